From an optimization exercise on the open Yosys and OpenROAD flow, aimed at small area, a short achievable clock period and few clock cycles per item; shortcuts taken in it are not production practice.
RTL that was checked went through simulation tests only; none was proved equivalent to the original.
The runs stand in the order in which they began. Some may have run side by side, so a run need not build on the results above it, and the first need not be the original design.
Some runs may be left out. An edit can pass the tests and still lose a function that they never use.
Function not checked in runs 2 to 4, 8, 9 and 12: the RTL went through the layout flow alone.

==> design.v <==
`timescale 1ns / 1ps
module RTL_crypto_hashblocks_sha256(
												input wire 			CLK,
                                    input	wire			RST,
                                    input	wire			start_in,
                                    input	wire	[511:0]	message_in,
                                    input	wire	[255:0]	digest_in,
                                    output	reg		[255:0]	digest_out,
                                    output	reg            	valid_out
);
    reg  [6:0] 		round_reg;
    reg				round_add;
    reg [511:0] 	message_reg;	
    wire [31:0] 	W0_wr, W1_wr, W2_wr, W3_wr, W4_wr, W5_wr, W6_wr, W7_wr, W8_wr, W9_wr, W10_wr, W11_wr, W12_wr, W13_wr, W14_wr, W15_wr, W16_wr;
    wire [31:0] 	a_wr, b_wr, c_wr, d_wr, e_wr, f_wr, g_wr, h_wr, a_new_wr, e_new_wr;
    reg [255:0] 	digest_reg;	
    reg [255:0] 	digest_init_reg;
    wire [31:0] 	sigma0_wr;
	wire [31:0] 	sigma1_wr;
	wire [31:0] 	SIGMA0_wr;
	wire [31:0] 	SIGMA1_wr;
	wire [31:0]  	Ch_wr;
	wire [31:0]  	Maj_wr;
    reg	 [31:0]		K_reg;
    always @ (posedge CLK)
    begin 
        if(RST == 1'b0) begin
            round_reg 			<= 7'b0;
            round_add			<= 1'b0;
        end
        else begin
            if(start_in) begin
                round_add			<= 1'b1;
                round_reg 			<= round_reg + 1'b1;
            end
            else if (round_reg == 7'd65) begin
                round_reg  		<= 7'b0;
                round_add		<= 1'b0;
            end
            else begin
                round_add			<= round_add;
                round_reg 			<= round_reg + round_add;
            end
        end
	end
	assign W0_wr  = (start_in) ? message_in[511:480] : message_reg[511:480];
	assign W1_wr  = (start_in) ? message_in[479:448] : message_reg[479:448];
	assign W2_wr  = (start_in) ? message_in[447:416] : message_reg[447:416];
	assign W3_wr  = (start_in) ? message_in[415:384] : message_reg[415:384];
	assign W4_wr  = (start_in) ? message_in[383:352] : message_reg[383:352];
	assign W5_wr  = (start_in) ? message_in[351:320] : message_reg[351:320];
	assign W6_wr  = (start_in) ? message_in[319:288] : message_reg[319:288];
	assign W7_wr  = (start_in) ? message_in[287:256] : message_reg[287:256];
	assign W8_wr  = (start_in) ? message_in[255:224] : message_reg[255:224];
	assign W9_wr  = (start_in) ? message_in[223:192] : message_reg[223:192];
	assign W10_wr = (start_in) ? message_in[191:160] : message_reg[191:160];
	assign W11_wr = (start_in) ? message_in[159:128] : message_reg[159:128];
	assign W12_wr = (start_in) ? message_in[127:96 ] : message_reg[127:96 ];
	assign W13_wr = (start_in) ? message_in[95:64  ] : message_reg[95:64  ];
	assign W14_wr = (start_in) ? message_in[63:32  ] : message_reg[63:32  ];
	assign W15_wr = (start_in) ? message_in[31:0   ] : message_reg[31:0   ];
    assign sigma0_wr = {W1_wr[6:0],W1_wr[31:7],W1_wr[6:0],W1_wr[31:7]}^{W1_wr[17:0],W1_wr[31:18],W1_wr[17:0],W1_wr[31:18]}^{3'b000,W1_wr[31:3],3'b000,W1_wr[31:3]};
	assign sigma1_wr = {W14_wr[16:0],W14_wr[31:17],W14_wr[16:0],W14_wr[31:17]}^{W14_wr[18:0],W14_wr[31:19],W14_wr[18:0],W14_wr[31:19]}^{10'b0000000000,W14_wr[31:10],10'b0000000000,W14_wr[31:10]};
	assign W16_wr = sigma0_wr + sigma1_wr + W0_wr + W9_wr; 
   always @(posedge CLK or negedge RST) 
	begin
		if(RST == 1'b0) begin
			message_reg 	<= 512'b0;
		end
		else begin
			message_reg <= {W1_wr, W2_wr, W3_wr, W4_wr, W5_wr, W6_wr, W7_wr, W8_wr, W9_wr, W10_wr, W11_wr, W12_wr, W13_wr, W14_wr, W15_wr, W16_wr};
		end
	end
    assign a_wr = (start_in) ? digest_in[255:224] : digest_reg[255:224];
	assign b_wr = (start_in) ? digest_in[223:192] : digest_reg[223:192];
	assign c_wr = (start_in) ? digest_in[191:160] : digest_reg[191:160];
	assign d_wr = (start_in) ? digest_in[159:128] : digest_reg[159:128];
	assign e_wr = (start_in) ? digest_in[127:96 ] : digest_reg[127:96 ];
	assign f_wr = (start_in) ? digest_in[95:64  ] : digest_reg[95:64  ];
	assign g_wr = (start_in) ? digest_in[63:32  ] : digest_reg[63:32  ];
	assign h_wr = (start_in) ? digest_in[31:0   ] : digest_reg[31:0   ];
    assign SIGMA1_wr 	= {e_wr[5:0],e_wr[31:6]} ^ {e_wr[10:0], e_wr[31:11]} ^ {e_wr[24:0], e_wr[31:25]};
	assign SIGMA0_wr 	= {a_wr[1:0], a_wr[31:2]} ^ {a_wr[12:0], a_wr[31:13]} ^ {a_wr[21:0], a_wr[31:22]};
	assign Ch_wr   	 	= (e_wr & f_wr) ^ ((~e_wr) & g_wr);
	assign Maj_wr	 	= (a_wr & b_wr) ^ (a_wr & c_wr) ^ (b_wr & c_wr);
	assign a_new_wr 		= SIGMA0_wr + Maj_wr + K_reg + W0_wr + h_wr + SIGMA1_wr + Ch_wr;
	assign e_new_wr 		= K_reg + W0_wr + h_wr + SIGMA1_wr + Ch_wr + d_wr;
    always @(posedge CLK or negedge RST)	
	begin
		if(RST == 1'b0) begin
			digest_reg			<= 256'h0;
			digest_init_reg	    <= 256'h0;
			digest_out			<= 256'h0;
			valid_out			<= 1'b0;
		end
		else begin
			digest_reg		<= {a_new_wr,a_wr,b_wr,c_wr,e_new_wr,e_wr,f_wr,g_wr};
			if(start_in) begin								
				digest_init_reg	    <= digest_in;
				digest_out			<= 256'h0;
				valid_out			<= 1'b0;
			end
			else if(round_reg == 7'd64) begin
				digest_out[255:224] <= digest_init_reg[255:224] + digest_reg[255:224];
				digest_out[223:192] <= digest_init_reg[223:192] + digest_reg[223:192];
				digest_out[191:160] <= digest_init_reg[191:160] + digest_reg[191:160];
				digest_out[159:128] <= digest_init_reg[159:128] + digest_reg[159:128];
				digest_out[127:96] 	<= digest_init_reg[127:96]  + digest_reg[127:96];
				digest_out[95:64] 	<= digest_init_reg[95:64]   + digest_reg[95:64];  
				digest_out[63:32]	<= digest_init_reg[63:32]   + digest_reg[63:32];  
				digest_out[31:0] 	<= digest_init_reg[31:0]    + digest_reg[31:0];   
				valid_out			<= 1'b1;
			end
			else begin				
				digest_init_reg	    <= digest_init_reg;				
				digest_out			<= digest_out;
				valid_out			<= 1'b0;
			end
		end
	end
    always @*
    begin
        case(round_reg)
            7'd00: K_reg <= 32'h428a2f98;
            7'd01: K_reg <= 32'h71374491;
            7'd02: K_reg <= 32'hb5c0fbcf;
            7'd03: K_reg <= 32'he9b5dba5;
            7'd04: K_reg <= 32'h3956c25b;
            7'd05: K_reg <= 32'h59f111f1;
            7'd06: K_reg <= 32'h923f82a4;
            7'd07: K_reg <= 32'hab1c5ed5;
            7'd08: K_reg <= 32'hd807aa98;
            7'd09: K_reg <= 32'h12835b01;
            7'd10: K_reg <= 32'h243185be;
            7'd11: K_reg <= 32'h550c7dc3;
            7'd12: K_reg <= 32'h72be5d74;
            7'd13: K_reg <= 32'h80deb1fe;
            7'd14: K_reg <= 32'h9bdc06a7;
            7'd15: K_reg <= 32'hc19bf174;
            7'd16: K_reg <= 32'he49b69c1;
            7'd17: K_reg <= 32'hefbe4786;
            7'd18: K_reg <= 32'h0fc19dc6;
            7'd19: K_reg <= 32'h240ca1cc;
            7'd20: K_reg <= 32'h2de92c6f;
            7'd21: K_reg <= 32'h4a7484aa;
            7'd22: K_reg <= 32'h5cb0a9dc;
            7'd23: K_reg <= 32'h76f988da;
            7'd24: K_reg <= 32'h983e5152;
            7'd25: K_reg <= 32'ha831c66d;
            7'd26: K_reg <= 32'hb00327c8;
            7'd27: K_reg <= 32'hbf597fc7;
            7'd28: K_reg <= 32'hc6e00bf3;
            7'd29: K_reg <= 32'hd5a79147;
            7'd30: K_reg <= 32'h06ca6351;
            7'd31: K_reg <= 32'h14292967;
            7'd32: K_reg <= 32'h27b70a85;
            7'd33: K_reg <= 32'h2e1b2138;
            7'd34: K_reg <= 32'h4d2c6dfc;
            7'd35: K_reg <= 32'h53380d13;
            7'd36: K_reg <= 32'h650a7354;
            7'd37: K_reg <= 32'h766a0abb;
            7'd38: K_reg <= 32'h81c2c92e;
            7'd39: K_reg <= 32'h92722c85;
            7'd40: K_reg <= 32'ha2bfe8a1;
            7'd41: K_reg <= 32'ha81a664b;
            7'd42: K_reg <= 32'hc24b8b70;
            7'd43: K_reg <= 32'hc76c51a3;
            7'd44: K_reg <= 32'hd192e819;
            7'd45: K_reg <= 32'hd6990624;
            7'd46: K_reg <= 32'hf40e3585;
            7'd47: K_reg <= 32'h106aa070;
            7'd48: K_reg <= 32'h19a4c116;
            7'd49: K_reg <= 32'h1e376c08;
            7'd50: K_reg <= 32'h2748774c;
            7'd51: K_reg <= 32'h34b0bcb5;
            7'd52: K_reg <= 32'h391c0cb3;
            7'd53: K_reg <= 32'h4ed8aa4a;
            7'd54: K_reg <= 32'h5b9cca4f;
            7'd55: K_reg <= 32'h682e6ff3;
            7'd56: K_reg <= 32'h748f82ee;
            7'd57: K_reg <= 32'h78a5636f;
            7'd58: K_reg <= 32'h84c87814;
            7'd59: K_reg <= 32'h8cc70208;
            7'd60: K_reg <= 32'h90befffa;
            7'd61: K_reg <= 32'ha4506ceb;
            7'd62: K_reg <= 32'hbef9a3f7;
            7'd63: K_reg <= 32'hc67178f2;
            default: K_reg <= 32'b0;
        endcase
    end
endmodule
`timescale 1ns/1ps
module sphincs_compute_H_msg (
  input  wire         CLK,
  input  wire         RST,         
  input  wire         start,       
  input  wire [127:0] R_in,
  input  wire [127:0] PKseed,
  input  wire [127:0] PKroot,
  input  wire [263:0] msg,         
  output reg  [271:0] H_msg,       
  output reg          valid
);
  localparam [255:0] SHA256_IV = {
    32'h6a09e667, 32'hbb67ae85, 32'h3c6ef372, 32'ha54ff53a,
    32'h510e527f, 32'h9b05688c, 32'h1f83d9ab, 32'h5be0cd19
  };
  wire [127:0] msg_hi16 = msg[263:136];
  wire [135:0] msg_lo17 = msg[135:0];
  wire [511:0] H_blk0 = {R_in, PKseed, PKroot, msg_hi16};
  wire [511:0] H_blk1 = { msg_lo17, 8'h80, 304'h0, 64'h0000_0000_0000_0288 };
  wire [511:0] MGF1_blk0 = { 256'b0, 256'h0 };  
  wire [511:0] MGF1_blk1 = { 256'b0, 256'h0 };
  reg          core_start;
  reg  [511:0] core_msg;
  reg  [255:0] core_digest_in;
  wire [255:0] core_digest_out;
  wire         core_valid_out;
  RTL_crypto_hashblocks_sha256 core (
    .CLK(CLK), .RST(RST), .start_in(core_start),
    .message_in(core_msg), .digest_in(core_digest_in),
    .digest_out(core_digest_out), .valid_out(core_valid_out)
  );
  localparam S_IDLE  = 4'd0;
  localparam S_H0_P  = 4'd1;
  localparam S_H0_W  = 4'd2;
  localparam S_H1_P  = 4'd3;
  localparam S_H1_W  = 4'd4;
  localparam S_M0_P  = 4'd5;
  localparam S_M0_W  = 4'd6;
  localparam S_M1_P  = 4'd7;
  localparam S_M1_W  = 4'd8;
  localparam S_DONE  = 4'd9;
  reg [3:0]  state, state_n;
  reg [255:0] h_digest;
  reg [255:0] T0, T1;
  wire [511:0] mgf_blk0 = { h_digest, 32'h00000000, 8'h80, 152'h0, 64'h0000_0000_0000_0120 };
  wire [511:0] mgf_blk1 = { h_digest, 32'h00000001, 8'h80, 152'h0, 64'h0000_0000_0000_0120 };
  always @(posedge CLK or negedge RST) begin
    if (RST == 1'b0) begin
      state     <= S_IDLE;
      h_digest  <= 256'b0;
      T0        <= 256'b0;
      T1        <= 256'b0;
      H_msg     <= 272'b0;
      valid     <= 1'b0;
    end else begin
      state <= state_n;
      if (state == S_H1_W && core_valid_out) begin
        h_digest <= core_digest_out;
      end
      if (state == S_M0_W && core_valid_out) begin
        T0 <= core_digest_out;
      end
      if (state == S_M1_W && core_valid_out) begin
        T1    <= core_digest_out;
        H_msg <= { T0, core_digest_out[255:240] };
        valid <= 1'b1;
      end else begin
        valid <= 1'b0;
      end
    end
  end
  always @* begin
    state_n        = state;
    core_start     = 1'b0;
    core_msg       = 512'b0;
    core_digest_in = 256'b0;
    case (state)
      S_IDLE: begin
        if (start) begin
          core_start     = 1'b1;
          core_msg       = H_blk0;
          core_digest_in = SHA256_IV;
          state_n        = S_H0_W;
        end
      end
      S_H0_W: begin
        if (core_valid_out) begin
          state_n = S_H1_P;
        end
      end
      S_H1_P: begin
        core_start     = 1'b1;
        core_msg       = H_blk1;
        core_digest_in = core_digest_out;  
        state_n        = S_H1_W;
      end
      S_H1_W: begin
        if (core_valid_out) begin
          state_n = S_M0_P;
        end
      end
      S_M0_P: begin
        core_start     = 1'b1;
        core_msg       = mgf_blk0;
        core_digest_in = SHA256_IV;
        state_n        = S_M0_W;
      end
      S_M0_W: begin
        if (core_valid_out) begin
          state_n = S_M1_P;
        end
      end
      S_M1_P: begin
        core_start     = 1'b1;
        core_msg       = mgf_blk1;
        core_digest_in = SHA256_IV;
        state_n        = S_M1_W;
      end
      S_M1_W: begin
        if (core_valid_out) begin
          state_n = S_DONE;
        end
      end
      S_DONE: begin
        if (start) begin
          core_start     = 1'b1;
          core_msg       = H_blk0;
          core_digest_in = SHA256_IV;
          state_n        = S_H0_W;
        end
      end
      default: state_n = S_IDLE;
    endcase
  end
endmodule
==> run.sh <==
#!/bin/bash
# synth_recipe.tcl (not shown) runs the flow's synth.tcl, then flattens the netlist and writes it again
# the make line also repeats each setting of config.mk as NAME=value (left out here)
make -C /OpenROAD-flow-scripts/flow DESIGN_CONFIG=/design/flow/config.mk WORK_HOME=/design/flow/orfs CLKGATE_MAP_FILE= SYNTH_SCRIPT=/design/flow/synth_recipe.tcl finish
==> config.mk <==
export PLATFORM = sky130hd
export DESIGN_NAME = sphincs_compute_H_msg
export DESIGN_NICKNAME = sphincs_compute_H_msg
export VERILOG_FILES = /design/flow/design.v
export SDC_FILE = /design/flow/constraint.sdc
export NUM_CORES = 4
export LEC_CHECK = 0
export CAP_MARGIN = 20
export CORE_MARGIN = 2
export CORE_UTILIZATION = 40
export SLEW_MARGIN = 20
==> constraint.sdc <==
create_clock -name core_clock -period 10.0 [get_ports {CLK}]
set_input_delay 2.0000 -clock core_clock [delete_from_list [all_inputs] [get_ports {CLK}]]
set_output_delay 2.0000 -clock core_clock [all_outputs]
set_load 0.01 [all_outputs]
==> summary.txt, run 1 <==
Status -> complete, no violations
Die extent in y -> 525 um
Global-route wire length before repair -> 669 mm
CTS buffer count -> 232
FMAX -> 112 MHz
Setup_tns -> 0 ps
Cts repair resizes -> 0
Post-DP HPWL -> 372 mm
Syn_area_per_cell -> 11.1 sq um
Share of flip-flops with an asynchronous set or reset -> 98.1%
Worst path arrival time -> 9780 ps
Most frequent cells in the layout -> dfrtp_1, nand2_1, clkdlybuf4s50_1
Antenna viol nets, final -> 0
CTS tree -> built
Slowest cell on the critical path -> a22oi_2
FF-to-FF Start -> state[0]
Die W -> 525 um
Row count -> 191
Reg clk slew, reported paths -> 70 ps
Max clock buf depth -> 4
Post-synth cell types -> 101
GRT Resource Usage Total -> 34.0%
Crit path from -> start
DP Worst Slack -> 200 ps
Top FF cell, synth -> dfrtp_1
Worst skew pair latency -> 960 ps
DIE AREA -> 0.276 sq mm
Post-Synthesis Cell Area -> 0.109 sq mm
Post-synth net total -> 11100
EDFF count, synth -> 0
Crit Path Category -> input pin to flip-flop
CP startpoint kind -> input pin
Core Region -> 0.270 sq mm
Delay of the slowest critical-path stage -> 800 ps
Max reg flops -> 512
Max-Cap Viols -> 0
Net count reported at finish -> 12000
Post-DR vias/cell -> 5.94
Detailed-route DRC error count -> 0
Worst Skew -> 109 ps
RSZ-0062 raised after global routing -> no
Worst-Margin Slew -> 1300 ps
Crit end category -> flip-flop
Final Cycle Share -> 89.5%
Min Tclk post-route -> 8950 ps
Number of top-level pins -> 924
CTS H-tree lvls -> 4
Commonest non-fill, non-tap cell in the layout -> dfrtp_1
WL per Instance -> 33.1 um
Mapped Cells -> 9750
Routed vias -> 85800
Routed WL -> 477 mm
Crit path depth -> 23
Clk sinks -> 2110
Most used cell, CP -> fa_1
Hold Buf Count CTS -> 0
Slew headroom -> 13.4%
Crit path to -> core.digest_reg[255]
Crit-path cells -> clkdlybuf4s50_1 > nor3b_2 > a22oi_2 > a22oi_1 > xnor2_1 > xor2_1 > fa_1 > fa_1 > fa_1 > inv_1 > ha_1 > ha_1 > fa_1 > a211oi_2 > o21ai_1 > a41oi_2 > nor4b_1 > o21a_1 > a221o_1 > a41o_1 > or4_4 > a31oi_4 > xor2_1
Final setup fails -> 0
Synthesis-to-layout area growth -> 20.5%
Hold crit path type -> flip-flop to flip-flop
Postcts setup bufs -> 0
PortBufs -> 923
Drt initial violations -> 11300
Seq/Total Area, Yosys -> 48.5%
Seq cells post-synth -> 2110
Reg-to-reg endpoint -> core.digest_reg[255]
Flop2flop setup slack -> 1170 ps
Initial DRT Pass Iterations -> 10
Buf/Inv on CP -> 2
Initial antenna violation count -> 73
Starting Density -> 40.2%
Required time worst endpoint -> 10830 ps
Final Hold Vio Count -> 0
Final WS setup -> 1050 ps
CP Max Fanout -> 8
Reg2reg path depth -> 24
Final GP Congestion -> 1.02
Overflow after GRT -> 0
YS warnings -> 2
Vias in the first global route -> 84300
Critical path's top delay family -> compound AO/OA/AOI/OAI gates
Share of cells above drive strength 1 -> 14.1%
Pin count of the biggest net entering global routing -> 167
Max Slew Vio Count -> 0
Root Buffer -> clkbuf_16
## synthesized netlist by cell type, types with 13 or more instances
library cell | count | share of area [%]
o21a_1 | 54 | 0.37
dfrtp_1 | 2070 | 48
o21ai_1 | 50 | 0.23
inv_1 | 611 | 2.1
a222oi_1 | 255 | 2.4
a22oi_1 | 52 | 0.36
o211ai_1 | 36 | 0.25
o22ai_1 | 17 | 0.098
o21ai_0 | 276 | 1.3
a211oi_1 | 76 | 0.53
o31ai_1 | 17 | 0.12
a221oi_1 | 13 | 0.10
nand4_1 | 20 | 0.12
nor4_1 | 16 | 0.092
a31oi_1 | 53 | 0.31
ha_1 | 364 | 4.2
fa_1 | 345 | 6.4
clkbuf_1 | 348 | 1.2
nand2_1 | 1015 | 3.5
o21bai_1 | 40 | 0.28
xor2_1 | 119 | 0.96
a21boi_0 | 13 | 0.090
mux2_2 | 801 | 8.3
and2_1 | 20 | 0.12
and3_1 | 39 | 0.22
buf_1 | 50 | 0.17
xnor2_1 | 422 | 3.4
maj3_1 | 23 | 0.21
buf_2 | 141 | 0.65
a21oi_1 | 722 | 3.3
nand2b_1 | 72 | 0.41
mux2i_1 | 20 | 0.18
a22o_1 | 447 | 3.6
nor3_1 | 76 | 0.35
nor2b_1 | 40 | 0.23
a21o_1 | 216 | 1.5
or3_1 | 27 | 0.16
dfxtp_1 | 40 | 0.74
a211o_1 | 17 | 0.14
nand3_1 | 104 | 0.48
nor2_1 | 403 | 1.4
## metal layers
layer | vias to the layer above | GRT usage, % | share of wire, %
met2 | 4334 | 49.5 | 43
met1 | 44300 | 48.2 | 43
met5 | - | 0 | 0.027
li1 | 36300 | - | -
met4 | 20 | 13.5 | 4.5
met3 | 728 | 8.78 | 9.7
## how the worst min path moves through the flow
stage,from,endpoint,slack [ps],depth (start not counted)
after global routing,core.message_reg[11],core.message_reg[43],420,1
after detailed placement,core.message_reg[137],core.message_reg[169],450,1
after global placement,core.message_reg[114],core.message_reg[146],450,1
after floorplan,core.message_reg[68],core.message_reg[100],440,1
after CTS,core.message_reg[11],core.message_reg[43],390,1
final,core.message_reg[11],core.message_reg[43],420,1
## metrics by stage
| step | hold WS (ps) | instances | utilization, % | cell area, sq um |
|---|---|---|---|---|
| after detailed placement | 447 | 14000 | 45.3 | 123000 |
| after global placement | 447 | 14000 | 45.3 | 122000 |
| after global routing | 422 | 14400 | 48.4 | 131000 |
| after CTS | 394 | 14400 | 48.4 | 131000 |
| after floorplan | 443 | 9750 | - | 109000 |
| final | 416 | 14400 | 48.4 | 131000 |
## area by class of cell
type	count	area (sq um)
Clock buffer	332	6730
Timing Repair Buffer	1200	11700
Fill cell	24400	139000
Antenna cell	36	90.1
Clock inverter	100	1460
Tap cell	3570	4470
Sequential cell	2110	52600
Inverter	618	2320
Multi-Input combinational cell	6476	51500
## logic make-up (layout without fill, tap and decap cells)
kind of cell	after synthesis	count (layout)	synth area share (%)
other cells	0	36	0
simple gates	1893	1893	7.53
xor+xnor	542	542	4.39
mux	821	821	8.49
fa+ha+maj	732	732	10.8
buf+inv	1164	2250	4.22
compound gates	2488	2488	16.1
flops	2110	2110	48.5
Testbench counts, summed over its fixed seeds: cycles 33,792, hashes 128.
Power of run 1 is not shown: default switching activity piles up to over one toggle a cycle in this logic, so the estimate is an artifact.
==> inputs of run 2 (changes only) <==
==> design.v (replaced) <==
`timescale 1ns/1ps
module sphincs_compute_H_msg (
  input  wire         CLK,
  input  wire         RST,         
  input  wire         start,       
  input  wire [127:0] R_in,
  input  wire [127:0] PKseed,
  input  wire [127:0] PKroot,
  input  wire [263:0] msg,         
  output wire [271:0] H_msg,       
  output reg          valid
);
  localparam [255:0] IV = {
    32'h6a09e667, 32'hbb67ae85, 32'h3c6ef372, 32'ha54ff53a,
    32'h510e527f, 32'h9b05688c, 32'h1f83d9ab, 32'h5be0cd19
  };
  localparam [31:0] K0_PLUS_IVH = 32'h428a2f98 + 32'h5be0cd19;
  function [31:0] rotr;
    input [31:0] x;
    input integer n;
    rotr = (x >> n) | (x << (32 - n));
  endfunction
  function [63:0] csa;
    input [31:0] x, y, z;
    reg [31:0] s, c;
    begin
      s = x ^ y ^ z;
      c = (x & y) | (x & z) | (y & z);
      csa = {s, c[30:0], 1'b0};
    end
  endfunction
  function [31:0] kconst;
    input [5:0] i;
    case (i)
      6'd00: kconst = 32'h428a2f98; 6'd01: kconst = 32'h71374491;
      6'd02: kconst = 32'hb5c0fbcf; 6'd03: kconst = 32'he9b5dba5;
      6'd04: kconst = 32'h3956c25b; 6'd05: kconst = 32'h59f111f1;
      6'd06: kconst = 32'h923f82a4; 6'd07: kconst = 32'hab1c5ed5;
      6'd08: kconst = 32'hd807aa98; 6'd09: kconst = 32'h12835b01;
      6'd10: kconst = 32'h243185be; 6'd11: kconst = 32'h550c7dc3;
      6'd12: kconst = 32'h72be5d74; 6'd13: kconst = 32'h80deb1fe;
      6'd14: kconst = 32'h9bdc06a7; 6'd15: kconst = 32'hc19bf174;
      6'd16: kconst = 32'he49b69c1; 6'd17: kconst = 32'hefbe4786;
      6'd18: kconst = 32'h0fc19dc6; 6'd19: kconst = 32'h240ca1cc;
      6'd20: kconst = 32'h2de92c6f; 6'd21: kconst = 32'h4a7484aa;
      6'd22: kconst = 32'h5cb0a9dc; 6'd23: kconst = 32'h76f988da;
      6'd24: kconst = 32'h983e5152; 6'd25: kconst = 32'ha831c66d;
      6'd26: kconst = 32'hb00327c8; 6'd27: kconst = 32'hbf597fc7;
      6'd28: kconst = 32'hc6e00bf3; 6'd29: kconst = 32'hd5a79147;
      6'd30: kconst = 32'h06ca6351; 6'd31: kconst = 32'h14292967;
      6'd32: kconst = 32'h27b70a85; 6'd33: kconst = 32'h2e1b2138;
      6'd34: kconst = 32'h4d2c6dfc; 6'd35: kconst = 32'h53380d13;
      6'd36: kconst = 32'h650a7354; 6'd37: kconst = 32'h766a0abb;
      6'd38: kconst = 32'h81c2c92e; 6'd39: kconst = 32'h92722c85;
      6'd40: kconst = 32'ha2bfe8a1; 6'd41: kconst = 32'ha81a664b;
      6'd42: kconst = 32'hc24b8b70; 6'd43: kconst = 32'hc76c51a3;
      6'd44: kconst = 32'hd192e819; 6'd45: kconst = 32'hd6990624;
      6'd46: kconst = 32'hf40e3585; 6'd47: kconst = 32'h106aa070;
      6'd48: kconst = 32'h19a4c116; 6'd49: kconst = 32'h1e376c08;
      6'd50: kconst = 32'h2748774c; 6'd51: kconst = 32'h34b0bcb5;
      6'd52: kconst = 32'h391c0cb3; 6'd53: kconst = 32'h4ed8aa4a;
      6'd54: kconst = 32'h5b9cca4f; 6'd55: kconst = 32'h682e6ff3;
      6'd56: kconst = 32'h748f82ee; 6'd57: kconst = 32'h78a5636f;
      6'd58: kconst = 32'h84c87814; 6'd59: kconst = 32'h8cc70208;
      6'd60: kconst = 32'h90befffa; 6'd61: kconst = 32'ha4506ceb;
      6'd62: kconst = 32'hbef9a3f7; default: kconst = 32'hc67178f2;
    endcase
  endfunction
  reg        busy;      
  reg        su;        
  reg [1:0]  blk;       
  reg [5:0]  rnd;       
  wire       rounding = busy & ~su;
  wire       setup    = ~busy | su;           
  wire [1:0] sblk     = busy ? blk : 2'd0;    
  wire       last     = (rnd == 6'd63);
  always @(posedge CLK or negedge RST) begin
    if (RST == 1'b0) begin
      busy  <= 1'b0;
      su    <= 1'b0;
      blk   <= 2'd0;
      rnd   <= 6'd0;
      valid <= 1'b0;
    end else begin
      valid <= rounding & last & (blk == 2'd3);
      if (!busy) begin
        if (start) begin
          busy <= 1'b1;
          su   <= 1'b0;
          blk  <= 2'd0;
          rnd  <= 6'd0;
        end
      end else if (su) begin
        su <= 1'b0;
      end else begin
        rnd <= rnd + 6'd1;
        if (last) begin
          if (blk == 2'd3) busy <= 1'b0;
          else begin
            su  <= 1'b1;
            blk <= blk + 2'd1;
          end
        end
      end
    end
  end
  reg [31:0] a, b, c, d, e, f, g, h;
  reg [31:0] P;
  reg [31:0] w0, w1, w2, w3, w4, w5, w6, w7, w8, w9, w10, w11, w12, w13, w14, w15;
  reg [255:0] hr;        
  reg [15:0]  t1top;     
  wire [255:0] state = {a, b, c, d, e, f, g, h};
  wire         ff_hr = busy & su & (blk == 2'd2);
  wire [255:0] ffx   = ff_hr ? hr : IV;
  wire [255:0] ff;
  genvar gi;
  generate
    for (gi = 0; gi < 8; gi = gi + 1) begin : g_ff
      assign ff[32*gi +: 32] = ffx[32*gi +: 32] + state[32*gi +: 32];
    end
  endgenerate
  assign H_msg = {ff, t1top};
  wire [31:0] S1 = rotr(e, 6) ^ rotr(e, 11) ^ rotr(e, 25);
  wire [31:0] S0 = rotr(a, 2) ^ rotr(a, 13) ^ rotr(a, 22);
  wire [31:0] ch = (e & f) ^ (~e & g);
  wire [31:0] mj = (a & b) | (c & (a | b));
  wire [63:0] l1 = csa(P, S1, ch);
  wire [63:0] le = csa(d, l1[63:32], l1[31:0]);
  wire [63:0] la2 = csa(l1[63:32], l1[31:0], S0);
  wire [63:0] la3 = csa(la2[63:32], la2[31:0], mj);
  wire [31:0] e_new = le[63:32] + le[31:0];
  wire [31:0] a_new = la3[63:32] + la3[31:0];
  wire [511:0] blk0 = {R_in, PKseed, PKroot, msg[263:136]};
  reg [31:0] srcw;
  always @* begin
    srcw = 32'h0;
    case (blk)
      2'd0: srcw = blk0[511 - 32*(rnd[3:0] + 4'd2) -: 32];
      2'd1: case (rnd[3:0] + 4'd2)
              4'd2:  srcw = msg[71:40];
              4'd3:  srcw = msg[39:8];
              4'd4:  srcw = {msg[7:0], 8'h80, 16'h0};
              4'd15: srcw = 32'h00000288;
              default: srcw = 32'h0;
            endcase
      default: case (rnd[3:0] + 4'd2)
              4'd2:  srcw = hr[191:160];
              4'd3:  srcw = hr[159:128];
              4'd4:  srcw = hr[127:96];
              4'd5:  srcw = hr[95:64];
              4'd6:  srcw = hr[63:32];
              4'd7:  srcw = hr[31:0];
              4'd8:  srcw = {31'h0, ~blk[0]};
              4'd9:  srcw = 32'h80000000;
              4'd15: srcw = 32'h00000120;
              default: srcw = 32'h0;
            endcase
    endcase
  end
  reg [31:0] src0, src1;
  always @* begin
    case (sblk)
      2'd0: begin src0 = R_in[127:96];  src1 = R_in[95:64];  end
      2'd1: begin src0 = msg[135:104];  src1 = msg[103:72];  end
      2'd2: begin src0 = ff[255:224];   src1 = ff[223:192];  end
      default: begin src0 = hr[255:224]; src1 = hr[223:192]; end
    endcase
  end
  wire [31:0] s0w = rotr(w1, 7) ^ rotr(w1, 18) ^ (w1 >> 3);
  wire [31:0] s1w = rotr(w14, 17) ^ rotr(w14, 19) ^ (w14 >> 10);
  wire [63:0] lw1 = csa(w0, w9, s0w);
  wire [63:0] lw2 = csa(lw1[63:32], lw1[31:0], s1w);
  wire [31:0] wcomp = lw2[63:32] + lw2[31:0];
  reg  [31:0] px, pw, pk;
  always @* begin
    if (setup) begin
      pk = K0_PLUS_IVH;
      case (sblk)
        2'd0: begin px = 32'h0; pw = R_in[127:96]; end
        2'd1: begin px = h;     pw = msg[135:104]; end
        2'd2: begin px = a;     pw = hr[255:224];  end
        default: begin px = 32'h0; pw = hr[255:224]; end
      endcase
    end else begin
      pk = kconst(rnd + 6'd1);
      px = g;
      pw = w15;
    end
  end
  wire [63:0] lp = csa(px, pw, pk);
  wire [31:0] p_new = lp[63:32] + lp[31:0];
  always @(posedge CLK) begin
    P <= p_new;
    if (setup) begin
      if (sblk == 2'd1) {a, b, c, d, e, f, g, h} <= ff;
      else              {a, b, c, d, e, f, g, h} <= IV;
    end else begin
      {a, b, c, d, e, f, g, h} <= {a_new, a, b, c, e_new, e, f, g};
    end
    {w0, w1, w2, w3, w4, w5, w6, w7, w8, w9, w10, w11, w12, w13} <=
      {w1, w2, w3, w4, w5, w6, w7, w8, w9, w10, w11, w12, w13, w14};
    if (setup) begin
      w14 <= src0;
      w15 <= src1;
    end else begin
      w14 <= w15;
      w15 <= (rnd < 6'd14) ? srcw : wcomp;
    end
    if (busy & su & (blk == 2'd1 | blk == 2'd2)) hr <= ff;
    if (busy & su & (blk == 2'd3)) t1top <= ff[255:240];
  end
endmodule
==> summary.txt, run 2 <==
Status -> complete, no violations
Final Cycle Share -> 89.0%
Final WS setup -> 1100 ps
Top FF cell, synth -> dfxtp_1
YS warnings -> 1
Worst skew pair latency -> 830 ps
Post-Synthesis Cell Area -> 0.0679 sq mm
GRT Resource Usage Total -> 45.8%
Initial DRT Pass Iterations -> 7
Syn_area_per_cell -> 9.54 sq um
Hold crit path type -> flip-flop to flip-flop
Max clock buf depth -> 3
Starting Density -> 40.2%
Reg2reg path depth -> 18
Routed WL -> 411 mm
FF-to-FF Start -> rnd[0]
EDFF count, synth -> 272
Seq/Total Area, Yosys -> 36.0%
Die extent in y -> 416 um
Commonest non-fill, non-tap cell in the layout -> clkdlybuf4s50_1
Count leader, synth -> dfxtp_1
Synth top area share -> 23.6%
Initial antenna violation count -> 62
Flop2flop setup slack -> 2670 ps
RSZ-0062 raised after global routing -> no
Reg clk slew, reported paths -> 70 ps
CTS tree -> built
Share of flip-flops with an asynchronous set or reset -> 1.02%
Hold_ws -> 303 ps
Critical path's top delay family -> compound AO/OA/AOI/OAI gates
Reg area -> 0.0245 sq mm
Worst hold start -> w12[14]
Crit Path Category -> flip-flop to primary output
Clk sinks -> 1083
Synth area leaders -> dfxtp_1, edfxtp_1, ha_1, xnor2_1, fa_1
Hold Path Sink -> w11[14]
Setup_tns -> 0 ps
WL per Instance -> 40.1 um
Slowest cell on the critical path -> and3_4
Most common library cells after synthesis -> dfxtp_1, nand2_1, a21oi_1
Pin count of the biggest net entering global routing -> 135
Reg-to-reg endpoint -> P[26]
Number of top-level pins -> 924
Max reg flops -> 256
Max Slew Vio Count -> 0
Final setup fails -> 0
FMAX -> 112 MHz
Worst-Margin Slew -> 1320 ps
Antenna viol nets, final -> 0
CTS buffer count -> 118
Post-layout util -> 49.6%
Min Tclk post-route -> 8900 ps
Hold Crit Depth -> 0
Mapped Cells -> 7120
Detailed-route DRC error count -> 0
Seq cells post-synth -> 1083
Routed vias -> 65600
Post-DP HPWL -> 333 mm
Worst Skew -> 100 ps
Most frequent cells in the layout -> clkdlybuf4s50_1, dfxtp_1, nand2_1
CTS H-tree lvls -> 3
Global-route wire length before repair -> 538 mm
DP Worst Slack -> 2080 ps
DIE AREA -> 0.173 sq mm
Postcts setup bufs -> 0
Footprint of the multi-input gates -> 0.0411 sq mm
Net count reported at finish -> 9135
Buf/Inv on CP -> 3
Crit-path cells -> and3_4 > buf_4 > buf_4 > nand2b_1 > ha_1 > a21o_1 > a21o_1 > a21oi_1 > a21boi_0 > a2111oi_0 > o21ai_1 > a311o_1 > xnor2_1 > clkdlybuf4s50_1
CP startpoint kind -> flip-flop
Post-synth net total -> 8379
# fillers -> 15900
Slew headroom -> 11.5%
PortBufs -> 923
Leading area contributor after synthesis -> dfxtp_1
Vias in the first global route -> 60300
Row count -> 151
Worst path arrival time -> 6900 ps
Delay of the slowest critical-path stage -> 880 ps
Drt initial violations -> 9361
Die W -> 416 um
Final GP Congestion -> 1.08
Overflow after GRT -> 0
Post-DR vias/cell -> 6.40
Cts repair resizes -> 0
Synthesis-to-layout area growth -> 23.4%
Core Region -> 0.169 sq mm
Post-synth cell types -> 107
CP Max Fanout -> 61
Root Buffer -> clkbuf_16
Final Hold Vio Count -> 0
Max-Cap Viols -> 0
Required time worst endpoint -> 8000 ps
Crit end category -> primary output
Hold Buf Count CTS -> 0
Share of cells above drive strength 1 -> 6.93%
==> run 2: cell types whose count changed after synthesis, moves of 109 or more <==
cell / delta
edfxtp_1: +272
inv_1: -371
fa_1: -146
a222oi_1: -236
a22o_1: -356
nand2_1: -422
o21ai_0: +172
a21oi_1: -218
dfxtp_1: +760
mux2_2: -783
dfrtp_1: -2059
buf_2: -109
==> run 2: how the worst max path moves through the flow <==
stage          from          to  slack, ps  cells past startpoint
2_1_floorplan  busy       hr[0]       2640                      3
3_3_place_gp   busy  H_msg[172]       2190                     14
3_5_place_dp   busy  H_msg[206]       2080                     15
4_1_cts        busy  H_msg[174]       1230                     14
5_1_grt        busy  H_msg[204]        730                     15
6_report       busy  H_msg[269]       1100                     14
==> run 2: layout make-up <==
class                           count  area share (%)
Clock buffer                      152            3.93
Tap cell                         2218            3.31
Antenna cell                       46           0.137
Multi-Input combinational cell   5360            49.0
Inverter                          245            1.10
Clock inverter                     72           0.897
Timing Repair Buffer             1068            12.4
Sequential cell                  1083            29.2
==> run 2: kinds of logic (layout without fill, tap and decap cells) <==
group	Yosys count	count (layout)	synth area share [%]
AOI/OAI and AO/OA	2188	2188	21.8
and+or+nand+nor	1722	1722	11.9
DFF	1083	1083	36.0
buffers and inverters	677	1537	3.80
adders and majority gates	639	639	13.9
xor gates and xnor gates	638	638	8.25
muxes	173	173	4.37
other	0	46	0
==> run 2: per-stage QoR <==
step	instance area (sq um)	instances
2_1_floorplan	67900	7120
5_1_grt	83800	10200
6_report	83800	10200
3_3_place_gp	79600	9972
4_1_cts	83700	10200
3_5_place_dp	79700	9973
==> run 2: per-layer routing <==
metal	wire [um]	part of all wire, %	track usage [%]
met5	99	0.024	0
met4	46400	11	42.2
met2	172000	42	67.1
met1	153000	37	56.1
met3	39500	9.6	10.0
Power of run 2 is left out for the same reason.
==> inputs of run 3 (changes only) <==
--- a/design.v
+++ b/design.v
@@ -30,39 +30,71 @@
     end
   endfunction
-  function [31:0] kconst;
+  function [31:0] knext;
     input [5:0] i;
     case (i)
-      6'd00: kconst = 32'h428a2f98; 6'd01: kconst = 32'h71374491;
-      6'd02: kconst = 32'hb5c0fbcf; 6'd03: kconst = 32'he9b5dba5;
-      6'd04: kconst = 32'h3956c25b; 6'd05: kconst = 32'h59f111f1;
-      6'd06: kconst = 32'h923f82a4; 6'd07: kconst = 32'hab1c5ed5;
-      6'd08: kconst = 32'hd807aa98; 6'd09: kconst = 32'h12835b01;
-      6'd10: kconst = 32'h243185be; 6'd11: kconst = 32'h550c7dc3;
-      6'd12: kconst = 32'h72be5d74; 6'd13: kconst = 32'h80deb1fe;
-      6'd14: kconst = 32'h9bdc06a7; 6'd15: kconst = 32'hc19bf174;
-      6'd16: kconst = 32'he49b69c1; 6'd17: kconst = 32'hefbe4786;
-      6'd18: kconst = 32'h0fc19dc6; 6'd19: kconst = 32'h240ca1cc;
-      6'd20: kconst = 32'h2de92c6f; 6'd21: kconst = 32'h4a7484aa;
-      6'd22: kconst = 32'h5cb0a9dc; 6'd23: kconst = 32'h76f988da;
-      6'd24: kconst = 32'h983e5152; 6'd25: kconst = 32'ha831c66d;
-      6'd26: kconst = 32'hb00327c8; 6'd27: kconst = 32'hbf597fc7;
-      6'd28: kconst = 32'hc6e00bf3; 6'd29: kconst = 32'hd5a79147;
-      6'd30: kconst = 32'h06ca6351; 6'd31: kconst = 32'h14292967;
-      6'd32: kconst = 32'h27b70a85; 6'd33: kconst = 32'h2e1b2138;
-      6'd34: kconst = 32'h4d2c6dfc; 6'd35: kconst = 32'h53380d13;
-      6'd36: kconst = 32'h650a7354; 6'd37: kconst = 32'h766a0abb;
-      6'd38: kconst = 32'h81c2c92e; 6'd39: kconst = 32'h92722c85;
-      6'd40: kconst = 32'ha2bfe8a1; 6'd41: kconst = 32'ha81a664b;
-      6'd42: kconst = 32'hc24b8b70; 6'd43: kconst = 32'hc76c51a3;
-      6'd44: kconst = 32'hd192e819; 6'd45: kconst = 32'hd6990624;
-      6'd46: kconst = 32'hf40e3585; 6'd47: kconst = 32'h106aa070;
-      6'd48: kconst = 32'h19a4c116; 6'd49: kconst = 32'h1e376c08;
-      6'd50: kconst = 32'h2748774c; 6'd51: kconst = 32'h34b0bcb5;
-      6'd52: kconst = 32'h391c0cb3; 6'd53: kconst = 32'h4ed8aa4a;
-      6'd54: kconst = 32'h5b9cca4f; 6'd55: kconst = 32'h682e6ff3;
-      6'd56: kconst = 32'h748f82ee; 6'd57: kconst = 32'h78a5636f;
-      6'd58: kconst = 32'h84c87814; 6'd59: kconst = 32'h8cc70208;
-      6'd60: kconst = 32'h90befffa; 6'd61: kconst = 32'ha4506ceb;
-      6'd62: kconst = 32'hbef9a3f7; default: kconst = 32'hc67178f2;
+      6'd00: knext = 32'h71374491;
+      6'd01: knext = 32'hb5c0fbcf;
+      6'd02: knext = 32'he9b5dba5;
+      6'd03: knext = 32'h3956c25b;
+      6'd04: knext = 32'h59f111f1;
+      6'd05: knext = 32'h923f82a4;
+      6'd06: knext = 32'hab1c5ed5;
+      6'd07: knext = 32'hd807aa98;
+      6'd08: knext = 32'h12835b01;
+      6'd09: knext = 32'h243185be;
+      6'd10: knext = 32'h550c7dc3;
+      6'd11: knext = 32'h72be5d74;
+      6'd12: knext = 32'h80deb1fe;
+      6'd13: knext = 32'h9bdc06a7;
+      6'd14: knext = 32'hc19bf174;
+      6'd15: knext = 32'he49b69c1;
+      6'd16: knext = 32'hefbe4786;
+      6'd17: knext = 32'h0fc19dc6;
+      6'd18: knext = 32'h240ca1cc;
+      6'd19: knext = 32'h2de92c6f;
+      6'd20: knext = 32'h4a7484aa;
+      6'd21: knext = 32'h5cb0a9dc;
+      6'd22: knext = 32'h76f988da;
+      6'd23: knext = 32'h983e5152;
+      6'd24: knext = 32'ha831c66d;
+      6'd25: knext = 32'hb00327c8;
+      6'd26: knext = 32'hbf597fc7;
+      6'd27: knext = 32'hc6e00bf3;
+      6'd28: knext = 32'hd5a79147;
+      6'd29: knext = 32'h06ca6351;
+      6'd30: knext = 32'h14292967;
+      6'd31: knext = 32'h27b70a85;
+      6'd32: knext = 32'h2e1b2138;
+      6'd33: knext = 32'h4d2c6dfc;
+      6'd34: knext = 32'h53380d13;
+      6'd35: knext = 32'h650a7354;
+      6'd36: knext = 32'h766a0abb;
+      6'd37: knext = 32'h81c2c92e;
+      6'd38: knext = 32'h92722c85;
+      6'd39: knext = 32'ha2bfe8a1;
+      6'd40: knext = 32'ha81a664b;
+      6'd41: knext = 32'hc24b8b70;
+      6'd42: knext = 32'hc76c51a3;
+      6'd43: knext = 32'hd192e819;
+      6'd44: knext = 32'hd6990624;
+      6'd45: knext = 32'hf40e3585;
+      6'd46: knext = 32'h106aa070;
+      6'd47: knext = 32'h19a4c116;
+      6'd48: knext = 32'h1e376c08;
+      6'd49: knext = 32'h2748774c;
+      6'd50: knext = 32'h34b0bcb5;
+      6'd51: knext = 32'h391c0cb3;
+      6'd52: knext = 32'h4ed8aa4a;
+      6'd53: knext = 32'h5b9cca4f;
+      6'd54: knext = 32'h682e6ff3;
+      6'd55: knext = 32'h748f82ee;
+      6'd56: knext = 32'h78a5636f;
+      6'd57: knext = 32'h84c87814;
+      6'd58: knext = 32'h8cc70208;
+      6'd59: knext = 32'h90befffa;
+      6'd60: knext = 32'ha4506ceb;
+      6'd61: knext = 32'hbef9a3f7;
+      6'd62: knext = 32'hc67178f2;
+      default: knext = 32'h428a2f98;
     endcase
   endfunction
@@ -75,4 +107,5 @@
   wire [1:0] sblk     = busy ? blk : 2'd0;    
   wire       last     = (rnd == 6'd63);
+  wire       fin      = busy & su & (blk == 2'd0);   
   always @(posedge CLK or negedge RST) begin
     if (RST == 1'b0) begin
@@ -83,5 +116,5 @@
       valid <= 1'b0;
     end else begin
-      valid <= rounding & last & (blk == 2'd3);
+      valid <= fin;
       if (!busy) begin
         if (start) begin
@@ -93,12 +126,10 @@
       end else if (su) begin
         su <= 1'b0;
+        if (blk == 2'd0) busy <= 1'b0;    
       end else begin
         rnd <= rnd + 6'd1;
         if (last) begin
-          if (blk == 2'd3) busy <= 1'b0;
-          else begin
-            su  <= 1'b1;
-            blk <= blk + 2'd1;
-          end
+          su  <= 1'b1;
+          blk <= blk + 2'd1;
         end
       end
@@ -120,5 +151,5 @@
     end
   endgenerate
-  assign H_msg = {ff, t1top};
+  assign H_msg = {a, b, c, d, e, f, g, h, t1top};
   wire [31:0] S1 = rotr(e, 6) ^ rotr(e, 11) ^ rotr(e, 25);
   wire [31:0] S0 = rotr(a, 2) ^ rotr(a, 13) ^ rotr(a, 22);
@@ -183,5 +214,5 @@
       endcase
     end else begin
-      pk = kconst(rnd + 6'd1);
+      pk = knext(rnd);
       px = g;
       pw = w15;
@@ -193,5 +224,5 @@
     P <= p_new;
     if (setup) begin
-      if (sblk == 2'd1) {a, b, c, d, e, f, g, h} <= ff;
+      if (sblk == 2'd1 || fin) {a, b, c, d, e, f, g, h} <= ff;
       else              {a, b, c, d, e, f, g, h} <= IV;
     end else begin
==> summary.txt, run 3 <==
Status -> complete, no violations
Worst path arrival time -> 8020 ps
Seq/Total Area, Yosys -> 36.7%
FMAX -> 136 MHz
Mapped Cells -> 6817
Count leader, synth -> dfxtp_1
DP Worst Slack -> 2750 ps
Post-synth cell types -> 105
Slowest cell on the critical path -> ha_4
Postcts setup bufs -> 0
Most used cell, CP -> a21oi_1
Crit Path Category -> flip-flop to flip-flop
Final Cycle Share -> 73.6%
Initial antenna violation count -> 70
Crit end category -> flip-flop
Commonest non-fill, non-tap cell in the layout -> clkdlybuf4s50_1
Final setup fails -> 0
Routed vias -> 63600
Core Region -> 0.165 sq mm
Crit path from -> busy
Reg clk slew, reported paths -> 60 ps
Max clock buf depth -> 3
Vias in the first global route -> 60500
DIE AREA -> 0.170 sq mm
Synth top area share -> 24.0%
Post-DR vias/cell -> 6.38
Final WS setup -> 2640 ps
WL per Instance -> 40.7 um
Routed WL -> 405 mm
Net count reported at finish -> 8870
EDFF count, synth -> 272
Syn_area_per_cell -> 9.78 sq um
Top FF cell, synth -> dfxtp_1
Post-synth net total -> 8087
Max-Cap Viols -> 0
Footprint of the multi-input gates -> 0.0401 sq mm
Final Cell Area -> 0.0827 sq mm
Worst Skew -> 82.2 ps
Clk sinks -> 1083
GRT Resource Usage Total -> 46.5%
Hold crit path type -> flip-flop to flip-flop
Share of cells above drive strength 1 -> 7.07%
Min Tclk post-route -> 7360 ps
Drt initial violations -> 8344
Number of top-level pins -> 924
Final Hold Vio Count -> 0
Starting Density -> 40.4%
Reg area -> 0.0245 sq mm
# fillers -> 15600
FF-to-FF Start -> busy
CTS H-tree lvls -> 3
Max Slew Vio Count -> 0
Pin count of the biggest net entering global routing -> 131
Leading area contributor after synthesis -> dfxtp_1
Global-route wire length before repair -> 533 mm
Initial DRT Pass Iterations -> 10
Hold Buf Count CTS -> 0
Post-DP HPWL -> 322 mm
Synth area leaders -> dfxtp_1, edfxtp_1, ha_1, xnor2_1, fa_1
Reg2reg path depth -> 19
YS warnings -> 1
CTS buffer count -> 119
Antenna viol nets, final -> 0
Final GP Congestion -> 1.09
CP Max Fanout -> 69
Root Buffer -> clkbuf_16
Worst hold start -> w8[17]
Delay of the slowest critical-path stage -> 930 ps
Overflow after GRT -> 0
Dpl cell area -> 0.0784 sq mm
Row count -> 149
Crit-path cells -> nand2_2 > ha_4 > a22oi_1 > nand2_1 > o21ai_0 > o21ai_0 > fa_1 > ha_1 > a2111oi_0 > o211ai_1 > nand2_1 > a221oi_1 > o21a_1 > a21oi_1 > o21bai_1 > o21a_1 > a21oi_1 > a21oi_1 > xor2_1
Worst-Margin Slew -> 1240 ps
Required time worst endpoint -> 10660 ps
RSZ-0062 raised after global routing -> no
Detailed-route DRC error count -> 0
Worst skew pair latency -> 850 ps
CTS tree -> built
Hold Crit Depth -> 0
Synthesis-to-layout area growth -> 24.0%
Most common library cells after synthesis -> dfxtp_1, a21oi_1, nand2_1
Share of flip-flops with an asynchronous set or reset -> 1.02%
Die W -> 412 um
Die extent in y -> 412 um
Max reg flops -> 256
Setup_tns -> 0 ps
CP startpoint kind -> flip-flop
Most frequent cells in the layout -> clkdlybuf4s50_1, dfxtp_1, a21oi_1
Slew headroom -> 17.1%
Seq cells post-synth -> 1083
Cts repair resizes -> 0
PortBufs -> 923
Post-Synthesis Cell Area -> 0.0667 sq mm
==> run 3: cell types whose count changed after synthesis, sizes merged, moves of 18 or more <==
cell and change:
inv -23, o21ai -23, o22ai -21, nand3 -46
buf -24, nand2 -93, a221oi -35, nor2 -35
a311oi +18, a211oi -43
==> run 3: layout make-up <==
class | instances | area share, %
inverter | 222 | 1.01
sequential | 1083 | 29.6
clock buffer | 170 | 4.02
timing repair buffer | 1062 | 12.6
multi-input combinational | 5112 | 48.5
tap | 2189 | 3.31
antenna | 66 | 0.200
clock inverter | 57 | 0.832
==> run 3: critical path, delay by kind of cell (launching register included) <==
kind | cells | cell delay, ps
AO/OA/AOI/OAI | 12 | 3530
XOR/XNOR | 1 | 160
flip-flops | 1 | 630
AND/OR/NAND/NOR | 3 | 910
adder cells (fa/ha/maj) | 3 | 1900
==> run 3: final timing paths <==
| path | to | slack [ps] |
|---|---|---|
| setup / recovery | P[29] | 2640 |
| hold / removal | w7[17] | 300 |
| setup reg to reg | P[29] | 2640 |
| hold reg to reg | w7[17] | 300 |
| max in group asynchronous | rnd[3] | 7820 |
| min in group asynchronous | blk[0] | 1630 |
==> run 3: routing by layer <==
metal / share of wire (%) / GRT usage (%)
met1: 35 / 52.3
met2: 43 / 70.7
met3: 9.2 / 11.5
met4: 12 / 47.3
met5: 0.046 / 0
==> run 3: logic make-up after synthesis <==
group                    after synthesis  share of synthesized area, %
XOR/XNOR                             641                          8.45
flip-flops                          1083                          36.7
AO/OA/AOI/OAI                       2121                          21.4
adder cells (fa/ha/maj)              650                          14.3
multiplexers                         176                          4.71
AND/OR/NAND/NOR                     1524                          10.9
buffers and inverters                622                          3.57
==> run 3: through the flow <==
| stage | std cells | hold WS, ps | util (%) |
|---|---|---|---|
| 2_1_floorplan | 6817 | 310 | - |
| 3_3_place_gp | 9660 | 310 | 47.5 |
| 3_5_place_dp | 9660 | 312 | 47.5 |
| 4_1_cts | 9887 | 295 | 49.9 |
| 5_1_grt | 9923 | 295 | 50.0 |
| 6_report | 9961 | 301 | 50.0 |
Power of run 3 is left out for the same reason.
==> inputs of run 4 (changes only) <==
--- a/config.mk
+++ b/config.mk
@@ -6,6 +6,8 @@
 export NUM_CORES = 4
 export LEC_CHECK = 0
+export ABC_CLOCK_PERIOD_IN_PS = 5000
 export CAP_MARGIN = 20
 export CORE_MARGIN = 2
 export CORE_UTILIZATION = 40
+export SETUP_SLACK_MARGIN = 4
 export SLEW_MARGIN = 20
==> summary.txt, run 4 <==
Status -> complete, no violations
Core Region -> 0.165 sq mm
Row count -> 149
Final Hold Vio Count -> 0
Reg-to-reg endpoint -> w15[9]
Synth area leaders -> dfxtp_1, edfxtp_1, ha_1, xnor2_1, fa_1
Crit Path Category -> flip-flop to flip-flop
Hold Path Sink -> w9[27]
Flop2flop setup slack -> 4010 ps
Crit-path cells -> buf_8 > ha_1 > xor2_4 > nor2_2 > and2_2 > buf_6 > a221o_1 > a221oi_1 > o22ai_1 > o21ai_1 > o21ai_0 > a21o_1
Post-synth net total -> 8087
Post-DR vias/cell -> 6.40
Final setup fails -> 0
Global-route wire length before repair -> 536 mm
Share of cells above drive strength 1 -> 7.84%
Leading area contributor after synthesis -> dfxtp_1
Seq/Total Area, Yosys -> 36.7%
RSZ-0062 raised after global routing -> no
Hold crit path type -> flip-flop to flip-flop
GRT Resource Usage Total -> 46.8%
Max clock buf depth -> 3
Most common library cells after synthesis -> dfxtp_1, a21oi_1, nand2_1
EDFF count, synth -> 272
Buf/Inv on CP -> 2
Hold Crit Depth -> 0
Pin count of the biggest net entering global routing -> 129
Worst Skew -> 119 ps
Worst-Margin Slew -> 1240 ps
Max-Cap Viols -> 0
Max Slew Vio Count -> 0
Fin cells -> 9941
Count leader, synth -> dfxtp_1
Top FF cell, synth -> dfxtp_1
Worst hold start -> w10[27]
Routed WL -> 411 mm
CTS tree -> built
Detailed-route DRC error count -> 0
Worst skew pair latency -> 830 ps
Hold_ws -> 317 ps
Share of flip-flops with an asynchronous set or reset -> 1.02%
Max reg flops -> 256
Post-synth cell types -> 105
PortBufs -> 923
Die W -> 412 um
Drt initial violations -> 8603
Reg2reg path depth -> 12
Antenna viol nets, final -> 0
Starting Density -> 40.4%
Synthesis-to-layout area growth -> 24.7%
Root Buffer -> clkbuf_16
Initial antenna violation count -> 61
Min Tclk post-route -> 5990 ps
FMAX -> 167 MHz
Syn_area_per_cell -> 9.78 sq um
Setup_tns -> 0 ps
Most frequent cells in the layout -> clkdlybuf4s50_1, dfxtp_1, a21oi_1
Synth top area share -> 24.0%
Crit end category -> flip-flop
CTS H-tree lvls -> 3
Post-Synthesis Cell Area -> 0.0667 sq mm
CTS buffer count -> 118
Slowest cell on the critical path -> o21ai_1
FF-to-FF Start -> rnd[2]
Slew headroom -> 17.0%
Final GP Congestion -> 1.12
Commonest non-fill, non-tap cell in the layout -> clkdlybuf4s50_1
# fillers -> 15600
Overflow after GRT -> 0
Post-layout util -> 50.3%
Vias in the first global route -> 60400
Clk sinks -> 1083
Critical path's top delay family -> compound AO/OA/AOI/OAI gates
CP Max Fanout -> 65
Routed vias -> 63600
Delay of the slowest critical-path stage -> 680 ps
Initial DRT Pass Iterations -> 8
Final Cycle Share -> 59.9%
CP startpoint kind -> flip-flop
YS warnings -> 1
Seq cells post-synth -> 1083
Hold Buf Count CTS -> 0
WL per Instance -> 41.3 um
Number of top-level pins -> 924
Required time worst endpoint -> 10660 ps
Post-DP HPWL -> 323 mm
Worst path arrival time -> 6650 ps
Reg clk slew, reported paths -> 70 ps
DIE AREA -> 0.170 sq mm
Mapped Cells -> 6817
Net count reported at finish -> 8870
Die extent in y -> 412 um
Placed cell count -> 9648
==> run 4: what timing repair did <==
action,4_1_cts,5_1_grt
gates resized for setup,42,53
setup buffers,3,9
cloned,1,4
endpoints found under the setup margin,32,29
pin swaps,2,4
==> run 4: stage by stage <==
step                      setup slack, ps  instance area [sq um]
after floorplan                      4030                  66700
after global placement               2800                  78300
after detailed placement             2860                  78300
after CTS                            3970                  82600
after global routing                 4010                  83100
final                                4010                  83200
==> run 4: how the worst max path moves through the flow <==
stage                     startpoint  endpoint  slack (ps)  depth (start not counted)
after floorplan               rnd[0]     P[29]        4030                         29
after global placement     R_in[102]     P[29]        2800                         18
after detailed placement   R_in[102]     P[29]        2860                         18
after CTS                  R_in[102]     P[29]        3970                         18
after global routing          rnd[1]     P[29]        4010                         24
final                         rnd[2]    w15[9]        4010                         12
==> run 4: per-layer routing <==
layer | up-vias | wire length [um] | GRT usage [%]
met1 | 31400 | 144000 | 53.3
met5 | - | 102 | 0.0565
met2 | 4539 | 177000 | 70.5
met3 | 1276 | 39200 | 10.8
li1 | 26400 | - | -
met4 | 16 | 50900 | 47.9
==> run 4: layout make-up <==
cell class                      count  area, sq um  share of cell area, %
Clock buffer                      161         3350                   4.03
Clock inverter                     63          752                  0.904
Sequential cell                  1083        24500                   29.4
Inverter                          222          852                   1.02
Tap cell                         2189         2740                   3.29
Antenna cell                       48          120                  0.144
Multi-Input combinational cell   5115        40400                   48.5
Timing Repair Buffer             1060        10500                   12.6
==> run 4: kinds of logic after synthesis <==
| logic type | synth area share (%) |
|---|---|
| buffers and inverters | 3.57 |
| XOR/XNOR | 8.45 |
| flip-flops | 36.7 |
| AND/OR/NAND/NOR | 10.9 |
| AO/OA/AOI/OAI | 21.4 |
| multiplexers | 4.71 |
| adder cells (fa/ha/maj) | 14.3 |
Power of run 4 is left out for the same reason.
==> inputs of run 5 (changes only) <==
--- a/design.v
+++ b/design.v
@@ -15,4 +15,5 @@
     32'h510e527f, 32'h9b05688c, 32'h1f83d9ab, 32'h5be0cd19
   };
+  localparam [31:0] K0          = 32'h428a2f98;
   localparam [31:0] K0_PLUS_IVH = 32'h428a2f98 + 32'h5be0cd19;
   function [31:0] rotr;
@@ -100,25 +101,37 @@
   endfunction
   reg        busy;      
+  reg        dr;        
   reg        su;        
+  reg [1:0]  dk;
   reg [1:0]  blk;       
   reg [5:0]  rnd;       
-  wire       rounding = busy & ~su;
-  wire       setup    = ~busy | su;           
-  wire [1:0] sblk     = busy ? blk : 2'd0;    
-  wire       last     = (rnd == 6'd63);
-  wire       fin      = busy & su & (blk == 2'd0);   
+  wire rounding = busy & ~dr & ~su;
+  wire last     = (rnd == 6'd63);
+  wire dlast    = (dk == 2'd3);
+  wire d1       = busy & dr & (blk == 2'd0);    
+  wire d2       = busy & dr & (blk == 2'd1);    
+  wire d3       = busy & dr & (blk == 2'd3);    
+  wire su_b0    = ~busy;                        
+  wire su_b1    = d1 & dlast;
+  wire su_t1    = d2 & dlast;
+  wire su_t0    = busy & su;
+  wire load_iv  = su_b0 | su_t1 | su_t0;
   always @(posedge CLK or negedge RST) begin
     if (RST == 1'b0) begin
       busy  <= 1'b0;
+      dr    <= 1'b0;
       su    <= 1'b0;
+      dk    <= 2'd0;
       blk   <= 2'd0;
       rnd   <= 6'd0;
       valid <= 1'b0;
     end else begin
-      valid <= fin;
+      valid <= d3 & dlast;
       if (!busy) begin
         if (start) begin
           busy <= 1'b1;
+          dr   <= 1'b0;
           su   <= 1'b0;
+          dk   <= 2'd0;
           blk  <= 2'd0;
           rnd  <= 6'd0;
@@ -126,10 +139,20 @@
       end else if (su) begin
         su <= 1'b0;
-        if (blk == 2'd0) busy <= 1'b0;    
+      end else if (dr) begin
+        dk <= dk + 2'd1;
+        if (dlast) begin
+          dr  <= 1'b0;
+          blk <= blk + 2'd1;
+          if (blk == 2'd3) busy <= 1'b0;
+        end
       end else begin
         rnd <= rnd + 6'd1;
         if (last) begin
-          su  <= 1'b1;
-          blk <= blk + 2'd1;
+          if (blk == 2'd2) begin
+            su  <= 1'b1;
+            blk <= 2'd3;
+          end else begin
+            dr <= 1'b1;
+          end
         end
       end
@@ -139,23 +162,28 @@
   reg [31:0] P;
   reg [31:0] w0, w1, w2, w3, w4, w5, w6, w7, w8, w9, w10, w11, w12, w13, w14, w15;
-  reg [255:0] hr;        
-  reg [15:0]  t1top;     
-  wire [255:0] state = {a, b, c, d, e, f, g, h};
-  wire         ff_hr = busy & su & (blk == 2'd2);
-  wire [255:0] ffx   = ff_hr ? hr : IV;
-  wire [255:0] ff;
-  genvar gi;
-  generate
-    for (gi = 0; gi < 8; gi = gi + 1) begin : g_ff
-      assign ff[32*gi +: 32] = ffx[32*gi +: 32] + state[32*gi +: 32];
-    end
-  endgenerate
+  reg [31:0] ha, hb, hc, hd, he, hf, hg, hh;    
+  reg [15:0] t1top;                             
   assign H_msg = {a, b, c, d, e, f, g, h, t1top};
+  reg [31:0] xa_iv, xe_iv;
+  always @* begin
+    case (dk)
+      2'd0: begin xa_iv = IV[159:128]; xe_iv = IV[31:0];   end
+      2'd1: begin xa_iv = IV[191:160]; xe_iv = IV[63:32];  end
+      2'd2: begin xa_iv = IV[223:192]; xe_iv = IV[95:64];  end
+      default: begin xa_iv = IV[255:224]; xe_iv = IV[127:96]; end
+    endcase
+    if (su_t0) xa_iv = IV[255:224];
+  end
+  wire [31:0] opa  = su_t0 ? a : d;
+  wire [31:0] xa   = d2 ? hd : xa_iv;
+  wire [31:0] xe   = d2 ? hh : xe_iv;
+  wire [31:0] suma = opa + xa;
+  wire [31:0] sume = h + xe;
   wire [31:0] S1 = rotr(e, 6) ^ rotr(e, 11) ^ rotr(e, 25);
   wire [31:0] S0 = rotr(a, 2) ^ rotr(a, 13) ^ rotr(a, 22);
   wire [31:0] ch = (e & f) ^ (~e & g);
   wire [31:0] mj = (a & b) | (c & (a | b));
-  wire [63:0] l1 = csa(P, S1, ch);
-  wire [63:0] le = csa(d, l1[63:32], l1[31:0]);
+  wire [63:0] l1  = csa(P, S1, ch);
+  wire [63:0] le  = csa(d, l1[63:32], l1[31:0]);
   wire [63:0] la2 = csa(l1[63:32], l1[31:0], S0);
   wire [63:0] la3 = csa(la2[63:32], la2[31:0], mj);
@@ -176,10 +204,10 @@
             endcase
       default: case (rnd[3:0] + 4'd2)
-              4'd2:  srcw = hr[191:160];
-              4'd3:  srcw = hr[159:128];
-              4'd4:  srcw = hr[127:96];
-              4'd5:  srcw = hr[95:64];
-              4'd6:  srcw = hr[63:32];
-              4'd7:  srcw = hr[31:0];
+              4'd2:  srcw = hc;
+              4'd3:  srcw = hd;
+              4'd4:  srcw = he;
+              4'd5:  srcw = hf;
+              4'd6:  srcw = hg;
+              4'd7:  srcw = hh;
               4'd8:  srcw = {31'h0, ~blk[0]};
               4'd9:  srcw = 32'h80000000;
@@ -189,13 +217,4 @@
     endcase
   end
-  reg [31:0] src0, src1;
-  always @* begin
-    case (sblk)
-      2'd0: begin src0 = R_in[127:96];  src1 = R_in[95:64];  end
-      2'd1: begin src0 = msg[135:104];  src1 = msg[103:72];  end
-      2'd2: begin src0 = ff[255:224];   src1 = ff[223:192];  end
-      default: begin src0 = hr[255:224]; src1 = hr[223:192]; end
-    endcase
-  end
   wire [31:0] s0w = rotr(w1, 7) ^ rotr(w1, 18) ^ (w1 >> 3);
   wire [31:0] s1w = rotr(w14, 17) ^ rotr(w14, 19) ^ (w14 >> 10);
@@ -203,41 +222,39 @@
   wire [63:0] lw2 = csa(lw1[63:32], lw1[31:0], s1w);
   wire [31:0] wcomp = lw2[63:32] + lw2[31:0];
-  reg  [31:0] px, pw, pk;
+  reg [31:0] px, pw, pk, src0, src1;
   always @* begin
-    if (setup) begin
-      pk = K0_PLUS_IVH;
-      case (sblk)
-        2'd0: begin px = 32'h0; pw = R_in[127:96]; end
-        2'd1: begin px = h;     pw = msg[135:104]; end
-        2'd2: begin px = a;     pw = hr[255:224];  end
-        default: begin px = 32'h0; pw = hr[255:224]; end
-      endcase
-    end else begin
-      pk = knext(rnd);
-      px = g;
-      pw = w15;
+    px = g; pw = w15; pk = knext(rnd);
+    src0 = w15; src1 = srcw;
+    if (su_b0) begin
+      px = 32'h0; pw = R_in[127:96]; pk = K0_PLUS_IVH;
+      src0 = R_in[127:96]; src1 = R_in[95:64];
+    end else if (su_b1) begin
+      px = g; pw = msg[135:104]; pk = K0;              
+      src0 = msg[135:104]; src1 = msg[103:72];
+    end else if (su_t1) begin
+      px = d; pw = hd; pk = K0_PLUS_IVH;               
+      src0 = suma; src1 = ha;                          
+    end else if (su_t0) begin
+      px = 32'h0; pw = ha; pk = K0_PLUS_IVH;
+      src0 = ha; src1 = hb;
     end
   end
   wire [63:0] lp = csa(px, pw, pk);
   wire [31:0] p_new = lp[63:32] + lp[31:0];
+  wire setup = su_b0 | su_b1 | su_t1 | su_t0;
   always @(posedge CLK) begin
     P <= p_new;
-    if (setup) begin
-      if (sblk == 2'd1 || fin) {a, b, c, d, e, f, g, h} <= ff;
-      else              {a, b, c, d, e, f, g, h} <= IV;
-    end else begin
-      {a, b, c, d, e, f, g, h} <= {a_new, a, b, c, e_new, e, f, g};
-    end
+    if (load_iv) {a, b, c, d, e, f, g, h} <= IV;
+    else {a, b, c, d, e, f, g, h} <= {rounding ? a_new : suma, a, b, c,
+                                      rounding ? e_new : sume, e, f, g};
     {w0, w1, w2, w3, w4, w5, w6, w7, w8, w9, w10, w11, w12, w13} <=
       {w1, w2, w3, w4, w5, w6, w7, w8, w9, w10, w11, w12, w13, w14};
-    if (setup) begin
-      w14 <= src0;
-      w15 <= src1;
-    end else begin
-      w14 <= w15;
-      w15 <= (rnd < 6'd14) ? srcw : wcomp;
-    end
-    if (busy & su & (blk == 2'd1 | blk == 2'd2)) hr <= ff;
-    if (busy & su & (blk == 2'd3)) t1top <= ff[255:240];
+    w14 <= src0;
+    w15 <= (setup | rnd < 6'd14) ? src1 : wcomp;
+    if (d1 | d2) begin
+      {ha, hb, hc, hd} <= {suma, ha, hb, hc};
+      {he, hf, hg, hh} <= {sume, he, hf, hg};
+    end
+    if (su_t0) t1top <= suma[31:16];
   end
 endmodule
--- a/config.mk
+++ b/config.mk
@@ -6,8 +6,8 @@
 export NUM_CORES = 4
 export LEC_CHECK = 0
-export ABC_CLOCK_PERIOD_IN_PS = 5000
+export ABC_CLOCK_PERIOD_IN_PS = 4000
 export CAP_MARGIN = 20
 export CORE_MARGIN = 2
 export CORE_UTILIZATION = 40
-export SETUP_SLACK_MARGIN = 4
+export SETUP_SLACK_MARGIN = 5
 export SLEW_MARGIN = 20
==> summary.txt, run 5 <==
Routed vias -> 52600
Detailed-route DRC error count -> 0
Overflow after GRT -> 0
Commonest non-fill, non-tap cell in the layout -> clkdlybuf4s50_1
CTS buffer count -> 115
FMAX -> 188 MHz
CTS H-tree lvls -> 3
Max-Cap Viols -> 0
Root Buffer -> clkbuf_16
GRT Resource Usage Total -> 43.8%
Max Slew Vio Count -> 0
Synth area leaders -> dfxtp_1, edfxtp_1, fa_1, ha_1, mux4_2
Mapped Cells -> 5623
PortBufs -> 923
Seq cells post-synth -> 1086
Share of flip-flops with an asynchronous set or reset -> 1.29%
DP Worst Slack -> 3320 ps
Starting Density -> 40.2%
Global-route wire length before repair -> 438 mm
Post-synth cell types -> 87
Final Cycle Share -> 53.1%
Worst path arrival time -> 5920 ps
Fin cells -> 8475
CTS tree -> built
RSZ-0062 raised after global routing -> yes
Initial DRT Pass Iterations -> 8
Synth top area share -> 27.8%
Post-Synthesis Cell Area -> 0.0576 sq mm
Leading area contributor after synthesis -> dfxtp_1
Share of cells above drive strength 1 -> 12.5%
Worst skew pair latency -> 800 ps
Syn_area_per_cell -> 10.2 sq um
Reg2reg path depth -> 19
Setup_tns -> 0 ps
Initial antenna violation count -> 38
Required time worst endpoint -> 10600 ps
WL per Instance -> 39.0 um
Clk sinks -> 1086
Top FF cell, synth -> dfxtp_1
Die W -> 383 um
Slew headroom -> 11.7%
Most common library cells after synthesis -> dfxtp_1, nand2_1, a21oi_1
CP Max Fanout -> 5
Row count -> 139
Worst-Margin Slew -> 1310 ps
Final setup fails -> 0
Net count reported at finish -> 7541
Hold crit path type -> flip-flop to flip-flop
Post-DR vias/cell -> 6.20
Count leader, synth -> dfxtp_1
Vias in the first global route -> 50800
Placed cell count -> 8159
YS warnings -> 1
Core Region -> 0.143 sq mm
Max clock buf depth -> 3
Pin count of the biggest net entering global routing -> 170
CP startpoint kind -> input pin
Status -> complete, no violations
EDFF count, synth -> 272
Drt initial violations -> 7360
Most frequent cells in the layout -> clkdlybuf4s50_1, dfxtp_1, nand2_1
Hold Path Sink -> w6[27]
FF-to-FF Start -> rnd[1]
Worst Skew -> 72.4 ps
Reg clk slew, reported paths -> 60 ps
Routed WL -> 331 mm
Number of top-level pins -> 924
Die extent in y -> 383 um
Final Hold Vio Count -> 0
Reg-to-reg endpoint -> P[30]
Hold_ws -> 293 ps
Final WS setup -> 4690 ps
Worst hold start -> w7[27]
Flop2flop setup slack -> 4690 ps
Synthesis-to-layout area growth -> 30.5%
DIE AREA -> 0.147 sq mm
Min Tclk post-route -> 5310 ps
Crit end category -> flip-flop
Post-synth net total -> 6712
Hold Crit Depth -> 0
Crit Path Category -> input pin to flip-flop
# fillers -> 13000
Antenna viol nets, final -> 0
Post-DP HPWL -> 259 mm
Seq/Total Area, Yosys -> 42.6%
Final GP Congestion -> 1.09
-- run 5: cell count changes in the layout (fill, tap and decap cells not counted), moves of 80 or more --
| cell | previous run | this run |
|---|---|---|
| ha_1 | 409 | 196 |
| xnor2_1 | 477 | 273 |
| a21oi_1 | 510 | 377 |
| o21ai_0 | 389 | 258 |
| o22a_1 | 111 | 9 |
| a22o_1 | 100 | 20 |
-- run 5: stage by stage --
stage | util, % | cell area [sq um]
after floorplan | - | 57900
after global placement | 47.9 | 68700
after detailed placement | 47.9 | 68700
after CTS | 52.1 | 74600
after global routing | 52.4 | 75100
final | 52.4 | 75100
-- run 5: kinds of logic (layout without fill, tap and decap cells) --
group | Yosys count | in the layout | synth area share [%]
AOI/OAI and AO/OA | 1477 | 1477 | 16.6
and+or+nand+nor | 1409 | 1413 | 11.5
DFF | 1086 | 1086 | 42.6
buffers and inverters | 556 | 1481 | 3.84
adders and majority gates | 469 | 469 | 12.9
xor gates and xnor gates | 414 | 414 | 6.35
muxes | 212 | 212 | 6.25
other | 0 | 20 | 0
-- run 5: routing by layer --
| metal | global-route usage, % | part of all wire (%) | vias up |
|---|---|---|---|
| met4 | 36.7 | 10 | 18 |
| met1 | 52.2 | 36 | 26200 |
| met3 | 11.7 | 10 | 901 |
| met5 | 0 | 0.031 | - |
| li1 | - | - | 21800 |
| met2 | 66.0 | 43 | 3647 |
-- run 5: critical path, stage by stage --
cell and delay [ps]:
clkdlybuf4s50_1 410, a21oi_1 880, a21oi_1 400, fa_1 590, ha_1 400, and2_1 210
a31o_2 270, a311o_1 360, a31oi_1 150, o21bai_1 100, xnor2_1 130
-- run 5: area by class of cell --
class | instances | area, sq um | share of cell area [%]
antenna | 20 | 50.0 | 0.0666
clock buffer | 167 | 3460 | 4.61
clock inverter | 50 | 598 | 0.796
inverter | 188 | 748 | 0.996
multi-input combinational | 3985 | 32400 | 43.2
sequential | 1086 | 24600 | 32.8
tap | 1903 | 2380 | 3.17
timing repair buffer | 1075 | 10800 | 14.4
timing repair inverter | 1 | 8.76 | 0.0117
-- run 5: timing repair --
item / in CTS / in global routing
pin swaps: 49 / 23
buffers inserted: 55 / 9
gates cloned: 13 / 0
endpoints found under the setup margin: 178 / 93
resized for setup: 286 / 88
hold buffers: 0 / 0
-- run 5: how the worst max path moves through the flow --
stage                     startpoint  endpoint  cells after the start
final                       msg[129]     P[31]                     11
after floorplan               rnd[0]     P[30]                     29
after global placement        rnd[1]     P[30]                     19
after global routing          rnd[1]     P[30]                     20
after detailed placement        busy     P[30]                     18
after CTS                     rnd[1]     P[30]                     19
Testbench counts for the RTL of run 5, summed over its fixed seeds: cycles 34,560, hashes 128.
Power of run 5 is left out for the same reason.
==> inputs of run 6 (changes only) <==
==> flow/run.sh (new file) <==
#!/bin/bash
# The standard layout (standard.sh, standard synthesis unchanged), with
# every input and output port buffered by a buf_1 instead of the default
# clkdlybuf4s50_1 that buffer_ports picks.
set -euo pipefail
export BUFFER_PORTS_ARGS="-buffer_cell sky130_fd_sc_hd__buf_1"
bash standard.sh > standard_make.log 2>&1
==> standard.sh (new file) <==
#!/bin/bash
# synth_recipe.tcl (not shown) runs the flow's synth.tcl, then flattens the netlist and writes it again
# the make line also repeats each setting of config.mk as NAME=value (left out here)
make -C /OpenROAD-flow-scripts/flow DESIGN_CONFIG=/design/flow/config.mk WORK_HOME=/design/flow/orfs CLKGATE_MAP_FILE= SYNTH_SCRIPT=/design/flow/synth_recipe.tcl "${@:-finish}"
removed: run.sh
==> summary.txt, run 6 <==
Reg area -> 0.0246 sq mm
Row count -> 139
Final WS setup -> 4840 ps
Worst Skew -> 54.2 ps
CTS buffer count -> 113
PortBufs -> 923
Overflow after GRT -> 0
Pin count of the biggest net entering global routing -> 177
Status -> complete, no violations
Share of flip-flops with an asynchronous set or reset -> 1.29%
Crit Path Category -> flip-flop to flip-flop
Worst-Margin Slew -> 1270 ps
Vias in the first global route -> 49700
Synthesis-to-layout area growth -> 20.6%
CTS H-tree lvls -> 3
Seq cells post-synth -> 1086
Footprint of the multi-input gates -> 0.0323 sq mm
Slew headroom -> 15.3%
GRT Resource Usage Total -> 42.6%
Final setup fails -> 0
Reg clk slew, reported paths -> 60 ps
Crit end category -> flip-flop
Final Hold Vio Count -> 0
Worst skew pair latency -> 790 ps
Starting Density -> 40.2%
WL per Instance -> 38.0 um
Syn_area_per_cell -> 10.2 sq um
Drt initial violations -> 7267
Antenna viol nets, final -> 0
DIE AREA -> 0.147 sq mm
Post-DR vias/cell -> 6.18
Max Slew Vio Count -> 0
Post-synth net total -> 6712
Final Cycle Share -> 51.6%
Post-Synthesis Cell Area -> 0.0576 sq mm
Number of top-level pins -> 924
Count leader, synth -> dfxtp_1
Share of cells above drive strength 1 -> 12.8%
Detailed-route DRC error count -> 0
Final Cell Area -> 0.0695 sq mm
Initial DRT Pass Iterations -> 10
CP startpoint kind -> flip-flop
Mapped Cells -> 5623
Required time worst endpoint -> 10650 ps
Net count reported at finish -> 7573
Die extent in y -> 383 um
Final GP Congestion -> 1.07
Routed vias -> 52600
Leading area contributor after synthesis -> dfxtp_1
Worst path arrival time -> 5800 ps
Hold crit path type -> flip-flop to flip-flop
DP Worst Slack -> 3230 ps
Global-route wire length before repair -> 426 mm
Commonest non-fill, non-tap cell in the layout -> buf_1
Hold Buf Count CTS -> 0
Synth area leaders -> dfxtp_1, edfxtp_1, fa_1, ha_1, mux4_2
Routed WL -> 323 mm
Clk sinks -> 1086
RSZ-0062 raised after global routing -> yes
Post-synth cell types -> 87
Core Region -> 0.143 sq mm
# fillers -> 13600
Max clock buf depth -> 3
Min Tclk post-route -> 5160 ps
Most common library cells after synthesis -> dfxtp_1, nand2_1, a21oi_1
Max-Cap Viols -> 0
EDFF count, synth -> 272
Initial antenna violation count -> 68
Synth top area share -> 27.8%
CTS tree -> built
Most frequent cells in the layout -> buf_1, dfxtp_1, nand2_1
Post-DP HPWL -> 254 mm
Die W -> 383 um
YS warnings -> 1
Dpl cell area -> 0.0630 sq mm
Post-layout util -> 48.5%
Root Buffer -> clkbuf_16
Setup_tns -> 0 ps
Top FF cell, synth -> dfxtp_1
CP Max Fanout -> 36
Seq/Total Area, Yosys -> 42.6%
FMAX -> 194 MHz
==> run 6: cell counts after synthesis <==
No cell type changed its count.
==> run 6: worst paths after layout <==
kind | from | to | slack (ps) | depth (start not counted)
worst max-delay path | rnd[5] | P[30] | 4840 | 15
worst min-delay path | w2[31] | w1[31] | 300 | 0
worst max register to register | rnd[5] | P[30] | 4840 | 15
worst min register to register | w2[31] | w1[31] | 300 | 0
max in group asynchronous | RST | rnd[3] | 7970 | 1
min in group asynchronous | RST | rnd[1] | 1350 | 1
==> run 6: final cells by class <==
class	instances	share of cell area, %
Tap cell	1903	3.43
Antenna cell	30	0.108
Timing Repair Buffer	1109	7.80
Sequential cell	1086	35.4
Clock inverter	56	0.933
Clock buffer	155	4.65
Inverter	188	1.07
Timing Repair inverter	1	0.0126
Multi-Input combinational cell	3985	46.6
==> run 6: logic make-up after synthesis <==
group	Yosys count	share of synthesized area, %
compound gates	1477	16.6
xor+xnor	414	6.35
fa+ha+maj	469	12.9
buf+inv	556	3.84
flops	1086	42.6
mux	212	6.25
simple gates	1409	11.5
==> run 6: timing repair <==
item                       CTS  global route
cloned                       9             1
gates resized for setup    246           140
pin swaps                   33            36
setup buffers               63            26
setup endpoints to repair  192            84
==> run 6: stage by stage <==
| step | hold WS [ps] | cells |
|---|---|---|
| floorplan | 310 | 5623 |
| global placement | 310 | 8170 |
| detailed placement | 312 | 8170 |
| CTS | 296 | 8453 |
| global route | 303 | 8499 |
| finish | 304 | 8513 |
==> run 6: metal layers <==
metal	vias up	track usage [%]	wire, um
met1	25900	52.2	118000
met3	937	9.82	33400
met2	3875	64.5	140000
met5	-	0	178
li1	21900	-	-
met4	26	34.4	31800
==> run 6: worst max-delay path, cell delays in order (launching register included) <==
cell and delay, ps:
dfrtp_2 390, buf_4 290, nor2_1 930, o211ai_1 380, nand4_1 390, fa_1 460, ha_1 390, nor2_1 80
a21oi_2 200, a311o_1 280, nand4b_1 260, o31ai_4 300, a41o_1 260, o31a_1 170, mux2i_1 190, nand2_1 80
Power of run 6 is left out for the same reason.
==> inputs of run 7 (changes only) <==
--- a/design.v
+++ b/design.v
@@ -29,4 +29,22 @@
       c = (x & y) | (x & z) | (y & z);
       csa = {s, c[30:0], 1'b0};
+    end
+  endfunction
+  function [31:0] add32;
+    input [31:0] x, y;
+    reg [31:0] gg, pp, p0;
+    integer l, i, j;
+    begin
+      gg = x & y;
+      p0 = x ^ y;
+      pp = p0;
+      for (l = 0; l < 5; l = l + 1)
+        for (i = 0; i < 32; i = i + 1)
+          if ((i >> l) & 1) begin
+            j = ((i >> l) << l) - 1;
+            gg[i] = gg[i] | (pp[i] & gg[j]);
+            pp[i] = pp[i] & pp[j];
+          end
+      add32 = p0 ^ {gg[30:0], 1'b0};
     end
   endfunction
@@ -161,4 +179,5 @@
   reg [31:0] a, b, c, d, e, f, g, h;
   reg [31:0] P;
+  reg [31:0] Kr;        
   reg [31:0] w0, w1, w2, w3, w4, w5, w6, w7, w8, w9, w10, w11, w12, w13, w14, w15;
   reg [31:0] ha, hb, hc, hd, he, hf, hg, hh;    
@@ -188,6 +207,6 @@
   wire [63:0] la2 = csa(l1[63:32], l1[31:0], S0);
   wire [63:0] la3 = csa(la2[63:32], la2[31:0], mj);
-  wire [31:0] e_new = le[63:32] + le[31:0];
-  wire [31:0] a_new = la3[63:32] + la3[31:0];
+  wire [31:0] e_new = add32(le[63:32], le[31:0]);
+  wire [31:0] a_new = add32(la3[63:32], la3[31:0]);
   wire [511:0] blk0 = {R_in, PKseed, PKroot, msg[263:136]};
   reg [31:0] srcw;
@@ -224,5 +243,5 @@
   reg [31:0] px, pw, pk, src0, src1;
   always @* begin
-    px = g; pw = w15; pk = knext(rnd);
+    px = g; pw = w15; pk = Kr;
     src0 = w15; src1 = srcw;
     if (su_b0) begin
@@ -241,8 +260,9 @@
   end
   wire [63:0] lp = csa(px, pw, pk);
-  wire [31:0] p_new = lp[63:32] + lp[31:0];
+  wire [31:0] p_new = add32(lp[63:32], lp[31:0]);
   wire setup = su_b0 | su_b1 | su_t1 | su_t0;
   always @(posedge CLK) begin
     P <= p_new;
+    Kr <= rounding ? knext(rnd + 6'd1) : 32'h71374491;
     if (load_iv) {a, b, c, d, e, f, g, h} <= IV;
     else {a, b, c, d, e, f, g, h} <= {rounding ? a_new : suma, a, b, c,
==> flow/run.sh (replaced) <==
#!/bin/bash
# The standard layout (standard.sh, standard synthesis unchanged), with
# every input and output port buffered by a buf_1 instead of the default
# clkdlybuf4s50_1 that buffer_ports picks, and timing repair aiming at a
# setup slack of 6 ns (the clock period stays the design's).
set -euo pipefail
export BUFFER_PORTS_ARGS="-buffer_cell sky130_fd_sc_hd__buf_1"
export SETUP_SLACK_MARGIN=6
bash standard.sh > standard_make.log 2>&1
--- a/config.mk
+++ b/config.mk
@@ -10,4 +10,3 @@
 export CORE_MARGIN = 2
 export CORE_UTILIZATION = 40
-export SETUP_SLACK_MARGIN = 5
 export SLEW_MARGIN = 20
==> summary.txt, run 7 <==
Status -> complete, no violations
Worst skew pair latency -> 770 ps
Fin cells -> 8737
Placed cell count -> 8124
Post-DR vias/cell -> 6.31
FMAX -> 200 MHz
CTS H-tree lvls -> 3
Routed WL -> 340 mm
Global-route met2 utilization -> 62.9%
Post-synth net total -> 6685
Core Region -> 0.144 sq mm
Top FF cell, synth -> dfxtp_1
Met3 Use GR -> 12.8%
Share of flip-flops with an asynchronous set or reset -> 1.25%
Seq/Total Area, Yosys -> 43.4%
Synth area leaders -> dfxtp_1, edfxtp_1, fa_1, xnor2_1, ha_1
Max Slew Vio Count -> 0
Detailed-route DRC error count -> 0
Required time worst endpoint -> 10650 ps
Critical path's top delay family -> adder cells
FF-to-FF Start -> e[0]
Routed vias -> 55100
Seq cells post-synth -> 1118
Hold Crit Depth -> 0
Synthesis-to-layout area growth -> 31.7%
Slew headroom -> 13.4%
Crit end category -> flip-flop
Syn_area_per_cell -> 10.4 sq um
Final GP Congestion -> 1.05
Root Buffer -> clkbuf_16
Post-layout util -> 53.2%
Final Cycle Share -> 49.9%
Worst Skew -> 50.4 ps
Clk sinks -> 1118
Mapped Cells -> 5589
Post-synth cell types -> 95
Setup_tns -> 0 ps
CTS tree -> built
RSZ-0062 raised after global routing -> yes
Met1 Track Usage GR -> 60.2%
DIE AREA -> 0.148 sq mm
Number of top-level pins -> 924
EDFF count, synth -> 272
WL per Instance -> 39.0 um
Synth top area share -> 28.7%
Post-Synthesis Cell Area -> 0.0581 sq mm
Net count reported at finish -> 7803
Post-DP HPWL -> 259 mm
Reg2reg path depth -> 16
Final setup fails -> 0
Vias in the first global route -> 50900
Worst hold start -> w4[17]
Hold crit path type -> flip-flop to flip-flop
CP startpoint kind -> flip-flop
Slowest cell on the critical path -> dfxtp_2
Reg-to-reg endpoint -> a[31]
Most common library cells after synthesis -> dfxtp_1, nand2_1, a21oi_1
DP Worst Slack -> 3870 ps
Most frequent cells in the layout -> buf_1, dfxtp_1, nand2_1
Die W -> 385 um
Starting Density -> 40.4%
Hold Buf Count CTS -> 0
Final WS setup -> 5010 ps
Crit Path Category -> flip-flop to flip-flop
Worst-Margin Slew -> 1290 ps
Die extent in y -> 385 um
CTS buffer count -> 110
Row count -> 139
Pin count of the biggest net entering global routing -> 151
PortBufs -> 923
Reg clk slew, reported paths -> 70 ps
Share of cells above drive strength 1 -> 22.3%
CP Max Fanout -> 6
Buf/Inv on CP -> 1
Busiest grt layer -> met2
Leading area contributor after synthesis -> dfxtp_1
Antenna viol nets, final -> 0
GRT Resource Usage Total -> 44.2%
Commonest non-fill, non-tap cell in the layout -> buf_1
Overflow after GRT -> 0
Max-Cap Viols -> 0
Drt initial violations -> 8057
Hold Path Sink -> w3[17]
Count leader, synth -> dfxtp_1
Worst path arrival time -> 5640 ps
YS warnings -> 1
Delay of the slowest critical-path stage -> 530 ps
Crit-path cells -> xor2_1 > xnor2_1 > fa_1 > inv_1 > fa_1 > fa_1 > ha_1 > a21o_1 > a21oi_1 > o2111ai_2 > o21ai_4 > o21ai_4 > o41ai_4 > xnor2_1 > nand2_1 > o211a_1
Flop2flop setup slack -> 5010 ps
Global-route wire length before repair -> 444 mm
Initial DRT Pass Iterations -> 7
Final Hold Vio Count -> 0
Most used cell, CP -> fa_1
Max clock buf depth -> 3
Min Tclk post-route -> 4990 ps
Initial antenna violation count -> 84
-- run 7: through the flow --
step                hold WS, ps  area (sq um)
floorplan                   310         58700
global placement            310         63700
detailed placement          312         63700
CTS                         308         73500
global route                317         76400
finish                      304         76400
-- run 7: timing repair --
action | 4_1_cts | 5_1_grt
cloned | 25 | 4
buffers inserted | 213 | 132
pin swaps | 252 | 261
endpoints found under the setup margin | 249 | 179
gates resized for setup | 705 | 347
-- run 7: cells by family after synthesis --
| group | Yosys count | share of synthesized area [%] |
|---|---|---|
| DFF | 1118 | 43.4 |
| buffers and inverters | 611 | 4.12 |
| muxes | 206 | 6.20 |
| AOI/OAI and AO/OA | 1434 | 16.2 |
| adders and majority gates | 473 | 12.9 |
| and+or+nand+nor | 1309 | 10.6 |
| xor gates and xnor gates | 438 | 6.66 |
-- run 7: metal layers --
| layer | wire length, um | part of all wire (%) |
|---|---|---|
| met4 | 23900 | 7.0 |
| met2 | 140000 | 41 |
| met3 | 42100 | 12 |
| met1 | 134000 | 39 |
| met5 | 201 | 0.059 |
-- run 7: worst max path at each step --
stage	from	to	slack, ps	cells past startpoint
detailed placement	blk[1]	P[17]	3870	18
CTS	e[27]	e[31]	5130	16
global placement	blk[1]	P[17]	3910	18
finish	e[0]	a[31]	5010	16
floorplan	blk[1]	ha[0]	5000	5
global route	e[0]	a[31]	4940	16
-- run 7: layout make-up --
class | instances | area [sq um]
clock inverters | 69 | 925
inverters | 230 | 916
multi-input cells | 3869 | 35400
diodes | 34 | 85.1
repair buffers | 1378 | 8420
well taps | 1903 | 2380
fillers | 13000 | 67400
clock buffers | 136 | 2990
flip-flops and latches | 1118 | 25400
Testbench counts for the RTL of run 7, summed over its fixed seeds: cycles 34,560, hashes 128.
Power of run 7 is left out for the same reason.
==> inputs of run 8 (changes only) <==
--- a/design.v
+++ b/design.v
@@ -49,71 +49,71 @@
     end
   endfunction
-  function [31:0] knext;
+  function [31:0] knext2;
     input [5:0] i;
     case (i)
-      6'd00: knext = 32'h71374491;
-      6'd01: knext = 32'hb5c0fbcf;
-      6'd02: knext = 32'he9b5dba5;
-      6'd03: knext = 32'h3956c25b;
-      6'd04: knext = 32'h59f111f1;
-      6'd05: knext = 32'h923f82a4;
-      6'd06: knext = 32'hab1c5ed5;
-      6'd07: knext = 32'hd807aa98;
-      6'd08: knext = 32'h12835b01;
-      6'd09: knext = 32'h243185be;
-      6'd10: knext = 32'h550c7dc3;
-      6'd11: knext = 32'h72be5d74;
-      6'd12: knext = 32'h80deb1fe;
-      6'd13: knext = 32'h9bdc06a7;
-      6'd14: knext = 32'hc19bf174;
-      6'd15: knext = 32'he49b69c1;
-      6'd16: knext = 32'hefbe4786;
-      6'd17: knext = 32'h0fc19dc6;
-      6'd18: knext = 32'h240ca1cc;
-      6'd19: knext = 32'h2de92c6f;
-      6'd20: knext = 32'h4a7484aa;
-      6'd21: knext = 32'h5cb0a9dc;
-      6'd22: knext = 32'h76f988da;
-      6'd23: knext = 32'h983e5152;
-      6'd24: knext = 32'ha831c66d;
-      6'd25: knext = 32'hb00327c8;
-      6'd26: knext = 32'hbf597fc7;
-      6'd27: knext = 32'hc6e00bf3;
-      6'd28: knext = 32'hd5a79147;
-      6'd29: knext = 32'h06ca6351;
-      6'd30: knext = 32'h14292967;
-      6'd31: knext = 32'h27b70a85;
-      6'd32: knext = 32'h2e1b2138;
-      6'd33: knext = 32'h4d2c6dfc;
-      6'd34: knext = 32'h53380d13;
-      6'd35: knext = 32'h650a7354;
-      6'd36: knext = 32'h766a0abb;
-      6'd37: knext = 32'h81c2c92e;
-      6'd38: knext = 32'h92722c85;
-      6'd39: knext = 32'ha2bfe8a1;
-      6'd40: knext = 32'ha81a664b;
-      6'd41: knext = 32'hc24b8b70;
-      6'd42: knext = 32'hc76c51a3;
-      6'd43: knext = 32'hd192e819;
-      6'd44: knext = 32'hd6990624;
-      6'd45: knext = 32'hf40e3585;
-      6'd46: knext = 32'h106aa070;
-      6'd47: knext = 32'h19a4c116;
-      6'd48: knext = 32'h1e376c08;
-      6'd49: knext = 32'h2748774c;
-      6'd50: knext = 32'h34b0bcb5;
-      6'd51: knext = 32'h391c0cb3;
-      6'd52: knext = 32'h4ed8aa4a;
-      6'd53: knext = 32'h5b9cca4f;
-      6'd54: knext = 32'h682e6ff3;
-      6'd55: knext = 32'h748f82ee;
-      6'd56: knext = 32'h78a5636f;
-      6'd57: knext = 32'h84c87814;
-      6'd58: knext = 32'h8cc70208;
-      6'd59: knext = 32'h90befffa;
-      6'd60: knext = 32'ha4506ceb;
-      6'd61: knext = 32'hbef9a3f7;
-      6'd62: knext = 32'hc67178f2;
-      default: knext = 32'h428a2f98;
+      6'd00: knext2 = 32'hb5c0fbcf;
+      6'd01: knext2 = 32'he9b5dba5;
+      6'd02: knext2 = 32'h3956c25b;
+      6'd03: knext2 = 32'h59f111f1;
+      6'd04: knext2 = 32'h923f82a4;
+      6'd05: knext2 = 32'hab1c5ed5;
+      6'd06: knext2 = 32'hd807aa98;
+      6'd07: knext2 = 32'h12835b01;
+      6'd08: knext2 = 32'h243185be;
+      6'd09: knext2 = 32'h550c7dc3;
+      6'd10: knext2 = 32'h72be5d74;
+      6'd11: knext2 = 32'h80deb1fe;
+      6'd12: knext2 = 32'h9bdc06a7;
+      6'd13: knext2 = 32'hc19bf174;
+      6'd14: knext2 = 32'he49b69c1;
+      6'd15: knext2 = 32'hefbe4786;
+      6'd16: knext2 = 32'h0fc19dc6;
+      6'd17: knext2 = 32'h240ca1cc;
+      6'd18: knext2 = 32'h2de92c6f;
+      6'd19: knext2 = 32'h4a7484aa;
+      6'd20: knext2 = 32'h5cb0a9dc;
+      6'd21: knext2 = 32'h76f988da;
+      6'd22: knext2 = 32'h983e5152;
+      6'd23: knext2 = 32'ha831c66d;
+      6'd24: knext2 = 32'hb00327c8;
+      6'd25: knext2 = 32'hbf597fc7;
+      6'd26: knext2 = 32'hc6e00bf3;
+      6'd27: knext2 = 32'hd5a79147;
+      6'd28: knext2 = 32'h06ca6351;
+      6'd29: knext2 = 32'h14292967;
+      6'd30: knext2 = 32'h27b70a85;
+      6'd31: knext2 = 32'h2e1b2138;
+      6'd32: knext2 = 32'h4d2c6dfc;
+      6'd33: knext2 = 32'h53380d13;
+      6'd34: knext2 = 32'h650a7354;
+      6'd35: knext2 = 32'h766a0abb;
+      6'd36: knext2 = 32'h81c2c92e;
+      6'd37: knext2 = 32'h92722c85;
+      6'd38: knext2 = 32'ha2bfe8a1;
+      6'd39: knext2 = 32'ha81a664b;
+      6'd40: knext2 = 32'hc24b8b70;
+      6'd41: knext2 = 32'hc76c51a3;
+      6'd42: knext2 = 32'hd192e819;
+      6'd43: knext2 = 32'hd6990624;
+      6'd44: knext2 = 32'hf40e3585;
+      6'd45: knext2 = 32'h106aa070;
+      6'd46: knext2 = 32'h19a4c116;
+      6'd47: knext2 = 32'h1e376c08;
+      6'd48: knext2 = 32'h2748774c;
+      6'd49: knext2 = 32'h34b0bcb5;
+      6'd50: knext2 = 32'h391c0cb3;
+      6'd51: knext2 = 32'h4ed8aa4a;
+      6'd52: knext2 = 32'h5b9cca4f;
+      6'd53: knext2 = 32'h682e6ff3;
+      6'd54: knext2 = 32'h748f82ee;
+      6'd55: knext2 = 32'h78a5636f;
+      6'd56: knext2 = 32'h84c87814;
+      6'd57: knext2 = 32'h8cc70208;
+      6'd58: knext2 = 32'h90befffa;
+      6'd59: knext2 = 32'ha4506ceb;
+      6'd60: knext2 = 32'hbef9a3f7;
+      6'd61: knext2 = 32'hc67178f2;
+      6'd62: knext2 = 32'h428a2f98;
+      default: knext2 = 32'h71374491;
     endcase
   endfunction
@@ -127,12 +127,12 @@
   wire last     = (rnd == 6'd63);
   wire dlast    = (dk == 2'd3);
-  wire d1       = busy & dr & (blk == 2'd0);    
-  wire d2       = busy & dr & (blk == 2'd1);    
-  wire d3       = busy & dr & (blk == 2'd3);    
   wire su_b0    = ~busy;                        
-  wire su_b1    = d1 & dlast;
-  wire su_t1    = d2 & dlast;
-  wire su_t0    = busy & su;
-  wire load_iv  = su_b0 | su_t1 | su_t0;
+  wire su_b1    = busy & dr & dlast;
+  wire su_t1    = busy & su & (blk == 2'd1);
+  wire su_t0    = busy & su & (blk == 2'd2);
+  wire fin      = busy & su & (blk == 2'd3);
+  wire load_iv  = ~busy | su;
+  wire ovl      = busy & blk[0] & ((rounding & (rnd[5:2] == 4'hf) & (rnd[1:0] != 2'd0)) | su);
+  wire [1:0] lk = dr ? dk : (su ? 2'd3 : rnd[1:0] - 2'd1);
   always @(posedge CLK or negedge RST) begin
     if (RST == 1'b0) begin
@@ -145,5 +145,5 @@
       valid <= 1'b0;
     end else begin
-      valid <= d3 & dlast;
+      valid <= fin;
       if (!busy) begin
         if (start) begin
@@ -156,21 +156,18 @@
         end
       end else if (su) begin
-        su <= 1'b0;
+        su  <= 1'b0;
+        blk <= blk + 2'd1;
+        if (blk == 2'd3) busy <= 1'b0;
       end else if (dr) begin
         dk <= dk + 2'd1;
         if (dlast) begin
           dr  <= 1'b0;
-          blk <= blk + 2'd1;
-          if (blk == 2'd3) busy <= 1'b0;
+          blk <= 2'd1;
         end
       end else begin
         rnd <= rnd + 6'd1;
         if (last) begin
-          if (blk == 2'd2) begin
-            su  <= 1'b1;
-            blk <= 2'd3;
-          end else begin
-            dr <= 1'b1;
-          end
+          if (blk == 2'd0) dr <= 1'b1;
+          else             su <= 1'b1;
         end
       end
@@ -183,8 +180,8 @@
   reg [31:0] ha, hb, hc, hd, he, hf, hg, hh;    
   reg [15:0] t1top;                             
-  assign H_msg = {a, b, c, d, e, f, g, h, t1top};
+  assign H_msg = {ha, hb, hc, hd, he, hf, hg, hh, t1top};
   reg [31:0] xa_iv, xe_iv;
   always @* begin
-    case (dk)
+    case (lk)
       2'd0: begin xa_iv = IV[159:128]; xe_iv = IV[31:0];   end
       2'd1: begin xa_iv = IV[191:160]; xe_iv = IV[63:32];  end
@@ -192,11 +189,12 @@
       default: begin xa_iv = IV[255:224]; xe_iv = IV[127:96]; end
     endcase
-    if (su_t0) xa_iv = IV[255:224];
-  end
-  wire [31:0] opa  = su_t0 ? a : d;
-  wire [31:0] xa   = d2 ? hd : xa_iv;
-  wire [31:0] xe   = d2 ? hh : xe_iv;
+  end
+  wire        addh = busy & (blk == 2'd1) & ~dr;    
+  wire [31:0] opa  = dr ? d : a;
+  wire [31:0] ope  = dr ? h : e;
+  wire [31:0] xa   = addh ? hd : xa_iv;
+  wire [31:0] xe   = addh ? hh : xe_iv;
   wire [31:0] suma = opa + xa;
-  wire [31:0] sume = h + xe;
+  wire [31:0] sume = ope + xe;
   wire [31:0] S1 = rotr(e, 6) ^ rotr(e, 11) ^ rotr(e, 25);
   wire [31:0] S0 = rotr(a, 2) ^ rotr(a, 13) ^ rotr(a, 22);
@@ -252,5 +250,5 @@
       src0 = msg[135:104]; src1 = msg[103:72];
     end else if (su_t1) begin
-      px = d; pw = hd; pk = K0_PLUS_IVH;               
+      px = a; pw = hd; pk = K0_PLUS_IVH;               
       src0 = suma; src1 = ha;                          
     end else if (su_t0) begin
@@ -261,16 +259,19 @@
   wire [63:0] lp = csa(px, pw, pk);
   wire [31:0] p_new = add32(lp[63:32], lp[31:0]);
-  wire setup = su_b0 | su_b1 | su_t1 | su_t0;
+  wire setup = su_b0 | su_b1 | su_t1 | su_t0 | fin;
+  wire [31:0] a_alt = load_iv ? IV[255:224] : suma;
+  wire [31:0] e_alt = load_iv ? IV[127:96]  : sume;
   always @(posedge CLK) begin
     P <= p_new;
-    Kr <= rounding ? knext(rnd + 6'd1) : 32'h71374491;
-    if (load_iv) {a, b, c, d, e, f, g, h} <= IV;
-    else {a, b, c, d, e, f, g, h} <= {rounding ? a_new : suma, a, b, c,
-                                      rounding ? e_new : sume, e, f, g};
+    Kr <= rounding ? knext2(rnd) : 32'h71374491;
+    a <= rounding ? a_new : a_alt;
+    e <= rounding ? e_new : e_alt;
+    if (load_iv) {b, c, d, f, g, h} <= {IV[223:128], IV[95:0]};
+    else         {b, c, d, f, g, h} <= {a, b, c, e, f, g};
     {w0, w1, w2, w3, w4, w5, w6, w7, w8, w9, w10, w11, w12, w13} <=
       {w1, w2, w3, w4, w5, w6, w7, w8, w9, w10, w11, w12, w13, w14};
     w14 <= src0;
     w15 <= (setup | rnd < 6'd14) ? src1 : wcomp;
-    if (d1 | d2) begin
+    if (dr | ovl) begin
       {ha, hb, hc, hd} <= {suma, ha, hb, hc};
       {he, hf, hg, hh} <= {sume, he, hf, hg};
==> flow/run.sh (replaced) <==
#!/bin/bash
# The standard layout (standard.sh, standard synthesis unchanged), with
# every input and output port buffered by a buf_1 instead of the default
# clkdlybuf4s50_1 that buffer_ports picks.
set -euo pipefail
export BUFFER_PORTS_ARGS="-buffer_cell sky130_fd_sc_hd__buf_1"
bash standard.sh > standard_make.log 2>&1
--- a/config.mk
+++ b/config.mk
@@ -6,7 +6,8 @@
 export NUM_CORES = 4
 export LEC_CHECK = 0
-export ABC_CLOCK_PERIOD_IN_PS = 4000
+export ABC_CLOCK_PERIOD_IN_PS = 2500
 export CAP_MARGIN = 20
 export CORE_MARGIN = 2
 export CORE_UTILIZATION = 40
+export SETUP_SLACK_MARGIN = 5
 export SLEW_MARGIN = 20
==> summary.txt, run 8 <==
Antenna viol nets, final -> 0
Synthesis-to-layout area growth -> 21.7%
Core Region -> 0.143 sq mm
Worst path arrival time -> 5830 ps
Hold Crit Depth -> 0
Post-Synthesis Cell Area -> 0.0576 sq mm
Seq/Total Area, Yosys -> 43.7%
Crit Path Category -> input pin to flip-flop
Share of cells above drive strength 1 -> 16.1%
Routed WL -> 352 mm
Min Tclk post-route -> 5130 ps
Starting Density -> 40.2%
Mapped Cells -> 5525
PortBufs -> 923
CTS buffer count -> 109
Detailed-route DRC error count -> 0
EDFF count, synth -> 272
Post-synth net total -> 6626
Reg area -> 0.0253 sq mm
Setup_tns -> 0 ps
Max-Cap Viols -> 0
Pin count of the biggest net entering global routing -> 82
Max Slew Vio Count -> 0
Final GP Congestion -> 1.10
Synth area leaders -> dfxtp_1, edfxtp_1, fa_1, ha_1, xnor2_1
Share of flip-flops with an asynchronous set or reset -> 1.25%
Hold Path Sink -> w12[4]
Final setup fails -> 0
Initial antenna violation count -> 98
YS warnings -> 1
Row count -> 139
Footprint of the multi-input gates -> 0.0317 sq mm
Post-DR vias/cell -> 6.29
Worst skew pair latency -> 790 ps
Seq cells post-synth -> 1118
Slew headroom -> 9.98%
Required time worst endpoint -> 10690 ps
FMAX -> 195 MHz
Final Cycle Share -> 51.3%
Count leader, synth -> dfxtp_1
Final Hold Vio Count -> 0
Crit end category -> flip-flop
Synth top area share -> 28.9%
Commonest non-fill, non-tap cell in the layout -> buf_1
Reg clk slew, reported paths -> 60 ps
RSZ-0062 raised after global routing -> yes
CTS tree -> built
Clk sinks -> 1118
Most common library cells after synthesis -> dfxtp_1, nand2_1, nor2_1
GRT Resource Usage Total -> 46.5%
CP Max Fanout -> 4
Reg-to-reg endpoint -> w15[16]
Die W -> 383 um
CP startpoint kind -> input pin
Top FF cell, synth -> dfxtp_1
Global-route wire length before repair -> 455 mm
Root Buffer -> clkbuf_16
Crit path from -> msg[127]
FF-to-FF Start -> rnd[2]
# fillers -> 13600
Post-DP HPWL -> 283 mm
Most frequent cells in the layout -> buf_1, dfxtp_1, nand2_1
Initial DRT Pass Iterations -> 10
Syn_area_per_cell -> 10.4 sq um
Die extent in y -> 383 um
Hold Buf Count CTS -> 0
Drt initial violations -> 8664
CTS H-tree lvls -> 3
Net count reported at finish -> 7527
Flop2flop setup slack -> 4900 ps
Max clock buf depth -> 3
WL per Instance -> 41.6 um
Worst-Margin Slew -> 1350 ps
Status -> complete, no violations
Routed vias -> 53200
Worst Skew -> 70.8 ps
Vias in the first global route -> 49400
Number of top-level pins -> 924
Overflow after GRT -> 0
Hold crit path type -> flip-flop to flip-flop
DIE AREA -> 0.147 sq mm
Worst hold start -> w13[4]
Leading area contributor after synthesis -> dfxtp_1
Post-synth cell types -> 83
Reg2reg path depth -> 15
[run 8: layout make-up]
cell class,instances,area share [%]
Multi-Input combinational cell,3753,45.3
Tap cell,1903,3.40
Sequential cell,1118,36.1
Antenna cell,40,0.143
Clock inverter,55,0.882
Inverter,306,1.68
Timing Repair Buffer,1138,8.01
Clock buffer,152,4.56
[run 8: repair_timing]
| item | CTS | global route |
|---|---|---|
| pin swaps | 50 | 57 |
| buffers inserted | 59 | 35 |
| resized for setup | 265 | 143 |
| endpoints found under the setup margin | 196 | 89 |
| gates cloned | 10 | 3 |
[run 8: metrics by stage]
stage	std cells	area, sq um	setup slack [ps]	util (%)	hold WS, ps
after global routing	8432	70000	4890	48.9	323
after detailed placement	8110	63300	3250	44.2	312
final	8465	70100	4870	48.9	316
after global placement	8110	63300	3260	44.2	310
after floorplan	5525	57900	1680	-	310
after CTS	8386	69000	4970	48.2	311
[run 8: logic make-up after synthesis]
group           after synthesis  share of synthesized area (%)
xor+xnor                    415                           6.31
buf+inv                     660                           4.38
flops                      1118                           43.7
simple gates               1271                           10.4
mux                         246                           6.68
compound gates             1341                           15.3
fa+ha+maj                   474                           13.2
[run 8: worst max-delay path: stages]
cell	delay, ps
buf_1	290
or3_1	200
o21ai_0	80
buf_4	180
a21oi_1	610
fa_1	610
ha_1	380
inv_1	90
a2111oi_4	340
nor3_4	90
buf_12	150
o21ai_4	210
o41ai_4	110
o21bai_2	190
buf_4	140
xor2_1	130
[run 8: layer usage]
layer	GRT usage [%]	wire length (um)	vias up
met5	0	268	-
met4	22.6	21100	40
met3	16.9	48200	762
met2	64.8	142000	4179
met1	63.2	141000	26800
li1	-	-	21400
[run 8: how the worst max path moves through the flow]
stage / end / depth (start not counted) / slack, ps
after detailed placement: P[31] / 16 / 3250
after CTS: w15[30] / 14 / 4970
final: P[30] / 16 / 4870
after global placement: P[31] / 16 / 3260
after floorplan: ha[0] / 9 / 1680
after global routing: P[30] / 25 / 4890
Power of run 8 is left out for the same reason.
==> inputs of run 9 (changes only) <==
--- a/config.mk
+++ b/config.mk
@@ -10,4 +10,6 @@
 export CORE_MARGIN = 2
 export CORE_UTILIZATION = 40
+export CTS_BUF_LIST = sky130_fd_sc_hd__clkbuf_8
+export CTS_CLUSTER_SIZE = 24
 export SETUP_SLACK_MARGIN = 5
 export SLEW_MARGIN = 20
==> summary.txt, run 9 <==
Mapped Cells -> 5525
# fillers -> 13600
GRT Resource Usage Total -> 46.5%
Max Slew Vio Count -> 0
Antenna viol nets, final -> 0
Drt initial violations -> 8409
Vias in the first global route -> 50000
Crit Path Category -> flip-flop to flip-flop
YS warnings -> 1
Overflow after GRT -> 0
Crit end category -> flip-flop
Top FF cell, synth -> dfxtp_1
Final Cycle Share -> 51.4%
Number of top-level pins -> 924
Setup_tns -> 0 ps
Worst-Margin Slew -> 1340 ps
Min Tclk post-route -> 5140 ps
EDFF count, synth -> 272
Final setup fails -> 0
Seq/Total Area, Yosys -> 43.7%
Root Buffer -> clkbuf_8
Clk sinks -> 1118
Detailed-route DRC error count -> 0
Initial antenna violation count -> 89
Synth top area share -> 28.9%
Routed WL -> 353 mm
Footprint of the multi-input gates -> 0.0318 sq mm
Syn_area_per_cell -> 10.4 sq um
Hold crit path type -> flip-flop to flip-flop
CTS H-tree lvls -> 4
Final Cell Area -> 0.0705 sq mm
Count leader, synth -> dfxtp_1
Hold Buf Count CTS -> 0
Required time worst endpoint -> 10810 ps
Leading area contributor after synthesis -> dfxtp_1
Pin count of the biggest net entering global routing -> 82
Worst skew pair latency -> 960 ps
Final Hold Vio Count -> 0
Reg clk slew, reported paths -> 70 ps
Row count -> 139
Routed vias -> 53500
Synth area leaders -> dfxtp_1, edfxtp_1, fa_1, ha_1, xnor2_1
Reg area -> 0.0253 sq mm
Commonest non-fill, non-tap cell in the layout -> buf_1
CP startpoint kind -> flip-flop
FMAX -> 195 MHz
Worst path arrival time -> 5950 ps
CTS buffer count -> 175
Most frequent cells in the layout -> buf_1, dfxtp_1, nand2_1
Starting Density -> 40.2%
PortBufs -> 923
Worst Skew -> 89.7 ps
WL per Instance -> 41.1 um
Most common library cells after synthesis -> dfxtp_1, nand2_1, nor2_1
Die extent in y -> 383 um
Status -> complete, no violations
Synthesis-to-layout area growth -> 22.4%
DIE AREA -> 0.147 sq mm
Core Region -> 0.143 sq mm
Seq cells post-synth -> 1118
Slew headroom -> 10.7%
RSZ-0062 raised after global routing -> yes
Final GP Congestion -> 1.10
CP Max Fanout -> 29
Max clock buf depth -> 3
Dpl cell area -> 0.0633 sq mm
Die W -> 383 um
Initial DRT Pass Iterations -> 9
Post-Synthesis Cell Area -> 0.0576 sq mm
Max-Cap Viols -> 0
CTS tree -> built
Share of flip-flops with an asynchronous set or reset -> 1.25%
Net count reported at finish -> 7604
Post-synth net total -> 6626
Post-DP HPWL -> 283 mm
Global-route wire length before repair -> 456 mm
Post-DR vias/cell -> 6.23
Share of cells above drive strength 1 -> 17.2%
Post-synth cell types -> 83
run 9: cell counts after synthesis:
No cell type changed its count.
run 9: critical path: stages, from the launching register on:
cell and delay, ps:
dfrtp_4 520, buf_16 200, inv_6 230, and3_4 480
buf_6 320, nor3_4 110, nor2_1 170, ha_2 240
inv_1 70, fa_1 470, nor2b_1 190, o31a_1 270
o21ai_0 110, nand2b_1 130, a21oi_1 90, nor2_1 100
nor2_1 70, xnor2_2 530, o21ai_1 240, nand2_1 380
run 9: per-stage QoR:
step,util [%],hold WS (ps),setup slack (ps),std cells
floorplan,-,310,1680,5525
global placement,44.2,310,3260,8110
detailed placement,44.2,312,3250,8110
CTS,48.3,287,4950,8514
global route,49.1,298,4930,8567
finish,49.2,308,4860,8595
run 9: logic make-up (layout without fill, tap and decap cells):
logic type / after synthesis / in the layout / synth area share [%]
adders and majority gates: 474 / 474 / 13.2
xor gates and xnor gates: 415 / 415 / 6.31
and+or+nand+nor: 1271 / 1276 / 10.4
AOI/OAI and AO/OA: 1341 / 1341 / 15.3
muxes: 246 / 246 / 6.68
DFF: 1118 / 1118 / 43.7
other: 0 / 37 / 0
buffers and inverters: 660 / 1785 / 4.38
run 9: area by class of cell:
cell class                      instances  area share [%]
Sequential cell                      1118            35.9
Clock buffer                          218            4.26
Multi-Input combinational cell       3752            45.1
Timing Repair Buffer                 1150            8.11
Antenna cell                           37           0.131
Inverter                              306            1.68
Clock inverter                        111            1.46
Tap cell                             1903            3.38
run 9: worst paths after layout:
path,startpoint,endpoint,slack (ps),cells past startpoint
max,dr,w14[8],4860,19
min,w12[27],w11[27],310,0
max reg2reg,dr,w14[8],4860,19
min reg2reg,w12[27],w11[27],310,0
max in group asynchronous,RST,dr,7990,1
min in group asynchronous,RST,rnd[3],1240,1
run 9: what timing repair did:
action	CTS	global route
resized for setup	253	154
endpoints found under the setup margin	197	94
buffers inserted	65	38
gates cloned	10	5
pin swaps	47	69
run 9: metal layers:
layer | global-route usage (%) | wire length, um | part of all wire (%) | vias up
met5 | 0 | 286 | 0.081 | -
met4 | 23.7 | 20800 | 5.9 | 38
met3 | 17.2 | 47200 | 13 | 776
met2 | 64.9 | 142000 | 40 | 4155
met1 | 62.8 | 143000 | 40 | 27000
li1 | - | - | - | 21600
Power of run 9 is left out for the same reason.
==> inputs of run 10 (changes only) <==
--- a/design.v
+++ b/design.v
@@ -124,52 +124,86 @@
   reg [1:0]  blk;       
   reg [5:0]  rnd;       
-  wire rounding = busy & ~dr & ~su;
-  wire last     = (rnd == 6'd63);
-  wire dlast    = (dk == 2'd3);
-  wire su_b0    = ~busy;                        
-  wire su_b1    = busy & dr & dlast;
-  wire su_t1    = busy & su & (blk == 2'd1);
-  wire su_t0    = busy & su & (blk == 2'd2);
-  wire fin      = busy & su & (blk == 2'd3);
-  wire load_iv  = ~busy | su;
-  wire ovl      = busy & blk[0] & ((rounding & (rnd[5:2] == 4'hf) & (rnd[1:0] != 2'd0)) | su);
-  wire [1:0] lk = dr ? dk : (su ? 2'd3 : rnd[1:0] - 2'd1);
+  reg        busy_n, dr_n, su_n;
+  reg [1:0]  dk_n, blk_n;
+  reg [5:0]  rnd_n;
+  always @* begin
+    busy_n = busy; dr_n = dr; su_n = su; dk_n = dk; blk_n = blk; rnd_n = rnd;
+    if (!busy) begin
+      if (start) begin
+        busy_n = 1'b1; dr_n = 1'b0; su_n = 1'b0;
+        dk_n = 2'd0; blk_n = 2'd0; rnd_n = 6'd0;
+      end
+    end else if (su) begin
+      su_n  = 1'b0;
+      blk_n = blk + 2'd1;
+      if (blk == 2'd3) busy_n = 1'b0;
+    end else if (dr) begin
+      dk_n = dk + 2'd1;
+      if (dk == 2'd3) begin
+        dr_n  = 1'b0;
+        blk_n = 2'd1;
+      end
+    end else begin
+      rnd_n = rnd + 6'd1;
+      if (rnd == 6'd63) begin
+        if (blk == 2'd0) dr_n = 1'b1;
+        else             su_n = 1'b1;
+      end
+    end
+  end
+  wire       n_round = busy_n & ~dr_n & ~su_n;
+  reg        rounding;    
+  reg        su_b0;       
+  reg        su_b1;       
+  reg        su_t1;       
+  reg        su_t0;       
+  reg        fin;         
+  reg        load_iv;     
+  reg        setup;       
+  reg        ldw0;        
+  reg        ovl;         
+  reg        addh;        
+  reg [1:0]  lk;          
+  reg        wcen;        
+  reg [15:2] sel0;        
+  reg [4:2]  sel1;        
+  reg [7:2]  selh;        
+  reg        selk;        
+  reg [31:0] kword;
   always @(posedge CLK or negedge RST) begin
     if (RST == 1'b0) begin
-      busy  <= 1'b0;
-      dr    <= 1'b0;
-      su    <= 1'b0;
-      dk    <= 2'd0;
-      blk   <= 2'd0;
-      rnd   <= 6'd0;
+      busy <= 1'b0; dr <= 1'b0; su <= 1'b0;
+      dk <= 2'd0; blk <= 2'd0; rnd <= 6'd0;
       valid <= 1'b0;
+      rounding <= 1'b0; su_b0 <= 1'b1; su_b1 <= 1'b0; su_t1 <= 1'b0;
+      su_t0 <= 1'b0; fin <= 1'b0; load_iv <= 1'b1; setup <= 1'b1;
+      ldw0 <= 1'b0; ovl <= 1'b0; addh <= 1'b0; lk <= 2'd0; wcen <= 1'b0;
+      sel0 <= 14'd0; sel1 <= 3'd0; selh <= 6'd0; selk <= 1'b0;
+      kword <= 32'h0;
     end else begin
+      busy <= busy_n; dr <= dr_n; su <= su_n;
+      dk <= dk_n; blk <= blk_n; rnd <= rnd_n;
       valid <= fin;
-      if (!busy) begin
-        if (start) begin
-          busy <= 1'b1;
-          dr   <= 1'b0;
-          su   <= 1'b0;
-          dk   <= 2'd0;
-          blk  <= 2'd0;
-          rnd  <= 6'd0;
-        end
-      end else if (su) begin
-        su  <= 1'b0;
-        blk <= blk + 2'd1;
-        if (blk == 2'd3) busy <= 1'b0;
-      end else if (dr) begin
-        dk <= dk + 2'd1;
-        if (dlast) begin
-          dr  <= 1'b0;
-          blk <= 2'd1;
-        end
-      end else begin
-        rnd <= rnd + 6'd1;
-        if (last) begin
-          if (blk == 2'd0) dr <= 1'b1;
-          else             su <= 1'b1;
-        end
-      end
+      rounding <= n_round;
+      su_b0    <= ~busy_n;
+      su_b1    <= busy_n & dr_n & (dk_n == 2'd3);
+      su_t1    <= busy_n & su_n & (blk_n == 2'd1);
+      su_t0    <= busy_n & su_n & (blk_n == 2'd2);
+      fin      <= busy_n & su_n & (blk_n == 2'd3);
+      load_iv  <= ~busy_n | su_n;
+      setup    <= ~busy_n | su_n | (dr_n & (dk_n == 2'd3));
+      ldw0     <= busy_n & dr_n & (dk_n == 2'd2);
+      ovl      <= busy_n & blk_n[0] &
+                  ((n_round & (rnd_n[5:2] == 4'hf) & (rnd_n[1:0] != 2'd0)) | su_n);
+      addh     <= busy_n & (blk_n == 2'd1) & ~dr_n;
+      lk       <= dr_n ? dk_n : (su_n ? 2'd3 : rnd_n[1:0] - 2'd1);
+      wcen     <= n_round & (rnd_n >= 6'd14);
+      sel0     <= (n_round & (blk_n == 2'd0) & (rnd_n < 6'd14)) ? (14'd1 << rnd_n[3:0]) : 14'd0;
+      sel1     <= (n_round & (blk_n == 2'd1) & (rnd_n < 6'd3))  ? (3'd1 << rnd_n[1:0]) : 3'd0;
+      selh     <= (n_round & blk_n[1] & (rnd_n < 6'd6))         ? (6'd1 << rnd_n[2:0]) : 6'd0;
+      selk     <= n_round & (blk_n != 2'd0) & ((rnd_n == 6'd13) | (blk_n[1] & ((rnd_n == 6'd6) | (rnd_n == 6'd7))));
+      kword    <= (blk_n == 2'd1) ? 32'h00000288 :
+                  (rnd_n == 6'd6) ? {31'h0, ~blk_n[0]} :
+                  (rnd_n == 6'd7) ? 32'h80000000 : 32'h00000120;
     end
   end
@@ -190,5 +224,4 @@
     endcase
   end
-  wire        addh = busy & (blk == 2'd1) & ~dr;    
   wire [31:0] opa  = dr ? d : a;
   wire [31:0] ope  = dr ? h : e;
@@ -208,29 +241,17 @@
   wire [31:0] a_new = add32(la3[63:32], la3[31:0]);
   wire [511:0] blk0 = {R_in, PKseed, PKroot, msg[263:136]};
+  wire [255:0] hw   = {ha, hb, hc, hd, he, hf, hg, hh};
   reg [31:0] srcw;
+  integer k;
   always @* begin
     srcw = 32'h0;
-    case (blk)
-      2'd0: srcw = blk0[511 - 32*(rnd[3:0] + 4'd2) -: 32];
-      2'd1: case (rnd[3:0] + 4'd2)
-              4'd2:  srcw = msg[71:40];
-              4'd3:  srcw = msg[39:8];
-              4'd4:  srcw = {msg[7:0], 8'h80, 16'h0};
-              4'd15: srcw = 32'h00000288;
-              default: srcw = 32'h0;
-            endcase
-      default: case (rnd[3:0] + 4'd2)
-              4'd2:  srcw = hc;
-              4'd3:  srcw = hd;
-              4'd4:  srcw = he;
-              4'd5:  srcw = hf;
-              4'd6:  srcw = hg;
-              4'd7:  srcw = hh;
-              4'd8:  srcw = {31'h0, ~blk[0]};
-              4'd9:  srcw = 32'h80000000;
-              4'd15: srcw = 32'h00000120;
-              default: srcw = 32'h0;
-            endcase
-    endcase
+    for (k = 2; k < 16; k = k + 1)
+      srcw = srcw | ({32{sel0[k]}} & blk0[511 - 32*k -: 32]);
+    srcw = srcw | ({32{sel1[2]}} & msg[71:40])
+                | ({32{sel1[3]}} & msg[39:8])
+                | ({32{sel1[4]}} & {msg[7:0], 8'h80, 16'h0});
+    for (k = 2; k < 8; k = k + 1)
+      srcw = srcw | ({32{selh[k]}} & hw[255 - 32*k -: 32]);
+    srcw = srcw | ({32{selk}} & kword);
   end
   wire [31:0] s0w = rotr(w1, 7) ^ rotr(w1, 18) ^ (w1 >> 3);
@@ -238,15 +259,15 @@
   wire [63:0] lw1 = csa(w0, w9, s0w);
   wire [63:0] lw2 = csa(lw1[63:32], lw1[31:0], s1w);
-  wire [31:0] wcomp = lw2[63:32] + lw2[31:0];
+  wire [31:0] wcomp = add32(lw2[63:32], lw2[31:0]);
   reg [31:0] px, pw, pk, src0, src1;
   always @* begin
     px = g; pw = w15; pk = Kr;
-    src0 = w15; src1 = srcw;
+    src0 = w15; src1 = 32'h0;
     if (su_b0) begin
       px = 32'h0; pw = R_in[127:96]; pk = K0_PLUS_IVH;
       src0 = R_in[127:96]; src1 = R_in[95:64];
     end else if (su_b1) begin
-      px = g; pw = msg[135:104]; pk = K0;              
-      src0 = msg[135:104]; src1 = msg[103:72];
+      pk = K0;                                         
+      src1 = msg[103:72];
     end else if (su_t1) begin
       px = a; pw = hd; pk = K0_PLUS_IVH;               
@@ -255,9 +276,10 @@
       px = 32'h0; pw = ha; pk = K0_PLUS_IVH;
       src0 = ha; src1 = hb;
+    end else if (ldw0) begin
+      src1 = msg[135:104];
     end
   end
   wire [63:0] lp = csa(px, pw, pk);
   wire [31:0] p_new = add32(lp[63:32], lp[31:0]);
-  wire setup = su_b0 | su_b1 | su_t1 | su_t0 | fin;
   wire [31:0] a_alt = load_iv ? IV[255:224] : suma;
   wire [31:0] e_alt = load_iv ? IV[127:96]  : sume;
@@ -272,5 +294,5 @@
       {w1, w2, w3, w4, w5, w6, w7, w8, w9, w10, w11, w12, w13, w14};
     w14 <= src0;
-    w15 <= (setup | rnd < 6'd14) ? src1 : wcomp;
+    w15 <= wcen ? wcomp : (src1 | srcw);
     if (dr | ovl) begin
       {ha, hb, hc, hd} <= {suma, ha, hb, hc};
--- a/config.mk
+++ b/config.mk
@@ -10,6 +10,4 @@
 export CORE_MARGIN = 2
 export CORE_UTILIZATION = 40
-export CTS_BUF_LIST = sky130_fd_sc_hd__clkbuf_8
-export CTS_CLUSTER_SIZE = 24
 export SETUP_SLACK_MARGIN = 5
 export SLEW_MARGIN = 20
==> summary.txt, run 10 <==
Met3 Use GR -> 25.9%
Post-Synthesis Cell Area -> 0.0570 sq mm
Max clock buf depth -> 3
Worst Skew -> 54.1 ps
Worst path arrival time -> 5890 ps
Post-synth cell types -> 88
Overflow after GRT -> 0
Failed Checks -> slew limit
Vias in the first global route -> 49400
Crit Path Category -> flip-flop to flip-flop
Synthesis-to-layout area growth -> 19.2%
Clk sinks -> 1159
Crit end category -> flip-flop
Met1 Track Usage GR -> 62.8%
Routed vias -> 54800
Core Region -> 0.141 sq mm
Busiest grt layer -> met2
Antenna viol nets, final -> 0
GRT Resource Usage Total -> 52.4%
Crit path from -> lk[0]
Initial antenna violation count -> 92
Most frequent cells in the layout -> buf_1, dfxtp_1, inv_1
Seq/Total Area, Yosys -> 46.0%
YS warnings -> 1
Seq cells post-synth -> 1159
DIE AREA -> 0.145 sq mm
CP startpoint kind -> flip-flop
Pin count of the biggest net entering global routing -> 100
EDFF count, synth -> 272
Post-layout util -> 48.0%
Syn_area_per_cell -> 10.4 sq um
FF-to-FF Start -> lk[0]
Row count -> 138
Mapped Cells -> 5453
Root Buffer -> clkbuf_16
CTS tree -> built
Die W -> 381 um
Share of flip-flops with an asynchronous set or reset -> 4.75%
Net count reported at finish -> 7435
Number of top-level pins -> 924
Worst-Margin Slew -> 1510 ps
Reg clk slew, reported paths -> 60 ps
Min Tclk post-route -> 5190 ps
Final GP Congestion -> 1.14
Final Cycle Share -> 51.9%
Required time worst endpoint -> 10690 ps
Final setup fails -> 0
CP Max Fanout -> 6
Hold crit path type -> flip-flop to flip-flop
Post-DR vias/cell -> 6.52
Max-Cap Viols -> 0
Commonest non-fill, non-tap cell in the layout -> buf_1
Die extent in y -> 381 um
Post-synth net total -> 6556
Routed WL -> 394 mm
Slew headroom -> -0.429%
Leading area contributor after synthesis -> dfxtp_1
Worst hold start -> w5[5]
WL per Instance -> 46.8 um
Worst skew pair latency -> 790 ps
Drt initial violations -> 9427
Hold Buf Count CTS -> 0
Synth top area share -> 29.2%
Post-DP HPWL -> 326 mm
CTS buffer count -> 120
Detailed-route DRC error count -> 0
Count leader, synth -> dfxtp_1
Global-route met2 utilization -> 69.0%
Share of cells above drive strength 1 -> 10.9%
Max Slew Vio Count -> 1
Setup_tns -> 0 ps
Top FF cell, synth -> dfxtp_1
RSZ-0062 raised after global routing -> yes
Synth area leaders -> dfxtp_1, edfxtp_1, fa_1, ha_1, xnor2_1
CTS H-tree lvls -> 3
Status -> finished with violations
Starting Density -> 40.3%
Hold_ws -> 322 ps
Most common library cells after synthesis -> dfxtp_1, inv_1, a21oi_1
PortBufs -> 923
Global-route wire length before repair -> 495 mm
FMAX -> 193 MHz
Final Hold Vio Count -> 0
Initial DRT Pass Iterations -> 13
-- run 10: area by class of cell --
type	instances	area (sq um)
antenna	90	225
clock buffer	160	3540
clock inverter	67	883
fill	13400	73500
inverter	486	1830
multi-input combinational	3484	28000
sequential	1159	26300
tap	1890	2360
timing repair buffer	1081	4750
-- run 10: through the flow --
stage               instance area, sq um  worst slack [ps]  std cells
CTS                                67400              4940       8317
global route                       67700              4920       8355
global placement                   62700              4070       8081
floorplan                          57000              5120       5453
detailed placement                 62800              4040       8082
finish                             67900              4810       8417
-- run 10: critical path: stages, from the launching register on --
cell and delay [ps]:
dfrtp_1 400, inv_1 110, ha_1 410, nand2b_1 750, nand2_1 300, ha_1 510, nand3_1 110, nor2_1 140
o211ai_1 160, o211ai_1 380, a41oi_2 350, a21boi_0 400, a31oi_1 160, xnor2_1 640, a22o_1 270
-- run 10: what timing repair did --
item,CTS,global route
gates resized for setup,35,66
pin swaps,5,7
endpoints found under the setup margin,46,43
setup buffers,8,7
-- run 10: final timing paths --
check | endpoint | slack (ps) | depth (start not counted)
min in group asynchronous | kword[31] | 1390 | 2
hold / removal | w4[5] | 320 | 0
max in group asynchronous | su_b1 | 8010 | 2
setup reg to reg | e[25] | 4810 | 14
setup / recovery | e[25] | 4810 | 14
hold reg to reg | w4[5] | 320 | 0
-- run 10: metal layers --
metal / wire [um] / share of wire (%) / up-vias
met2: 150000 / 38 / 5014
met5: 810 / 0.21 / -
li1: - / - / 21100
met3: 57600 / 15 / 1131
met1: 144000 / 37 / 27500
met4: 42100 / 11 / 38
-- run 10: kinds of logic after synthesis --
family	count (synthesis)	synth area share [%]
AO/OA/AOI/OAI	1449	17.8
XOR/XNOR	408	6.27
adder cells (fa/ha/maj)	462	13.1
buffers and inverters	810	5.35
flip-flops	1159	46.0
multiplexers	120	2.33
AND/OR/NAND/NOR	1045	9.12
Testbench counts for the RTL of run 10, summed over its fixed seeds: cycles 33,792, hashes 128.
Power of run 10 is left out for the same reason.
==> inputs of run 11 (changes only) <==
==> design.v: back to that of run 7 <==
--- a/config.mk
+++ b/config.mk
@@ -6,5 +6,5 @@
 export NUM_CORES = 4
 export LEC_CHECK = 0
-export ABC_CLOCK_PERIOD_IN_PS = 2500
+export ABC_CLOCK_PERIOD_IN_PS = 4000
 export CAP_MARGIN = 20
 export CORE_MARGIN = 2
==> summary.txt, run 11 <==
Status -> complete, no violations
Clk sinks -> 1118
Synth Area in Simple Gates -> 10.6%
Post-Synth XOR/XNOR Area -> 6.66%
Row count -> 139
Delay of the slowest critical-path stage -> 570 ps
Crit-path cells -> xor2_1 > xnor2_1 > fa_2 > nor2_1 > o21ai_0 > fa_1 > inv_1 > ha_1 > a21o_1 > a221o_1 > o31ai_4 > o2111ai_2 > o21ai_2 > o21ai_2 > o41ai_2 > xnor2_1 > nand2_1 > o211a_1
Worst path arrival time -> 5660 ps
Synth top area share -> 28.7%
Reg area -> 0.0253 sq mm
Starting Density -> 40.4%
Hold Path Sink -> w12[10]
Detailed-route DRC error count -> 0
Overflow after GRT -> 0
Synth Area in Adders -> 12.9%
Seq cells post-synth -> 1118
Share of cells above drive strength 1 -> 11.3%
Mux cell area share after synthesis -> 6.20%
# fillers -> 13400
Commonest non-fill, non-tap cell in the layout -> buf_1
Final Cell Area -> 0.0694 sq mm
Share of flip-flops with an asynchronous set or reset -> 1.25%
Initial antenna violation count -> 98
Min Tclk post-route -> 5020 ps
Final Cycle Share -> 50.2%
Final setup fails -> 0
Post-synth cell types -> 95
Count leader, synth -> dfxtp_1
Syn_area_per_cell -> 10.4 sq um
Post-DR vias/cell -> 6.27
Drt initial violations -> 7987
Number of top-level pins -> 924
Max clock buf depth -> 3
Worst skew pair latency -> 790 ps
Reg clk slew, reported paths -> 70 ps
CTS buffer count -> 110
Slew headroom -> 15.5%
Hold crit path type -> flip-flop to flip-flop
Die W -> 385 um
Leading area contributor after synthesis -> dfxtp_1
Fin cells -> 8456
CP startpoint kind -> flip-flop
Vias in the first global route -> 49100
CTS tree -> built
Core Region -> 0.144 sq mm
WL per Instance -> 39.3 um
Crit Path Category -> flip-flop to flip-flop
Worst hold start -> w13[10]
Required time worst endpoint -> 10640 ps
Dpl cell area -> 0.0636 sq mm
Final GP Congestion -> 1.09
Slowest cell on the critical path -> fa_2
Global-route wire length before repair -> 432 mm
EDFF count, synth -> 272
Pin count of the biggest net entering global routing -> 150
Net count reported at finish -> 7520
Synthesis-to-layout area growth -> 19.5%
Hold Buf Count CTS -> 0
Final WS setup -> 4980 ps
Routed vias -> 53000
Post-Synthesis Cell Area -> 0.0581 sq mm
Reg2reg path depth -> 18
RSZ-0062 raised after global routing -> yes
Synth Area in Compound Gates -> 16.2%
Hold Crit Depth -> 0
Post-DP HPWL -> 263 mm
Antenna viol nets, final -> 0
Post-synth net total -> 6685
Routed WL -> 332 mm
Worst Skew -> 60.7 ps
Placed cell count -> 8149
FF-to-FF Start -> e[20]
Root Buffer -> clkbuf_16
FMAX -> 199 MHz
Footprint of the multi-input gates -> 0.0317 sq mm
DIE AREA -> 0.148 sq mm
Seq/Total Area, Yosys -> 43.4%
Most frequent cells in the layout -> buf_1, dfxtp_1, nand2_1
Crit end category -> flip-flop
Top FF cell, synth -> dfxtp_1
Final Hold Vio Count -> 0
DP Worst Slack -> 3750 ps
Max Slew Vio Count -> 0
PortBufs -> 923
GRT Resource Usage Total -> 43.1%
Synth area leaders -> dfxtp_1, edfxtp_1, fa_1, xnor2_1, ha_1
Worst-Margin Slew -> 1260 ps
Flop2flop setup slack -> 4980 ps
Largest family of logic cells by synthesized area -> compound AO/OA/AOI/OAI gates
YS warnings -> 1
Most common library cells after synthesis -> dfxtp_1, nand2_1, a21oi_1
Reg-to-reg endpoint -> a[31]
Mapped Cells -> 5589
Die extent in y -> 385 um
Max-Cap Viols -> 0
Setup_tns -> 0 ps
CP Max Fanout -> 6
Initial DRT Pass Iterations -> 7
CTS H-tree lvls -> 3
-- run 11: changes by cell type after synthesis, sizes merged, moves of 77 or more --
cell,previous run,this run
a221oi,144,27
mux4,3,122
and3,22,119
inv,483,228
a22o,143,34
o21ai,243,320
or2,117,5
nor2b,105,20
nand2b,37,140
nand2,293,491
-- run 11: what timing repair did --
| action | CTS | global route |
|---|---|---|
| setup buffers | 20 | 30 |
| gates resized for setup | 124 | 127 |
| pin swaps | 13 | 33 |
| endpoints found under the setup margin | 151 | 65 |
| cloned | 7 | 7 |
| endpoints found under the hold margin | 0 | 0 |
-- run 11: routing by layer --
layer  track usage [%]  routed length [um]  part of all wire (%)  up-vias
met2              62.8              139000                    42     4047
met4              21.2               19900                   6.0       50
met1              58.1              132000                    40    26300
met5                 0                 312                 0.094        -
met3              13.0               40700                    12      896
li1                  -                   -                     -    21700
-- run 11: worst max-delay path, delay by kind of cell, from the launching register on --
family / cells / cell delay, ps
simple gates: 2 / 170
fa+ha+maj: 3 / 1490
xor+xnor: 3 / 660
flops: 1 / 420
buf+inv: 1 / 50
compound gates: 9 / 2110
-- run 11: area by class of cell --
type / count / area share (%)
repair buffers: 1095 / 7.33
flip-flops and latches: 1118 / 36.4
inverters: 230 / 1.25
clock buffers: 142 / 4.54
diodes: 35 / 0.126
clock inverters: 64 / 1.23
multi-input cells: 3869 / 45.7
well taps: 1903 / 3.43
-- run 11: kinds of logic after synthesis --
group / count (synthesis)
buffers and inverters: 611
and+or+nand+nor: 1309
DFF: 1118
xor gates and xnor gates: 438
muxes: 206
adders and majority gates: 473
AOI/OAI and AO/OA: 1434
-- run 11: metrics by stage --
step / hold WS [ps] / utilization [%]
2_1_floorplan: 310 / -
3_3_place_gp: 310 / 44.2
5_1_grt: 307 / 48.2
4_1_cts: 291 / 47.5
6_report: 302 / 48.3
3_5_place_dp: 312 / 44.2
-- run 11: worst max-delay path by stage --
stage	slack [ps]	startpoint	to	cells after the start
after global routing	4870	e[22]	a[31]	19
after floorplan	5000	blk[0]	ha[0]	4
after detailed placement	3750	blk[0]	P[30]	18
after CTS	4940	busy	P[30]	20
after global placement	3680	blk[1]	t1top[12]	18
final	4980	e[20]	a[31]	18
Testbench counts for the RTL of run 11, summed over its fixed seeds: cycles 34,560, hashes 128.
Power of run 11 is left out for the same reason.
==> inputs of run 12 (changes only) <==
==> design.v: back to that of run 8 <==
==> flow/run.sh (replaced) <==
#!/bin/bash
# The standard layout (standard.sh, standard synthesis unchanged), with
# every input and output port buffered by a buf_1 instead of the default
# clkdlybuf4s50_1 that buffer_ports picks, and timing repair aiming at a
# setup slack of 5.5 ns (the clock period stays the design's).
set -euo pipefail
export BUFFER_PORTS_ARGS="-buffer_cell sky130_fd_sc_hd__buf_1"
export SETUP_SLACK_MARGIN=5.5
bash standard.sh > standard_make.log 2>&1
--- a/config.mk
+++ b/config.mk
@@ -6,8 +6,7 @@
 export NUM_CORES = 4
 export LEC_CHECK = 0
-export ABC_CLOCK_PERIOD_IN_PS = 4000
+export ABC_CLOCK_PERIOD_IN_PS = 2500
 export CAP_MARGIN = 20
 export CORE_MARGIN = 2
 export CORE_UTILIZATION = 40
-export SETUP_SLACK_MARGIN = 5
 export SLEW_MARGIN = 20
==> summary.txt, run 12 <==
Footprint of the multi-input gates -> 0.0338 sq mm
Synth area leaders -> dfxtp_1, edfxtp_1, fa_1, ha_1, xnor2_1
Flop2flop setup slack -> 5120 ps
Top FF cell, synth -> dfxtp_1
Routed WL -> 359 mm
Post-layout util -> 51.6%
GRT Resource Usage Total -> 46.7%
Crit path to -> P[30]
CP startpoint kind -> input pin
Synth top area share -> 28.9%
Hold Buf Count CTS -> 0
Routed vias -> 54500
Worst skew pair latency -> 790 ps
CTS H-tree lvls -> 3
RSZ-0062 raised after global routing -> yes
Required time worst endpoint -> 10640 ps
Reg area -> 0.0253 sq mm
Initial antenna violation count -> 107
Overflow after GRT -> 0
Post-DR vias/cell -> 6.35
Reg-to-reg endpoint -> he[30]
Max Slew Vio Count -> 0
Pin count of the biggest net entering global routing -> 165
FMAX -> 198 MHz
Vias in the first global route -> 49500
Max clock buf depth -> 3
CP Max Fanout -> 4
Root Buffer -> clkbuf_16
Final Cycle Share -> 50.5%
Antenna viol nets, final -> 0
Post-Synthesis Cell Area -> 0.0576 sq mm
Die W -> 383 um
Most common library cells after synthesis -> dfxtp_1, nand2_1, nor2_1
Core Region -> 0.143 sq mm
Syn_area_per_cell -> 10.4 sq um
# fillers -> 13100
Commonest non-fill, non-tap cell in the layout -> buf_1
Seq/Total Area, Yosys -> 43.7%
Crit path from -> R_in[122]
Leading area contributor after synthesis -> dfxtp_1
Hold crit path type -> flip-flop to flip-flop
Global-route wire length before repair -> 457 mm
Final GP Congestion -> 1.07
Post-synth net total -> 6626
Post-synth cell types -> 83
Initial DRT Pass Iterations -> 12
Worst-Margin Slew -> 1220 ps
Count leader, synth -> dfxtp_1
Detailed-route DRC error count -> 0
Share of cells above drive strength 1 -> 21.9%
Final Hold Vio Count -> 0
Die extent in y -> 383 um
Number of top-level pins -> 924
Post-DP HPWL -> 280 mm
EDFF count, synth -> 272
Clk sinks -> 1118
Min Tclk post-route -> 5050 ps
Most frequent cells in the layout -> buf_1, dfxtp_1, nand2_1
Share of flip-flops with an asynchronous set or reset -> 1.25%
Reg2reg path depth -> 22
CTS tree -> built
Mapped Cells -> 5525
YS warnings -> 1
Status -> complete, no violations
Seq cells post-synth -> 1118
PortBufs -> 923
Synthesis-to-layout area growth -> 28.3%
Drt initial violations -> 8556
Starting Density -> 40.2%
FF-to-FF Start -> rnd[1]
WL per Instance -> 41.8 um
Setup_tns -> 0 ps
Max-Cap Viols -> 0
Worst path arrival time -> 5690 ps
Crit Path Category -> input pin to flip-flop
Crit end category -> flip-flop
DIE AREA -> 0.147 sq mm
Row count -> 139
Slew headroom -> 18.5%
Final setup fails -> 0
Worst Skew -> 78.2 ps
Reg clk slew, reported paths -> 60 ps
CTS buffer count -> 111
Net count reported at finish -> 7660
[run 12: cell types whose count changed after synthesis, sizes merged, moves of 35 or more]
cell    previous run  this run
a21oi            359       272
and2              24       122
and3             119        46
buf               87        52
inv              228       303
mux2              10       117
mux2i             74        30
nand2            491       397
nand2b           140        37
o211ai            89        47
o22ai             18        62
or2                5       113
[run 12: worst max-delay path: stages]
cell	delay, ps
buf_1	270
a21oi_1	860
and2_1	490
fa_1	480
inv_1	70
ha_1	260
and3_1	160
a21oi_1	220
o21ai_4	120
o41ai_4	270
o21bai_1	160
buf_4	160
xor2_1	140
[run 12: cell families after synthesis]
logic type / after synthesis / share of synthesized area, %
XOR/XNOR: 415 / 6.31
flip-flops: 1118 / 43.7
AO/OA/AOI/OAI: 1341 / 15.3
adder cells (fa/ha/maj): 474 / 13.2
buffers and inverters: 660 / 4.38
AND/OR/NAND/NOR: 1271 / 10.4
multiplexers: 246 / 6.68
[run 12: area by class of cell]
type / count / share of cell area (%)
flip-flops and latches: 1118 / 34.2
diodes: 34 / 0.115
repair buffers: 1267 / 9.66
clock buffers: 144 / 4.28
clock inverters: 66 / 1.13
well taps: 1903 / 3.22
inverters: 306 / 1.63
multi-input cells: 3755 / 45.7
[run 12: stage by stage]
stage,cell area (sq um),instances,worst slack [ps],hold WS [ps]
global placement,63500,8099,3160,310
global route,73800,8566,4900,302
floorplan,58100,5525,1680,310
finish,73900,8593,4950,315
CTS,71300,8449,5130,309
detailed placement,63500,8099,3210,312
[run 12: per-layer routing]
layer	share of wire (%)	up-vias	global-route usage (%)
met5	0.048	-	0
met1	41	27600	65.8
met2	40	4442	64.5
li1	-	21700	-
met4	5.8	28	21.0
met3	14	810	15.2
[run 12: worst min-delay path by stage]
| stage | from | endpoint | slack (ps) | cells after the start |
|---|---|---|---|---|
| after global placement | w10[20] | w9[20] | 310 | 0 |
| final | w11[23] | w10[23] | 310 | 0 |
| after CTS | w11[19] | w10[19] | 310 | 0 |
| after floorplan | w11[0] | w10[0] | 310 | 0 |
| after global routing | w11[19] | w10[19] | 300 | 0 |
| after detailed placement | w11[28] | w10[28] | 310 | 0 |
[run 12: timing repair]
action                                 in CTS  in global routing
cloned                                     14                 13
pin swaps                                 133                151
buffers inserted                          126                 97
setup endpoints to repair                 213                130
resized for setup                         536                301
endpoints found under the hold margin       0                  0
Power of run 12 is left out for the same reason.
==> inputs of run 13 (changes only) <==
==> design.v: back to that of run 10 <==
--- a/config.mk
+++ b/config.mk
@@ -7,6 +7,6 @@
 export LEC_CHECK = 0
 export ABC_CLOCK_PERIOD_IN_PS = 2500
-export CAP_MARGIN = 20
+export CAP_MARGIN = 30
 export CORE_MARGIN = 2
 export CORE_UTILIZATION = 40
-export SLEW_MARGIN = 20
+export SLEW_MARGIN = 35
==> summary.txt, run 13 <==
Hold Buf Count CTS -> 0
Final setup fails -> 0
Post-layout util -> 49.4%
Drt initial violations -> 10900
Slew headroom -> 21.1%
Starting Density -> 40.3%
PortBufs -> 923
Reg clk slew, reported paths -> 70 ps
Mapped Cells -> 5453
Worst Skew -> 93.9 ps
Routed WL -> 407 mm
WL per Instance -> 48.0 um
Most frequent cells in the layout -> buf_1, dfxtp_1, inv_1
Post-synth net total -> 6556
Synth top area share -> 29.2%
Die extent in y -> 381 um
Post-DP HPWL -> 331 mm
Hold crit path type -> flip-flop to flip-flop
GRT Resource Usage Total -> 53.7%
Worst path arrival time -> 5450 ps
Number of top-level pins -> 924
Setup_tns -> 0 ps
Mux cell area share after synthesis -> 2.33%
Core Region -> 0.141 sq mm
Syn_area_per_cell -> 10.4 sq um
Antenna viol nets, final -> 0
Synth Area in Compound Gates -> 17.8%
Row count -> 138
Share of cells above drive strength 1 -> 15.3%
Leading area contributor after synthesis -> dfxtp_1
Worst-Margin Slew -> 1180 ps
Post-Synthesis Cell Area -> 0.0570 sq mm
Overflow after GRT -> 0
Top FF cell, synth -> dfxtp_1
FMAX -> 212 MHz
Buf/Inv on CP -> 1
Share of flip-flops with an asynchronous set or reset -> 4.75%
CP startpoint kind -> flip-flop
Slowest cell on the critical path -> ha_1
CP Max Fanout -> 6
Largest family of logic cells by synthesized area -> compound AO/OA/AOI/OAI gates
Post-Synth XOR/XNOR Area -> 6.27%
Required time worst endpoint -> 10730 ps
Status -> complete, no violations
Pin count of the biggest net entering global routing -> 130
Count leader, synth -> dfxtp_1
Seq cells post-synth -> 1159
Seq/Total Area, Yosys -> 46.0%
Routed vias -> 56000
Max Slew Vio Count -> 0
Crit Path Category -> flip-flop to flip-flop
Vias in the first global route -> 50200
Net count reported at finish -> 7513
Final GP Congestion -> 1.19
Commonest non-fill, non-tap cell in the layout -> buf_1
CTS H-tree lvls -> 3
YS warnings -> 1
DIE AREA -> 0.145 sq mm
Clk sinks -> 1159
Initial antenna violation count -> 83
Synth Area in Adders -> 13.1%
CTS buffer count -> 118
Post-DR vias/cell -> 6.61
CTS tree -> built
Critical path's top delay family -> compound AO/OA/AOI/OAI gates
Crit end category -> flip-flop
Max-Cap Viols -> 0
Max clock buf depth -> 3
Root Buffer -> clkbuf_16
Synth area leaders -> dfxtp_1, edfxtp_1, fa_1, ha_1, xnor2_1
# fillers -> 13200
Synthesis-to-layout area growth -> 22.6%
Initial DRT Pass Iterations -> 12
Post-synth cell types -> 88
EDFF count, synth -> 272
Hold_ws -> 284 ps
Min Tclk post-route -> 4720 ps
RSZ-0062 raised after global routing -> yes
Detailed-route DRC error count -> 0
Most common library cells after synthesis -> dfxtp_1, inv_1, a21oi_1
Final Cycle Share -> 47.2%
Delay of the slowest critical-path stage -> 500 ps
Die W -> 381 um
Global-route wire length before repair -> 508 mm
Worst skew pair latency -> 810 ps
Synth Area in Simple Gates -> 9.12%
Crit-path cells -> inv_1 > ha_1 > nand2b_4 > nand2_1 > ha_1 > nand3_1 > nor2_1 > o211ai_1 > o211ai_1 > a41oi_2 > a211oi_2 > a31oi_2 > xnor2_1 > a22o_1
Final Hold Vio Count -> 0
-- run 13: cell count changes after synthesis, sizes merged, moves of 91 or more --
cell	delta
a22o	+122
a221oi	+91
inv	+180
nand2	-104
and2	-98
nor2	-98
mux4	-96
-- run 13: per-layer routing --
layer  vias to the layer above  global-route usage [%]  share of wire, %
met3                      1309                    28.6                16
met1                     28100                    64.1                36
li1                      21300                       -                 -
met2                      5371                    69.6                37
met5                         -                    1.52              0.11
met4                        28                    45.7                11
-- run 13: kinds of logic (layout without fill, tap and decap cells) --
| kind of cell | Yosys count | after routing |
|---|---|---|
| mux | 120 | 120 |
| other cells | 0 | 76 |
| fa+ha+maj | 462 | 462 |
| flops | 1159 | 1159 |
| buf+inv | 810 | 1868 |
| simple gates | 1045 | 1047 |
| compound gates | 1449 | 1449 |
| xor+xnor | 408 | 408 |
-- run 13: per-stage QoR --
step / cells / area (sq um) / worst slack [ps]
after floorplan: 5453 / 57000 / 5280
after global placement: 8066 / 62700 / 4050
after detailed placement: 8073 / 62800 / 4030
after CTS: 8343 / 68300 / 5400
after global routing: 8433 / 69700 / 5230
final: 8479 / 69800 / 5280
-- run 13: final timing paths --
check	slack, ps	start	to	cells past startpoint
worst max register to register	5280	lk[0]	e[31]	14
worst max-delay path	5280	lk[0]	e[31]	14
max in group asynchronous	7940	RST	rnd[3]	2
worst min-delay path	280	w10[7]	w9[7]	0
min in group asynchronous	1390	RST	lk[0]	2
worst min register to register	280	w10[7]	w9[7]	0
-- run 13: cell type report --
class / count / area [sq um] / area share [%]
Inverter: 486 / 1830 / 2.62
Tap cell: 1890 / 2360 / 3.39
Clock inverter: 69 / 762 / 1.09
Antenna cell: 76 / 190 / 0.272
Clock buffer: 154 / 3430 / 4.91
Sequential cell: 1159 / 26400 / 37.8
Multi-Input combinational cell: 3486 / 29300 / 41.9
Timing Repair Buffer: 1159 / 5590 / 8.01
-- run 13: worst reg2reg max path, stage by stage (launching register included) --
cell and delay, ps:
dfrtp_1 410, inv_1 120, ha_1 500, nand2b_4 260, nand2_1 300, ha_1 500
nand3_1 100, nor2_1 180, o211ai_1 190, o211ai_1 370, a41oi_2 310, a211oi_2 470
a31oi_2 280, xnor2_1 420, a22o_1 250
-- run 13: what timing repair did --
| item | CTS | global route |
|---|---|---|
| setup buffers | 44 | 55 |
| gates cloned | 3 | 4 |
| pin swaps | 49 | 85 |
| resized for setup | 226 | 164 |
| endpoints found under the setup margin | 127 | 94 |
Testbench counts for the RTL of run 13, summed over its fixed seeds: cycles 33,792, hashes 128.
Power of run 13 is left out for the same reason.
==> inputs of run 14 (changes only) <==
==> flow/run.sh (replaced) <==
#!/bin/bash
# The standard layout (standard.sh, standard synthesis unchanged), with
# every input and output port buffered by a buf_1 instead of the default
# clkdlybuf4s50_1 that buffer_ports picks, and timing repair aiming at a
# setup slack of 5.75 ns (the clock period stays the design's).
set -euo pipefail
export BUFFER_PORTS_ARGS="-buffer_cell sky130_fd_sc_hd__buf_1"
export SETUP_SLACK_MARGIN=5.75
bash standard.sh > standard_make.log 2>&1
==> summary.txt, run 14 <==
Status -> complete, no violations
Crit path depth -> 15
Dpl cell area -> 0.0628 sq mm
Crit path to -> a[31]
Die W -> 381 um
Footprint of the multi-input gates -> 0.0303 sq mm
Antenna viol nets, final -> 0
Net count reported at finish -> 7572
Most common library cells after synthesis -> dfxtp_1, inv_1, a21oi_1
Worst hold start -> w12[24]
Die extent in y -> 381 um
Max-Cap Viols -> 0
Post-Synthesis Cell Area -> 0.0570 sq mm
Overflow after GRT -> 0
Root Buffer -> clkbuf_16
CTS tree -> built
Crit Path Category -> flip-flop to flip-flop
Hold crit path type -> flip-flop to flip-flop
Global-route wire length before repair -> 502 mm
Synth area leaders -> dfxtp_1, edfxtp_1, fa_1, ha_1, xnor2_1
Reg clk slew, reported paths -> 60 ps
Final Hold Vio Count -> 0
Detailed-route DRC error count -> 0
Number of top-level pins -> 924
Final GP Congestion -> 1.14
WL per Instance -> 46.8 um
Share of flip-flops with an asynchronous set or reset -> 4.75%
Count leader, synth -> dfxtp_1
DIE AREA -> 0.145 sq mm
Setup_tns -> 0 ps
Post-DP HPWL -> 322 mm
Max Slew Vio Count -> 0
Slowest cell on the critical path -> fa_1
CTS H-tree lvls -> 4
Crit-path cells -> xor2_1 > xnor2_1 > fa_1 > inv_1 > fa_1 > inv_1 > fa_1 > inv_1 > ha_1 > or2_2 > a21oi_2 > o31ai_4 > o41ai_4 > xnor2_1 > a22o_1
Crit path from -> e[30]
CTS buffer count -> 131
EDFF count, synth -> 272
Min Tclk post-route -> 4740 ps
Leading area contributor after synthesis -> dfxtp_1
Mapped Cells -> 5453
Required time worst endpoint -> 10650 ps
Starting Density -> 40.3%
Routed WL -> 399 mm
Slew headroom -> 23.3%
Worst skew pair latency -> 800 ps
Worst path arrival time -> 5400 ps
Post-synth net total -> 6556
PortBufs -> 923
RSZ-0062 raised after global routing -> yes
Commonest non-fill, non-tap cell in the layout -> buf_1
FF-to-FF Start -> e[30]
Crit end category -> flip-flop
Delay of the slowest critical-path stage -> 670 ps
Most frequent cells in the layout -> buf_1, dfxtp_1, inv_1
Worst Skew -> 62.2 ps
Synth top area share -> 29.2%
Synthesis-to-layout area growth -> 26.0%
Reg-to-reg endpoint -> a[31]
Hold Buf Count CTS -> 0
# fillers -> 13100
CP startpoint kind -> flip-flop
Top FF cell, synth -> dfxtp_1
GRT Resource Usage Total -> 53.1%
Pin count of the biggest net entering global routing -> 136
Final Cycle Share -> 47.4%
CP Max Fanout -> 4
Final Cell Area -> 0.0718 sq mm
Worst-Margin Slew -> 1140 ps
Critical path's top delay family -> adder cells
Core Region -> 0.141 sq mm
Reg area -> 0.0264 sq mm
Flop2flop setup slack -> 5260 ps
Post-DR vias/cell -> 6.52
Seq cells post-synth -> 1159
Syn_area_per_cell -> 10.4 sq um
Initial DRT Pass Iterations -> 9
YS warnings -> 1
Seq/Total Area, Yosys -> 46.0%
Row count -> 138
FMAX -> 211 MHz
Share of cells above drive strength 1 -> 17.5%
Drt initial violations -> 9519
Vias in the first global route -> 50300
Initial antenna violation count -> 106
Routed vias -> 55700
Reg2reg path depth -> 15
Clk sinks -> 1159
Post-synth cell types -> 88
Max clock buf depth -> 3
Final setup fails -> 0
Buf/Inv on CP -> 3
## run 14: worst min-delay path by stage
stage | end | slack, ps | cells past startpoint
3_5_place_dp | w10[20] | 310 | 0
4_1_cts | w12[5] | 310 | 0
6_report | w11[24] | 310 | 0
2_1_floorplan | w10[0] | 310 | 0
3_3_place_gp | w10[0] | 310 | 0
5_1_grt | w12[5] | 320 | 0
## run 14: kinds of logic (layout without fill, tap and decap cells)
family,after synthesis,after routing,share of synthesized area [%]
AO/OA/AOI/OAI,1449,1449,17.8
XOR/XNOR,408,408,6.27
adder cells (fa/ha/maj),462,462,13.1
buffers and inverters,810,1934,5.35
flip-flops,1159,1159,46.0
multiplexers,120,120,2.33
other,0,71,0
AND/OR/NAND/NOR,1045,1046,9.12
## run 14: cell type report
| class | instances | area share [%] |
|---|---|---|
| multi-input combinational | 3485 | 42.2 |
| tap | 1890 | 3.29 |
| inverter | 486 | 2.55 |
| antenna | 71 | 0.247 |
| clock inverter | 55 | 1.04 |
| sequential | 1159 | 36.8 |
| clock buffer | 187 | 5.30 |
| timing repair buffer | 1206 | 8.65 |
## run 14: layer usage
metal	share of wire [%]	up-vias	GRT usage [%]
li1	-	21300	-
met1	36	28000	64.0
met2	38	5110	69.2
met4	10	40	44.8
met3	15	1240	26.9
met5	0.081	-	0.628
## run 14: metrics by stage
stage                     worst slack, ps  utilization, %  hold WS (ps)  std cells
after CTS                            5280            49.5           312       8413
after global routing                 5130            50.7           315       8483
after global placement               4150            44.3           310       8062
final                                5260            50.8           313       8539
after detailed placement             4470            44.4           312       8066
after floorplan                      5280               -           310       5453
## run 14: what timing repair did
item | CTS | global route
gates resized for setup | 358 | 241
buffers inserted | 97 | 49
pin swaps | 110 | 121
setup endpoints to repair | 170 | 108
cloned | 8 | 0
Power of run 14 is left out for the same reason.

what the ideal ports hide:
How much do the figures lean on ideal ports? The routed layouts below were timed once more, with nothing changed but the port constraints. Step 1 (the two cells are an assumption about what drives the block):
set clk [get_ports {CLK}]
set_driving_cell -lib_cell sky130_fd_sc_hd__clkbuf_16 $clk
set_driving_cell -lib_cell sky130_fd_sc_hd__buf_2 [delete_from_list [all_inputs] $clk]
Step 2 adds t to the input delays and takes it off the output delays; t is the mean of the earliest and latest rising clock arrival at the registers after step 1. Input paths then give back, and output paths get back, about the clock's delay inside the block. a / b / c = ideal ports / drivers / drivers and shift; a / b = the first two.
run	t, ns	setup slack, ns	worst setup path at the end	worst data-port slew with drivers (ns)
run 1	1.030	1.054 / 1.086 / 0.056	input to register	0.12
run 2	0.876	1.103 / 1.010 / 1.886	register to output	0.31
run 3	0.911	2.640 / 2.640 / 2.378	input to register	0.35
run 4	0.873	4.008 / 4.008 / 3.198	input to register	0.41
run 5	0.844	4.685 / 4.689 / 3.864	input to register	0.19
run 6	0.847	4.844 / 4.844 / 4.088	input to register	0.26
run 7	0.835	5.010 / 5.010 / 4.324	input to register	0.33
run 8	0.834	4.866 / 4.821 / 3.987	input to register	0.31
run 9	0.990	4.863 / 4.863 / 3.986	input to register	0.30
run 10	0.835	4.805 / 4.805 / 4.033	input to register	0.32
run 11	0.841	4.981 / 4.981 / 4.238	input to register	0.40
run 12	0.829	4.946 / 4.960 / 4.131	input to register	0.30
run 13	0.845	5.279 / 5.279 / 4.618	input to register	0.44
run 14	0.853	5.255 / 5.255 / 4.699	input to register	0.39
For run 1, which loses most, drivers alone change the setup slack by +0.032 ns; drivers and shift together by -0.998 ns.
